This design comes from an exercise in tuning for small area on the open sky130 flow, not from production work. In this exercise RTL edits were held to simulation tests only and were not proved equivalent to the original. Order is by start time. A run may have started before the one above it ended, and the first run may already hold edits. Not every run is shown, and edits may drop behaviour that the tests do not exercise. No activity file was given, so power comes from the tool's default toggle rates.

## flow/design.v

```verilog
module YD_reg (
	input wire clk,   
	input wire rst,   
	input wire jpc,	 
	input wire dsv,  
	input wire [15:0]din0,
	input wire [3:0]waddr0,
	input wire we0,
	input wire [15:0]din1,
	input wire [3:0]waddr1,
	input wire we1,
	input wire [3:0]raddr0,
	output reg [15:0]dout0, 
	input wire [3:0]raddr1,
	output reg [15:0]dout1, 
	output reg [15:0]PC, 
	output reg [15:0]DKD 
);
reg [15:0]RX[12:0];
reg [15:0]DK;
reg [3:0]raddr0_r; 
reg [3:0]raddr1_r; 
reg [3:0]waddr0_r; 
reg [3:0]waddr1_r; 
reg we0_r; 
reg we1_r; 
reg [15:0]din0_r; 
reg [15:0]din1_r; 
reg [15:0]dout0_r; 
reg [15:0]dout1_r;
localparam ZEA=4'b0000;
localparam DKA=4'b0001;
localparam R0A=4'b0010;
localparam PCA=4'b1111;
always @(posedge clk) begin
if(rst) begin 
	DK <= 16'h0;
	PC <= 16'h0;
	RX[0] <= 16'h0;
	RX[1] <= 16'h0;
	RX[2] <= 16'h0;
	RX[3] <= 16'h0;
	RX[4] <= 16'h0;
	RX[5] <= 16'h0;
	RX[6] <= 16'h0;
	RX[7] <= 16'h0;
	RX[8] <= 16'h0;
	RX[9] <= 16'h0;
	RX[10] <= 16'h0;
	RX[11] <= 16'h0;
	RX[12] <= 16'h0;
	end 
else begin
	if(~jpc && ~dsv) 
		PC <= PC+16'h1;
	if(we0&&we1&&(waddr0==waddr1)) begin 
		case(waddr0)
			ZEA:; 
			DKA:DK <= din0;
			PCA:if(jpc) PC <= din0; 
			default:RX[waddr0-R0A] <= din0;
			endcase 
		end
	else begin 
		if(we0) begin 
			case(waddr0)
				ZEA:;
				DKA:DK <= din0;
				PCA:if(jpc) PC <= din0; 
				default:RX[waddr0-R0A] <= din0;
				endcase 
			end
		if(we1) begin 
			case(waddr1)
				ZEA:;
				DKA:DK <= din1;
				PCA:if(jpc) PC <= din1; 
				default:RX[waddr1-R0A] <= din1;
				endcase 
			end
		end
	end
end
always @(posedge clk) begin
if(rst) begin
	raddr0_r <= 4'h0;
	raddr1_r <= 4'h0;
	waddr0_r <= 4'h0;
	waddr1_r <= 4'h0;
	din0_r <= 16'h0;
	din1_r <= 16'h0;
	we0_r <= 1'b0;
	we1_r <= 1'b0;
	end 
else begin
	raddr0_r <= raddr0; 
	raddr1_r <= raddr1; 
	waddr0_r <= waddr0; 
	waddr1_r <= waddr1; 
	din0_r <= din0; 
	din1_r <= din1; 
	we0_r <= we0;
	we1_r <= we1;
	end
end
always @(*) begin
	case (raddr0_r)
		ZEA:dout0=16'h0;
		DKA:
			if ((raddr0_r==waddr0_r&&we0_r)||(raddr0_r==waddr1_r&&we1_r))  
				if(raddr0_r==waddr0_r&&we0_r)
					dout0=din0_r;
				else if(raddr0_r==waddr1_r&&we1_r)
					dout0=din1_r;
				else
					dout0=DK;
			else
				dout0=DK;
		PCA:
			if (((raddr0_r==waddr0_r&&we0_r)||(raddr0_r==waddr1_r&&we1_r))&&jpc)  
				if(raddr0_r==waddr0_r&&we0_r)
					dout0=din0_r;
				else if(raddr0_r==waddr1_r&&we1_r)
					dout0=din1_r;
				else
					dout0=PC;
			else
				dout0=PC;
		default:
			if ((raddr0_r==waddr0_r&&we0_r)||(raddr0_r==waddr1_r&&we1_r)) 
				if(raddr0_r==waddr0_r&&we0_r)
					dout0=din0_r;
				else if(raddr0_r==waddr1_r&&we1_r)
					dout0=din1_r;
				else
					dout0=RX[raddr0_r-R0A];
			else
				dout0=RX[raddr0_r-R0A];
		endcase
	case (raddr1_r)
		ZEA:dout1=16'h0;
		DKA:
			if ((raddr1_r==waddr0_r&&we0_r)||(raddr1_r==waddr1_r&&we1_r))  
				if(raddr1_r==waddr0_r&&we0_r)
					dout1=din0_r;
				else if(raddr1_r==waddr1_r&&we1_r)
					dout1=din1_r;
				else
					dout1=DK;
			else
				dout1=DK;
		PCA:
			if (((raddr1_r==waddr0_r&&we0_r)||(raddr1_r==waddr1_r&&we1_r))&&jpc)  
				if(raddr1_r==waddr0_r&&we0_r)
					dout1=din0_r;
				else if(raddr1_r==waddr1_r&&we1_r)
					dout1=din1_r;
				else
					dout1=PC;
			else
				dout1=PC;
		default:
			if ((raddr1_r==waddr0_r&&we0_r)||(raddr1_r==waddr1_r&&we1_r)) 
				if(raddr1_r==waddr0_r&&we0_r)
					dout1=din0_r;
				else if(raddr1_r==waddr1_r&&we1_r)
					dout1=din1_r;
				else
					dout1=RX[raddr1_r-R0A];
			else
				dout1=RX[raddr1_r-R0A];
		endcase
end
always @(*) begin
	DKD=DK;
	if(waddr0==DKA && we0 || waddr1==DKA && we1) 
		if(waddr0==DKA && we0)
			DKD=din0;
		else if(waddr1==DKA && we1)
			DKD=din1;
	else
		DKD=DK;
end
wire [15:0]R0W=RX[0];
wire [15:0]R1W=RX[1];
wire [15:0]R2W=RX[2];
wire [15:0]R3W=RX[3];
wire [15:0]R4W=RX[4];
wire [15:0]R5W=RX[5];
wire [15:0]R6W=RX[6];
wire [15:0]R7W=RX[7];
wire [15:0]R8W=RX[8];
wire [15:0]R9W=RX[9];
wire [15:0]RAW=RX[10];
wire [15:0]RBW=RX[11];
wire [15:0]RCW=RX[12];
endmodule
module YD_int
(
	input		wire	clk,  
	input		wire	rst,   
	input 	wire int_vld,  
	output 	reg int_rdy,  
	input wire[15:0]PC,  
	input wire jpc,  
	output reg int_jpc,  
	output reg inp, 
	input wire [15:0]din0,
	input wire [3:0]waddr0,
	input wire we0,
	input wire [15:0]din1,
	input wire [3:0]waddr1,
	input wire we1,
	output reg [15:0]int_din0,
	output reg [3:0]int_waddr0,
	output reg int_we0,
	output reg [15:0]int_din1,
	output reg [3:0]int_waddr1,
	output reg int_we1
);
reg [2:0]state; 
reg sen; 
localparam IDLE=3'h0; 
localparam CPL=3'h1; 
localparam WBK=3'h2; 
localparam RIN=3'h3; 
localparam IED=3'h4; 
reg [15:0]PC_r;
always @(posedge clk) begin
	if(rst) begin
		sen <= 1'b0;
		state <= 3'h0;
		end 
	else begin
		if(int_vld) begin 
			sen <= 1'b1; 
			state <= CPL; 
			PC_r <= PC;
			end
		if(sen) 
			if(state<IED) 
				state <= state+1; 
			else begin 
				state <= IDLE; 
				sen <= 1'b0;
				end
		else 
			if(state!=IDLE)
				state <= IDLE;
		end
end
always @(*) begin
	if(rst) begin
		int_din0=din0;
		int_waddr0=waddr0;
		int_we0=we0;
		int_din1=din1;
		int_waddr1=waddr1;
		int_we1=we1;
		int_rdy=1;
		inp=0;
		int_jpc=jpc;
		end 
	else begin
		case (state)
			IDLE: begin 
				int_din0=din0;
				int_waddr0=waddr0;
				int_we0=we0;
				int_din1=din1;
				int_waddr1=waddr1;
				int_we1=we1;
				int_rdy=1;
				inp=0;
				int_jpc=jpc;
				end
			CPL: begin 
				int_din0=din0;
				int_waddr0=waddr0;
				int_we0=we0;
				int_din1=din1;
				int_waddr1=waddr1;
				int_we1=we1;
				int_rdy=0;
				inp=1;
				int_jpc=jpc;
				end
			WBK: begin 
				int_din0=PC_r; 
				int_waddr0=4'b1110;
				int_we0=1;
				int_din1=16'h0004; 
				int_waddr1=4'b1111;
				int_we1=1;
				int_rdy=0;
				inp=1;
				int_jpc=1;
				end
			RIN: begin 
				int_din0=din0;
				int_waddr0=waddr0;
				int_we0=we0;
				int_din1=din1;
				int_waddr1=waddr1;
				int_we1=we1;
				int_rdy=0;
				inp=1;
				int_jpc=jpc;
				end
			IED: begin 
				int_din0=din0;
				int_waddr0=waddr0;
				int_we0=we0;
				int_din1=din1;
				int_waddr1=waddr1;
				int_we1=we1;
				int_rdy=0;
				inp=0;
				int_jpc=jpc;
				end
			default: begin
				int_din0=din0;
				int_waddr0=waddr0;
				int_we0=we0;
				int_din1=din1;
				int_waddr1=waddr1;
				int_we1=we1;
				int_rdy=1;
				inp=0;
				int_jpc=jpc;
				end
		endcase
		end
end
endmodule
module YD_core
(
	input		wire	clk,  
	input		wire	rst,   
	output 	wire[15:0]	i_addr,  
	input 	wire[15:0]	i_dout,  
	output	reg[15:0]	d_din,  
	output 	reg[15:0]	d_addr,  
	output	reg 		d_we,  
	input 	wire[15:0]	d_dout,  
	input 	wire int_vld,  
	output 	wire int_rdy  
);
reg rst_r; 
reg jpc,jpc_r; 
reg dwi; 
reg dsv_0;
reg dsv_1;
reg dsw; 
reg dsw_r; 
reg [15:0]idata; 
reg [15:0]idata_r; 
reg [15:0]din0;
reg [3:0]waddr0;
reg we0;
reg [15:0]din1;
reg [3:0]waddr1;
reg we1;
reg [3:0]raddr0;
reg [3:0]raddr1;
reg [15:0]d_addr_d0; 
reg [15:0]d_addr_d1; 
reg [15:0]d_addr_z0; 
reg [15:0]d_addr_z1; 
reg [15:0]d_din_z0; 
reg [15:0]d_din_z1; 
reg d_we_z0; 
reg d_we_z1; 
wire [15:0]dout0;
wire [15:0]dout1;
wire [15:0]DKD; 
wire inp;
wire [15:0]int_din0;
wire [3:0]int_waddr0;
wire int_we0;
wire [15:0]int_din1;
wire [3:0]int_waddr1;
wire int_we1;
localparam NF=4'b0000;	 
localparam LD=4'b0001;	 
localparam SV=4'b0010;	 
localparam IN=4'b0011;	 
localparam SW=4'b0100;	 
localparam WR=4'b0101;	 
localparam CR=4'b0110;	 
localparam LA=4'b0111;	 
localparam LO=4'b1000;	 
localparam AD=4'b1001;	 
localparam SB=4'b1010;	 
localparam JW=4'b1011;	 
localparam JA=4'b1100;	 
localparam LL=4'b1101;	 
localparam LR=4'b1110;	 
localparam TL=4'b1111;	 
localparam ZEA=4'b0000;
localparam DKA=4'b0001;
localparam R0A=4'b0010;
localparam PCA=4'b1111;
always @(*) begin
	if(jpc|jpc_r|dwi|inp)
		idata=16'h0;
	else
		idata=i_dout;
end
always @(posedge clk) begin
	if(rst_r)
		idata_r <= 16'h0;
	else
		idata_r <= idata;
end
always @(posedge clk) rst_r <= rst; 
always @(*) begin
	dsw=1'b0;
	raddr0=4'h0;
	d_addr_d0=16'h0;
	dsv_0=1'b0;
	dsv_1=1'b0;
	raddr1=4'h0;
	d_addr_d1=16'h0;
	case (idata[15:12])
		NF:begin 
			dsw=1'b1; 
			raddr0=idata[11:8];
			end
		LD:begin 
			dsw=1'b1;
			d_addr_d0=DKD; 
			end
		SV:begin 
			dsw=1'b1;
			raddr0=idata[11:8];
			dsv_0=1'b1; 
			end
		IN:begin 
			dsw=1'b1;
			raddr0=idata[11:8];
			end
		SW:begin 
			dsw=1'b1;
			raddr0=idata[11:8];
			end
		WR:begin 
			dsw=1'b0; 
			raddr0=idata[11:8];
			raddr1=idata[7:4];
			end
		CR:begin 
			dsw=1'b0;
			raddr0=idata[11:8];
			raddr1=idata[7:4];
			end
		LA:begin 
			dsw=1'b0;
			raddr0=idata[11:8];
			raddr1=idata[7:4];
			end
		LO:begin 
			dsw=1'b0;
			raddr0=idata[11:8];
			raddr1=idata[7:4];
			end
		AD:begin 
			dsw=1'b0;
			raddr0=idata[11:8];
			raddr1=DKA;
			end
		SB:begin 
			dsw=1'b0;
			raddr0=idata[11:8];
			raddr1=DKA;
			end
		JW:begin 
			dsw=1'b0;
			raddr0=idata[11:8];
			raddr1=DKA;
			end
		JA:begin 
			dsw=1'b0;
			raddr0=idata[11:8];
			end
		LL:begin 
			dsw=1'b0;
			raddr0=idata[11:8];
			raddr1=DKA;
			end
		LR:begin 
			dsw=1'b0;
			raddr0=idata[11:8];
			raddr1=DKA;
			end
		TL:begin 
			dsw=1'b0;
			raddr0=idata[11:8];
			raddr1=DKA;
			end
	endcase
	if(dsw) begin
		case (idata[7:4])
			NF:raddr1=idata[3:0];
			LD:d_addr_d1=DKD;
			SV: begin raddr1=idata[3:0]; dsv_1=1'b1; end 
			IN:raddr1=idata[3:0];
			SW:raddr1=idata[3:0];
		endcase
		end
end
always @(*) begin
	dsw_r=1'b0;
	d_din_z0=16'h0;
	d_addr_z0=16'h0;
	d_we_z0=1'b0;
	d_din_z1=16'h0;
	d_addr_z1=16'h0;
	d_we_z1=1'b0;
	din0=16'h0;
	waddr0=4'h0;
	we0=1'b0;
	din1=16'h0;
	waddr1=4'h0;
	we1=1'b0;
	case (idata_r[15:12])
		NF:begin 
			dsw_r=1'b1; 
			din0=~dout0;
			waddr0=idata_r[11:8];
			we0=1'b1;
			end
		LD:begin 
			dsw_r=1'b1;
			din0=d_dout;
			waddr0=idata_r[11:8];
			we0=1'b1;
			end
		SV:begin 
			dsw_r=1'b1;
			d_din_z0=dout0;
			d_addr_z0=DKD;
			d_we_z0=1'b1;
			end
		IN:begin 
			dsw_r=1'b1;
			din0=dout0+1;
			waddr0=idata_r[11:8];
			we0=1'b1;
			end
		SW:begin 
			dsw_r=1'b1;
			din0={dout0[7:0],dout0[15:8]};
			waddr0=idata_r[11:8];
			we0=1'b1;
			end
		WR:begin 
			dsw_r=1'b0; 
			din0=dout0;
			waddr0=idata_r[7:4];
			we0=1'b1;
			end
		CR:begin 
			dsw_r=1'b0;
			din0=dout0>dout1?16'h1:16'h0;
			waddr0=DKA;
			we0=1'b1;
			end
		LA:begin 
			dsw_r=1'b0;
			din0=dout0&dout1;
			waddr0=DKA;
			we0=1'b1;
			end
		LO:begin 
			dsw_r=1'b0;
			din0=dout0|dout1;
			waddr0=DKA;
			we0=1'b1;
			end
		AD:begin 
			dsw_r=1'b0;
			din0=dout1+dout0+{8'h0,idata_r[7:0]};
			waddr0=DKA;
			we0=1'b1;
			end
		SB:begin 
			dsw_r=1'b0;
			din0=dout1-dout0-{8'h0,idata_r[7:0]};
			waddr0=DKA;
			we0=1'b1;
			end
		JW:begin 
			dsw_r=1'b0;
			din0=(dout1!=16'h0)?dout0+{8'h0,idata_r[7:0]}:16'h0;
			waddr0=(dout1!=16'h0)?PCA:4'h0;
			we0=(dout1!=16'h0)?1'b1:1'b0;
			end
		JA:begin 
			dsw_r=1'b0;
			din0=dout0+{8'h0,idata_r[7:0]};
			waddr0=PCA;
			we0=1'b1;
			end
		LL:begin 
			dsw_r=1'b0;
			din0=dout1<<(dout0[3:0]+idata_r[3:0]);
			waddr0=DKA;
			we0=1'b1;
			end
		LR:begin 
			dsw_r=1'b0;
			din0=dout1>>(dout0[3:0]+idata_r[3:0]);
			waddr0=DKA;
			we0=1'b1;
			end
		TL:begin 
			dsw_r=1'b0;
			if(idata_r[0])
				if(idata_r[1]==1'b0)
					din0={dout1[14:0],dout1[15]};
				else
					din0={dout1[0],dout1[15:1]};
			else
				if(dout0==16'h0)
					din0={dout1[14:0],dout1[15]};
				else
					din0={dout1[0],dout1[15:1]};
			waddr0=DKA;
			we0=1'b1;
			end
	endcase
	if(dsw_r) begin
		case (idata[7:4])
			NF:begin 
				din1=~dout1;
				waddr1=idata_r[3:0];
				we1=1'b1;
				end
			LD:begin 
				din1=d_dout;
				waddr1=idata_r[3:0];
				we0=1'b1;
				end
			SV:begin 
				d_din_z1=dout1;
				d_addr_z1=DKD;
				d_we_z1=1'b1;
				end
			IN:begin 
				din1=dout1+1;
				waddr1=idata_r[3:0];
				we1=1'b1;
				end
			SW:begin 
				din1={dout1[7:0],dout1[15:8]};
				waddr1=idata_r[3:0];
				we1=1'b1;
				end
		endcase
	end
end
always @(posedge clk) begin
	if(rst_r) begin
		dwi <= 1'b0;
		jpc <= 1'b0;
		jpc_r <= 1'b0;
		end 
	else begin
		jpc_r <= jpc;
		if(idata[15:12]==JA || idata[15:12]==JW)
			jpc <= 1'b1;
		else
			jpc <= 1'b0;
		if((idata[15:12]==SV || idata[7:4]==SV) && dsw)
			dwi <= 1'b1;
		else
			dwi <= 1'b0;
		end
end
always @(*) begin
	if(rst) begin
		d_din = 16'h0;
		d_addr = 16'h0;
		d_we = 1'b0;
		end
	else begin
		if(dwi) begin
			d_addr = d_addr_z1 | d_addr_z0;
			d_din = d_din_z1 | d_din_z0;
			d_we = d_we_z1 | d_we_z0;
			end
		else begin
			d_din = 16'h0;
			d_addr = d_addr_d0 | d_addr_d1;
			d_we =1'b0;
			end
		end
end
wire [15:0]PC;
assign i_addr=PC; 
YD_reg u_YD_reg 
(
	.clk    (clk),
	.rst    (rst),
	.jpc    (int_jpc),
	.dsv	(dsv_0 | dsv_1),
	.din0   (int_din0),
	.waddr0 (int_waddr0),
	.we0    (int_we0),
	.din1   (int_din1),
	.waddr1 (int_waddr1),
	.we1    (int_we1),
	.raddr0 (raddr0),
	.dout0  (dout0),
	.raddr1 (raddr1),
	.dout1  (dout1),
	.PC     (PC),
	.DKD	(DKD)
);
YD_int u_YD_int 
(
	.clk        (clk),
	.rst        (rst),
	.int_vld    (int_vld),
	.int_rdy    (int_rdy),
	.PC         (PC),
	.jpc        (jpc),
	.int_jpc    (int_jpc),
	.inp        (inp),
	.din0       (din0),
	.waddr0     (waddr0),
	.we0        (we0),
	.din1       (din1),
	.waddr1     (waddr1),
	.we1        (we1),
	.int_din0   (int_din0),
	.int_waddr0 (int_waddr0),
	.int_we0    (int_we0),
	.int_din1   (int_din1),
	.int_waddr1 (int_waddr1),
	.int_we1    (int_we1)
);
endmodule
module ram
#(
	parameter DW = 16,
	parameter AW = 13,
	parameter RAM_AW = 7
)(
	input			clk,  
	input 			rst,   
	input [DW-1:0]	din,  
	input [AW-1:0]	addr,  
	input			we,  
	output [DW-1:0] dout  
);
reg [DW-1:0] mem_r [(2**RAM_AW)-1:0]; 
always @(posedge clk) begin
	if(we)
		mem_r[addr[RAM_AW-1:0]] <= din; 
end
reg [RAM_AW-1:0] addr_r; 
always @(posedge clk) begin
	if (~we)
		addr_r <= addr[RAM_AW-1:0]; 
end
assign dout = mem_r[addr_r[RAM_AW-1:0]];
endmodule
module io
#(
	parameter DW = 16,
	parameter AW = 12 
)(
	input			clk,  
	input 			rst,   
	input [DW-1:0]	din,  
	input [AW-1:0]	addr,  
	input			we,  
	output reg[DW-1:0] dout,  
	input wire [DW-1:0]gpio_in, 
	output wire [DW-1:0]gpio_out 
);
localparam GPI_A = 12'h000;
localparam GPO_A = 12'h001;
reg [DW-1:0]gpio_in_reg;
reg [DW-1:0]gpio_out_reg;
always @(posedge clk) begin
	gpio_in_reg <= gpio_in;
end
assign gpio_out=gpio_out_reg;
always @(posedge clk) begin
if(rst) begin
	gpio_out_reg <= 16'h0;
	dout <= 16'h0;
end	
else
	if(we)
		case (addr)
			GPO_A: gpio_out_reg <= din;
			default: ;
		endcase
	else
		case (addr)
			GPI_A: dout <= gpio_in_reg;
			default: dout <= 0;
		endcase
end
endmodule
module timer
#(
	parameter DW = 16,
	parameter AW = 12 
)(
	input			clk,  
	input			 rst,   
	input [DW-1:0]	din,  
	input [AW-1:0]	addr,  
	input			we,  
	output reg[DW-1:0] dout,  
	output reg T0_PWM_P, 
	output reg T0_PWM_N, 
	output reg T1_PWM_P, 
	output reg T1_PWM_N, 
	output reg intp_T0, 
	output reg intp_T1 
);
localparam TCTR_A = 12'h00; 
localparam TDIV_A = 12'h01; 
localparam TATS0_A = 12'h02; 
localparam TCMP0_A = 12'h03; 
localparam TCNT0_A = 12'h04; 
localparam TATS1_A = 12'h05; 
localparam TCMP1_A = 12'h06; 
localparam TCNT1_A = 12'h07; 
reg[15:0]TCTR;
reg[15:0]TDIV;
reg[15:0]TDIV_r; 
reg[15:0]TATS0;
reg[15:0]TATS0_r; 
reg[15:0]TCMP0;
reg[15:0]TCMP0_r; 
reg[15:0]TCNT0;
reg[15:0]TATS1;
reg[15:0]TATS1_r; 
reg[15:0]TCMP1;
reg[15:0]TCMP1_r; 
reg[15:0]TCNT1;
reg DIV_EN; 
reg [15:0]DIV_CNT; 
always @(posedge clk) begin
	if(rst) begin
		DIV_CNT<=16'h0;
		TDIV_r<=16'h0;
		end
	else begin
		if(DIV_CNT==TDIV_r) begin 
			DIV_EN<=1'b1; 
			DIV_CNT<=16'h0;
			if(TDIV_r!=TDIV) 
				TDIV_r<=TDIV;
			end
		else begin 
			DIV_CNT<=DIV_CNT+1; 
			DIV_EN<=1'b0;
			end
		end
end
always @(posedge clk) begin
if(rst) begin
	TCTR <= 16'h0;
	TDIV <= 16'h0;
	TATS0 <= 16'h0;
	TATS1 <= 16'h0;
	TCMP0 <= 16'h0;
	TCMP1 <= 16'h0;
	dout <= 16'h0;
end	
else
	if(we)
		case (addr) 
			TCTR_A: TCTR <= din;
			TDIV_A: TDIV <= din;
			TATS0_A: TATS0 <= din;
			TCMP0_A: TCMP0 <= din;
			TATS1_A: TATS1 <= din;
			TCMP1_A: TCMP1 <= din;
			default: ;
		endcase
	else begin
		case (addr) 
			TCTR_A: dout <= TCTR;
			TCNT0_A: dout <= TCNT0;
			TCNT1_A: dout <= TCNT1;
			default: dout <= 16'h0;
		endcase
		end
end
always @(posedge clk) begin
if(rst) begin
	TCNT0 <= 16'h0;
	TCNT1 <= 16'h0;
	intp_T0 <= 1'b0;
	intp_T1 <= 1'b0;
	end	
else begin
	if(TCTR[0]) begin 
		if(TCNT0==TATS0_r) begin 
			TCNT0 <= 16'h0; 
			intp_T0 <= 1'b1; 
			TATS0_r <= TATS0; 
			TCMP0_r <= TCMP0; 
			end
		else begin
			TCNT0 <= TCNT0+1; 
			intp_T0 <= 1'b0;
			end
		end
	else begin 
		TCNT0 <= 16'h0;
		intp_T0 <= 1'b0;
		TATS0_r <= TATS0;
		TCMP0_r <= TCMP0;
		end
	if(TCTR[8]) begin 
		if(TCNT1==TATS1_r) begin 
			TCNT1 <= 16'h0; 
			intp_T1 <= 1'b1; 
			TATS1_r <= TATS1; 
			TCMP1_r <= TCMP1; 
			end
		else begin
			TCNT1 <= TCNT1+1; 
			intp_T0 <= 1'b0;
			end
		end
	else begin 
		TCNT1 <= 16'h0;
		intp_T0 <= 1'b0;
		TATS1_r <= TATS1;
		TCMP1_r <= TCMP1;
		end
	end
end
always @(*) begin
if(TCNT0<=TCMP0_r) begin
	T0_PWM_P = TCTR[1];
	T0_PWM_N = ~TCTR[1];
	end
else begin
	T0_PWM_P = ~TCTR[1];
	T0_PWM_N = TCTR[1];
	end
if(TCNT1<=TCMP1_r) begin
	T1_PWM_P = TCTR[9];
	T1_PWM_N = ~TCTR[9];
	end
else begin
	T1_PWM_P = ~TCTR[9];
	T1_PWM_N = TCTR[9];
	end
end
endmodule
module intc
#(
	parameter DW = 16,
	parameter AW = 13 
)(
	input			clk,  
	input			 rst,   
	input [DW-1:0]	din,  
	input [AW-1:0]	addr,  
	input			we,  
	output reg[DW-1:0] dout,  
	input wire[7:0]intp_i, 
	input wire int_rdy, 
	output reg int_vld 
);
localparam INTC_A=12'h0; 
localparam INT0_A=12'h1; 
localparam INT1_A=12'h2; 
reg [10:0]INTC; 
reg [15:0]INT0; 
reg [16:0]INT1; 
wire [31:0]INTA={INT1,INT0};
reg [7:0]intp_i_r; 
reg [7:0]intp_i_rr; 
reg [7:0]intp_c; 
reg [7:0]intp_tg; 
reg [7:0]intp_h; 
reg intp_ht; 
reg [2:0]intp_hn; 
reg [7:0]intp_l; 
reg intp_lt; 
reg [2:0]intp_ln; 
always @(posedge clk) begin
if(rst) begin
	INTC[7:0] <= 8'h0;
	INT0 <= 16'h0;
	INT1 <= 16'h0;
	dout <= 16'h0;
	end	
else begin
	if(we)
		case (addr) 
			INTC_A: INTC[7:0] <= din[7:0];
			INT0_A: INT0 <= din;
			INT1_A: INT1 <= din;
			default: ;
		endcase
	else begin
		case (addr) 
			INTC_A: dout <= INTC;
			INT0_A: dout <= INT0;
			INT1_A: dout <= INT1;
			default: dout <= 16'h0;
		endcase
		end
	end
end
integer j;
always @(*) begin
	for(j=0;j<=7;j=j+1)
		intp_c[j]=INTA[4*j]?intp_i[j]:1'b0;
end
always @(posedge clk) begin
if(rst) begin
	intp_i_r <= 16'h0;
	intp_i_rr <= 16'h0;
	end	
else begin
	intp_i_r <= intp_c;
	intp_i_rr <= intp_i_r;
	end
end
always @(*) begin
	for(j=0;j<=7;j=j+1) begin
		case ({INTA[4*j+3],INTA[4*j+2]})
			2'b00: intp_tg[j]=intp_i_r[j];
			2'b01: intp_tg[j]=~intp_i_r[j];
			2'b10: intp_tg[j]=(intp_i_r[j] && ~intp_i_rr[j])?1'b1:1'b0;
			2'b11: intp_tg[j]=(~intp_i_r[j] && intp_i_rr[j])?1'b1:1'b0;
		endcase
		end
end
always @(*) begin
	for(j=0;j<=7;j=j+1) begin
		if(INTA[4*j+1]) begin
			intp_h[j]=1'b0;
			intp_l[j]=intp_tg[j];
			end
		else begin
			intp_h[j]=intp_tg[j];
			intp_l[j]=1'b0;
			end
		end
end
always @(*) begin
	if(intp_h[0]) begin
		intp_ht=1'b1;
		intp_hn=3'h0;
		end
	else if(intp_h[1]) begin
		intp_ht=1'b1;
		intp_hn=3'h1;
		end
	else if(intp_h[2]) begin
		intp_ht=1'b1;
		intp_hn=3'h2;
		end
	else if(intp_h[3]) begin
		intp_ht=1'b1;
		intp_hn=3'h3;
		end
	else if(intp_h[4]) begin
		intp_ht=1'b1;
		intp_hn=3'h4;
		end
	else if(intp_h[5]) begin
		intp_ht=1'b1;
		intp_hn=3'h5;
		end
	else if(intp_h[6]) begin
		intp_ht=1'b1;
		intp_hn=3'h6;
		end
	else if(intp_h[7]) begin
		intp_ht=1'b1;
		intp_hn=3'h7;
		end
	else begin
		intp_ht=1'b0;
		intp_hn=3'h0;
		end
end
always @(*) begin
	if(intp_l[0]) begin
		intp_lt=1'b1;
		intp_ln=3'h0;
		end
	else if(intp_h[1]) begin
		intp_lt=1'b1;
		intp_ln=3'h1;
		end
	else if(intp_h[2]) begin
		intp_lt=1'b1;
		intp_ln=3'h2;
		end
	else if(intp_h[3]) begin
		intp_lt=1'b1;
		intp_ln=3'h3;
		end
	else if(intp_h[4]) begin
		intp_lt=1'b1;
		intp_ln=3'h4;
		end
	else if(intp_h[5]) begin
		intp_lt=1'b1;
		intp_ln=3'h5;
		end
	else if(intp_h[6]) begin
		intp_lt=1'b1;
		intp_ln=3'h6;
		end
	else if(intp_h[7]) begin
		intp_lt=1'b1;
		intp_ln=3'h7;
		end
	else begin
		intp_lt=1'b0;
		intp_ln=3'h0;
		end
end
always @(posedge clk) begin
	if(rst) begin
		int_vld <= 1'b0;
		INTC[10:8] <= 3'h0;
		end 
	else begin
		if(INTC[0]) begin
			if(intp_ht) begin
				int_vld <= 1'b1;
				INTC[10:8] <= intp_hn;
				end
			else if(intp_lt) begin
				int_vld <= 1'b1;
				INTC[10:8] <= intp_ln;
				end
			else begin
				int_vld <= 1'b0;
				INTC[10:8] <= 3'h0;
				end
			end
		else begin
			int_vld <= 1'b0;
			INTC[10:8] <= 3'h0;
			end
		end
end
endmodule
module dbus
#(
	parameter RAM_AW = 7
)(
	input			clk,  
	input			rst,   
	input [15:0]	din,  
	input [15:0]	addr,  
	input			we,  
	output reg [15:0]	dout,  
	input wire [15:0]	gpio_in, 
	output wire [15:0]gpio_out, 
	output wire T0_PWM_P, 
	output wire T0_PWM_N, 
	output wire T1_PWM_P, 
	output wire T1_PWM_N, 
	input wire [3:0]intp_ext, 
	input wire int_rdy, 
	output wire int_vld 
);
localparam BKAW=12;
localparam DW = 16;
localparam AW = 16;
localparam s0_bk=4'h0; 
wire [DW-1:0]s0_dout; 
reg  [DW-1:0]s0_din; 
reg  [AW-5:0]s0_addr; 
reg  s0_we; 
localparam s1_bk=4'h1;
wire [DW-1:0]s1_dout;
reg  [DW-1:0]s1_din;
reg  [AW-5:0]s1_addr;
reg  s1_we;
localparam s2_bk=4'h2;
wire [DW-1:0]s2_dout;
reg  [DW-1:0]s2_din;
reg  [AW-5:0]s2_addr;
reg  s2_we;
localparam s3_bk=4'h3;
wire [DW-1:0]s3_dout;
reg  [DW-1:0]s3_din;
reg  [AW-5:0]s3_addr;
reg  s3_we;
wire intp_T0;
wire intp_T1;
wire [7:0]intp_i={intp_ext,2'b0,intp_T1,intp_T0};
always @(*) begin
	s0_din=0;
	s0_addr=0;
	s0_we=0;
	s1_din=0;
	s1_addr=0;
	s1_we=0;
	s2_din=0;
	s2_addr=0;
	s2_we=0;
	s3_din=0;
	s3_addr=0;
	s3_we=0;
	case(addr[AW-1:AW-4])
		s0_bk:begin
			s0_din=din; 
			s0_addr=addr[AW-5:0]; 
			s0_we=we; 
			end
		s1_bk:begin
			s1_din=din;
			s1_addr=addr[AW-5:0];
			s1_we=we;
			end
		s2_bk:begin
			s2_din=din;
			s2_addr=addr[AW-5:0];
			s2_we=we;
			end
		s3_bk:begin
			s3_din=din;
			s3_addr=addr[AW-5:0];
			s3_we=we;
			end
		default:;
	endcase
end
reg [3:0]bkr; 
always @(posedge clk ) begin
	if(rst)
		bkr<=4'h0;
	else
		bkr <= addr[AW-1:AW-4];
end
always @(*) begin
	case(bkr)
		s0_bk:dout=s0_dout;
		s1_bk:dout=s1_dout;
		s2_bk:dout=s2_dout;
		s3_bk:dout=s3_dout;
		default:dout=32'h0;
	endcase
end
ram #(
	.DW(16),
	.AW(BKAW),
	.RAM_AW(RAM_AW)
)u_ram(
	.clk     (clk),
	.rst     (rst),
	.din     (s0_din),
	.addr    (s0_addr),
	.we      (s0_we),
	.dout    (s0_dout)
);
io #(
	.DW(16),
	.AW(BKAW)
)u_io(
	.clk     (clk),
	.rst     (rst),
	.din     (s1_din),
	.addr    (s1_addr),
	.we      (s1_we),
	.dout    (s1_dout),
	.gpio_in (gpio_in),
	.gpio_out(gpio_out)
);
timer #(
	.DW(16),
	.AW(BKAW)
)u_timer(
	.clk     (clk),
	.rst     (rst),
	.din     (s2_din),
	.addr    (s2_addr),
	.we      (s2_we),
	.dout    (s2_dout),
	.T0_PWM_P(T0_PWM_P),
	.T0_PWM_N(T0_PWM_N),
	.T1_PWM_P(T1_PWM_P),
	.T1_PWM_N(T1_PWM_N),
	.intp_T0 (intp_T0),
	.intp_T1 (intp_T1)
);
intc #(
	.DW(16),
	.AW(BKAW)
)u_intc (
	.clk     (clk),
	.rst     (rst),
	.din     (s3_din),
	.addr    (s3_addr),
	.we      (s3_we),
	.dout    (s3_dout),
	.intp_i  (intp_i),
	.int_rdy (int_rdy),
	.int_vld (int_vld)
);
endmodule
module ibus
(
	input			clk,
	input [15:0]	addr,
	output wire [15:0] dout,
	output wire [15:0] rom_addr,
	input  wire [15:0] rom_data
    );
reg [15:0] addr_r;
always @(posedge clk) begin
		addr_r <= addr;
end
assign rom_addr = addr_r;
assign dout = rom_data;
endmodule
module yduck_soc (
	input wire clk,
	input wire rst,                  
	output wire [15:0] rom_addr,
	input wire [15:0] rom_data,
	input wire [15:0] gpio_in,
	output wire [15:0] gpio_out,
	output wire T0_PWM_P,
	output wire T0_PWM_N,
	output wire T1_PWM_P,
	output wire T1_PWM_N,
	input wire [3:0] intp_ext,
	input wire intp_s
);
parameter RAM_AW=5;
wire [15:0]i_addr,i_dout,d_din,d_addr,d_dout;
wire d_we;
wire int_rdy,int_vld;
YD_core u_YD_core
(
	.clk    (clk),
	.rst    (rst),
	.i_addr (i_addr),
	.i_dout (i_dout),
	.d_din  (d_din),
	.d_addr (d_addr),
	.d_we   (d_we),
	.d_dout (d_dout),
	.int_vld(int_vld|intp_s),
	.int_rdy(int_rdy)
);
dbus #(
	.RAM_AW(RAM_AW)
) u_dbus (
	.clk      (clk),
	.rst      (rst),
	.din      (d_din),
	.addr     (d_addr),
	.we       (d_we),
	.dout     (d_dout),
	.gpio_in  (gpio_in),
	.gpio_out (gpio_out),
	.T0_PWM_P(T0_PWM_P),
	.T0_PWM_N(T0_PWM_N),
	.T1_PWM_P(T1_PWM_P),
	.T1_PWM_N(T1_PWM_N),
	.intp_ext(intp_ext),
	.int_rdy (int_rdy),
	.int_vld (int_vld)
);
ibus u_ibus (
	.clk(clk),
	.addr(i_addr),
	.dout(i_dout),
	.rom_addr(rom_addr),
	.rom_data(rom_data)
);
endmodule
```

## flow/run.sh

```bash
#!/bin/bash
# synth_recipe.tcl (not shown) runs the flow's synth.tcl, then flattens the netlist and writes it again
# the make line also repeats each setting of config.mk as NAME=value (left out here)
make -C /OpenROAD-flow-scripts/flow DESIGN_CONFIG=/design/flow/config.mk WORK_HOME=/design/flow/orfs CLKGATE_MAP_FILE= SYNTH_SCRIPT=/design/flow/synth_recipe.tcl finish
```

## flow/config.mk

```make
export PLATFORM = sky130hd
export DESIGN_NAME = yduck_soc
export DESIGN_NICKNAME = yduck_soc
export VERILOG_FILES = /design/flow/design.v
export SDC_FILE = /design/flow/constraint.sdc
export NUM_CORES = 4
export LEC_CHECK = 0
export CAP_MARGIN = 20
export CORE_MARGIN = 2
export CORE_UTILIZATION = 40
export SLEW_MARGIN = 20
```

## flow/constraint.sdc

```tcl
create_clock -name core_clock -period 12.0 [get_ports {clk}]
set_input_delay 2.4000 -clock core_clock [delete_from_list [all_inputs] [get_ports {clk}]]
set_output_delay 2.4000 -clock core_clock [all_outputs]
set_load 0.01 [all_outputs]
```

==> results_dict.tcl, run 1 <==
set metrics [dict create \
    outcome "finished clean" \
    final_layout_size_suffix_gt1_frac 0.167 \
    hold_start "u_dbus.u_timer.intp_T0$_SDFF_PP0_" \
    grt_pass1_vias 51200 \
    tns_ps 0 \
    top_level_ports 75 \
    die-area_um2 168000 \
    synth_area_leaders "edfxtp_1 39%, dfxtp_1 12%, mux4_2 8.6%, mux2i_1 3.1%, nor2_1 2.8%" \
    slew-limit-headroom 0.157 \
    firstDrtPassIters 8 \
    ctsResizeCount 0 \
    cts-buffers-inserted 138 \
    cts_tree "yes" \
    crit_top_cell "ha_1" \
    worst_ep_required_time_ps 12710 \
    worstHoldPathType "reg -> reg" \
    reg2reg_slack_ps 1410 \
    htreeDepth 4 \
    core_um2 163000 \
    cts_max_path_buffers 3 \
    antenna_found_initial 20 \
    synthXorXnorAreaFrac 0.0182 \
    syn_area_per_cell_um2 11.2 \
    whs_endpoint "u_dbus.u_intc.intp_i_r[0]$_SDFF_PP0_" \
    track_usage 0.334 \
    start_util 0.403 \
    clk_pin_slew_ps 60 \
    p_per_area_nw_per_um2 170 \
    maxCapViolations 0 \
    finish.utilization 0.459 \
    finalSetupViolCount 0 \
    synth_top_family_by_area "simple AND/OR/NAND/NOR gates" \
    grt_max_degree 78 \
    layout.nets 6152 \
    first_iter_violations 8455 \
    clock_skew_ps 73.9 \
    rsz0062_at_grt "false" \
    post_cts_buffers 0 \
    criticalPathCategory "reg -> reg" \
    port_buffers 74 \
    final_hold_viol_count 0 \
    r2r_end "u_dbus.u_io.gpio_out_reg[14]$_SDFFE_PP0P_" \
    syn2layout_area_growth_pct 13.8 \
    r2r_start "u_YD_core.u_YD_reg.raddr0_r[1]$_SDFF_PP0_" \
    routabilityCongestion 1.04 \
    vias_per_cell 6.52 \
    synthMuxAreaShare 0.124 \
    total_leakage_power_nw 25.4 \
    cts_hold_buffers 0 \
    synth_edf_count 853 \
    end_kind "register" \
    p_switching_w 0.00459 \
    ys_warn_count 10 \
    cts-root-buf "clkbuf_16" \
    pwr-share-seq 0.373 \
    critPathSlowestCell "nor3b_2" \
    antenna_left 0 \
    synth_compound_area_frac 0.136 \
    die-height_um 409 \
    synth_nets 6061 \
    switching_share 0.360 \
    dr_total_vias 53800 \
    cp-start-kind "register" \
    p_comb_frac 0.282 \
    synthCells 5863 \
    ys_seq_elements 1234 \
    placed_cell_area_um2 69900 \
    synth_simple_gate_area_frac 0.143 \
    final_area_um2 74800 \
    p_int_w 0.00816 \
    arrival_ps 11300 \
    worst-path-max-fanout 23 \
    fin_crit_sh 0.882 \
    hold_path_depth 1 \
    largest_reg_flops 512 \
    seq_area_frac_synth 0.506 \
    syn_area_um2 65700 \
    dieWidth_um 409 \
    max_freq_ghz 0.0944 \
    cpPeakStageDelay_ps 800 \
    synthDistinctLibCells 129 \
    worst_pin_slew_ps 1250 \
    synth_top_area_share 0.390 \
    slew_viol_final 0 \
    synthArstFlopShare 0 \
    num_rows 148 \
    hold_slack_ps 400 \
    fillers 15000 \
    wl_mm 286 \
    grt-ovfl-total 0 \
    rr_worst_depth 34 \
    peakVddDrop_uv 156 \
    clkSinkCount 1234 \
    drc 0 \
    ys_dominant_reg_cell "edfxtp_1" \
    wl_per_cell_um 34.7 \
    clkLatencyLatePin_ps 820 \
    grt_pass1_wl_mm 401 \
    dp.final_hpwl_mm 205 \
    synthAdderAreaFrac 0.0320 \
    fin_crit_ps 10590 \
    clkPwrFrac 0.345 \
    synth_top_area_cell "edfxtp_1" \
]
## cells in the mapped netlist, types with 69 or more instances
cell,n
edfxtp_1,853
nor2_1,490
nand2_1,461
dfxtp_1,381
o21ai_0,343
clkbuf_1,276
nand3_1,261
mux4_2,250
a21oi_1,241
mux2i_1,205
inv_1,163
nor3_1,155
ha_1,144
or3_1,98
buf_2,86
a22oi_1,79
nand4_1,73
xor2_1,69
## cells in the final DEF (no fill, tap or decap), drive strengths merged, types with 23 or more instances in the layout
cell,count
a211oi,46
a21boi,23
a21o,34
a21oi,241
a221oi,31
a22o,48
a22oi,80
a31oi,53
and2,47
and3,23
buf,305
clkbuf,178
clkdlybuf4s50,73
clkinv,57
dfxtp,381
edfxtp,853
ha,144
inv,182
mux2,36
mux2i,205
mux4,252
nand2,462
nand2b,46
nand3,261
nand4,75
nor2,493
nor2b,49
nor3,165
nor4,56
o211ai,25
o21ai,368
o221ai,32
o22ai,50
o31ai,59
or2,44
or3,99
xnor2,67
xor2,69
## cells by family (layout without fill, tap and decap cells)
logic type                 Yosys count  count (layout)
DFF                               1234            1234
and+or+nand+nor                   1910            1910
AOI/OAI and AO/OA                 1320            1320
adders and majority gates          159             159
muxes                              493             493
other                                0               7
buffers and inverters              611             818
xor gates and xnor gates           136             136
## worst max-delay path by stage
stage | from | to | slack [ps] | depth (start not counted)
final | u_YD_core.u_YD_reg.raddr0_r[1]$_SDFF_PP0_ | u_dbus.u_io.gpio_out_reg[14]$_SDFFE_PP0P_ | 1410 | 34
after global routing | u_YD_core.u_YD_reg.raddr0_r[1]$_SDFF_PP0_ | u_dbus.u_io.gpio_out_reg[1]$_SDFFE_PP0P_ | 1060 | 34
after CTS | u_YD_core.u_YD_reg.raddr0_r[1]$_SDFF_PP0_ | u_dbus.u_io.gpio_out_reg[2]$_SDFFE_PP0P_ | 1760 | 34
after detailed placement | rst | u_dbus.u_io.gpio_out_reg[2]$_SDFFE_PP0P_ | 1010 | 32
after global placement | rst | u_dbus.u_ram.mem_r[31][10]$_DFFE_PP_ | 1090 | 31
after floorplan | rst | u_dbus.u_ram.mem_r[21][0]$_DFFE_PP_ | 1860 | 30
## layer usage
| metal | up-vias | global-route usage | part of all wire |
|---|---|---|---|
| met3 | 792 | 0.0866 | 0.11 |
| met2 | 3757 | 0.504 | 0.44 |
| met4 | 14 | 0.183 | 0.066 |
| met5 | - | 0 | 0.00033 |
| met1 | 26800 | 0.439 | 0.38 |
| li1 | 22500 | - | - |
## stage by stage
| stage | total power, W | instances | setup WS, ps |
|---|---|---|---|
| after floorplan | 0.00673 | 5863 | 1860 |
| after global placement | 0.00827 | 7985 | 1090 |
| after global routing | 0.0130 | 8245 | 1060 |
| after detailed placement | 0.00824 | 7987 | 1010 |
| final | 0.0127 | 8252 | 1410 |
| after CTS | 0.0126 | 8243 | 1760 |
## power by group through the flow
stage / Clock [W] / Sequential (W) / Combinational, W
3_3_place_gp: 0 / 0.00484 / 0.00343
4_1_cts: 0.00445 / 0.00475 / 0.00342
6_report: 0.00439 / 0.00476 / 0.00360
2_1_floorplan: 0 / 0.00477 / 0.00196
5_1_grt: 0.00461 / 0.00476 / 0.00367
3_5_place_dp: 0 / 0.00484 / 0.00340
## worst max-delay path: cells and delay by family (launching register included)
kind	cells	cell delay, ps
AOI/OAI and AO/OA	13	4080
and+or+nand+nor	8	2370
buffers and inverters	6	1500
adders and majority gates	5	1250
xor gates and xnor gates	2	650
DFF	1	600
## cell type report
cell class / count / area [um2] / share of cell area
diodes: 7 / 17.5 / 0.000234
clock buffers: 177 / 3720 / 0.0498
clock inverters: 79 / 1030 / 0.0138
inverters: 182 / 684 / 0.00915
multi-input cells: 4018 / 30200 / 0.404
flip-flops and latches: 1234 / 33300 / 0.445
well taps: 2175 / 2720 / 0.0364
repair buffers: 380 / 3150 / 0.0421
==> run 2, diff against run 1 <==
==> flow/design.v (replaced) <==
module yduck_soc (
	input wire clk,
	input wire rst,                  
	output wire [15:0] rom_addr,
	input wire [15:0] rom_data,
	input wire [15:0] gpio_in,
	output wire [15:0] gpio_out,
	output wire T0_PWM_P,
	output wire T0_PWM_N,
	output wire T1_PWM_P,
	output wire T1_PWM_N,
	input wire [3:0] intp_ext,
	input wire intp_s
);
localparam NF=4'h0, LD=4'h1, SV=4'h2, IN=4'h3, SW=4'h4, WR=4'h5, CR=4'h6, LA=4'h7,
           LO=4'h8, AD=4'h9, SB=4'ha, JW=4'hb, JA=4'hc, LL=4'hd, LR=4'he, TL=4'hf;
reg        rst_r;
reg [15:0] PC;
reg [15:0] rom_addr_r;
reg [15:0] DK;
reg [15:0] RX [2:14];
reg [15:0] idata_r;
reg        jpc, jpc_r, dwi;
reg        pcb_v;
reg [15:0] pcb_d;
reg [2:0]  state;
reg        sen;
reg [15:0] PC_r;
reg [15:0] mem [0:31];
reg [4:0]  ram_addr_r;
reg        ram_sel_r;
reg [15:0] rdata_r;
reg [15:0] gpio_in_reg, gpio_out_reg;
reg [15:0] TCTR, TATS0, TATS0_r, TCMP0, TCMP0_r, TCNT0, TATS1, TATS1_r, TCMP1, TCMP1_r, TCNT1;
reg        intp_T0, intp_T1;
reg [10:0] INTC;
reg [15:0] INT0, INT1;
reg [7:0]  intp_i_r, intp_i_rr;
reg        int_vld;
assign rom_addr = rom_addr_r;
assign gpio_out = gpio_out_reg;
always @(posedge clk) rst_r <= rst;
always @(posedge clk) rom_addr_r <= PC;
localparam IDLE=3'h0, CPL=3'h1, WBK=3'h2, RIN=3'h3, IED=3'h4;
wire int_req = int_vld | intp_s;
always @(posedge clk) begin
	if (rst) begin
		sen <= 1'b0;
		state <= IDLE;
	end else begin
		if (int_req) begin
			sen <= 1'b1;
			state <= CPL;
			PC_r <= PC;
		end
		if (sen)
			if (state < IED)
				state <= state + 3'd1;
			else begin
				state <= IDLE;
				sen <= 1'b0;
			end
		else if (state != IDLE)
			state <= IDLE;
	end
end
wire wbk = (state == WBK);
wire inp = (state == CPL) | (state == WBK) | (state == RIN);
wire [15:0] idata = (jpc | jpc_r | dwi | inp) ? 16'h0 : rom_data;
wire [3:0]  op_d  = idata[15:12];
wire [3:0]  op2   = idata[7:4];
wire        dsw_d = (op_d <= SW);
wire        dsv   = (op_d == SV) | (dsw_d & (op2 == SV));
always @(posedge clk) begin
	if (rst_r) begin
		idata_r <= 16'h0;
		jpc <= 1'b0;
		jpc_r <= 1'b0;
		dwi <= 1'b0;
	end else begin
		idata_r <= idata;
		jpc <= (op_d == JA) | (op_d == JW);
		jpc_r <= jpc;
		dwi <= dsv;
	end
end
wire [3:0] op    = idata_r[15:12];
wire       dsw_r = (op <= SW);
wire [7:0] imm   = idata_r[7:0];
wire       int_jpc = jpc | wbk;
wire [3:0] ra = idata_r[11:8];
wire       op2r_ok = (idata_r[7:4] == NF) | (idata_r[7:4] == SV) | (idata_r[7:4] == IN) | (idata_r[7:4] == SW);
wire [3:0] rb = dsw_r ? (op2r_ok ? idata_r[3:0] : 4'h0) :
                ((op == CR) | (op == LA) | (op == LO)) ? idata_r[7:4] : 4'h1;
wire [15:0] pc_rd = (int_jpc & pcb_v) ? pcb_d : PC;
reg [15:0] a, b;
always @(*) begin
	case (ra)
		4'h0: a = 16'h0;
		4'h1: a = DK;
		4'hf: a = pc_rd;
		default: a = RX[ra];
	endcase
	case (rb)
		4'h0: b = 16'h0;
		4'h1: b = DK;
		4'hf: b = pc_rd;
		default: b = RX[rb];
	endcase
end
wire [15:0] d_dout;
wire [3:0] sh = a[3:0] + idata_r[3:0];
reg [15:0] din0;
reg [3:0]  waddr0;
reg        we0;
always @(*) begin
	din0 = 16'h0;
	waddr0 = 4'h1;
	we0 = 1'b1;
	case (op)
		NF: begin din0 = ~a; waddr0 = ra; end
		LD: begin din0 = d_dout; waddr0 = ra; end
		SV: begin we0 = 1'b0; waddr0 = 4'h0; end
		IN: begin din0 = a + 16'h1; waddr0 = ra; end
		SW: begin din0 = {a[7:0], a[15:8]}; waddr0 = ra; end
		WR: begin din0 = a; waddr0 = idata_r[7:4]; end
		CR: din0 = (a > b) ? 16'h1 : 16'h0;
		LA: din0 = a & b;
		LO: din0 = a | b;
		AD: din0 = b + a + {8'h0, imm};
		SB: din0 = b - a - {8'h0, imm};
		JW: begin din0 = a + {8'h0, imm}; waddr0 = 4'hf; we0 = (b != 16'h0); end
		JA: begin din0 = a + {8'h0, imm}; waddr0 = 4'hf; end
		LL: din0 = b << sh;
		LR: din0 = b >> sh;
		TL: begin
			if (idata_r[0] ? ~idata_r[1] : (a == 16'h0))
				din0 = {b[14:0], b[15]};
			else
				din0 = {b[0], b[15:1]};
		end
	endcase
end
reg [15:0] din1;
reg        we1;
always @(*) begin
	din1 = 16'h0;
	we1 = 1'b0;
	if (dsw_r)
		case (op2)
			NF: begin din1 = ~b; we1 = 1'b1; end
			IN: begin din1 = b + 16'h1; we1 = 1'b1; end
			SW: begin din1 = {b[7:0], b[15:8]}; we1 = 1'b1; end
			default: ;
		endcase
end
wire [3:0] waddr1 = idata_r[3:0];
wire [15:0] idin0 = wbk ? PC_r : din0;
wire [3:0]  iwa0  = wbk ? 4'he : waddr0;
wire        iwe0  = wbk | we0;
wire [15:0] idin1 = wbk ? 16'h0004 : din1;
wire [3:0]  iwa1  = wbk ? 4'hf : waddr1;
wire        iwe1  = wbk | we1;
wire [15:0] DKD = (iwe0 & (iwa0 == 4'h1)) ? idin0 :
                  (iwe1 & (iwa1 == 4'h1)) ? idin1 : DK;
wire w0pc = iwe0 & (iwa0 == 4'hf);
wire w1pc = iwe1 & (iwa1 == 4'hf);
integer k;
always @(posedge clk) begin
	if (rst) begin
		DK <= 16'h0;
		PC <= 16'h0;
		for (k = 2; k <= 14; k = k + 1) RX[k] <= 16'h0;
		pcb_v <= 1'b0;
	end else begin
		if (iwe0 & (iwa0 == 4'h1)) DK <= idin0;
		else if (iwe1 & (iwa1 == 4'h1)) DK <= idin1;
		for (k = 2; k <= 14; k = k + 1)
			if (iwe0 & (iwa0 == k)) RX[k] <= idin0;
			else if (iwe1 & (iwa1 == k)) RX[k] <= idin1;
		if (int_jpc) begin
			if (w0pc) PC <= idin0;
			else if (w1pc) PC <= idin1;
		end else if (~dsv)
			PC <= PC + 16'h1;
		pcb_v <= w0pc | w1pc;
	end
end
always @(posedge clk) pcb_d <= w0pc ? idin0 : idin1;
wire        d_we = ~rst & dwi & (op == SV);
wire [15:0] d_din = a;
wire [3:0]  bank = DKD[15:12];
wire [11:0] off  = DKD[11:0];
always @(posedge clk)
	if (d_we & (bank == 4'h0)) mem[DKD[4:0]] <= d_din;
reg [15:0] rsel;
always @(*) begin
	rsel = 16'h0;
	case (bank)
		4'h1: if (off == 12'h000) rsel = gpio_in_reg;
		4'h2: case (off)
			12'h000: rsel = TCTR;
			12'h004: rsel = TCNT0;
			12'h007: rsel = TCNT1;
			default: ;
		endcase
		4'h3: case (off)
			12'h000: rsel = {5'h0, INTC};
			12'h001: rsel = INT0;
			12'h002: rsel = INT1;
			default: ;
		endcase
		default: ;
	endcase
end
always @(posedge clk) begin
	ram_addr_r <= DKD[4:0];
	ram_sel_r <= (bank == 4'h0);
	rdata_r <= rsel;
end
assign d_dout = ram_sel_r ? mem[ram_addr_r] : rdata_r;
always @(posedge clk) gpio_in_reg <= gpio_in;
always @(posedge clk)
	if (rst) gpio_out_reg <= 16'h0;
	else if (d_we & (bank == 4'h1) & (off == 12'h001)) gpio_out_reg <= d_din;
wire t_we = d_we & (bank == 4'h2);
always @(posedge clk) begin
	if (rst) begin
		TCTR <= 16'h0;
		TATS0 <= 16'h0;
		TATS1 <= 16'h0;
		TCMP0 <= 16'h0;
		TCMP1 <= 16'h0;
	end else if (t_we)
		case (off)
			12'h000: TCTR <= d_din;
			12'h002: TATS0 <= d_din;
			12'h003: TCMP0 <= d_din;
			12'h005: TATS1 <= d_din;
			12'h006: TCMP1 <= d_din;
			default: ;
		endcase
end
wire eq0 = (TCNT0 == TATS0_r);
wire eq1 = (TCNT1 == TATS1_r);
always @(posedge clk) begin
	if (rst) begin
		TCNT0 <= 16'h0;
		TCNT1 <= 16'h0;
		intp_T0 <= 1'b0;
		intp_T1 <= 1'b0;
	end else begin
		if (TCTR[0] & ~eq0) TCNT0 <= TCNT0 + 16'h1;
		else TCNT0 <= 16'h0;
		if (~TCTR[0] | eq0) begin
			TATS0_r <= TATS0;
			TCMP0_r <= TCMP0;
		end
		if (TCTR[8] & ~eq1) TCNT1 <= TCNT1 + 16'h1;
		else TCNT1 <= 16'h0;
		if (~TCTR[8] | eq1) begin
			TATS1_r <= TATS1;
			TCMP1_r <= TCMP1;
		end
		intp_T0 <= TCTR[0] & eq0 & TCTR[8] & eq1;
		if (TCTR[8] & eq1) intp_T1 <= 1'b1;
	end
end
assign T0_PWM_P = (TCNT0 <= TCMP0_r) ? TCTR[1] : ~TCTR[1];
assign T0_PWM_N = ~T0_PWM_P;
assign T1_PWM_P = (TCNT1 <= TCMP1_r) ? TCTR[9] : ~TCTR[9];
assign T1_PWM_N = ~T1_PWM_P;
wire [31:0] INTA = {INT1, INT0};
wire [7:0]  intp_i = {intp_ext, 2'b0, intp_T1, intp_T0};
wire i_we = d_we & (bank == 4'h3);
always @(posedge clk) begin
	if (rst) begin
		INTC[7:0] <= 8'h0;
		INT0 <= 16'h0;
		INT1 <= 16'h0;
	end else if (i_we)
		case (off)
			12'h000: INTC[7:0] <= d_din[7:0];
			12'h001: INT0 <= d_din;
			12'h002: INT1 <= d_din;
			default: ;
		endcase
end
reg [7:0] intp_c, intp_tg, intp_h;
reg       intp_ht;
reg [2:0] intp_hn;
integer j;
always @(*) begin
	for (j = 0; j <= 7; j = j + 1) begin
		intp_c[j] = INTA[4*j] ? intp_i[j] : 1'b0;
		case ({INTA[4*j+3], INTA[4*j+2]})
			2'b00: intp_tg[j] = intp_i_r[j];
			2'b01: intp_tg[j] = ~intp_i_r[j];
			2'b10: intp_tg[j] = intp_i_r[j] & ~intp_i_rr[j];
			2'b11: intp_tg[j] = ~intp_i_r[j] & intp_i_rr[j];
		endcase
		intp_h[j] = ~INTA[4*j+1] & intp_tg[j];
	end
	intp_ht = |intp_h;
	casez (intp_h)
		8'b???????1: intp_hn = 3'h0;
		8'b??????10: intp_hn = 3'h1;
		8'b?????100: intp_hn = 3'h2;
		8'b????1000: intp_hn = 3'h3;
		8'b???10000: intp_hn = 3'h4;
		8'b??100000: intp_hn = 3'h5;
		8'b?1000000: intp_hn = 3'h6;
		8'b10000000: intp_hn = 3'h7;
		default:     intp_hn = 3'h0;
	endcase
end
wire intp_l0 = INTA[1] & intp_tg[0];
always @(posedge clk) begin
	if (rst) begin
		intp_i_r <= 8'h0;
		intp_i_rr <= 8'h0;
		int_vld <= 1'b0;
		INTC[10:8] <= 3'h0;
	end else begin
		intp_i_r <= intp_c;
		intp_i_rr <= intp_i_r;
		int_vld <= INTC[0] & (intp_ht | intp_l0);
		INTC[10:8] <= (INTC[0] & intp_ht) ? intp_hn : 3'h0;
	end
end
endmodule
--- a/flow/config.mk
+++ b/flow/config.mk
@@ -8,4 +8,5 @@
 export CAP_MARGIN = 20
 export CORE_MARGIN = 2
-export CORE_UTILIZATION = 40
+export CORE_UTILIZATION = 65
+export CTS_BUF_LIST = sky130_fd_sc_hd__clkbuf_4 sky130_fd_sc_hd__clkbuf_8
 export SLEW_MARGIN = 20
==> results_dict.tcl, run 2 <==
set metrics [dict create \
    seq_area_frac_synth 0.481 \
    synthDistinctLibCells 132 \
    routabilityCongestion 1.13 \
    synth_top_area_cell "edfxtp_1" \
    ctsResizeCount 0 \
    outcome "stopped before the end" \
    dp.final_hpwl_mm 202 \
    ys_seq_elements 1113 \
    clkSinkCount 1113 \
    ys_warn_count 34 \
    flow.stopped_at "global routing" \
    cts-root-buf "clkbuf_8" \
    synth_top_area_share 0.303 \
    cts-buffers-inserted 177 \
    synth_common_cells "592 x edfxtp_1, 521 x dfxtp_1, 513 x nor2_1, 454 x nand2_1, 312 x a211oi_1" \
    grt-ovfl-total 5 \
    synth_nets 5678 \
    synth_area_leaders "edfxtp_1 30%, dfxtp_1 18%, mux4_2 6.0%, mux2i_1 4.8%, a211oi_1 4.0%" \
    synthArstFlopShare 0 \
    grt_max_degree 101 \
    syn_area_um2 58700 \
    syn_area_per_cell_um2 10.7 \
    cts_hold_buffers 0 \
    ys_dominant_reg_cell "edfxtp_1" \
    synth_edf_count 592 \
    track_usage 0.697 \
    die-height_um 304 \
    htreeDepth 4 \
    placed_cell_area_um2 60900 \
    synth_most_common_cell "edfxtp_1" \
    synthCells 5482 \
    grt_pass1_wl_mm 458 \
    start_util 0.654 \
    dieWidth_um 304 \
    num_rows 110 \
    cts_max_path_buffers 3 \
    port_buffers 74 \
    tool.error "[ERROR GRT-0116] Global routing finished with congestion. Check the congestion regions in the DRC Viewer." \
    top_level_ports 75 \
    post_cts_buffers 0 \
    grt_pass1_vias 58900 \
]
## run 2: how the worst max path moves through the flow
stage                           start               endpoint  slack, ps  depth (start not counted)
2_1_floorplan   state[0]$_SDFFE_PP0P_    mem[9][0]$_DFFE_PP_       3400                         24
3_3_place_gp   idata_r[13]$_SDFF_PP0_  TCMP1[5]$_SDFFE_PP0P_       2060                         28
3_5_place_dp   idata_r[13]$_SDFF_PP0_   mem[2][13]$_DFFE_PP_       1880                         29
4_1_cts        idata_r[13]$_SDFF_PP0_   mem[16][7]$_DFFE_PP_       1600                         27
## run 2: through the flow
stage | util | worst slack (ps) | cells
3_5_place_dp | 0.678 | 1880 | 6513
4_1_cts | 0.721 | 1600 | 6839
2_1_floorplan | - | 3400 | 5482
3_3_place_gp | 0.678 | 2060 | 6513
## run 2: logic make-up after synthesis
group | synth area share
mux | 0.115
simple gates | 0.133
compound gates | 0.178
fa+ha+maj | 0.0360
flops | 0.481
xor+xnor | 0.0149
buf+inv | 0.0430
## run 2: per-layer routing
metal,GRT overflow,GRT usage
met1,1,0.722
met2,3,0.890
met3,0,0.487
met4,1,0.679
met5,0,0.176
## run 2: power by group through the flow
stage	Sequential, W	Combinational, W	Clock, W
CTS	0.00436	0.00353	0.00365
detailed placement	0.00444	0.00347	0
global placement	0.00443	0.00332	0
floorplan	0.00431	0.00209	0
==> run 3, diff against run 2 <==
--- a/flow/config.mk
+++ b/flow/config.mk
@@ -8,5 +8,5 @@
 export CAP_MARGIN = 20
 export CORE_MARGIN = 2
-export CORE_UTILIZATION = 65
+export CORE_UTILIZATION = 50
 export CTS_BUF_LIST = sky130_fd_sc_hd__clkbuf_4 sky130_fd_sc_hd__clkbuf_8
 export SLEW_MARGIN = 20
==> results_dict.tcl, run 3 <==
set metrics [dict create \
    seq_area_frac_synth 0.481 \
    grt-ovfl-total 0 \
    grt_max_degree 92 \
    grt_pass1_wl_mm 370 \
    criticalPathCategory "reg -> reg" \
    finalSetupViolCount 0 \
    syn2layout_area_growth_pct 11.0 \
    place_inst 6849 \
    rr_worst_depth 27 \
    slew-limit-headroom 0.138 \
    first_iter_violations 7224 \
    largest_reg_flops 512 \
    arrival_ps 11200 \
    top_level_ports 75 \
    worst_pin_slew_ps 1290 \
    worst-path-max-fanout 32 \
    synthArstFlopShare 0 \
    final_layout_size_suffix_gt1_frac 0.153 \
    ys_dominant_reg_cell "edfxtp_1" \
    post_cts_buffers 0 \
    peakVddDrop_uv 118 \
    finish.utilization 0.560 \
    finalNonFillerCells 7190 \
    total_leakage_power_nw 22.9 \
    p_total_w 0.0115 \
    synthDistinctLibCells 132 \
    ys_warn_count 34 \
    mostFrequentLayoutCell "edfxtp_1" \
    cts_tree "yes" \
    syn_area_um2 58700 \
    vias_per_cell 6.93 \
    worstHoldPathType "reg -> reg" \
    p_per_area_nw_per_um2 176 \
    dieWidth_um 347 \
    clock_skew_ps 122 \
    rsz0062_at_grt "false" \
    syn_area_per_cell_um2 10.7 \
    routabilityCongestion 1.16 \
    slew_viol_final 0 \
    antenna_found_initial 21 \
    die-area_um2 120000 \
    fin_crit_sh 0.884 \
    clk_pin_slew_ps 70 \
    cts_hold_buffers 0 \
    drc 0 \
    synth_top_area_cell "edfxtp_1" \
    cts-root-buf "clkbuf_8" \
    reg2reg_slack_ps 1400 \
    max_freq_ghz 0.0943 \
    end_kind "register" \
    r2r_end "mem[1][3]$_DFFE_PP_" \
    worst_ep_required_time_ps 12590 \
    antenna_left 0 \
    synth_top_area_share 0.303 \
    outcome "finished clean" \
    cts-buffers-inserted 181 \
    layout.nets 5707 \
    synthCells 5482 \
    synth_area_leaders "edfxtp_1 30%, dfxtp_1 18%, mux4_2 6.0%, mux2i_1 4.8%, a211oi_1 4.0%" \
    final_hold_viol_count 0 \
    dp.final_hpwl_mm 189 \
    final_cell_mix "592 x edfxtp_1, 514 x dfxtp_1, 499 x nor2_1, 449 x nand2_1, 310 x a211oi_1" \
    synth_most_common_cell "edfxtp_1" \
    core_um2 116000 \
    port_buffers 74 \
    clkLatencyLatePin_ps 990 \
    clkSinkCount 1113 \
    maxCapViolations 0 \
    whs_endpoint "TATS1_r[7]$_DFFE_PP_" \
    htreeDepth 4 \
    synth_nets 5678 \
    firstDrtPassIters 7 \
    start_util 0.504 \
    ctsResizeCount 0 \
    track_usage 0.435 \
    die-height_um 347 \
    synth_edf_count 592 \
    cts_max_path_buffers 3 \
    num_rows 125 \
    hold_path_depth 0 \
    grt_pass1_vias 47800 \
    wl_mm 264 \
    wl_per_cell_um 36.7 \
    synth_common_cells "592 x edfxtp_1, 521 x dfxtp_1, 513 x nor2_1, 454 x nand2_1, 312 x a211oi_1" \
    dr_total_vias 49800 \
    r2r_start "idata_r[15]$_SDFF_PP0_" \
    ys_seq_elements 1113 \
    fin_crit_ps 10600 \
    cp-start-kind "register" \
    hold_start "TATS1[7]$_SDFFE_PP0P_" \
    tns_ps 0 \
]
-- run 3: cell counts after synthesis --
Identical to the previous run, type by type.
-- run 3: kinds of logic after synthesis --
kind of cell / after synthesis / share of synthesized area
simple gates: 1617 / 0.133
xor+xnor: 100 / 0.0149
mux: 471 / 0.115
fa+ha+maj: 157 / 0.0360
compound gates: 1442 / 0.178
flops: 1113 / 0.481
buf+inv: 582 / 0.0430
-- run 3: per-stage QoR --
stage	setup slack (ps)	hold slack (ps)	instance area, um2
6_report	1400	407	65200
5_1_grt	1320	411	65100
4_1_cts	1830	409	65100
3_5_place_dp	1940	413	61200
3_3_place_gp	1960	411	61200
2_1_floorplan	3400	345	58700
-- run 3: worst max path at each step --
stage	startpoint	end	slack, ps	cells past startpoint
after CTS	idata_r[15]$_SDFF_PP0_	mem[1][11]$_DFFE_PP_	1830	27
final	idata_r[15]$_SDFF_PP0_	mem[1][3]$_DFFE_PP_	1400	27
after global routing	idata_r[15]$_SDFF_PP0_	mem[1][11]$_DFFE_PP_	1320	27
after floorplan	state[0]$_SDFFE_PP0P_	mem[9][0]$_DFFE_PP_	3400	24
after global placement	idata_r[13]$_SDFF_PP0_	mem[13][0]$_DFFE_PP_	1960	30
after detailed placement	idata_r[15]$_SDFF_PP0_	mem[1][7]$_DFFE_PP_	1940	27
-- run 3: routing by layer --
layer	global-route usage	share of wire	up-vias
met1	0.515	0.36	24200
met5	0.000400	0.00042	-
met4	0.352	0.099	18
met3	0.116	0.099	1184
met2	0.667	0.44	3429
li1	-	-	21000
-- run 3: layout make-up --
type                            count  area [um2]
Sequential cell                  1113       28200
Clock buffer                      261        3250
Fill cell                       10000       51200
Tap cell                         1524        1910
Inverter                          143         542
Timing Repair Buffer              285        2380
Clock inverter                     69         593
Antenna cell                        8        20.0
Multi-Input combinational cell   3787       28200
-- run 3: critical path, cell delays in order, from the launching register on --
cell       delay (ps)
dfxtp_1           300
buf_4             310
or4b_1            720
o221ai_2          590
o21a_1            650
buf_4             440
a22oi_1           290
o311ai_1          280
o2111ai_4         460
fa_1              530
ha_1              240
a211oi_1          280
o21ai_0           230
a211oi_1          420
o31ai_1           130
a21oi_1           310
xnor2_1           140
a211oi_1          320
nand4_1           130
a2111oi_1         570
a31oi_2           220
a2bb2oi_2         160
buf_4             280
nand2b_1          140
nor4_2            650
nand2_1           450
nor2_1            650
buf_4             310
-- run 3: power breakdown --
part,switching [W],internal [W],leakage (nW)
registers,0.000216,0.00418,9.70
logic,0.00248,0.00109,11.2
clock network,0.00165,0.00186,2.02
total,0.00435,0.00713,22.9
==> run 4, diff against run 3 <==
--- a/flow/design.v
+++ b/flow/design.v
@@ -95,49 +95,65 @@
 wire [15:0] pc_rd = (int_jpc & pcb_v) ? pcb_d : PC;
 reg [15:0] a, b;
+integer n;
 always @(*) begin
-	case (ra)
-		4'h0: a = 16'h0;
-		4'h1: a = DK;
-		4'hf: a = pc_rd;
-		default: a = RX[ra];
-	endcase
-	case (rb)
-		4'h0: b = 16'h0;
-		4'h1: b = DK;
-		4'hf: b = pc_rd;
-		default: b = RX[rb];
-	endcase
+	a = (DK & {16{ra == 4'h1}}) | (pc_rd & {16{ra == 4'hf}});
+	b = (DK & {16{rb == 4'h1}}) | (pc_rd & {16{rb == 4'hf}});
+	for (n = 2; n <= 14; n = n + 1) begin
+		a = a | (RX[n] & {16{ra == n}});
+		b = b | (RX[n] & {16{rb == n}});
+	end
 end
 wire [15:0] d_dout;
+wire op_ad = (op == AD), op_sb = (op == SB), op_cr = (op == CR);
+wire op_j  = (op == JA) | (op == JW);
+wire op_in = (op == IN);
+wire use_b = op_ad | op_sb | op_cr;
+wire use_i = op_ad | op_sb | op_j;
+wire op_nf = (op == NF);
+wire inv   = op_sb | op_cr | op_nf;
+wire [15:0] ximm = use_i ? {8'h0, imm} : 16'h0;
+wire [15:0] xa = a ^ {16{inv}};
+wire [15:0] xi = ximm ^ {16{op_sb}};
+wire [15:0] xb = use_b ? b : 16'h0;
+wire [1:0]  cin = {1'b0, op_sb | op_cr | op_in} + {1'b0, op_sb};
+wire [16:0] sum = {1'b0, xb} + {1'b0, xa} + {1'b0, xi} + {15'h0, cin};
+wire        cr_bit = ~sum[16];
 wire [3:0] sh = a[3:0] + idata_r[3:0];
+wire       shl = (op == LL);
+reg  [15:0] b_rev, s_rev;
+wire [15:0] sh_in = shl ? b_rev : b;
+wire [15:0] sh_out = sh_in >> sh;
+integer q;
+always @(*) for (q = 0; q < 16; q = q + 1) begin
+	b_rev[q] = b[15-q];
+	s_rev[q] = sh_out[15-q];
+end
+wire [15:0] shres = shl ? s_rev : sh_out;
+wire rotl = idata_r[0] ? ~idata_r[1] : (a == 16'h0);
+wire [15:0] rot = rotl ? {b[14:0], b[15]} : {b[0], b[15:1]};
 reg [15:0] din0;
 reg [3:0]  waddr0;
 reg        we0;
 always @(*) begin
-	din0 = 16'h0;
+	din0 = sum[15:0];
 	waddr0 = 4'h1;
 	we0 = 1'b1;
 	case (op)
-		NF: begin din0 = ~a; waddr0 = ra; end
+		NF: waddr0 = ra;
 		LD: begin din0 = d_dout; waddr0 = ra; end
 		SV: begin we0 = 1'b0; waddr0 = 4'h0; end
-		IN: begin din0 = a + 16'h1; waddr0 = ra; end
+		IN: waddr0 = ra;
 		SW: begin din0 = {a[7:0], a[15:8]}; waddr0 = ra; end
-		WR: begin din0 = a; waddr0 = idata_r[7:4]; end
-		CR: din0 = (a > b) ? 16'h1 : 16'h0;
+		WR: waddr0 = idata_r[7:4];
+		CR: din0 = {15'h0, cr_bit};
 		LA: din0 = a & b;
 		LO: din0 = a | b;
-		AD: din0 = b + a + {8'h0, imm};
-		SB: din0 = b - a - {8'h0, imm};
-		JW: begin din0 = a + {8'h0, imm}; waddr0 = 4'hf; we0 = (b != 16'h0); end
-		JA: begin din0 = a + {8'h0, imm}; waddr0 = 4'hf; end
-		LL: din0 = b << sh;
-		LR: din0 = b >> sh;
-		TL: begin
-			if (idata_r[0] ? ~idata_r[1] : (a == 16'h0))
-				din0 = {b[14:0], b[15]};
-			else
-				din0 = {b[0], b[15:1]};
-		end
+		AD: ;
+		SB: ;
+		JW: begin waddr0 = 4'hf; we0 = (b != 16'h0); end
+		JA: waddr0 = 4'hf;
+		LL: din0 = shres;
+		LR: din0 = shres;
+		TL: din0 = rot;
 	endcase
 end
@@ -166,17 +182,19 @@
 wire w0pc = iwe0 & (iwa0 == 4'hf);
 wire w1pc = iwe1 & (iwa1 == 4'hf);
+wire [15:0] wd0 = idin0 & {16{~rst}};
+wire [15:0] wd1 = idin1 & {16{~rst}};
 integer k;
 always @(posedge clk) begin
+	if (rst | (iwe0 & (iwa0 == 4'h1)) | (iwe1 & (iwa1 == 4'h1)))
+		DK <= (iwe0 & (iwa0 == 4'h1)) ? wd0 : wd1;
+	for (k = 2; k <= 14; k = k + 1)
+		if (rst | (iwe0 & (iwa0 == k)) | (iwe1 & (iwa1 == k)))
+			RX[k] <= (iwe0 & (iwa0 == k)) ? wd0 : wd1;
+end
+always @(posedge clk) begin
 	if (rst) begin
-		DK <= 16'h0;
 		PC <= 16'h0;
-		for (k = 2; k <= 14; k = k + 1) RX[k] <= 16'h0;
 		pcb_v <= 1'b0;
 	end else begin
-		if (iwe0 & (iwa0 == 4'h1)) DK <= idin0;
-		else if (iwe1 & (iwa1 == 4'h1)) DK <= idin1;
-		for (k = 2; k <= 14; k = k + 1)
-			if (iwe0 & (iwa0 == k)) RX[k] <= idin0;
-			else if (iwe1 & (iwa1 == k)) RX[k] <= idin1;
 		if (int_jpc) begin
 			if (w0pc) PC <= idin0;
@@ -190,8 +208,12 @@
 wire        d_we = ~rst & dwi & (op == SV);
 wire [15:0] d_din = a;
+wire [15:0] pwd = d_din & {16{~rst}};
 wire [3:0]  bank = DKD[15:12];
 wire [11:0] off  = DKD[11:0];
+wire [15:0] sta  = (idata_r[3:0] == 4'h1) ? ~b : DK;
+wire [3:0]  sbank = sta[15:12];
+wire [11:0] soff  = sta[11:0];
 always @(posedge clk)
-	if (d_we & (bank == 4'h0)) mem[DKD[4:0]] <= d_din;
+	if (d_we & (sbank == 4'h0)) mem[sta[4:0]] <= d_din;
 reg [15:0] rsel;
 always @(*) begin
@@ -219,26 +241,22 @@
 	rdata_r <= rsel;
 end
-assign d_dout = ram_sel_r ? mem[ram_addr_r] : rdata_r;
+reg [15:0] ram_q;
+integer m;
+always @(*) begin
+	ram_q = 16'h0;
+	for (m = 0; m < 32; m = m + 1)
+		ram_q = ram_q | (mem[m] & {16{ram_addr_r == m}});
+end
+assign d_dout = ram_sel_r ? ram_q : rdata_r;
 always @(posedge clk) gpio_in_reg <= gpio_in;
 always @(posedge clk)
-	if (rst) gpio_out_reg <= 16'h0;
-	else if (d_we & (bank == 4'h1) & (off == 12'h001)) gpio_out_reg <= d_din;
-wire t_we = d_we & (bank == 4'h2);
+	if (rst | (d_we & (sbank == 4'h1) & (soff == 12'h001))) gpio_out_reg <= pwd;
+wire t_we = d_we & (sbank == 4'h2);
 always @(posedge clk) begin
-	if (rst) begin
-		TCTR <= 16'h0;
-		TATS0 <= 16'h0;
-		TATS1 <= 16'h0;
-		TCMP0 <= 16'h0;
-		TCMP1 <= 16'h0;
-	end else if (t_we)
-		case (off)
-			12'h000: TCTR <= d_din;
-			12'h002: TATS0 <= d_din;
-			12'h003: TCMP0 <= d_din;
-			12'h005: TATS1 <= d_din;
-			12'h006: TCMP1 <= d_din;
-			default: ;
-		endcase
+	if (rst | (t_we & (soff == 12'h000))) TCTR <= pwd;
+	if (rst | (t_we & (soff == 12'h002))) TATS0 <= pwd;
+	if (rst | (t_we & (soff == 12'h003))) TCMP0 <= pwd;
+	if (rst | (t_we & (soff == 12'h005))) TATS1 <= pwd;
+	if (rst | (t_we & (soff == 12'h006))) TCMP1 <= pwd;
 end
 wire eq0 = (TCNT0 == TATS0_r);
@@ -267,23 +285,25 @@
 	end
 end
-assign T0_PWM_P = (TCNT0 <= TCMP0_r) ? TCTR[1] : ~TCTR[1];
+reg gt0, gt1;
+always @(posedge clk) begin
+	if (rst) begin
+		gt0 <= 1'b0;
+		gt1 <= 1'b0;
+	end else begin
+		gt0 <= TCTR[0] & ~eq0 & (gt0 | (TCNT0 == TCMP0_r));
+		gt1 <= TCTR[8] & ~eq1 & (gt1 | (TCNT1 == TCMP1_r));
+	end
+end
+assign T0_PWM_P = gt0 ^ TCTR[1];
 assign T0_PWM_N = ~T0_PWM_P;
-assign T1_PWM_P = (TCNT1 <= TCMP1_r) ? TCTR[9] : ~TCTR[9];
+assign T1_PWM_P = gt1 ^ TCTR[9];
 assign T1_PWM_N = ~T1_PWM_P;
 wire [31:0] INTA = {INT1, INT0};
 wire [7:0]  intp_i = {intp_ext, 2'b0, intp_T1, intp_T0};
-wire i_we = d_we & (bank == 4'h3);
+wire i_we = d_we & (sbank == 4'h3);
 always @(posedge clk) begin
-	if (rst) begin
-		INTC[7:0] <= 8'h0;
-		INT0 <= 16'h0;
-		INT1 <= 16'h0;
-	end else if (i_we)
-		case (off)
-			12'h000: INTC[7:0] <= d_din[7:0];
-			12'h001: INT0 <= d_din;
-			12'h002: INT1 <= d_din;
-			default: ;
-		endcase
+	if (rst | (i_we & (soff == 12'h000))) INTC[7:0] <= pwd[7:0];
+	if (rst | (i_we & (soff == 12'h001))) INT0 <= pwd;
+	if (rst | (i_we & (soff == 12'h002))) INT1 <= pwd;
 end
 reg [7:0] intp_c, intp_tg, intp_h;
--- a/flow/config.mk
+++ b/flow/config.mk
@@ -6,7 +6,10 @@
 export NUM_CORES = 4
 export LEC_CHECK = 0
+export ABC_AREA = 1
 export CAP_MARGIN = 20
 export CORE_MARGIN = 2
 export CORE_UTILIZATION = 50
-export CTS_BUF_LIST = sky130_fd_sc_hd__clkbuf_4 sky130_fd_sc_hd__clkbuf_8
+export CTS_BUF_LIST = sky130_fd_sc_hd__clkbuf_16
+export CTS_CLUSTER_DIAMETER = 70
+export CTS_CLUSTER_SIZE = 24
 export SLEW_MARGIN = 20
==> results_dict.tcl, run 4 <==
set metrics [dict create \
    seq_area_frac_synth 0.605 \
    worst_pin_slew_ps 1180 \
    p_per_area_nw_per_um2 202 \
    drc 0 \
    start_util 0.502 \
    final_cell_mix "1311 x nand2_1, 952 x edfxtp_1, 559 x nand3_1, 451 x nor2_1, 380 x inv_1" \
    clkSinkCount 1115 \
    rr_worst_depth 37 \
    arrival_ps 9200 \
    grt_max_degree 84 \
    fin_crit_sh 0.714 \
    slew_viol_final 0 \
    synth_most_common_cell "nand2_1" \
    criticalPathCategory "reg -> reg" \
    cpPeakStageDelay_ps 860 \
    dieWidth_um 328 \
    cp_num_buf_inv 6 \
    synth_top_area_cell "edfxtp_1" \
    syn_area_per_cell_um2 9.84 \
    worst_ep_required_time_ps 12630 \
    max_freq_ghz 0.117 \
    worstHoldPathType "reg -> reg" \
    mostFrequentLayoutCell "nand2_1" \
    critPathSlowestCell "a21oi_1" \
    die-height_um 328 \
    fillers 9306 \
    ctsResizeCount 0 \
    reg2reg_slack_ps 3430 \
    finalSetupViolCount 0 \
    fin_crit_ps 8570 \
    vias_per_cell 6.10 \
    port_buffers 74 \
    num_rows 119 \
    synthArstFlopShare 0 \
    syn2layout_area_growth_pct 9.91 \
    cts-root-buf "clkbuf_16" \
    r2r_start "state[0]$_SDFFE_PP0P_" \
    cp-start-kind "register" \
    post_cts_buffers 0 \
    antenna_left 0 \
    ff_latch_area_um2 31900 \
    final_hold_viol_count 0 \
    ys_dominant_reg_cell "edfxtp_1" \
    finish.utilization 0.552 \
    first_iter_violations 5609 \
    cts-buffers-inserted 70 \
    hold_start "TATS1[13]$_DFFE_PP_" \
    finalNonFillerCells 6885 \
    worst-path-stages 37 \
    synthCells 5350 \
    place_inst 6754 \
    cp-startpoint "state[0]$_SDFFE_PP0P_" \
    rsz0062_at_grt "false" \
    synth_common_cells "1311 x nand2_1, 952 x edfxtp_1, 561 x nand3_1, 467 x nor2_1, 372 x inv_1" \
    synth_top_area_share 0.543 \
    clk_pin_slew_ps 100 \
    clkLatencyLatePin_ps 700 \
    largest_reg_flops 512 \
    synthMuxAreaShare 0 \
    synthXorXnorAreaFrac 0.0164 \
    synthDistinctLibCells 70 \
    track_usage 0.360 \
    tns_ps 0 \
    crit_family "simple AND/OR/NAND/NOR gates" \
    maxCapViolations 0 \
    multi_input_comb_area_um2 18300 \
    synth_nets 5435 \
    final_layout_size_suffix_gt1_frac 0.0803 \
    synthAdderAreaFrac 0.0136 \
    synth_simple_gate_area_frac 0.224 \
    wl_mm 196 \
    cts_tree "yes" \
    top_level_ports 75 \
    worst-path-max-fanout 83 \
    synth_top_family_by_area "simple AND/OR/NAND/NOR gates" \
    htreeDepth 3 \
    core_um2 105000 \
    ys_seq_elements 1115 \
    peakVddDrop_uv 113 \
    firstDrtPassIters 6 \
    synth_compound_area_frac 0.0912 \
    dp.final_hpwl_mm 136 \
    grt_pass1_wl_mm 278 \
    cts_hold_buffers 0 \
    grt_pass1_vias 39300 \
    hold_slack_ps 404 \
    synth_edf_count 952 \
    grt-ovfl-total 0 \
    synth_area_leaders "edfxtp_1 54%, nand2_1 9.3%, dfxtp_1 6.2%, nand3_1 5.3%, nor2_1 3.3%" \
    syn_area_um2 52600 \
    routabilityCongestion 1.06 \
    clock_skew_ps 34.7 \
    ys_warn_count 2 \
    endpoint "rdata_r[15]$_DFF_P_" \
    slew-limit-headroom 0.208 \
    crit_top_cell "nand2_1" \
    r2r_end "rdata_r[15]$_DFF_P_" \
    antenna_found_initial 7 \
    dr_total_vias 42000 \
    die-area_um2 108000 \
    p_total_w 0.0117 \
    cts_max_path_buffers 3 \
    layout.nets 5521 \
    outcome "finished clean" \
    end_kind "register" \
    total_leakage_power_nw 21.5 \
    wl_per_cell_um 28.4 \
]
-- run 4: cell count changes after synthesis, moves of 110 or more --
cell,before,now
o21ai_0,213,339
mux4_2,156,0
edfxtp_1,592,952
mux2i_1,284,0
inv_1,131,372
ha_1,137,27
dfxtp_1,521,163
a211oi_1,312,20
nand3_1,137,561
nand2_1,454,1311
clkbuf_1,285,161
-- run 4: worst min path at each step --
stage | depth (start not counted) | end | slack [ps]
2_1_floorplan | 0 | rom_addr_r[5]$_DFF_P_ | 360
3_3_place_gp | 0 | rom_addr_r[5]$_DFF_P_ | 390
3_5_place_dp | 0 | rom_addr_r[5]$_DFF_P_ | 390
4_1_cts | 0 | rom_addr_r[5]$_DFF_P_ | 410
5_1_grt | 0 | rom_addr_r[15]$_DFF_P_ | 400
6_report | 0 | TATS1_r[13]$_DFFE_PP_ | 400
-- run 4: report_power, final --
part / internal [W] / switching [W]
Sequential: 0.00480 / 0.000229
Clock: 0.00126 / 0.00144
Combinational: 0.000919 / 0.00305
-- run 4: cell families (layout without fill, tap and decap cells) --
| group | after synthesis | count (layout) |
|---|---|---|
| other | 0 | 4 |
| DFF | 1115 | 1115 |
| xor gates and xnor gates | 98 | 98 |
| buffers and inverters | 640 | 780 |
| adders and majority gates | 46 | 46 |
| and+or+nand+nor | 2669 | 2669 |
| AOI/OAI and AO/OA | 782 | 782 |
-- run 4: layer usage --
metal | vias to the layer above | GRT usage | wire length (um)
li1 | 18900 | - | -
met1 | 20100 | 0.463 | 74300
met2 | 2320 | 0.567 | 88700
met3 | 653 | 0.0654 | 17900
met4 | 8 | 0.224 | 14900
met5 | - | 0 | 52
-- run 4: final cells by class --
class	count	area share
Clock inverter	53	0.0101
Multi-Input combinational cell	3595	0.316
Clock buffer	73	0.0316
Inverter	404	0.0263
Tap cell	1391	0.0301
Antenna cell	4	0.000173
Sequential cell	1115	0.551
Timing Repair Buffer	250	0.0356
-- run 4: stage by stage --
stage,setup slack [ps],area (um2)
final,3430,57900
after global routing,2890,57800
after CTS,3770,57800
after detailed placement,3860,55400
after global placement,3960,55400
after floorplan,6330,52600
==> run 5, diff against run 4 <==
--- a/flow/config.mk
+++ b/flow/config.mk
@@ -10,6 +10,6 @@
 export CORE_MARGIN = 2
 export CORE_UTILIZATION = 50
-export CTS_BUF_LIST = sky130_fd_sc_hd__clkbuf_16
-export CTS_CLUSTER_DIAMETER = 70
-export CTS_CLUSTER_SIZE = 24
+export CTS_BUF_LIST = sky130_fd_sc_hd__clkbuf_8 sky130_fd_sc_hd__clkbuf_16
+export CTS_CLUSTER_DIAMETER = 60
+export CTS_CLUSTER_SIZE = 16
 export SLEW_MARGIN = 20
==> results_dict.tcl, run 5 <==
set metrics [dict create \
    grt-ovfl-total 0 \
    p_per_area_nw_per_um2 209 \
    grt_pass1_wl_mm 279 \
    clkLatencyLatePin_ps 720 \
    ys_seq_elements 1115 \
    fillers 9213 \
    antenna_found_initial 8 \
    wl_met2_mm 89.1 \
    slew_viol_final 0 \
    synthMuxAreaShare 0 \
    top_level_ports 75 \
    first_iter_violations 5625 \
    die-height_um 328 \
    synth_top_area_cell "edfxtp_1" \
    clkSinkCount 1115 \
    synthDistinctLibCells 70 \
    htreeDepth 3 \
    synthArstFlopShare 0 \
    grt_max_degree 84 \
    final_cell_mix "1311 x nand2_1, 952 x edfxtp_1, 559 x nand3_1, 451 x nor2_1, 387 x inv_1" \
    wl_per_cell_um 28.4 \
    post_cts_buffers 0 \
    dp.final_hpwl_mm 136 \
    cts-buffers-inserted 96 \
    seq_area_frac_synth 0.605 \
    num_rows 119 \
    track_usage 0.361 \
    grt_pass1_vias 39600 \
    max_freq_ghz 0.116 \
    final_hold_viol_count 0 \
    synth_top_family_by_area "simple AND/OR/NAND/NOR gates" \
    peakVddDrop_uv 141 \
    worst_pin_slew_ps 1340 \
    vias_per_cell 6.10 \
    cts-root-buf "clkbuf_16" \
    finish.utilization 0.560 \
    top_layer_used "met5" \
    placed_cell_area_um2 55400 \
    ctsResizeCount 0 \
    dieWidth_um 328 \
    outcome "finished clean" \
    clk_pin_slew_ps 80 \
    synth_simple_gate_area_frac 0.224 \
    synth_nets 5435 \
    cp_num_buf_inv 6 \
    die-area_um2 108000 \
    tns_ps 0 \
    arrival_ps 9250 \
    start_util 0.502 \
    worst_ep_required_time_ps 12640 \
    final_area_um2 58700 \
    end_kind "register" \
    met1Wirelength_mm 75.4 \
    cts_tree "yes" \
    synth_area_leaders "edfxtp_1 54%, nand2_1 9.3%, dfxtp_1 6.2%, nand3_1 5.3%, nor2_1 3.3%" \
    cts_hold_buffers 0 \
    ys_warn_count 2 \
    rsz0062_at_grt "false" \
    crit_family "simple AND/OR/NAND/NOR gates" \
    finalSetupViolCount 0 \
    dr_total_vias 42200 \
    core_um2 105000 \
    maxCapViolations 0 \
    worstHoldPathType "reg -> reg" \
    clock_skew_ps 38.9 \
    p_total_w 0.0123 \
    fin_crit_sh 0.717 \
    firstDrtPassIters 9 \
    layout.nets 5546 \
    routabilityCongestion 1.06 \
    ys_dominant_reg_cell "edfxtp_1" \
    cp-start-kind "register" \
    largest_reg_flops 512 \
    mostFrequentLayoutCell "nand2_1" \
    port_buffers 74 \
    worst-path-max-fanout 83 \
    wl_met3_mm 17.4 \
    syn_area_per_cell_um2 9.84 \
    fin_crit_ps 8600 \
    synth_top_area_share 0.543 \
    drc 0 \
    syn_area_um2 52600 \
    syn2layout_area_growth_pct 11.5 \
    slew-limit-headroom 0.104 \
    synthCells 5350 \
    synthAdderAreaFrac 0.0136 \
    synthXorXnorAreaFrac 0.0164 \
    cpPeakStageDelay_ps 900 \
    antenna_left 0 \
    wl_mm 197 \
    hold_slack_ps 395 \
    critPathSlowestCell "a21oi_1" \
    total_leakage_power_nw 21.9 \
    final_layout_size_suffix_gt1_frac 0.0859 \
    cts_max_path_buffers 3 \
    criticalPathCategory "reg -> reg" \
    synth_common_cells "1311 x nand2_1, 952 x edfxtp_1, 561 x nand3_1, 467 x nor2_1, 372 x inv_1" \
    synth_most_common_cell "nand2_1" \
    synth_edf_count 952 \
    synth_compound_area_frac 0.0912 \
    crit_top_cell "nand2_1" \
]
run 5: worst reg2reg max path, delay by kind of cell, from the launching register on:
family                     cells  cell delay, ps
buffers and inverters          6            1670
AOI/OAI and AO/OA              6            1700
DFF                            1             380
xor gates and xnor gates       1             230
adders and majority gates      3            1000
and+or+nand+nor               21            3580
run 5: kinds of logic (layout without fill, tap and decap cells):
family | after synthesis | in the layout
and+or+nand+nor | 2669 | 2669
DFF | 1115 | 1115
AOI/OAI and AO/OA | 782 | 782
buffers and inverters | 640 | 819
xor gates and xnor gates | 98 | 98
adders and majority gates | 46 | 46
other | 0 | 3
run 5: cell type report:
class	count	area [um2]	share of cell area
multi-input combinational	3595	18300	0.311
clock buffer	104	2560	0.0436
timing repair buffer	249	2050	0.0350
clock inverter	62	697	0.0119
tap	1391	1740	0.0297
inverter	404	1520	0.0259
sequential	1115	31900	0.543
antenna	3	7.51	0.000128
run 5: routing by layer:
metal,vias up,global-route usage
met5,-,0
met4,4,0.222
met3,675,0.0641
met2,2342,0.568
met1,20300,0.467
li1,18900,-
run 5: final timing paths:
check                        start  slack [ps]  depth (start not counted)                     to
max          state[0]$_SDFFE_PP0P_        3400                         37    rdata_r[15]$_DFF_P_
min             PC[5]$_SDFFE_PP0P_         400                          0  rom_addr_r[5]$_DFF_P_
max reg2reg  state[0]$_SDFFE_PP0P_        3400                         37    rdata_r[15]$_DFF_P_
min reg2reg     PC[5]$_SDFFE_PP0P_         400                          0  rom_addr_r[5]$_DFF_P_
run 5: power breakdown:
group | switching, W | total, W | internal [W]
Sequential | 0.000230 | 0.00504 | 0.00481
Clock | 0.00153 | 0.00325 | 0.00172
Combinational | 0.00306 | 0.00398 | 0.000918
Total | 0.00482 | 0.0123 | 0.00745
run 5: stage by stage:
step           setup slack (ps)  instances
2_1_floorplan              6330       5350
3_3_place_gp               3960       6754
3_5_place_dp               3860       6754
4_1_cts                    3800       6920
5_1_grt                    2930       6920
6_report                   3400       6923
==> run 6, diff against run 5 <==
--- a/flow/design.v
+++ b/flow/design.v
@@ -38,4 +38,15 @@
 reg [7:0]  intp_i_r, intp_i_rr;
 reg        int_vld;
+function [15:0] inc16(input [15:0] x);
+	reg c;
+	integer i;
+	begin
+		c = 1'b1;
+		for (i = 0; i < 16; i = i + 1) begin
+			inc16[i] = x[i] ^ c;
+			c = c & x[i];
+		end
+	end
+endfunction
 assign rom_addr = rom_addr_r;
 assign gpio_out = gpio_out_reg;
@@ -116,6 +127,13 @@
 wire [15:0] xi = ximm ^ {16{op_sb}};
 wire [15:0] xb = use_b ? b : 16'h0;
-wire [1:0]  cin = {1'b0, op_sb | op_cr | op_in} + {1'b0, op_sb};
-wire [16:0] sum = {1'b0, xb} + {1'b0, xa} + {1'b0, xi} + {15'h0, cin};
+wire [15:0] s1 = xb ^ xa ^ xi;
+wire [16:0] c1 = {(xb & xa) | (xb & xi) | (xa & xi), op_sb | op_cr | op_in};
+wire [16:0] rc;
+assign rc[0] = op_sb;
+genvar g;
+generate for (g = 0; g < 16; g = g + 1) begin : rca
+	assign rc[g+1] = (s1[g] & c1[g]) | (s1[g] & rc[g]) | (c1[g] & rc[g]);
+end endgenerate
+wire [16:0] sum = {rc[16] ^ c1[16], s1 ^ c1[15:0] ^ rc[15:0]};
 wire        cr_bit = ~sum[16];
 wire [3:0] sh = a[3:0] + idata_r[3:0];
@@ -166,5 +184,5 @@
 		case (op2)
 			NF: begin din1 = ~b; we1 = 1'b1; end
-			IN: begin din1 = b + 16'h1; we1 = 1'b1; end
+			IN: begin din1 = inc16(b); we1 = 1'b1; end
 			SW: begin din1 = {b[7:0], b[15:8]}; we1 = 1'b1; end
 			default: ;
@@ -201,5 +219,5 @@
 			else if (w1pc) PC <= idin1;
 		end else if (~dsv)
-			PC <= PC + 16'h1;
+			PC <= inc16(PC);
 		pcb_v <= w0pc | w1pc;
 	end
@@ -269,5 +287,5 @@
 		intp_T1 <= 1'b0;
 	end else begin
-		if (TCTR[0] & ~eq0) TCNT0 <= TCNT0 + 16'h1;
+		if (TCTR[0] & ~eq0) TCNT0 <= inc16(TCNT0);
 		else TCNT0 <= 16'h0;
 		if (~TCTR[0] | eq0) begin
@@ -275,5 +293,5 @@
 			TCMP0_r <= TCMP0;
 		end
-		if (TCTR[8] & ~eq1) TCNT1 <= TCNT1 + 16'h1;
+		if (TCTR[8] & ~eq1) TCNT1 <= inc16(TCNT1);
 		else TCNT1 <= 16'h0;
 		if (~TCTR[8] | eq1) begin
==> flow/flow/run.sh (new file) <==
#!/bin/bash
# Layout flow: the standard flow (standard.sh), with one change to synthesis:
# ABC maps the combinational logic for area and leaves buffering and gate sizing to
# OpenROAD's repair steps. Flip-flops are mapped (dfflibmap) before ABC runs, so the
# registers, their names and cell types are those of the standard synthesis.
set -euo pipefail
W=$(pwd)
cat > "$W/abc_area_nobuf.script" <<'EOT'
&get -n
&st
&dch
&nf -R 1000 -p
&put
topo
EOT
{
	head -n 1 "$W/synth_recipe.tcl"
	echo "proc abc {args} { set i [lsearch \$args -script]; if {\$i >= 0} { lset args [expr {\$i+1}] $W/abc_area_nobuf.script }; yosys abc {*}\$args }"
	tail -n +2 "$W/synth_recipe.tcl"
} > "$W/area_synth.tcl"
bash "$W/standard.sh" SYNTH_SCRIPT="$W/area_synth.tcl" finish > "$W/make.log" 2>&1
==> flow/standard.sh (new file) <==
#!/bin/bash
# synth_recipe.tcl (not shown) runs the flow's synth.tcl, then flattens the netlist and writes it again
# the make line also repeats each setting of config.mk as NAME=value (left out here)
make -C /OpenROAD-flow-scripts/flow DESIGN_CONFIG=/design/flow/config.mk WORK_HOME=/design/flow/orfs CLKGATE_MAP_FILE= SYNTH_SCRIPT=/design/flow/synth_recipe.tcl "${@:-finish}"
--- a/flow/config.mk
+++ b/flow/config.mk
@@ -10,6 +10,6 @@
 export CORE_MARGIN = 2
 export CORE_UTILIZATION = 50
-export CTS_BUF_LIST = sky130_fd_sc_hd__clkbuf_8 sky130_fd_sc_hd__clkbuf_16
-export CTS_CLUSTER_DIAMETER = 60
-export CTS_CLUSTER_SIZE = 16
+export CTS_BUF_LIST = sky130_fd_sc_hd__clkbuf_16
+export CTS_CLUSTER_DIAMETER = 70
+export CTS_CLUSTER_SIZE = 24
 export SLEW_MARGIN = 20
removed: flow/run.sh
==> results_dict.tcl, run 6 <==
set metrics [dict create \
    dr_total_vias 35600 \
    crit_top_cell "fa_2" \
    finalNonFillerCells 5388 \
    firstDrtPassIters 13 \
    p_per_area_nw_per_um2 189 \
    critPathSlowestCell "fa_1" \
    cpPeakStageDelay_ps 520 \
    syn_area_per_cell_um2 13.0 \
    die-height_um 313 \
    synthArstFlopShare 0 \
    hold_slack_ps 423 \
    synth_top_area_share 0.600 \
    antenna_left 0 \
    worst_ep_required_time_ps 12540 \
    track_usage 0.330 \
    multi_input_comb_area_um2 16400 \
    syn_area_um2 47700 \
    synth_area_leaders "edfxtp_1 60%, dfxtp_1 6.8%, a222oi_1 4.1%, nor2_1 2.9%, nand2_1 2.9%" \
    worstHoldPathType "reg -> reg" \
    cts_hold_buffers 0 \
    synth_edf_count 952 \
    port_buffers 74 \
    cp_num_buf_inv 4 \
    cts-buffers-inserted 66 \
    grt_max_degree 60 \
    synth_nets 3797 \
    end_kind "register" \
    ys_dominant_reg_cell "edfxtp_1" \
    maxCapViolations 0 \
    core_um2 94700 \
    fin_crit_ps 11600 \
    outcome "finished clean" \
    r2r_end "rdata_r[3]$_DFF_P_" \
    synth_most_common_cell "edfxtp_1" \
    cp-startpoint "idata_r[13]$_SDFF_PP0_" \
    routabilityCongestion 0.988 \
    r2r_start "idata_r[13]$_SDFF_PP0_" \
    max_freq_ghz 0.0862 \
    layout.nets 4202 \
    grt-ovfl-total 0 \
    worst-path-max-fanout 7 \
    slew_viol_final 0 \
    grt_pass1_vias 32900 \
    antenna_found_initial 9 \
    crit_family "adder cells" \
    total_leakage_power_nw 19.1 \
    criticalPathCategory "reg -> reg" \
    fin_ws_ps 401 \
    cts_tree "yes" \
    vias_per_cell 6.60 \
    num_rows 113 \
    syn2layout_area_growth_pct 15.3 \
    place_inst 5254 \
    dieWidth_um 313 \
    ff_latch_area_um2 31900 \
    cts-root-buf "clkbuf_16" \
    drc 0 \
    fillers 7707 \
    clkSinkCount 1115 \
    fin_crit_sh 0.967 \
    peakVddDrop_uv 133 \
    arrival_ps 12140 \
    place_ws_ps -171 \
    worst-path-stages 44 \
    wl_mm 165 \
    ys_seq_elements 1115 \
    clkLatencyLatePin_ps 680 \
    largest_reg_flops 512 \
    seq_area_frac_synth 0.668 \
    wl_per_cell_um 30.6 \
    cp-start-kind "register" \
    clk_pin_slew_ps 90 \
    first_iter_violations 6464 \
    final_hold_viol_count 0 \
    endpoint "rdata_r[3]$_DFF_P_" \
    synthCells 3661 \
    top_level_ports 75 \
    synthDistinctLibCells 60 \
    dp.final_hpwl_mm 110 \
    synth_top_area_cell "edfxtp_1" \
    htreeDepth 3 \
    start_util 0.503 \
    worst_pin_slew_ps 1200 \
    cts_max_path_buffers 3 \
    rr_worst_depth 44 \
    clock_skew_ps 38.4 \
    slew-limit-headroom 0.200 \
    finalSetupViolCount 0 \
    grt_pass1_wl_mm 234 \
    reg2reg_slack_ps 400 \
    final_layout_size_suffix_gt1_frac 0.125 \
    die-area_um2 97800 \
    final_cell_mix "952 x edfxtp_1, 365 x nand2_1, 348 x nor2_1, 261 x buf_4, 254 x o21ai_0" \
    mostFrequentLayoutCell "edfxtp_1" \
    ys_warn_count 2 \
    synth_common_cells "952 x edfxtp_1, 372 x nor2_1, 368 x nand2_1, 263 x o21ai_0, 242 x a21oi_1" \
]
[run 6: cell types whose count changed after synthesis, sizes merged, moves of 41 or more]
| cell | delta |
|---|---|
| a21oi | +83 |
| a222oi | +193 |
| a22oi | +122 |
| buf | -75 |
| clkbuf | -161 |
| clkinv | +41 |
| inv | -394 |
| nand2 | -976 |
| nand2b | +41 |
| nand3 | -508 |
| nand4 | -54 |
| nor2 | -130 |
| nor2b | +59 |
| o21ai | -92 |
[run 6: final cells by class]
class	count	area share
timing repair buffer	337	0.0496
clock inverter	53	0.00895
clock buffer	69	0.0314
inverter	51	0.00351
antenna	3	0.000137
tap	1265	0.0288
sequential	1115	0.580
multi-input combinational	2495	0.298
[run 6: cell families (layout without fill, tap and decap cells)]
logic type,after synthesis,in the layout,synth area share
buffers and inverters,51,510,0.00402
adder cells (fa/ha/maj),97,97,0.0307
AND/OR/NAND/NOR,1200,1200,0.117
AO/OA/AOI/OAI,1063,1063,0.154
flip-flops,1115,1115,0.668
other,0,3,0
multiplexers,37,37,0.00782
XOR/XNOR,98,98,0.0180
[run 6: report_power, final]
group / switching [W] / total [W] / internal, W / leakage, nW
Sequential: 0.000213 / 0.00488 / 0.00466 / 10.5
Combinational: 0.00213 / 0.00300 / 0.000867 / 7.44
Clock: 0.00136 / 0.00253 / 0.00116 / 1.15
[run 6: stage by stage]
| step | TNS, ps | util | cell area (um2) | total power [W] |
|---|---|---|---|---|
| 2_1_floorplan | 0 | - | 48000 | 0.00636 |
| 3_3_place_gp | -643 | 0.554 | 52500 | 0.00782 |
| 3_5_place_dp | -1910 | 0.554 | 52500 | 0.00783 |
| 4_1_cts | 0 | 0.578 | 54800 | 0.0103 |
| 5_1_grt | -403 | 0.580 | 54900 | 0.0107 |
| 6_report | 0 | 0.580 | 54900 | 0.0104 |
[run 6: metal layers]
layer,vias to the layer above,global-route usage,part of all wire
li1,15400,-,-
met1,17600,0.464,0.40
met2,2160,0.510,0.45
met3,436,0.0564,0.099
met4,4,0.144,0.048
met5,-,0,0.00016
[run 6: worst min path at each step]
stage	from	endpoint	slack [ps]	depth (start not counted)
6_report	TCMP1[7]$_DFFE_PP_	TCMP1_r[7]$_DFFE_PP_	420	0
5_1_grt	TCMP1[12]$_DFFE_PP_	TCMP1_r[12]$_DFFE_PP_	430	0
4_1_cts	TATS0[5]$_DFFE_PP_	TATS0_r[5]$_DFFE_PP_	420	0
3_5_place_dp	TCMP0[14]$_DFFE_PP_	TCMP0_r[14]$_DFFE_PP_	400	0
3_3_place_gp	TCMP1[13]$_DFFE_PP_	TCMP1_r[13]$_DFFE_PP_	400	0
2_1_floorplan	PC[1]$_SDFFE_PP0P_	rom_addr_r[1]$_DFF_P_	380	0
[run 6: repair_timing]
| item | in CTS | in global routing |
|---|---|---|
| endpoints found under the setup margin | 16 | 16 |
| gates cloned | 1 | 0 |
| setup buffers | 4 | 4 |
| gates resized for setup | 8 | 21 |
| pin swaps | 4 | 21 |
| hold endpoints to repair | 0 | 0 |
==> run 7, diff against run 6 <==
==> flow/run.sh (new file) <==
#!/bin/bash
# synth_recipe.tcl (not shown) runs the flow's synth.tcl, then flattens the netlist and writes it again
# the make line also repeats each setting of config.mk as NAME=value (left out here)
make -C /OpenROAD-flow-scripts/flow DESIGN_CONFIG=/design/flow/config.mk WORK_HOME=/design/flow/orfs CLKGATE_MAP_FILE= SYNTH_SCRIPT=/design/flow/synth_recipe.tcl finish
removed: flow/flow/run.sh
removed: flow/standard.sh
==> results_dict.tcl, run 7 <==
set metrics [dict create \
    antenna_found_initial 2 \
    core_um2 103000 \
    clkSinkCount 1115 \
    track_usage 0.363 \
    synth_area_leaders "edfxtp_1 55%, nand2_1 9.4%, dfxtp_1 6.3%, nand3_1 4.9%, o21ai_0 3.0%" \
    slew-limit-headroom 0.163 \
    num_rows 118 \
    synth_edf_count 952 \
    final_layout_size_suffix_gt1_frac 0.100 \
    slew_viol_final 0 \
    fin_ws_ps 522 \
    cts_max_path_buffers 3 \
    critPathSlowestCell "fa_1" \
    routabilityCongestion 1.07 \
    seq_area_frac_synth 0.611 \
    dieWidth_um 327 \
    start_util 0.504 \
    top_level_ports 75 \
    fin_crit_sh 0.957 \
    synth_most_common_cell "nand2_1" \
    clk_pin_slew_ps 90 \
    grt_max_degree 44 \
    layout.nets 5406 \
    worst_ep_required_time_ps 12570 \
    ys_warn_count 2 \
    die-area_um2 107000 \
    synthArstFlopShare 0 \
    crit_top_cell "fa_1" \
    maxCapViolations 0 \
    p_per_area_nw_per_um2 192 \
    fin_crit_ps 11480 \
    antenna_left 0 \
    vias_per_cell 6.06 \
    ys_dominant_reg_cell "edfxtp_1" \
    total_leakage_power_nw 22.0 \
    syn_area_um2 52100 \
    clkLatencyLatePin_ps 700 \
    drc 0 \
    mostFrequentLayoutCell "nand2_1" \
    worst_pin_slew_ps 1250 \
    synthCells 5135 \
    cp-start-kind "register" \
    cp_num_buf_inv 4 \
    grt_pass1_wl_mm 276 \
    first_iter_violations 5316 \
    dr_total_vias 40600 \
    synth_nets 5271 \
    ys_seq_elements 1115 \
    cpPeakStageDelay_ps 480 \
    end_kind "register" \
    outcome "finished clean" \
    worstHoldPathType "reg -> reg" \
    worst-path-max-fanout 13 \
    cts_tree "yes" \
    tns_ps 0 \
    place_ws_ps 294 \
    synthDistinctLibCells 66 \
    clock_skew_ps 35.5 \
    die-height_um 327 \
    firstDrtPassIters 8 \
    grt_pass1_vias 37700 \
    synth_common_cells "1300 x nand2_1, 952 x edfxtp_1, 515 x nand3_1, 378 x nor2_1, 319 x inv_1" \
    criticalPathCategory "reg -> reg" \
    max_freq_ghz 0.0871 \
    final_cell_mix "1295 x nand2_1, 952 x edfxtp_1, 508 x nand3_1, 370 x nor2_1, 332 x inv_1" \
    finish.utilization 0.557 \
    htreeDepth 3 \
    peakVddDrop_uv 146 \
    largest_reg_flops 512 \
    cts-buffers-inserted 68 \
    dp.final_hpwl_mm 137 \
    wl_mm 196 \
    grt-ovfl-total 0 \
    crit_family "adder cells" \
    cts-root-buf "clkbuf_16" \
    wl_per_cell_um 29.3 \
    final_hold_viol_count 0 \
    cts_hold_buffers 0 \
    finalSetupViolCount 0 \
    synth_top_area_cell "edfxtp_1" \
    syn2layout_area_growth_pct 10.6 \
    synth_top_area_share 0.548 \
    arrival_ps 12050 \
    syn_area_per_cell_um2 10.1 \
    port_buffers 74 \
]
[run 7: cell type report]
class	count	area, um2
Fill cell	9114	45800
Sequential cell	1115	31900
Multi-Input combinational cell	3411	17900
Timing Repair Buffer	302	2490
Clock buffer	72	1800
Tap cell	1380	1730
Inverter	372	1400
Clock inverter	48	463
Antenna cell	1	2.50
[run 7: cell families after synthesis]
group / Yosys count / synth area share
adders and majority gates: 97 / 0.0280
and+or+nand+nor: 2512 / 0.212
muxes: 2 / 0.000432
DFF: 1115 / 0.611
buffers and inverters: 609 / 0.0478
xor gates and xnor gates: 94 / 0.0158
AOI/OAI and AO/OA: 706 / 0.0849
[run 7: routing by layer]
layer	part of all wire	GRT usage	routed length, um	vias up
met5	0	0	0	-
met4	0.072	0.221	14100	0
met3	0.087	0.0638	17000	579
met2	0.45	0.561	88100	2231
met1	0.39	0.481	77000	19600
li1	-	-	-	18200
[run 7: metrics by stage]
stage	cell area [um2]	power (W)	std cells	hold WS, ps
final	57700	0.0111	6701	389
after global routing	57700	0.0114	6700	413
after global placement	55300	0.00844	6575	380
after CTS	57500	0.0110	6695	396
after detailed placement	55300	0.00845	6575	381
after floorplan	52100	0.00682	5135	365
[run 7: worst paths after layout]
kind,start,slack [ps],depth (start not counted),to
worst max-delay path,idata_r[13]$_SDFF_PP0_,520,44,rdata_r[12]$_DFF_P_
worst min-delay path,PC[11]$_SDFFE_PP0P_,390,0,rom_addr_r[11]$_DFF_P_
worst max register to register,idata_r[13]$_SDFF_PP0_,520,44,rdata_r[12]$_DFF_P_
worst min register to register,PC[11]$_SDFFE_PP0P_,390,0,rom_addr_r[11]$_DFF_P_
[run 7: what timing repair did]
| action | CTS | global route |
|---|---|---|
| setup buffers | 0 | 2 |
| setup endpoints to repair | 0 | 19 |
| gates resized for setup | 0 | 12 |
[run 7: power breakdown]
group,internal (W),switching [W],total (W)
logic,0.000859,0.00276,0.00362
registers,0.00470,0.000200,0.00490
clock network,0.00116,0.00142,0.00257
==> run 8, diff against run 7 <==
--- a/flow/design.v
+++ b/flow/design.v
@@ -16,5 +16,5 @@
            LO=4'h8, AD=4'h9, SB=4'ha, JW=4'hb, JA=4'hc, LL=4'hd, LR=4'he, TL=4'hf;
 reg        rst_r;
-reg [15:0] PC;
+reg [1:0]  pcm;     
 reg [15:0] rom_addr_r;
 reg [15:0] DK;
@@ -52,4 +52,5 @@
 assign gpio_out = gpio_out_reg;
 always @(posedge clk) rst_r <= rst;
+wire [15:0] PC = (pcm == 2'd3) ? 16'h0 : pcm[1] ? pcb_d : (pcm[0] ? inc16(rom_addr_r) : rom_addr_r);
 always @(posedge clk) rom_addr_r <= PC;
 localparam IDLE=3'h0, CPL=3'h1, WBK=3'h2, RIN=3'h3, IED=3'h4;
@@ -212,12 +213,9 @@
 always @(posedge clk) begin
 	if (rst) begin
-		PC <= 16'h0;
+		pcm <= 2'd3;
 		pcb_v <= 1'b0;
 	end else begin
-		if (int_jpc) begin
-			if (w0pc) PC <= idin0;
-			else if (w1pc) PC <= idin1;
-		end else if (~dsv)
-			PC <= inc16(PC);
+		if (int_jpc) pcm <= (w0pc | w1pc) ? 2'd2 : 2'd0;
+		else pcm <= ~dsv ? 2'd1 : 2'd0;
 		pcb_v <= w0pc | w1pc;
 	end
==> flow/flow/run.sh (new file) <==
#!/bin/bash
# Layout flow: the standard flow (standard.sh) with these changes:
#  - synthesis: ABC maps the combinational logic for area and leaves buffering and gate
#    sizing to OpenROAD's repair steps. Flip-flops are mapped (dfflibmap) before ABC runs,
#    so the registers, their names and cell types are those of the standard synthesis.
#  - clock tree: clkbuf_16 sink clusters of up to 24 flops, no dummy balancing loads.
#  - port buffers: buf_2 cells.
# Each tool's output goes to the ORFS logs under orfs/logs; make's own output to make.log.
set -euo pipefail
W=$(pwd)
cat > "$W/abc_area_nobuf.script" <<'EOT'
&get -n
&st
&dch
&nf -R 1000 -p
&put
topo
EOT
{
	head -n 1 "$W/synth_recipe.tcl"
	echo "proc abc {args} { set i [lsearch \$args -script]; if {\$i >= 0} { lset args [expr {\$i+1}] $W/abc_area_nobuf.script }; yosys abc {*}\$args }"
	tail -n +2 "$W/synth_recipe.tcl"
} > "$W/area_synth.tcl"
bash "$W/standard.sh" SYNTH_SCRIPT="$W/area_synth.tcl" \
	CTS_ARGS="-sink_clustering_enable -repair_clock_nets -sink_clustering_size 24 -sink_clustering_max_diameter 70 -buf_list sky130_fd_sc_hd__clkbuf_16 -dont_use_dummy_load" \
	BUFFER_PORTS_ARGS="-buffer_cell sky130_fd_sc_hd__buf_2" \
	finish > "$W/make.log" 2>&1
==> flow/standard.sh (new file) <==
#!/bin/bash
# synth_recipe.tcl (not shown) runs the flow's synth.tcl, then flattens the netlist and writes it again
# the make line also repeats each setting of config.mk as NAME=value (left out here)
make -C /OpenROAD-flow-scripts/flow DESIGN_CONFIG=/design/flow/config.mk WORK_HOME=/design/flow/orfs CLKGATE_MAP_FILE= SYNTH_SCRIPT=/design/flow/synth_recipe.tcl "${@:-finish}"
--- a/flow/config.mk
+++ b/flow/config.mk
@@ -10,6 +10,3 @@
 export CORE_MARGIN = 2
 export CORE_UTILIZATION = 50
-export CTS_BUF_LIST = sky130_fd_sc_hd__clkbuf_16
-export CTS_CLUSTER_DIAMETER = 70
-export CTS_CLUSTER_SIZE = 24
 export SLEW_MARGIN = 20
removed: flow/run.sh
==> results_dict.tcl, run 8 <==
set metrics [dict create \
    outcome "finished clean" \
    grt-ovfl-total 0 \
    cpPeakStageDelay_ps 550 \
    wl_per_cell_um 31.4 \
    fin_crit_sh 0.967 \
    vias_per_cell 6.64 \
    syn_area_per_cell_um2 13.1 \
    hold_path_depth 0 \
    cp-start-kind "register" \
    track_usage 0.335 \
    synth_nets 3766 \
    maxCapViolations 0 \
    crit_top_cell "fa_2" \
    worst_ep_required_time_ps 12600 \
    worstHoldPathType "reg -> reg" \
    hold_start "TCMP1[6]$_DFFE_PP_" \
    cts_tree "yes" \
    rr_worst_depth 44 \
    r2r_end "rdata_r[9]$_DFF_P_" \
    seq_area_frac_synth 0.666 \
    dieWidth_um 312 \
    place_inst 5209 \
    largest_reg_flops 512 \
    final_cell_mix "952 x edfxtp_1, 371 x nand2_1, 344 x nor2_1, 252 x o21ai_0, 251 x buf_4" \
    start_util 0.506 \
    synth_area_leaders "edfxtp_1 60%, dfxtp_1 6.3%, a222oi_1 3.9%, nand2_1 3.0%, nor2_1 2.9%" \
    clk_pin_slew_ps 90 \
    cts_max_path_buffers 3 \
    slew_viol_final 0 \
    peakVddDrop_uv 141 \
    ys_dominant_reg_cell "edfxtp_1" \
    synthArstFlopShare 0 \
    synthDistinctLibCells 60 \
    antenna_left 0 \
    wl_mm 166 \
    reg2reg_slack_ps 390 \
    drc 0 \
    arrival_ps 12210 \
    synth_top_area_cell "edfxtp_1" \
    total_leakage_power_nw 18.4 \
    final_layout_size_suffix_gt1_frac 0.132 \
    ys_warn_count 2 \
    syn_area_um2 47400 \
    first_iter_violations 5703 \
    die-area_um2 97300 \
    critPathSlowestCell "fa_1" \
    criticalPathCategory "reg -> reg" \
    port_buffers 74 \
    r2r_start "idata_r[13]$_SDFF_PP0_" \
    synth_common_cells "952 x edfxtp_1, 373 x nand2_1, 367 x nor2_1, 260 x o21ai_0, 218 x a21oi_1" \
    synth_edf_count 952 \
    synthCells 3630 \
    finalSetupViolCount 0 \
    finish.utilization 0.571 \
    whs_endpoint "TCMP1_r[6]$_DFFE_PP_" \
    routabilityCongestion 0.955 \
    cts-root-buf "clkbuf_16" \
    clkSinkCount 1101 \
    core_um2 93600 \
    finalNonFillerCells 5275 \
    firstDrtPassIters 10 \
    antenna_found_initial 4 \
    mostFrequentLayoutCell "edfxtp_1" \
    top_level_ports 75 \
    fin_crit_ps 11610 \
    synth_top_area_share 0.603 \
    dp.final_hpwl_mm 113 \
    htreeDepth 2 \
    die-height_um 312 \
    final_hold_viol_count 0 \
    ys_seq_elements 1101 \
    worst-path-max-fanout 7 \
    num_rows 112 \
    worst_pin_slew_ps 1170 \
    grt_pass1_vias 32600 \
    clock_skew_ps 70.6 \
    slew-limit-headroom 0.219 \
    p_per_area_nw_per_um2 187 \
    syn2layout_area_growth_pct 12.8 \
    dr_total_vias 35000 \
    cts-buffers-inserted 60 \
    grt_max_degree 65 \
    clkLatencyLatePin_ps 710 \
    grt_pass1_wl_mm 236 \
    synth_most_common_cell "edfxtp_1" \
    cp-startpoint "idata_r[13]$_SDFF_PP0_" \
    layout.nets 4158 \
    end_kind "register" \
    max_freq_ghz 0.0861 \
]
run 8: cell types whose count changed after synthesis, sizes merged, moves of 150 or more:
cell    change
a22oi     +150
a222oi    +183
inv       -358
nand3     -477
nand2     -970
clkbuf    -158
run 8: report_power, final:
group          switching, W  internal (W)
sequential         0.000218       0.00463
combinational       0.00221      0.000866
clock               0.00117      0.000883
run 8: worst max-delay path by stage:
stage / end / slack [ps]
floorplan: rdata_r[7]$_DFF_P_ / 40
global placement: rdata_r[0]$_DFF_P_ / -160
detailed placement: rdata_r[5]$_DFF_P_ / -380
CTS: rdata_r[4]$_DFF_P_ / 6
global route: rdata_r[9]$_DFF_P_ / -30
finish: rdata_r[9]$_DFF_P_ / 390
run 8: metrics by stage:
stage                     setup slack (ps)  power, W  cell area, um2  hold WS (ps)  TNS, ps
final                                  390   0.00998           53500           415        0
after CTS                             5.99   0.00989           53400           420        0
after floorplan                       44.0   0.00638           47700           400        0
after global placement                -163   0.00787           51800           400    -1910
after global routing                 -32.1    0.0103           53500           425    -33.9
after detailed placement              -375   0.00789           51800           405    -4610
run 8: worst max-delay path: cells and delay by family, from the launching register on:
family | cells | cell delay [ps]
compound gates | 10 | 1890
buf+inv | 5 | 500
flops | 1 | 370
fa+ha+maj | 17 | 6670
simple gates | 11 | 2080
xor+xnor | 1 | 60
run 8: metal layers:
layer / wire (um) / share of wire / up-vias / global-route usage
met1: 64900 / 0.39 / 17200 / 0.462
li1: - / - / 15200 / -
met3: 15900 / 0.096 / 401 / 0.0536
met2: 75800 / 0.46 / 2136 / 0.528
met4: 9200 / 0.056 / 2 / 0.149
met5: 13 / 0.000078 / - / 0
run 8: timing repair:
action,4_1_cts,5_1_grt
buffers inserted,2,2
hold buffers,0,0
endpoints found under the setup margin,16,44
endpoints found under the hold margin,0,0
gates cloned,0,1
pin swaps,5,19
resized for setup,7,19
run 8: kinds of logic (layout without fill, tap and decap cells):
| kind of cell | Yosys count | in the layout | share of synthesized area |
|---|---|---|---|
| other cells | 0 | 1 | 0 |
| simple gates | 1189 | 1189 | 0.117 |
| xor+xnor | 98 | 98 | 0.0181 |
| fa+ha+maj | 97 | 97 | 0.0308 |
| compound gates | 1044 | 1044 | 0.153 |
| flops | 1101 | 1101 | 0.666 |
| mux | 53 | 53 | 0.0113 |
| buf+inv | 48 | 438 | 0.00380 |
run 8: layout make-up:
class / instances / area [um2]
fillers: 7821 / 40200
flip-flops and latches: 1101 / 31600
multi-input cells: 2481 / 16300
repair buffers: 330 / 2340
well taps: 1254 / 1570
clock buffers: 60 / 1500
inverters: 48 / 180
diodes: 1 / 2.50
==> run 9, diff against run 8 <==
--- a/flow/design.v
+++ b/flow/design.v
@@ -16,5 +16,5 @@
            LO=4'h8, AD=4'h9, SB=4'ha, JW=4'hb, JA=4'hc, LL=4'hd, LR=4'he, TL=4'hf;
 reg        rst_r;
-reg [1:0]  pcm;     
+reg [15:0] PC;
 reg [15:0] rom_addr_r;
 reg [15:0] DK;
@@ -52,5 +52,4 @@
 assign gpio_out = gpio_out_reg;
 always @(posedge clk) rst_r <= rst;
-wire [15:0] PC = (pcm == 2'd3) ? 16'h0 : pcm[1] ? pcb_d : (pcm[0] ? inc16(rom_addr_r) : rom_addr_r);
 always @(posedge clk) rom_addr_r <= PC;
 localparam IDLE=3'h0, CPL=3'h1, WBK=3'h2, RIN=3'h3, IED=3'h4;
@@ -130,11 +129,19 @@
 wire [15:0] s1 = xb ^ xa ^ xi;
 wire [16:0] c1 = {(xb & xa) | (xb & xi) | (xa & xi), op_sb | op_cr | op_in};
-wire [16:0] rc;
-assign rc[0] = op_sb;
+wire [8:0]  rl;             
+wire [16:8] rh0, rh1;       
+assign rl[0] = op_sb;
+assign rh0[8] = 1'b0;
+assign rh1[8] = 1'b1;
 genvar g;
-generate for (g = 0; g < 16; g = g + 1) begin : rca
-	assign rc[g+1] = (s1[g] & c1[g]) | (s1[g] & rc[g]) | (c1[g] & rc[g]);
+generate for (g = 0; g < 8; g = g + 1) begin : rcl
+	assign rl[g+1] = (s1[g] & c1[g]) | (s1[g] & rl[g]) | (c1[g] & rl[g]);
 end endgenerate
-wire [16:0] sum = {rc[16] ^ c1[16], s1 ^ c1[15:0] ^ rc[15:0]};
+generate for (g = 8; g < 16; g = g + 1) begin : rch
+	assign rh0[g+1] = (s1[g] & c1[g]) | (s1[g] & rh0[g]) | (c1[g] & rh0[g]);
+	assign rh1[g+1] = (s1[g] & c1[g]) | (s1[g] & rh1[g]) | (c1[g] & rh1[g]);
+end endgenerate
+wire [16:8] rh = rl[8] ? rh1 : rh0;
+wire [16:0] sum = {rh[16] ^ c1[16], s1[15:8] ^ c1[15:8] ^ rh[15:8], s1[7:0] ^ c1[7:0] ^ rl[7:0]};
 wire        cr_bit = ~sum[16];
 wire [3:0] sh = a[3:0] + idata_r[3:0];
@@ -161,5 +168,5 @@
 		NF: waddr0 = ra;
 		LD: begin din0 = d_dout; waddr0 = ra; end
-		SV: begin we0 = 1'b0; waddr0 = 4'h0; end
+		SV: we0 = 1'b0;
 		IN: waddr0 = ra;
 		SW: begin din0 = {a[7:0], a[15:8]}; waddr0 = ra; end
@@ -177,26 +184,16 @@
 	endcase
 end
-reg [15:0] din1;
-reg        we1;
-always @(*) begin
-	din1 = 16'h0;
-	we1 = 1'b0;
-	if (dsw_r)
-		case (op2)
-			NF: begin din1 = ~b; we1 = 1'b1; end
-			IN: begin din1 = inc16(b); we1 = 1'b1; end
-			SW: begin din1 = {b[7:0], b[15:8]}; we1 = 1'b1; end
-			default: ;
-		endcase
-end
+wire [15:0] din1 = (op2 == IN) ? inc16(b) : (op2 == SW) ? {b[7:0], b[15:8]} : ~b;
+wire        we1 = dsw_r & ((op2 == NF) | (op2 == IN) | (op2 == SW));
 wire [3:0] waddr1 = idata_r[3:0];
 wire [15:0] idin0 = wbk ? PC_r : din0;
 wire [3:0]  iwa0  = wbk ? 4'he : waddr0;
 wire        iwe0  = wbk | we0;
-wire [15:0] idin1 = wbk ? 16'h0004 : din1;
+wire [15:0] idin1 = {din1[15:3] & {13{~wbk}}, din1[2] | wbk, din1[1:0] & {2{~wbk}}};
 wire [3:0]  iwa1  = wbk ? 4'hf : waddr1;
 wire        iwe1  = wbk | we1;
-wire [15:0] DKD = (iwe0 & (iwa0 == 4'h1)) ? idin0 :
-                  (iwe1 & (iwa1 == 4'h1)) ? idin1 : DK;
+wire dk0 = iwe0 & (iwa0 == 4'h1);
+wire dk1 = ~dk0 & iwe1 & (iwa1 == 4'h1);
+wire [15:0] DKD = (idin0 & {16{dk0}}) | (idin1 & {16{dk1}}) | (DK & {16{~(dk0 | dk1)}});
 wire w0pc = iwe0 & (iwa0 == 4'hf);
 wire w1pc = iwe1 & (iwa1 == 4'hf);
@@ -206,16 +203,19 @@
 always @(posedge clk) begin
 	if (rst | (iwe0 & (iwa0 == 4'h1)) | (iwe1 & (iwa1 == 4'h1)))
-		DK <= (iwe0 & (iwa0 == 4'h1)) ? wd0 : wd1;
+		DK <= (wd0 & {16{iwe0 & (iwa0 == 4'h1)}}) | (wd1 & {16{~(iwe0 & (iwa0 == 4'h1)) & iwe1 & (iwa1 == 4'h1)}});
 	for (k = 2; k <= 14; k = k + 1)
 		if (rst | (iwe0 & (iwa0 == k)) | (iwe1 & (iwa1 == k)))
-			RX[k] <= (iwe0 & (iwa0 == k)) ? wd0 : wd1;
+			RX[k] <= (wd0 & {16{iwe0 & (iwa0 == k)}}) | (wd1 & {16{~(iwe0 & (iwa0 == k)) & iwe1 & (iwa1 == k)}});
 end
 always @(posedge clk) begin
 	if (rst) begin
-		pcm <= 2'd3;
+		PC <= 16'h0;
 		pcb_v <= 1'b0;
 	end else begin
-		if (int_jpc) pcm <= (w0pc | w1pc) ? 2'd2 : 2'd0;
-		else pcm <= ~dsv ? 2'd1 : 2'd0;
+		if (int_jpc) begin
+			if (w0pc) PC <= idin0;
+			else if (w1pc) PC <= idin1;
+		end else if (~dsv)
+			PC <= inc16(PC);
 		pcb_v <= w0pc | w1pc;
 	end
@@ -232,24 +232,12 @@
 always @(posedge clk)
 	if (d_we & (sbank == 4'h0)) mem[sta[4:0]] <= d_din;
-reg [15:0] rsel;
-always @(*) begin
-	rsel = 16'h0;
-	case (bank)
-		4'h1: if (off == 12'h000) rsel = gpio_in_reg;
-		4'h2: case (off)
-			12'h000: rsel = TCTR;
-			12'h004: rsel = TCNT0;
-			12'h007: rsel = TCNT1;
-			default: ;
-		endcase
-		4'h3: case (off)
-			12'h000: rsel = {5'h0, INTC};
-			12'h001: rsel = INT0;
-			12'h002: rsel = INT1;
-			default: ;
-		endcase
-		default: ;
-	endcase
-end
+wire hi0 = (off[11:3] == 9'h0);
+wire [15:0] rsel = (gpio_in_reg & {16{(bank == 4'h1) & hi0 & (off[2:0] == 3'd0)}}) |
+                   (TCTR  & {16{(bank == 4'h2) & hi0 & (off[2:0] == 3'd0)}}) |
+                   (TCNT0 & {16{(bank == 4'h2) & hi0 & (off[2:0] == 3'd4)}}) |
+                   (TCNT1 & {16{(bank == 4'h2) & hi0 & (off[2:0] == 3'd7)}}) |
+                   ({5'h0, INTC} & {16{(bank == 4'h3) & hi0 & (off[2:0] == 3'd0)}}) |
+                   (INT0  & {16{(bank == 4'h3) & hi0 & (off[2:0] == 3'd1)}}) |
+                   (INT1  & {16{(bank == 4'h3) & hi0 & (off[2:0] == 3'd2)}});
 always @(posedge clk) begin
 	ram_addr_r <= DKD[4:0];
==> results_dict.tcl, run 9 <==
set metrics [dict create \
    outcome "finished clean" \
    cts_max_path_buffers 3 \
    synth_most_common_cell "edfxtp_1" \
    p_int_w 0.00609 \
    synth_top_area_cell "edfxtp_1" \
    worst_ep_required_time_ps 12670 \
    max_freq_ghz 0.0884 \
    wl_mm 175 \
    slew_viol_final 0 \
    cpPeakStageDelay_ps 510 \
    fin_crit_ps 11310 \
    worstHoldPathType "reg -> reg" \
    p_switching_w 0.00326 \
    wl_per_cell_um 34.8 \
    grt_pass1_wl_mm 245 \
    total_leakage_power_nw 17.8 \
    peakVddDrop_uv 125 \
    final_area_um2 52200 \
    largest_reg_flops 512 \
    hold_start "TATS0[11]$_DFFE_PP_" \
    hold_path_depth 0 \
    synth_area_leaders "edfxtp_1 61%, dfxtp_1 6.9%, a222oi_1 3.6%, nand2_1 2.6%, o22ai_1 2.5%" \
    switching_share 0.349 \
    clock_skew_ps 73.7 \
    slew-limit-headroom 0.188 \
    cts-root-buf "clkbuf_16" \
    crit_top_cell "fa_1" \
    top_level_ports 75 \
    rsz0062_at_grt "false" \
    pwr-share-seq 0.507 \
    synth_edf_count 952 \
    clkLatencyLatePin_ps 720 \
    layout.nets 3905 \
    maxCapViolations 0 \
    dr_total_vias 35100 \
    worst_pin_slew_ps 1220 \
    r2r_end "rdata_r[12]$_DFF_P_" \
    p_comb_frac 0.270 \
    final_hold_viol_count 0 \
    grt_max_degree 72 \
    placed_cell_area_um2 50600 \
    die-area_um2 96900 \
    antenna_left 0 \
    syn_area_um2 47200 \
    port_buffers 74 \
    clkPwrFrac 0.222 \
    syn2layout_area_growth_pct 10.5 \
    dp.final_hpwl_mm 120 \
    reg2reg_slack_ps 690 \
    track_usage 0.354 \
    final_layout_size_suffix_gt1_frac 0.0951 \
    syn_area_per_cell_um2 13.6 \
    ys_dominant_reg_cell "edfxtp_1" \
    synth_nets 3612 \
    r2r_start "idata_r[15]$_SDFF_PP0_" \
    synthCells 3475 \
    ys_warn_count 2 \
    arrival_ps 11980 \
    dieWidth_um 311 \
    routabilityCongestion 1.01 \
    cts-buffers-inserted 60 \
    htreeDepth 2 \
    synth_common_cells "952 x edfxtp_1, 323 x nand2_1, 248 x nor2_1, 191 x o22ai_1, 170 x a222oi_1" \
    synth_top_area_share 0.605 \
    rr_worst_depth 45 \
    clkSinkCount 1115 \
    clk_pin_slew_ps 90 \
    first_iter_violations 5852 \
    tns_ps 0 \
    grt-ovfl-total 0 \
    cp-start-kind "register" \
    synthArstFlopShare 0 \
    synthDistinctLibCells 56 \
    finalSetupViolCount 0 \
    criticalPathCategory "reg -> reg" \
    firstDrtPassIters 12 \
    die-height_um 311 \
    whs_endpoint "TATS0_r[11]$_DFFE_PP_" \
    worst-path-max-fanout 16 \
    end_kind "register" \
    critPathSlowestCell "or3_1" \
    grt_pass1_vias 33500 \
    mostFrequentLayoutCell "edfxtp_1" \
    final_cell_mix "952 x edfxtp_1, 323 x nand2_1, 241 x nor2_1, 191 x o22ai_1, 170 x a222oi_1" \
    antenna_found_initial 12 \
    start_util 0.505 \
    num_rows 112 \
    cts_tree "yes" \
    seq_area_frac_synth 0.674 \
    ys_seq_elements 1115 \
    p_per_area_nw_per_um2 179 \
    core_um2 93500 \
    vias_per_cell 6.98 \
    fin_crit_sh 0.942 \
    drc 0 \
]
-- run 9: changes by cell type after synthesis, moves of 15 or more --
cell | previous run | this run
a21oi_1 | 218 | 138
o22ai_1 | 10 | 191
o32ai_1 | 2 | 34
o21ai_0 | 260 | 153
nand2_1 | 373 | 323
a22oi_1 | 158 | 106
nor2_1 | 367 | 248
o31ai_1 | 15 | 0
a221o_1 | 17 | 52
-- run 9: kinds of logic (layout without fill, tap and decap cells) --
group           after synthesis  after routing  synth area share
xor+xnor                    104            104            0.0193
compound gates             1024           1024             0.158
buf+inv                      59            350           0.00469
mux                          39             39           0.00837
fa+ha+maj                    98             98            0.0299
other cells                   0              7                 0
simple gates               1036           1036             0.106
flops                      1115           1115             0.674
-- run 9: layout make-up --
cell class                 count  area, um2
multi-input combinational   2301      15500
sequential                  1115      31900
inverter                      59        221
antenna                        7       17.5
fill                        7703      41300
tap                         1254       1570
clock buffer                  60       1500
timing repair buffer         231       1550
-- run 9: through the flow --
stage	util	total power, W	hold slack [ps]	instances	setup WS (ps)
2_1_floorplan	-	0.00599	376	3475	6.40
3_3_place_gp	0.541	0.00721	403	4959	385
3_5_place_dp	0.541	0.00724	405	4960	181
4_1_cts	0.557	0.00925	387	5020	149
5_1_grt	0.558	0.00958	386	5021	24.4
6_report	0.558	0.00934	386	5027	690
-- run 9: how the worst max path moves through the flow --
| stage | from | endpoint | slack, ps | cells after the start |
|---|---|---|---|---|
| after CTS | idata_r[15]$_SDFF_PP0_ | rdata_r[6]$_DFF_P_ | 150 | 48 |
| after global routing | idata_r[15]$_SDFF_PP0_ | rdata_r[6]$_DFF_P_ | 20 | 51 |
| final | idata_r[15]$_SDFF_PP0_ | rdata_r[12]$_DFF_P_ | 690 | 45 |
| after global placement | idata_r[15]$_SDFF_PP0_ | rdata_r[12]$_DFF_P_ | 380 | 49 |
| after detailed placement | idata_r[15]$_SDFF_PP0_ | rdata_r[7]$_DFF_P_ | 180 | 48 |
| after floorplan | state[0]$_SDFFE_PP0P_ | rdata_r[12]$_DFF_P_ | 6 | 42 |
-- run 9: power groups by stage --
stage | clock network [W] | logic (W) | registers (W)
global route | 0.00221 | 0.00262 | 0.00476
global placement | 0 | 0.00239 | 0.00482
floorplan | 0 | 0.00125 | 0.00474
detailed placement | 0 | 0.00242 | 0.00482
CTS | 0.00209 | 0.00243 | 0.00473
finish | 0.00208 | 0.00253 | 0.00474
-- run 9: timing repair --
action | CTS | global route
hold buffers | 0 | 0
gates resized for setup | 0 | 13
buffers inserted | 0 | 0
endpoints found under the setup margin | 0 | 17
-- run 9: critical path: cells and delay by family (launching register included) --
| family | cells | cell delay [ps] |
|---|---|---|
| DFF | 1 | 310 |
| AOI/OAI and AO/OA | 18 | 3700 |
| xor gates and xnor gates | 1 | 160 |
| buffers and inverters | 4 | 640 |
| and+or+nand+nor | 14 | 3340 |
| adders and majority gates | 8 | 3150 |
-- run 9: routing by layer --
metal  track usage  part of all wire  vias up  routed length [um]
met5       0.00247          0.000063        -                  11
met4         0.192             0.066        2               11500
met3        0.0693              0.11      483               18400
met2         0.559              0.46     2364               79900
met1         0.462              0.37    17400               64800
li1              -                 -    14800                   -
==> run 10, diff against run 9 <==
--- a/flow/design.v
+++ b/flow/design.v
@@ -129,19 +129,11 @@
 wire [15:0] s1 = xb ^ xa ^ xi;
 wire [16:0] c1 = {(xb & xa) | (xb & xi) | (xa & xi), op_sb | op_cr | op_in};
-wire [8:0]  rl;             
-wire [16:8] rh0, rh1;       
-assign rl[0] = op_sb;
-assign rh0[8] = 1'b0;
-assign rh1[8] = 1'b1;
+wire [16:0] rc;
+assign rc[0] = op_sb;
 genvar g;
-generate for (g = 0; g < 8; g = g + 1) begin : rcl
-	assign rl[g+1] = (s1[g] & c1[g]) | (s1[g] & rl[g]) | (c1[g] & rl[g]);
+generate for (g = 0; g < 16; g = g + 1) begin : rca
+	assign rc[g+1] = (s1[g] & c1[g]) | (s1[g] & rc[g]) | (c1[g] & rc[g]);
 end endgenerate
-generate for (g = 8; g < 16; g = g + 1) begin : rch
-	assign rh0[g+1] = (s1[g] & c1[g]) | (s1[g] & rh0[g]) | (c1[g] & rh0[g]);
-	assign rh1[g+1] = (s1[g] & c1[g]) | (s1[g] & rh1[g]) | (c1[g] & rh1[g]);
-end endgenerate
-wire [16:8] rh = rl[8] ? rh1 : rh0;
-wire [16:0] sum = {rh[16] ^ c1[16], s1[15:8] ^ c1[15:8] ^ rh[15:8], s1[7:0] ^ c1[7:0] ^ rl[7:0]};
+wire [16:0] sum = {rc[16] ^ c1[16], s1 ^ c1[15:0] ^ rc[15:0]};
 wire        cr_bit = ~sum[16];
 wire [3:0] sh = a[3:0] + idata_r[3:0];
--- a/flow/config.mk
+++ b/flow/config.mk
@@ -10,3 +10,4 @@
 export CORE_MARGIN = 2
 export CORE_UTILIZATION = 50
+export SETUP_SLACK_MARGIN = 0.3
 export SLEW_MARGIN = 20
==> results_dict.tcl, run 10 <==
set metrics [dict create \
    outcome "finished clean" \
    cts_hold_buffers 0 \
    synth_common_cells "952 x edfxtp_1, 293 x nand2_1, 229 x o22ai_1, 211 x nor2_1, 181 x a222oi_1" \
    fin_crit_ps 11250 \
    grt_max_degree 40 \
    port_buffers 74 \
    worst-path-max-fanout 8 \
    ys_seq_elements 1115 \
    wl_per_cell_um 33.8 \
    cpPeakStageDelay_ps 450 \
    busiest_layer "met2" \
    rsz0062_at_grt "false" \
    layout.nets 3866 \
    final_layout_size_suffix_gt1_frac 0.123 \
    vias_per_cell 6.94 \
    fillers 7638 \
    peakVddDrop_uv 148 \
    cp-startpoint "idata_r[14]$_SDFF_PP0_" \
    ff_latch_area_um2 31900 \
    finalSetupViolCount 0 \
    tns_ps 0 \
    met2_usage 0.553 \
    grtUsageMet3 0.0590 \
    cp-start-kind "register" \
    critPathSlowestCell "fa_1" \
    antenna_left 0 \
    worst_pin_slew_ps 1110 \
    p_per_area_nw_per_um2 173 \
    num_rows 112 \
    synthDistinctLibCells 60 \
    grt_util_met1 0.466 \
    synthCells 3403 \
    final_cell_mix "952 x edfxtp_1, 292 x nand2_1, 229 x o22ai_1, 194 x nor2_1, 185 x buf_4" \
    top_level_ports 75 \
    max_freq_ghz 0.0889 \
    final_hold_viol_count 0 \
    worst_ep_required_time_ps 12660 \
    clkSinkCount 1115 \
    hold_path_depth 0 \
    mostFrequentLayoutCell "edfxtp_1" \
    place_inst 4909 \
    cts-root-buf "clkbuf_16" \
    ys_dominant_reg_cell "edfxtp_1" \
    antenna_found_initial 5 \
    start_util 0.504 \
    criticalPathCategory "reg -> reg" \
    place_ws_ps 139 \
    synth_edf_count 952 \
    crit_top_cell "fa_2" \
    end_kind "register" \
    dp.final_hpwl_mm 117 \
    core_um2 93200 \
    first_iter_violations 5655 \
    ys_warn_count 2 \
    slew-limit-headroom 0.260 \
    synth_most_common_cell "edfxtp_1" \
    wl_mm 169 \
    largest_reg_flops 512 \
    cts_max_path_buffers 3 \
    clk_pin_slew_ps 90 \
    clock_skew_ps 115 \
    r2r_start "idata_r[14]$_SDFF_PP0_" \
    hold_start "TCMP1[11]$_DFFE_PP_" \
    synthArstFlopShare 0 \
    synth_top_area_share 0.609 \
    dieWidth_um 310 \
    cts_tree "yes" \
    fin_crit_sh 0.938 \
    multi_input_comb_area_um2 15600 \
    grt_pass1_wl_mm 238 \
    die-height_um 310 \
    syn2layout_area_growth_pct 11.8 \
    firstDrtPassIters 10 \
    finalNonFillerCells 4984 \
    grt-ovfl-total 0 \
    seq_area_frac_synth 0.678 \
    arrival_ps 11910 \
    grt_pass1_vias 33300 \
    die-area_um2 96400 \
    fin_ws_ps 746 \
    syn_area_per_cell_um2 13.8 \
    total_leakage_power_nw 17.9 \
    maxCapViolations 0 \
    track_usage 0.345 \
    rr_worst_depth 47 \
    worstHoldPathType "reg -> reg" \
    drc 0 \
    dr_total_vias 34600 \
    slew_viol_final 0 \
    synth_area_leaders "edfxtp_1 61%, dfxtp_1 6.9%, a222oi_1 3.9%, o22ai_1 3.1%, nand2_1 2.3%" \
    synth_nets 3539 \
    htreeDepth 2 \
    clkLatencyLatePin_ps 710 \
    routabilityCongestion 0.965 \
    hold_slack_ps 417 \
    syn_area_um2 47000 \
    synth_top_area_cell "edfxtp_1" \
    cts-buffers-inserted 61 \
]
==> run 10: changes by cell type after synthesis, moves of 19 or more <==
cell     previous run  this run
a221o_1            52        12
a22oi_1           106       136
nand2_1           323       293
nand3_1            43        67
nor2_1            248       211
nor2b_1            41        18
o21ai_0           153       134
o22ai_1           191       229
o32ai_1            34         0
==> run 10: where the power goes <==
part           switching, W  internal, W
sequential         0.000168      0.00453
clock               0.00118     0.000896
combinational       0.00171     0.000626
total               0.00305      0.00605
==> run 10: final timing paths <==
kind	slack (ps)	to
min	420	TCMP1_r[11]$_DFFE_PP_
min reg2reg	420	TCMP1_r[11]$_DFFE_PP_
max reg2reg	750	rdata_r[12]$_DFF_P_
max	750	rdata_r[12]$_DFF_P_
==> run 10: cell type report <==
type                    instances  area share
multi-input cells            2247       0.297
well taps                    1254      0.0299
inverters                      41     0.00298
clock buffers                  61      0.0291
repair buffers                264      0.0344
diodes                          2   0.0000953
flip-flops and latches       1115       0.607
==> run 10: cell families after synthesis <==
family | share of synthesized area
flip-flops | 0.678
AO/OA/AOI/OAI | 0.156
AND/OR/NAND/NOR | 0.105
adder cells (fa/ha/maj) | 0.0311
XOR/XNOR | 0.0179
multiplexers | 0.00925
buffers and inverters | 0.00328
==> run 10: through the flow <==
stage                     total power (W)   util  instance area [um2]
after floorplan                   0.00589      -                47200
after global placement            0.00698  0.545                50800
after detailed placement          0.00700  0.545                50800
after CTS                         0.00903  0.562                52300
after global routing              0.00936  0.563                52500
final                             0.00911  0.563                52500
==> run 10: repair_timing <==
item | 4_1_cts | 5_1_grt
resized for setup | 9 | 21
setup endpoints to repair | 16 | 22
hold endpoints to repair | 0 | 0
setup buffers | 3 | 7
cloned | 0 | 1
pin swaps | 1 | 17
==> run 10: critical path: cells and delay by family, from the launching register on <==
family                   cells  cell delay, ps
flip-flops                   1             390
buffers and inverters        6             590
AND/OR/NAND/NOR             12            2400
AO/OA/AOI/OAI               12            1890
adder cells (fa/ha/maj)     17            5950
==> run 10: routing by layer <==
metal,up-vias,share of wire
li1,14700,-
met1,17500,0.39
met2,2077,0.47
met3,357,0.097
met4,2,0.048
met5,-,0.000065
==> run 11, diff against run 10 <==
--- a/flow/design.v
+++ b/flow/design.v
@@ -129,11 +129,19 @@
 wire [15:0] s1 = xb ^ xa ^ xi;
 wire [16:0] c1 = {(xb & xa) | (xb & xi) | (xa & xi), op_sb | op_cr | op_in};
-wire [16:0] rc;
-assign rc[0] = op_sb;
+wire [8:0]  rl;             
+wire [16:8] rh0, rh1;       
+assign rl[0] = op_sb;
+assign rh0[8] = 1'b0;
+assign rh1[8] = 1'b1;
 genvar g;
-generate for (g = 0; g < 16; g = g + 1) begin : rca
-	assign rc[g+1] = (s1[g] & c1[g]) | (s1[g] & rc[g]) | (c1[g] & rc[g]);
+generate for (g = 0; g < 8; g = g + 1) begin : rcl
+	assign rl[g+1] = (s1[g] & c1[g]) | (s1[g] & rl[g]) | (c1[g] & rl[g]);
 end endgenerate
-wire [16:0] sum = {rc[16] ^ c1[16], s1 ^ c1[15:0] ^ rc[15:0]};
+generate for (g = 8; g < 16; g = g + 1) begin : rch
+	assign rh0[g+1] = (s1[g] & c1[g]) | (s1[g] & rh0[g]) | (c1[g] & rh0[g]);
+	assign rh1[g+1] = (s1[g] & c1[g]) | (s1[g] & rh1[g]) | (c1[g] & rh1[g]);
+end endgenerate
+wire [16:8] rh = rl[8] ? rh1 : rh0;
+wire [16:0] sum = {rh[16] ^ c1[16], s1[15:8] ^ c1[15:8] ^ rh[15:8], s1[7:0] ^ c1[7:0] ^ rl[7:0]};
 wire        cr_bit = ~sum[16];
 wire [3:0] sh = a[3:0] + idata_r[3:0];
@@ -192,11 +200,16 @@
 wire [15:0] wd0 = idin0 & {16{~rst}};
 wire [15:0] wd1 = idin1 & {16{~rst}};
+reg [15:0] sel0, sel1;      
 integer k;
+always @(*) begin
+	for (k = 0; k < 16; k = k + 1) begin
+		sel0[k] = iwe0 & (iwa0 == k);
+		sel1[k] = ~sel0[k] & iwe1 & (iwa1 == k);
+	end
+end
 always @(posedge clk) begin
-	if (rst | (iwe0 & (iwa0 == 4'h1)) | (iwe1 & (iwa1 == 4'h1)))
-		DK <= (wd0 & {16{iwe0 & (iwa0 == 4'h1)}}) | (wd1 & {16{~(iwe0 & (iwa0 == 4'h1)) & iwe1 & (iwa1 == 4'h1)}});
+	DK <= (DK & {16{~rst & ~sel0[1] & ~sel1[1]}}) | (wd0 & {16{sel0[1]}}) | (wd1 & {16{sel1[1]}});
 	for (k = 2; k <= 14; k = k + 1)
-		if (rst | (iwe0 & (iwa0 == k)) | (iwe1 & (iwa1 == k)))
-			RX[k] <= (wd0 & {16{iwe0 & (iwa0 == k)}}) | (wd1 & {16{~(iwe0 & (iwa0 == k)) & iwe1 & (iwa1 == k)}});
+		RX[k] <= (RX[k] & {16{~rst & ~sel0[k] & ~sel1[k]}}) | (wd0 & {16{sel0[k]}}) | (wd1 & {16{sel1[k]}});
 end
 always @(posedge clk) begin
--- a/flow/config.mk
+++ b/flow/config.mk
@@ -10,4 +10,3 @@
 export CORE_MARGIN = 2
 export CORE_UTILIZATION = 50
-export SETUP_SLACK_MARGIN = 0.3
 export SLEW_MARGIN = 20
==> results_dict.tcl, run 11 <==
set metrics [dict create \
    outcome "finished clean" \
    met2_usage 0.530 \
    rsz0062_at_grt "false" \
    place_ws_ps 777 \
    synth_area_leaders "edfxtp_1 47%, dfxtp_1 17%, a22oi_1 5.7%, nand2_1 5.6%, a222oi_1 3.9%" \
    rr_worst_depth 39 \
    clkPwrFrac 0.238 \
    synth_nets 4041 \
    peakVddDrop_uv 127 \
    crit_family "adder cells" \
    syn2layout_area_growth_pct 11.5 \
    firstDrtPassIters 10 \
    r2r_start "idata_r[15]$_SDFF_PP0_" \
    num_rows 112 \
    clock_skew_ps 80.8 \
    total_leakage_power_nw 18.6 \
    p_switching_w 0.00281 \
    worstHoldPathType "reg -> reg" \
    syn_area_um2 46900 \
    criticalPathCategory "reg -> reg" \
    p_int_w 0.00570 \
    slew-limit-headroom 0.229 \
    p_comb_frac 0.239 \
    clk_pin_slew_ps 90 \
    ys_warn_count 2 \
    cpPeakStageDelay_ps 660 \
    cts-buffers-inserted 58 \
    multi_input_comb_area_um2 17500 \
    drc 0 \
    grt_util_met1 0.465 \
    synth_compound_area_frac 0.164 \
    post_cts_buffers 0 \
    p_per_area_nw_per_um2 163 \
    fillers 8098 \
    fin_ws_ps 771 \
    worst_pin_slew_ps 1160 \
    synth_simple_gate_area_frac 0.140 \
    port_buffers 74 \
    dr_total_vias 36200 \
    mostFrequentLayoutCell "edfxtp_1" \
    wl_mm 164 \
    cts_tree "yes" \
    synthArstFlopShare 0 \
    busiest_layer "met2" \
    p_total_w 0.00851 \
    finish.utilization 0.562 \
    top_level_ports 75 \
    endpoint "rdata_r[9]$_DFF_P_" \
    die-height_um 310 \
    synthMuxAreaShare 0.00908 \
    grt_pass1_wl_mm 237 \
    max_freq_ghz 0.0891 \
    r2r_end "rdata_r[9]$_DFF_P_" \
    critPathSlowestCell "fa_1" \
    cts-root-buf "clkbuf_16" \
    routabilityCongestion 0.984 \
    grtUsageMet3 0.0528 \
    htreeDepth 2 \
    antenna_found_initial 8 \
    die-area_um2 96200 \
    synth_top_family_by_area "compound AO/OA/AOI/OAI gates" \
    start_util 0.504 \
    cts_max_path_buffers 3 \
    wl_per_cell_um 29.8 \
    synthAdderAreaFrac 0.0295 \
    layout.nets 4382 \
    track_usage 0.338 \
    worst-path-stages 39 \
    grt_pass1_vias 34200 \
    synthDistinctLibCells 59 \
    antenna_left 0 \
    synthXorXnorAreaFrac 0.0200 \
    dieWidth_um 310 \
    synthCells 3904 \
    grt_max_degree 67 \
    largest_reg_flops 512 \
    cp-startpoint "idata_r[15]$_SDFF_PP0_" \
    final_hold_viol_count 0 \
    dp.final_hpwl_mm 112 \
    worst_ep_required_time_ps 12660 \
    cp-start-kind "register" \
    ys_dominant_reg_cell "edfxtp_1" \
    fin_crit_sh 0.936 \
    ff_latch_area_um2 29600 \
    clkSinkCount 1115 \
    syn_area_per_cell_um2 12.0 \
    finalSetupViolCount 0 \
    cp_num_buf_inv 2 \
    final_layout_size_suffix_gt1_frac 0.105 \
    pwr-share-seq 0.523 \
    seq_area_frac_synth 0.632 \
    arrival_ps 11890 \
    reg2reg_slack_ps 770 \
    synth_top_area_share 0.467 \
    worst-path-max-fanout 16 \
    end_kind "register" \
    switching_share 0.330 \
    core_um2 93000 \
    tns_ps 0 \
    synth_common_cells "728 x edfxtp_1, 701 x nand2_1, 387 x dfxtp_1, 355 x a22oi_1, 248 x nor2_1" \
    synth_top_area_cell "edfxtp_1" \
    first_iter_violations 5636 \
    final_cell_mix "728 x edfxtp_1, 701 x nand2_1, 387 x dfxtp_1, 355 x a22oi_1, 239 x nor2_1" \
    ys_seq_elements 1115 \
    grt-ovfl-total 0 \
    fin_crit_ps 11230 \
    maxCapViolations 0 \
    vias_per_cell 6.59 \
    slew_viol_final 0 \
    synth_most_common_cell "edfxtp_1" \
    synth_edf_count 728 \
    crit_top_cell "fa_1" \
    clkLatencyLatePin_ps 720 \
    hold_slack_ps 400 \
]
==> run 11: changes by cell type after synthesis, sizes merged, moves of 25 or more <==
cell / change
dfxtp: +224
nor2b: +28
nor2: +37
o22ai: -224
o21ai: +25
edfxtp: -224
a22oi: +219
nand2: +408
==> run 11: layer usage <==
layer,part of all wire,vias to the layer above
li1,-,16000
met1,0.40,17900
met2,0.45,1962
met3,0.089,402
met4,0.053,10
met5,0.00038,-
==> run 11: cell families after synthesis <==
| group | count (synthesis) |
|---|---|
| AO/OA/AOI/OAI | 1039 |
| XOR/XNOR | 107 |
| adder cells (fa/ha/maj) | 98 |
| buffers and inverters | 62 |
| flip-flops | 1115 |
| multiplexers | 42 |
| AND/OR/NAND/NOR | 1441 |
==> run 11: worst min path at each step <==
stage	startpoint	end	slack (ps)	cells past startpoint
after floorplan	PC[1]$_SDFFE_PP0P_	rom_addr_r[1]$_DFF_P_	380	0
after global placement	TATS0[1]$_DFFE_PP_	TATS0_r[1]$_DFFE_PP_	400	0
after detailed placement	TATS0[11]$_DFFE_PP_	TATS0_r[11]$_DFFE_PP_	400	0
after CTS	TCMP0[6]$_DFFE_PP_	TCMP0_r[6]$_DFFE_PP_	400	0
after global routing	TCMP0[8]$_DFFE_PP_	TCMP0_r[8]$_DFFE_PP_	410	0
final	TCMP0[6]$_DFFE_PP_	TCMP0_r[6]$_DFFE_PP_	400	0
==> run 11: area by class of cell <==
type,instances,area share
Antenna cell,1,0.0000479
Clock buffer,58,0.0278
Inverter,62,0.00445
Multi-Input combinational cell,2727,0.334
Sequential cell,1115,0.567
Tap cell,1254,0.0300
Timing Repair Buffer,281,0.0369
==> run 11: power groups by stage <==
stage / logic, W / clock network [W] / registers, W
floorplan: 0.00103 / 0 / 0.00446
global placement: 0.00195 / 0 / 0.00453
detailed placement: 0.00196 / 0 / 0.00453
CTS: 0.00197 / 0.00205 / 0.00444
global route: 0.00213 / 0.00216 / 0.00446
finish: 0.00203 / 0.00203 / 0.00445
==> run 11: per-stage QoR <==
stage          std cells  instance area (um2)
2_1_floorplan       3904                46900
3_3_place_gp        5435                50700
3_5_place_dp        5437                50800
4_1_cts             5495                52200
5_1_grt             5497                52200
6_report            5498                52200
==> run 11: what timing repair did <==
item,CTS,global route
endpoints found under the setup margin,0,13
resized for setup,0,1
hold buffers,0,0
==> run 12, diff against run 11 <==
--- a/flow/flow/run.sh
+++ b/flow/flow/run.sh
@@ -1,5 +1,5 @@
 #!/bin/bash
 # Layout flow: the standard flow (standard.sh) with these changes:
-#  - synthesis: ABC maps the combinational logic for area and leaves buffering and gate
+#  - synthesis: ABC maps the combinational logic for area (three rounds) and leaves buffering and gate
 #    sizing to OpenROAD's repair steps. Flip-flops are mapped (dfflibmap) before ABC runs,
 #    so the registers, their names and cell types are those of the standard synthesis.
@@ -10,4 +10,14 @@
 W=$(pwd)
 cat > "$W/abc_area_nobuf.script" <<'EOT'
+&get -n
+&st
+&dch
+&nf -R 1000 -p
+&put
+&get -n
+&st
+&dch
+&nf -R 1000 -p
+&put
 &get -n
 &st
==> results_dict.tcl, run 12 <==
set metrics [dict create \
    outcome "finished clean" \
    clkSinkCount 1115 \
    fin_crit_sh 0.945 \
    grt_max_degree 64 \
    synth_top_area_share 0.470 \
    final_cell_mix "728 x edfxtp_1, 517 x nand2_1, 387 x dfxtp_1, 264 x a22oi_1, 257 x nor2_1" \
    worst-path-max-fanout 16 \
    vias_per_cell 6.91 \
    p_switching_w 0.00330 \
    antenna_found_initial 5 \
    syn2layout_area_growth_pct 12.1 \
    dieWidth_um 309 \
    cp-start-kind "register" \
    synthArstFlopShare 0 \
    synth_common_cells "728 x edfxtp_1, 517 x nand2_1, 387 x dfxtp_1, 278 x nor2_1, 264 x a22oi_1" \
    grt_pass1_vias 35100 \
    arrival_ps 11870 \
    wl_mm 188 \
    fin_crit_ps 11340 \
    worst-path-stages 43 \
    first_iter_violations 7060 \
    crit_top_cell "fa_1" \
    synth_nets 3939 \
    total_leakage_power_nw 19.1 \
    worstHoldPathType "reg -> reg" \
    cts_hold_buffers 0 \
    worst_pin_slew_ps 1240 \
    synthCells 3802 \
    criticalPathCategory "reg -> reg" \
    clock_skew_ps 75.7 \
    ys_dominant_reg_cell "edfxtp_1" \
    pwr-share-seq 0.499 \
    ys_seq_elements 1115 \
    post_cts_buffers 0 \
    syn_area_per_cell_um2 12.2 \
    grt_pass1_wl_mm 263 \
    cts-buffers-inserted 60 \
    synth_area_leaders "edfxtp_1 47%, dfxtp_1 17%, a222oi_1 5.2%, a22oi_1 4.3%, nand2_1 4.2%" \
    start_util 0.505 \
    synth_top_area_cell "edfxtp_1" \
    cts_max_path_buffers 3 \
    syn_area_um2 46500 \
    max_freq_ghz 0.0882 \
    grt-ovfl-total 0 \
    synth_edf_count 728 \
    core_um2 91900 \
    fillers 7943 \
    peakVddDrop_uv 123 \
    cpPeakStageDelay_ps 660 \
    ctsResizeCount 0 \
    p_int_w 0.00592 \
    slew-limit-headroom 0.171 \
    firstDrtPassIters 11 \
    track_usage 0.390 \
    p_total_w 0.00922 \
    ys_warn_count 2 \
    slew_viol_final 0 \
    die-area_um2 95400 \
    p_comb_frac 0.275 \
    die-height_um 309 \
    switching_share 0.358 \
    final_layout_size_suffix_gt1_frac 0.106 \
    maxCapViolations 0 \
    antenna_left 0 \
    port_buffers 74 \
    worst_ep_required_time_ps 12530 \
    finalSetupViolCount 0 \
    routabilityCongestion 1.03 \
    clkPwrFrac 0.226 \
    num_rows 111 \
    crit_family "adder cells" \
    seq_area_frac_synth 0.637 \
    synthDistinctLibCells 62 \
    end_kind "register" \
    reg2reg_slack_ps 660 \
    rsz0062_at_grt "false" \
    htreeDepth 2 \
    rr_worst_depth 43 \
    top_level_ports 75 \
    clkLatencyLatePin_ps 730 \
    cp_num_buf_inv 1 \
    critPathSlowestCell "o21ai_0" \
    final_hold_viol_count 0 \
    cts-root-buf "clkbuf_16" \
    drc 0 \
    cts_tree "yes" \
    dr_total_vias 37400 \
    wl_per_cell_um 34.7 \
    tns_ps 0 \
    hold_path_depth 0 \
    largest_reg_flops 512 \
    synth_most_common_cell "edfxtp_1" \
    clk_pin_slew_ps 90 \
    dp.final_hpwl_mm 126 \
    p_per_area_nw_per_um2 177 \
    layout.nets 4303 \
    mostFrequentLayoutCell "edfxtp_1" \
]
## run 12: final cells by class
class	instances	area, um2	share of cell area
Antenna cell	3	7.51	0.000144
Clock buffer	60	1500	0.0288
Inverter	117	439	0.00843
Multi-Input combinational cell	2570	16900	0.324
Sequential cell	1115	29600	0.568
Tap cell	1243	1560	0.0298
Timing Repair Buffer	302	2120	0.0406
## run 12: path summary, 6_finish.rpt
kind / start / endpoint
worst max-delay path: idata_r[13]$_SDFF_PP0_ / rdata_r[0]$_DFF_P_
worst min-delay path: TATS1[10]$_DFFE_PP_ / TATS1_r[10]$_DFFE_PP_
worst max register to register: idata_r[13]$_SDFF_PP0_ / rdata_r[0]$_DFF_P_
worst min register to register: TATS1[10]$_DFFE_PP_ / TATS1_r[10]$_DFFE_PP_
## run 12: power by group through the flow
| stage | combinational [W] | clock [W] | sequential [W] |
|---|---|---|---|
| after floorplan | 0.00122 | 0 | 0.00457 |
| after global placement | 0.00240 | 0 | 0.00468 |
| after detailed placement | 0.00240 | 0 | 0.00467 |
| after CTS | 0.00241 | 0.00210 | 0.00459 |
| after global routing | 0.00263 | 0.00222 | 0.00462 |
| final | 0.00253 | 0.00208 | 0.00460 |
## run 12: metrics by stage
stage	util	setup WS (ps)	instances	hold slack, ps	area [um2]
after floorplan	-	30.8	3802	375	46500
after global placement	0.549	553	5341	400	50400
after detailed placement	0.549	215	5343	405	50500
after CTS	0.566	165	5403	419	52000
after global routing	0.567	19.6	5407	426	52100
final	0.567	660	5410	418	52100
## run 12: worst reg2reg max path, delay by kind of cell, from the launching register on
kind | cells | cell delay [ps]
buf+inv | 1 | 200
fa+ha+maj | 9 | 3930
simple gates | 17 | 2850
flops | 1 | 450
compound gates | 15 | 3620
xor+xnor | 1 | 160
## run 12: cell families (layout without fill, tap and decap cells)
family | count (synthesis) | after routing | synth area share
muxes | 37 | 37 | 0.00813
and+or+nand+nor | 1275 | 1275 | 0.124
buffers and inverters | 117 | 479 | 0.00945
other | 0 | 3 | 0
DFF | 1115 | 1115 | 0.637
adders and majority gates | 98 | 98 | 0.0298
xor gates and xnor gates | 109 | 109 | 0.0205
AOI/OAI and AO/OA | 1051 | 1051 | 0.171
## run 12: routing by layer
| layer | global-route usage | part of all wire | vias to the layer above |
|---|---|---|---|
| li1 | - | - | 15800 |
| met1 | 0.532 | 0.39 | 18400 |
| met2 | 0.584 | 0.43 | 2569 |
| met3 | 0.0845 | 0.11 | 575 |
| met4 | 0.210 | 0.068 | 4 |
| met5 | 0.00253 | 0.00015 | - |
==> run 13, diff against run 12 <==
--- a/flow/config.mk
+++ b/flow/config.mk
@@ -10,3 +10,4 @@
 export CORE_MARGIN = 2
 export CORE_UTILIZATION = 50
+export PLACE_DENSITY = 0.75
 export SLEW_MARGIN = 20
==> results_dict.tcl, run 13 <==
set metrics [dict create \
    tns_ps 0 \
    syn_area_per_cell_um2 12.2 \
    clk_pin_slew_ps 90 \
    ys_warn_count 2 \
    synth_edf_count 728 \
    slew_viol_final 0 \
    crit_top_cell "fa_1" \
    peakVddDrop_uv 144 \
    worst_ep_required_time_ps 12620 \
    final_hold_viol_count 0 \
    critPathSlowestCell "fa_1" \
    dp.final_hpwl_mm 118 \
    worst-path-max-fanout 16 \
    antenna_left 0 \
    synthDistinctLibCells 62 \
    finalSetupViolCount 0 \
    ys_seq_elements 1115 \
    cp-start-kind "register" \
    syn2layout_area_growth_pct 11.8 \
    synth_top_area_cell "edfxtp_1" \
    grt-ovfl-total 0 \
    synthArstFlopShare 0 \
    fillers 7698 \
    final_cell_mix "728 x edfxtp_1, 517 x nand2_1, 386 x dfxtp_1, 264 x a22oi_1, 251 x nor2_1" \
    clkLatencyLatePin_ps 720 \
    ys_dominant_reg_cell "edfxtp_1" \
    die-height_um 309 \
    fin_crit_sh 0.946 \
    vias_per_cell 7.05 \
    wl_mm 178 \
    firstDrtPassIters 12 \
    start_util 0.505 \
    synth_nets 3939 \
    first_iter_violations 7968 \
    drc 0 \
    final_layout_size_suffix_gt1_frac 0.104 \
    cpPeakStageDelay_ps 480 \
    slew-limit-headroom 0.116 \
    dieWidth_um 309 \
    routabilityCongestion 1.07 \
    clock_skew_ps 110 \
    track_usage 0.366 \
    ctsResizeCount 0 \
    synth_top_area_share 0.470 \
    rr_worst_depth 44 \
    arrival_ps 11970 \
    largest_reg_flops 512 \
    clkSinkCount 1115 \
    worst_pin_slew_ps 1310 \
    die-area_um2 95400 \
    final_area_um2 51900 \
    cts_tree "yes" \
    post_cts_buffers 0 \
    syn_area_um2 46500 \
    max_freq_ghz 0.0881 \
    layout.nets 4290 \
    top_level_ports 75 \
    placed_cell_area_um2 50400 \
    grt_pass1_vias 35300 \
    synth_common_cells "728 x edfxtp_1, 517 x nand2_1, 387 x dfxtp_1, 278 x nor2_1, 264 x a22oi_1" \
    dr_total_vias 38100 \
    cts_max_path_buffers 3 \
    num_rows 111 \
    fin_crit_ps 11350 \
    cts-buffers-inserted 59 \
    p_total_w 0.00912 \
    synthCells 3802 \
    maxCapViolations 0 \
    worstHoldPathType "reg -> reg" \
    synth_area_leaders "edfxtp_1 47%, dfxtp_1 17%, a222oi_1 5.2%, a22oi_1 4.3%, nand2_1 4.2%" \
    total_leakage_power_nw 19.1 \
    htreeDepth 2 \
    wl_per_cell_um 32.9 \
    grt_max_degree 71 \
    end_kind "register" \
    antenna_found_initial 3 \
    p_per_area_nw_per_um2 176 \
    synth_most_common_cell "edfxtp_1" \
    mostFrequentLayoutCell "edfxtp_1" \
    cts_hold_buffers 0 \
    port_buffers 74 \
    hold_path_depth 0 \
    criticalPathCategory "reg -> reg" \
    cts-root-buf "clkbuf_16" \
    grt_pass1_wl_mm 251 \
    rsz0062_at_grt "false" \
    seq_area_frac_synth 0.637 \
    outcome "finished clean" \
    core_um2 91900 \
]
## run 13: cell counts after synthesis
No cell type changed its count.
## run 13: power by group
part	leakage [nW]	total, W	switching (W)	internal, W
combinational	7.54	0.00247	0.00182	0.000647
clock	0.727	0.00205	0.00118	0.000870
sequential	10.8	0.00461	0.000245	0.00436
total	19.1	0.00912	0.00324	0.00588
## run 13: cell families (layout without fill, tap and decap cells)
family	after synthesis	count (layout)	synth area share
other cells	0	4	0
flops	1115	1115	0.637
buf+inv	117	466	0.00945
xor+xnor	109	109	0.0205
fa+ha+maj	98	98	0.0298
compound gates	1051	1051	0.171
simple gates	1275	1275	0.124
mux	37	37	0.00813
## run 13: per-stage QoR
stage	utilization	std cells	hold WS, ps	worst slack, ps
detailed placement	0.548	5334	405	420
global route	0.565	5394	425	35.4
CTS	0.564	5393	418	388
floorplan	-	3802	375	30.8
global placement	0.548	5334	400	715
finish	0.565	5398	413	648
## run 13: worst paths after layout
path / startpoint / to / slack [ps]
worst min register to register: TATS1[5]$_DFFE_PP_ / TATS1_r[5]$_DFFE_PP_ / 410
worst max register to register: idata_r[13]$_SDFF_PP0_ / rdata_r[8]$_DFF_P_ / 650
worst min-delay path: TATS1[5]$_DFFE_PP_ / TATS1_r[5]$_DFFE_PP_ / 410
worst max-delay path: idata_r[13]$_SDFF_PP0_ / rdata_r[8]$_DFF_P_ / 650
## run 13: critical path: cells and delay by family (launching register included)
family	cells	cell delay, ps
adders and majority gates	9	3930
AOI/OAI and AO/OA	16	3350
and+or+nand+nor	16	2940
buffers and inverters	2	440
DFF	1	430
xor gates and xnor gates	1	180
## run 13: per-layer routing
| layer | part of all wire | vias to the layer above | track usage |
|---|---|---|---|
| met2 | 0.42 | 3200 | 0.532 |
| met1 | 0.37 | 18400 | 0.488 |
| met4 | 0.069 | 4 | 0.194 |
| li1 | - | 15800 | - |
| met3 | 0.15 | 728 | 0.118 |
| met5 | 0.00053 | - | 0.00809 |
## run 13: final cells by class
class / instances / area, um2 / share of cell area
flip-flops and latches: 1115 / 29600 / 0.570
multi-input cells: 2570 / 16900 / 0.325
repair buffers: 290 / 2000 / 0.0385
well taps: 1243 / 1560 / 0.0299
clock buffers: 59 / 1480 / 0.0284
inverters: 117 / 439 / 0.00845
diodes: 4 / 10.0 / 0.000193
==> run 14, diff against run 13 <==
--- a/flow/flow/run.sh
+++ b/flow/flow/run.sh
@@ -5,5 +5,5 @@
 #    so the registers, their names and cell types are those of the standard synthesis.
 #  - clock tree: clkbuf_16 sink clusters of up to 24 flops, no dummy balancing loads.
-#  - port buffers: buf_2 cells.
+#  - port buffers: buf_2 cells; buf_4 and buf_6 not used.
 # Each tool's output goes to the ORFS logs under orfs/logs; make's own output to make.log.
 set -euo pipefail
@@ -32,6 +32,10 @@
 	tail -n +2 "$W/synth_recipe.tcl"
 } > "$W/area_synth.tcl"
+# The platform's don't-use cells, plus the mid-size buffers, so that OpenROAD's repair
+# steps buffer high-fanout nets with buf_2 cells.
+DONT_USE="sky130_fd_sc_hd__probe_p_8 sky130_fd_sc_hd__probec_p_8 sky130_fd_sc_hd__lpflow_bleeder_1 sky130_fd_sc_hd__lpflow_clkbufkapwr_1 sky130_fd_sc_hd__lpflow_clkbufkapwr_16 sky130_fd_sc_hd__lpflow_clkbufkapwr_2 sky130_fd_sc_hd__lpflow_clkbufkapwr_4 sky130_fd_sc_hd__lpflow_clkbufkapwr_8 sky130_fd_sc_hd__lpflow_clkinvkapwr_1 sky130_fd_sc_hd__lpflow_clkinvkapwr_16 sky130_fd_sc_hd__lpflow_clkinvkapwr_2 sky130_fd_sc_hd__lpflow_clkinvkapwr_4 sky130_fd_sc_hd__lpflow_clkinvkapwr_8 sky130_fd_sc_hd__lpflow_decapkapwr_12 sky130_fd_sc_hd__lpflow_decapkapwr_3 sky130_fd_sc_hd__lpflow_decapkapwr_4 sky130_fd_sc_hd__lpflow_decapkapwr_6 sky130_fd_sc_hd__lpflow_decapkapwr_8 sky130_fd_sc_hd__lpflow_inputiso0n_1 sky130_fd_sc_hd__lpflow_inputiso0p_1 sky130_fd_sc_hd__lpflow_inputiso1n_1 sky130_fd_sc_hd__lpflow_inputiso1p_1 sky130_fd_sc_hd__lpflow_inputisolatch_1 sky130_fd_sc_hd__lpflow_isobufsrc_1 sky130_fd_sc_hd__lpflow_isobufsrc_16 sky130_fd_sc_hd__lpflow_isobufsrc_2 sky130_fd_sc_hd__lpflow_isobufsrc_4 sky130_fd_sc_hd__lpflow_isobufsrc_8 sky130_fd_sc_hd__lpflow_isobufsrckapwr_16 sky130_fd_sc_hd__lpflow_lsbuf_lh_hl_isowell_tap_1 sky130_fd_sc_hd__lpflow_lsbuf_lh_hl_isowell_tap_2 sky130_fd_sc_hd__lpflow_lsbuf_lh_hl_isowell_tap_4 sky130_fd_sc_hd__lpflow_lsbuf_lh_isowell_4 sky130_fd_sc_hd__lpflow_lsbuf_lh_isowell_tap_1 sky130_fd_sc_hd__lpflow_lsbuf_lh_isowell_tap_2 sky130_fd_sc_hd__lpflow_lsbuf_lh_isowell_tap_4 sky130_fd_sc_hd__buf_4 sky130_fd_sc_hd__buf_6"
 bash "$W/standard.sh" SYNTH_SCRIPT="$W/area_synth.tcl" \
 	CTS_ARGS="-sink_clustering_enable -repair_clock_nets -sink_clustering_size 24 -sink_clustering_max_diameter 70 -buf_list sky130_fd_sc_hd__clkbuf_16 -dont_use_dummy_load" \
 	BUFFER_PORTS_ARGS="-buffer_cell sky130_fd_sc_hd__buf_2" \
+	DONT_USE_CELLS="$DONT_USE" \
 	finish > "$W/make.log" 2>&1
--- a/flow/config.mk
+++ b/flow/config.mk
@@ -10,4 +10,3 @@
 export CORE_MARGIN = 2
 export CORE_UTILIZATION = 50
-export PLACE_DENSITY = 0.75
 export SLEW_MARGIN = 20
==> results_dict.tcl, run 14 <==
set metrics [dict create \
    tns_ps 0 \
    grt-ovfl-total 0 \
    first_iter_violations 6955 \
    wl_per_cell_um 33.9 \
    finalNonFillerCells 5420 \
    final_hold_viol_count 0 \
    syn2layout_area_growth_pct 11.4 \
    worst_ep_required_time_ps 12550 \
    slew-limit-headroom 0.129 \
    worstHoldPathType "reg -> reg" \
    synth_most_common_cell "edfxtp_1" \
    clk_pin_slew_ps 90 \
    synth_top_area_share 0.470 \
    worst_pin_slew_ps 1310 \
    crit_top_cell "fa_1" \
    final_area_um2 51800 \
    maxCapViolations 0 \
    cpPeakStageDelay_ps 560 \
    p_per_area_nw_per_um2 179 \
    grt_pass1_wl_mm 257 \
    antenna_found_initial 8 \
    clkLatencyLatePin_ps 670 \
    place_inst 5346 \
    die-height_um 309 \
    num_rows 111 \
    ys_warn_count 2 \
    grt_max_degree 63 \
    worst-path-max-fanout 12 \
    fin_crit_sh 0.934 \
    cp-start-kind "register" \
    arrival_ps 11760 \
    dr_total_vias 37700 \
    final_layout_size_suffix_gt1_frac 0.108 \
    finalSetupViolCount 0 \
    r2r_end "rdata_r[5]$_DFF_P_" \
    reg2reg_slack_ps 800 \
    fin_crit_ps 11200 \
    track_usage 0.379 \
    synthDistinctLibCells 62 \
    vias_per_cell 6.95 \
    drc 0 \
    r2r_start "idata_r[15]$_SDFF_PP0_" \
    cts-root-buf "clkbuf_16" \
    die-area_um2 95400 \
    synth_top_area_cell "edfxtp_1" \
    largest_reg_flops 512 \
    layout.nets 4314 \
    htreeDepth 3 \
    slew_viol_final 0 \
    mostFrequentLayoutCell "edfxtp_1" \
    routabilityCongestion 1.07 \
    ys_dominant_reg_cell "edfxtp_1" \
    total_leakage_power_nw 19.2 \
    max_freq_ghz 0.0893 \
    syn_area_um2 46500 \
    critPathSlowestCell "nor2_2" \
    clock_skew_ps 65.8 \
    cts-buffers-inserted 67 \
    cts_tree "yes" \
    firstDrtPassIters 14 \
    cts_max_path_buffers 3 \
    rsz0062_at_grt "false" \
    syn_area_per_cell_um2 12.2 \
    wl_mm 183 \
    synth_common_cells "728 x edfxtp_1, 517 x nand2_1, 387 x dfxtp_1, 278 x nor2_1, 264 x a22oi_1" \
    dieWidth_um 309 \
    outcome "finished clean" \
    seq_area_frac_synth 0.637 \
    end_kind "register" \
    final_cell_mix "728 x edfxtp_1, 517 x nand2_1, 387 x dfxtp_1, 298 x buf_2, 264 x a22oi_1" \
    cts_hold_buffers 0 \
    endpoint "rdata_r[5]$_DFF_P_" \
    criticalPathCategory "reg -> reg" \
    port_buffers 74 \
    synth_area_leaders "edfxtp_1 47%, dfxtp_1 17%, a222oi_1 5.2%, a22oi_1 4.3%, nand2_1 4.2%" \
    peakVddDrop_uv 119 \
    synthCells 3802 \
    antenna_left 0 \
    synth_edf_count 728 \
    finish.utilization 0.563 \
    top_level_ports 75 \
    synthArstFlopShare 0 \
    grt_pass1_vias 34600 \
    synth_nets 3939 \
    clkSinkCount 1115 \
    dp.final_hpwl_mm 124 \
    cp-startpoint "idata_r[15]$_SDFF_PP0_" \
    placed_cell_area_um2 49900 \
    rr_worst_depth 44 \
    hold_slack_ps 401 \
    start_util 0.505 \
    core_um2 91900 \
    ys_seq_elements 1115 \
]
## run 14: cell types whose count changed in the layout (fill, tap and decap cells not counted), moves of 3 or more
cell and change:
buf_2 +225, nor2_1 +6, nor2_2 -8, clkbuf_16 +8, buf_12 +3, buf_4 -216
## run 14: cell type report
class                   instances  area [um2]
well taps                    1243        1560
diodes                          2        5.00
multi-input cells            2570       16900
flip-flops and latches       1115       29600
repair buffers                306        1630
fillers                      7871       40200
inverters                     117         439
clock buffers                  67        1680
## run 14: routing by layer
metal / track usage / wire length [um] / vias to the layer above
met4: 0.195 / 11700 / 8
li1: - / - / 15900
met5: 0 / 41 / -
met3: 0.0983 / 22200 / 606
met2: 0.566 / 79000 / 2670
met1: 0.512 / 70500 / 18500
## run 14: cells by family (layout without fill, tap and decap cells)
kind of cell / count (synthesis) / count (layout) / share of synthesized area
other: 0 / 2 / 0
buffers and inverters: 117 / 490 / 0.00945
adder cells (fa/ha/maj): 98 / 98 / 0.0298
AND/OR/NAND/NOR: 1275 / 1275 / 0.124
AO/OA/AOI/OAI: 1051 / 1051 / 0.171
multiplexers: 37 / 37 / 0.00813
flip-flops: 1115 / 1115 / 0.637
XOR/XNOR: 109 / 109 / 0.0205
## run 14: worst min path at each step
stage	from	slack (ps)	cells past startpoint	end
2_1_floorplan	PC[12]$_SDFFE_PP0P_	380	0	rom_addr_r[12]$_DFF_P_
4_1_cts	TATS0[9]$_DFFE_PP_	400	0	TATS0_r[9]$_DFFE_PP_
5_1_grt	TATS1[13]$_DFFE_PP_	400	0	TATS1_r[13]$_DFFE_PP_
6_report	TATS0[9]$_DFFE_PP_	400	0	TATS0_r[9]$_DFFE_PP_
3_5_place_dp	TATS0[13]$_DFFE_PP_	400	0	TATS0_r[13]$_DFFE_PP_
3_3_place_gp	TCMP1[10]$_DFFE_PP_	400	0	TCMP1_r[10]$_DFFE_PP_
## run 14: critical path, delay by kind of cell, from the launching register on
kind / cells / cell delay, ps
adders and majority gates: 9 / 3940
AOI/OAI and AO/OA: 16 / 3310
and+or+nand+nor: 17 / 3100
DFF: 1 / 350
buffers and inverters: 1 / 250
xor gates and xnor gates: 1 / 170
## run 14: where the power goes
part / switching [W] / internal, W / leakage [nW] / total, W
Clock: 0.00121 / 0.000996 / 0.826 / 0.00221
Combinational: 0.00185 / 0.000615 / 7.62 / 0.00246
Sequential: 0.000234 / 0.00436 / 10.8 / 0.00459
## run 14: repair_timing
item                                    in CTS  in global routing
gates resized for setup                      0                  8
buffers inserted                             0                  3
endpoints found under the setup margin       0                 16
## run 14: stage by stage
| step | total power [W] | worst slack, ps |
|---|---|---|
| 2_1_floorplan | 0.00580 | 30.8 |
| 3_3_place_gp | 0.00698 | 659 |
| 3_5_place_dp | 0.00698 | 298 |
| 4_1_cts | 0.00912 | 300 |
| 5_1_grt | 0.00948 | 56.7 |
| 6_report | 0.00926 | 798 |
==> run 15, diff against run 14 <==
--- a/flow/config.mk
+++ b/flow/config.mk
@@ -10,3 +10,4 @@
 export CORE_MARGIN = 2
 export CORE_UTILIZATION = 50
+export PLACE_DENSITY = 0.75
 export SLEW_MARGIN = 20
==> results_dict.tcl, run 15 <==
set metrics [dict create \
    outcome "finished clean" \
    worst_pin_slew_ps 1260 \
    htreeDepth 3 \
    synth_common_cells "728 x edfxtp_1, 517 x nand2_1, 387 x dfxtp_1, 278 x nor2_1, 264 x a22oi_1" \
    seq_area_frac_synth 0.637 \
    start_util 0.505 \
    cp-startpoint "idata_r[13]$_SDFF_PP0_" \
    firstDrtPassIters 14 \
    dieWidth_um 309 \
    synthDistinctLibCells 62 \
    p_int_w 0.00597 \
    synth_top_area_share 0.470 \
    ys_seq_elements 1115 \
    clock_skew_ps 141 \
    core_um2 91900 \
    switching_share 0.355 \
    p_total_w 0.00925 \
    fin_crit_ps 11390 \
    reg2reg_slack_ps 610 \
    wl_per_cell_um 33.0 \
    grt-ovfl-total 0 \
    clk_pin_slew_ps 90 \
    synth_area_leaders "edfxtp_1 47%, dfxtp_1 17%, a222oi_1 5.2%, a22oi_1 4.3%, nand2_1 4.2%" \
    cts_hold_buffers 0 \
    syn_area_um2 46500 \
    syn_area_per_cell_um2 12.2 \
    cp-start-kind "register" \
    first_iter_violations 7588 \
    synthCells 3802 \
    dr_total_vias 38000 \
    die-height_um 309 \
    antenna_left 0 \
    r2r_end "rdata_r[8]$_DFF_P_" \
    cts_max_path_buffers 3 \
    maxCapViolations 0 \
    crit_top_cell "fa_1" \
    num_rows 111 \
    die-area_um2 95400 \
    synth_top_area_cell "edfxtp_1" \
    worst-path-stages 44 \
    largest_reg_flops 512 \
    wl_mm 179 \
    endpoint "rdata_r[8]$_DFF_P_" \
    ys_dominant_reg_cell "edfxtp_1" \
    cp_num_buf_inv 1 \
    dp.final_hpwl_mm 119 \
    worst_ep_required_time_ps 12570 \
    worstHoldPathType "reg -> reg" \
    synth_most_common_cell "edfxtp_1" \
    clkPwrFrac 0.238 \
    final_cell_mix "728 x edfxtp_1, 517 x nand2_1, 386 x dfxtp_1, 301 x buf_2, 262 x a22oi_1" \
    fin_crit_sh 0.949 \
    routabilityCongestion 1.04 \
    rr_worst_depth 44 \
    p_per_area_nw_per_um2 179 \
    slew_viol_final 0 \
    total_leakage_power_nw 19.2 \
    r2r_start "idata_r[13]$_SDFF_PP0_" \
    top_level_ports 75 \
    synth_edf_count 728 \
    cts_tree "yes" \
    fillers 7726 \
    grt_max_degree 46 \
    antenna_found_initial 5 \
    end_kind "register" \
    slew-limit-headroom 0.157 \
    final_area_um2 51800 \
    crit_family "adder cells" \
    peakVddDrop_uv 109 \
    synth_nets 3939 \
    clkLatencyLatePin_ps 690 \
    criticalPathCategory "reg -> reg" \
    placed_cell_area_um2 49900 \
    cts-buffers-inserted 67 \
    grt_pass1_wl_mm 252 \
    cts-root-buf "clkbuf_16" \
    syn2layout_area_growth_pct 11.4 \
    cpPeakStageDelay_ps 500 \
    layout.nets 4315 \
    drc 0 \
    mostFrequentLayoutCell "edfxtp_1" \
    worst-path-max-fanout 13 \
    port_buffers 74 \
    final_layout_size_suffix_gt1_frac 0.112 \
    grt_pass1_vias 35400 \
    synthArstFlopShare 0 \
    arrival_ps 11960 \
    critPathSlowestCell "fa_1" \
    p_comb_frac 0.263 \
    finalSetupViolCount 0 \
    p_switching_w 0.00328 \
    max_freq_ghz 0.0878 \
    clkSinkCount 1115 \
    track_usage 0.369 \
    final_hold_viol_count 0 \
    vias_per_cell 7.01 \
    ys_warn_count 2 \
    pwr-share-seq 0.498 \
]
==> run 15: cell counts after synthesis <==
Identical to the previous run, type by type.
==> run 15: metal layers <==
metal,vias up,part of all wire,GRT usage
met2,3163,0.42,0.534
met4,8,0.067,0.201
met5,-,0.00031,0
met1,18300,0.37,0.491
li1,15900,-,-
met3,705,0.15,0.121
==> run 15: cell families after synthesis <==
family	count (synthesis)	synth area share
simple gates	1275	0.124
flops	1115	0.637
compound gates	1051	0.171
buf+inv	117	0.00945
xor+xnor	109	0.0205
fa+ha+maj	98	0.0298
mux	37	0.00813
==> run 15: worst register-to-register path, delay by kind of cell (launching register included) <==
| kind | cells | cell delay [ps] |
|---|---|---|
| AND/OR/NAND/NOR | 17 | 3260 |
| flip-flops | 1 | 430 |
| XOR/XNOR | 1 | 160 |
| buffers and inverters | 1 | 250 |
| AO/OA/AOI/OAI | 16 | 3270 |
| adder cells (fa/ha/maj) | 9 | 3950 |
==> run 15: through the flow <==
step	std cells	setup TNS (ps)	util	hold WS [ps]	setup WS, ps
floorplan	3802	0	-	375	30.8
global placement	5332	0	0.543	400	687
detailed placement	5333	0	0.543	405	415
CTS	5400	0	0.561	404	344
global route	5419	-13.5	0.563	407	-13.5
finish	5421	0	0.563	398	606
==> run 15: how the worst min path moves through the flow <==
stage | start | end | slack (ps) | cells past startpoint
5_1_grt | PC[7]$_SDFFE_PP0P_ | rom_addr_r[7]$_DFF_P_ | 410 | 0
6_report | PC[7]$_SDFFE_PP0P_ | rom_addr_r[7]$_DFF_P_ | 400 | 0
3_3_place_gp | TCMP1[6]$_DFFE_PP_ | TCMP1_r[6]$_DFFE_PP_ | 400 | 0
2_1_floorplan | PC[12]$_SDFFE_PP0P_ | rom_addr_r[12]$_DFF_P_ | 380 | 0
3_5_place_dp | TATS0[15]$_DFFE_PP_ | TATS0_r[15]$_DFFE_PP_ | 400 | 0
4_1_cts | PC[7]$_SDFFE_PP0P_ | rom_addr_r[7]$_DFF_P_ | 400 | 0
==> run 15: layout make-up <==
type                    count  area (um2)  share of cell area
inverters                 117         439             0.00848
diodes                      2        5.00           0.0000966
clock buffers              67        1680              0.0324
well taps                1243        1560              0.0300
flip-flops and latches   1115       29600               0.572
multi-input cells        2570       16900               0.327
repair buffers            307        1580              0.0306
==> run 15: what timing repair did <==
action | in CTS | in global routing
buffers inserted | 0 | 16
endpoints found under the setup margin | 0 | 16
resized for setup | 0 | 12
==> run 15: power by group through the flow <==
| stage | registers (W) | logic [W] | clock network (W) |
|---|---|---|---|
| 2_1_floorplan | 0.00457 | 0.00122 | 0 |
| 3_3_place_gp | 0.00468 | 0.00223 | 0 |
| 3_5_place_dp | 0.00468 | 0.00225 | 0 |
| 4_1_cts | 0.00459 | 0.00226 | 0.00220 |
| 5_1_grt | 0.00462 | 0.00250 | 0.00233 |
| 6_report | 0.00461 | 0.00244 | 0.00220 |
==> run 16, diff against run 15 <==
--- a/flow/flow/run.sh
+++ b/flow/flow/run.sh
@@ -4,5 +4,5 @@
 #    sizing to OpenROAD's repair steps. Flip-flops are mapped (dfflibmap) before ABC runs,
 #    so the registers, their names and cell types are those of the standard synthesis.
-#  - clock tree: clkbuf_16 sink clusters of up to 24 flops, no dummy balancing loads.
+#  - clock tree: clkbuf_16 sink clusters of up to 28 flops, no dummy balancing loads.
 #  - port buffers: buf_2 cells; buf_4 and buf_6 not used.
 # Each tool's output goes to the ORFS logs under orfs/logs; make's own output to make.log.
@@ -36,5 +36,5 @@
 DONT_USE="sky130_fd_sc_hd__probe_p_8 sky130_fd_sc_hd__probec_p_8 sky130_fd_sc_hd__lpflow_bleeder_1 sky130_fd_sc_hd__lpflow_clkbufkapwr_1 sky130_fd_sc_hd__lpflow_clkbufkapwr_16 sky130_fd_sc_hd__lpflow_clkbufkapwr_2 sky130_fd_sc_hd__lpflow_clkbufkapwr_4 sky130_fd_sc_hd__lpflow_clkbufkapwr_8 sky130_fd_sc_hd__lpflow_clkinvkapwr_1 sky130_fd_sc_hd__lpflow_clkinvkapwr_16 sky130_fd_sc_hd__lpflow_clkinvkapwr_2 sky130_fd_sc_hd__lpflow_clkinvkapwr_4 sky130_fd_sc_hd__lpflow_clkinvkapwr_8 sky130_fd_sc_hd__lpflow_decapkapwr_12 sky130_fd_sc_hd__lpflow_decapkapwr_3 sky130_fd_sc_hd__lpflow_decapkapwr_4 sky130_fd_sc_hd__lpflow_decapkapwr_6 sky130_fd_sc_hd__lpflow_decapkapwr_8 sky130_fd_sc_hd__lpflow_inputiso0n_1 sky130_fd_sc_hd__lpflow_inputiso0p_1 sky130_fd_sc_hd__lpflow_inputiso1n_1 sky130_fd_sc_hd__lpflow_inputiso1p_1 sky130_fd_sc_hd__lpflow_inputisolatch_1 sky130_fd_sc_hd__lpflow_isobufsrc_1 sky130_fd_sc_hd__lpflow_isobufsrc_16 sky130_fd_sc_hd__lpflow_isobufsrc_2 sky130_fd_sc_hd__lpflow_isobufsrc_4 sky130_fd_sc_hd__lpflow_isobufsrc_8 sky130_fd_sc_hd__lpflow_isobufsrckapwr_16 sky130_fd_sc_hd__lpflow_lsbuf_lh_hl_isowell_tap_1 sky130_fd_sc_hd__lpflow_lsbuf_lh_hl_isowell_tap_2 sky130_fd_sc_hd__lpflow_lsbuf_lh_hl_isowell_tap_4 sky130_fd_sc_hd__lpflow_lsbuf_lh_isowell_4 sky130_fd_sc_hd__lpflow_lsbuf_lh_isowell_tap_1 sky130_fd_sc_hd__lpflow_lsbuf_lh_isowell_tap_2 sky130_fd_sc_hd__lpflow_lsbuf_lh_isowell_tap_4 sky130_fd_sc_hd__buf_4 sky130_fd_sc_hd__buf_6"
 bash "$W/standard.sh" SYNTH_SCRIPT="$W/area_synth.tcl" \
-	CTS_ARGS="-sink_clustering_enable -repair_clock_nets -sink_clustering_size 24 -sink_clustering_max_diameter 70 -buf_list sky130_fd_sc_hd__clkbuf_16 -dont_use_dummy_load" \
+	CTS_ARGS="-sink_clustering_enable -repair_clock_nets -sink_clustering_size 28 -sink_clustering_max_diameter 80 -buf_list sky130_fd_sc_hd__clkbuf_16 -dont_use_dummy_load" \
 	BUFFER_PORTS_ARGS="-buffer_cell sky130_fd_sc_hd__buf_2" \
 	DONT_USE_CELLS="$DONT_USE" \
--- a/flow/config.mk
+++ b/flow/config.mk
@@ -10,4 +10,3 @@
 export CORE_MARGIN = 2
 export CORE_UTILIZATION = 50
-export PLACE_DENSITY = 0.75
 export SLEW_MARGIN = 20
==> results_dict.tcl, run 16 <==
set metrics [dict create \
    outcome "finished clean" \
    fin_crit_ps 11400 \
    hold_slack_ps 397 \
    cpPeakStageDelay_ps 590 \
    synth_edf_count 728 \
    synthCells 3802 \
    grt-ovfl-total 0 \
    cp-start-kind "register" \
    die-area_um2 95400 \
    grt_pass1_wl_mm 257 \
    worst_ep_required_time_ps 12590 \
    rsz0062_at_grt "false" \
    synth_top_family_by_area "compound AO/OA/AOI/OAI gates" \
    cp_num_buf_inv 1 \
    fin_crit_sh 0.950 \
    slew-limit-headroom 0.138 \
    routabilityCongestion 1.07 \
    cts-root-buf "clkbuf_16" \
    peakVddDrop_uv 127 \
    dr_total_vias 37500 \
    final_layout_size_suffix_gt1_frac 0.105 \
    slew_viol_final 0 \
    antenna_found_initial 8 \
    clkLatencyLatePin_ps 700 \
    synthMuxAreaShare 0.00813 \
    final_hold_viol_count 0 \
    synthArstFlopShare 0 \
    worst_pin_slew_ps 1290 \
    cts_hold_buffers 0 \
    vias_per_cell 6.93 \
    clkSinkCount 1115 \
    crit_top_cell "fa_1" \
    critPathSlowestCell "nor3_4" \
    top_level_ports 75 \
    core_um2 91900 \
    synth_common_cells "728 x edfxtp_1, 517 x nand2_1, 387 x dfxtp_1, 278 x nor2_1, 264 x a22oi_1" \
    finalSetupViolCount 0 \
    seq_area_frac_synth 0.637 \
    syn_area_per_cell_um2 12.2 \
    wl_mm 184 \
    synth_compound_area_frac 0.171 \
    total_leakage_power_nw 19.0 \
    synth_top_area_cell "edfxtp_1" \
    ys_dominant_reg_cell "edfxtp_1" \
    maxCapViolations 0 \
    drc 0 \
    layout.nets 4297 \
    syn2layout_area_growth_pct 10.5 \
    max_freq_ghz 0.0877 \
    first_iter_violations 6789 \
    end_kind "register" \
    port_buffers 74 \
    cts-buffers-inserted 51 \
    crit_family "adder cells" \
    track_usage 0.379 \
    mostFrequentLayoutCell "edfxtp_1" \
    p_per_area_nw_per_um2 175 \
    criticalPathCategory "reg -> reg" \
    place_ws_ps 298 \
    wl_per_cell_um 34.0 \
    fillers 7924 \
    cts_tree "yes" \
    placed_cell_area_um2 49900 \
    worstHoldPathType "reg -> reg" \
    final_area_um2 51400 \
    die-height_um 309 \
    finish.utilization 0.559 \
    final_cell_mix "728 x edfxtp_1, 517 x nand2_1, 387 x dfxtp_1, 298 x buf_2, 264 x a22oi_1" \
    syn_area_um2 46500 \
    ys_warn_count 2 \
    htreeDepth 2 \
    num_rows 111 \
    synthDistinctLibCells 62 \
    synth_area_leaders "edfxtp_1 47%, dfxtp_1 17%, a222oi_1 5.2%, a22oi_1 4.3%, nand2_1 4.2%" \
    ys_seq_elements 1115 \
    synthAdderAreaFrac 0.0298 \
    dieWidth_um 309 \
    start_util 0.505 \
    synthXorXnorAreaFrac 0.0205 \
    grt_pass1_vias 34500 \
    synth_most_common_cell "edfxtp_1" \
    fin_ws_ps 601 \
    synth_simple_gate_area_frac 0.124 \
    synth_nets 3939 \
    grt_max_degree 63 \
    largest_reg_flops 512 \
    clk_pin_slew_ps 100 \
    dp.final_hpwl_mm 124 \
    antenna_left 0 \
    clock_skew_ps 52.4 \
    tns_ps 0 \
    cts_max_path_buffers 3 \
    arrival_ps 11990 \
    worst-path-max-fanout 16 \
    synth_top_area_share 0.470 \
    firstDrtPassIters 12 \
]
## run 16: changes by cell type in the layout (fill, tap and decap cells not counted), moves of 2 or more
cell,delta
clkbuf_16,-16
nor2_2,-12
nor3_4,-6
buf_2,-3
nor3_2,+7
a22oi_2,-2
nor2_1,+11
a22oi_1,+2
## run 16: layout make-up
cell class / instances / area, um2 / share of cell area
multi-input combinational: 2570 / 16900 / 0.329
sequential: 1115 / 29600 / 0.576
clock buffer: 51 / 1280 / 0.0248
antenna: 2 / 5.00 / 0.0000974
timing repair buffer: 305 / 1610 / 0.0313
inverter: 117 / 439 / 0.00855
tap: 1243 / 1560 / 0.0303
## run 16: routing by layer
metal,part of all wire,track usage,vias up
met5,0.00022,0,-
met4,0.067,0.204,8
met3,0.12,0.106,632
met2,0.43,0.558,2650
met1,0.38,0.509,18400
li1,-,-,15800
## run 16: final timing paths
| kind | from | slack (ps) | depth (start not counted) | to |
|---|---|---|---|---|
| setup / recovery | idata_r[15]$_SDFF_PP0_ | 600 | 44 | rdata_r[7]$_DFF_P_ |
| hold / removal | TATS1[0]$_DFFE_PP_ | 400 | 0 | TATS1_r[0]$_DFFE_PP_ |
| setup reg to reg | idata_r[15]$_SDFF_PP0_ | 600 | 44 | rdata_r[7]$_DFF_P_ |
| hold reg to reg | TATS1[0]$_DFFE_PP_ | 400 | 0 | TATS1_r[0]$_DFFE_PP_ |
## run 16: power breakdown
group	leakage [nW]	total, W	internal, W	switching (W)
sequential	10.8	0.00459	0.00436	0.000233
clock	0.628	0.00192	0.000761	0.00116
combinational	7.61	0.00246	0.000616	0.00185
## run 16: through the flow
step	total power (W)	instances
6_report	0.00898	5403
5_1_grt	0.00920	5401
4_1_cts	0.00884	5397
3_5_place_dp	0.00698	5346
3_3_place_gp	0.00698	5345
2_1_floorplan	0.00580	3802
## run 16: repair_timing
item,CTS,global route
endpoints found under the setup margin,0,16
buffers inserted,0,2
resized for setup,0,9
endpoints found under the hold margin,0,0
## run 16: kinds of logic after synthesis
logic type / after synthesis
multiplexers: 37
flip-flops: 1115
AND/OR/NAND/NOR: 1275
adder cells (fa/ha/maj): 98
XOR/XNOR: 109
buffers and inverters: 117
AO/OA/AOI/OAI: 1051
==> run 17, diff against run 16 <==
--- a/flow/design.v
+++ b/flow/design.v
@@ -83,7 +83,12 @@
 wire        dsw_d = (op_d <= SW);
 wire        dsv   = (op_d == SV) | (dsw_d & (op2 == SV));
+wire        op2d_ok = (op2 == NF) | (op2 == SV) | (op2 == IN) | (op2 == SW);
+wire [3:0]  rb_d  = dsw_d ? (op2d_ok ? idata[3:0] : 4'h0) :
+                    ((op_d == CR) | (op_d == LA) | (op_d == LO)) ? idata[7:4] : 4'h1;
+reg  [3:0]  rb;
 always @(posedge clk) begin
 	if (rst_r) begin
 		idata_r <= 16'h0;
+		rb <= 4'h0;
 		jpc <= 1'b0;
 		jpc_r <= 1'b0;
@@ -91,4 +96,5 @@
 	end else begin
 		idata_r <= idata;
+		rb <= rb_d;
 		jpc <= (op_d == JA) | (op_d == JW);
 		jpc_r <= jpc;
@@ -101,7 +107,4 @@
 wire       int_jpc = jpc | wbk;
 wire [3:0] ra = idata_r[11:8];
-wire       op2r_ok = (idata_r[7:4] == NF) | (idata_r[7:4] == SV) | (idata_r[7:4] == IN) | (idata_r[7:4] == SW);
-wire [3:0] rb = dsw_r ? (op2r_ok ? idata_r[3:0] : 4'h0) :
-                ((op == CR) | (op == LA) | (op == LO)) ? idata_r[7:4] : 4'h1;
 wire [15:0] pc_rd = (int_jpc & pcb_v) ? pcb_d : PC;
 reg [15:0] a, b;
==> flow/flow/run.sh: back to that of run 14 <==
==> results_dict.tcl, run 17 <==
set metrics [dict create \
    outcome "finished clean" \
    rsz0062_at_grt "false" \
    place_ws_ps 932 \
    met1Wirelength_mm 74.5 \
    syn2layout_area_growth_pct 11.2 \
    synth_common_cells "728 x edfxtp_1, 472 x nand2_1, 391 x dfxtp_1, 273 x a222oi_1, 272 x nor2_1" \
    total_leakage_power_nw 19.0 \
    grt-ovfl-total 0 \
    final_layout_size_suffix_gt1_frac 0.106 \
    synthDistinctLibCells 58 \
    p_per_area_nw_per_um2 171 \
    firstDrtPassIters 14 \
    synth_top_area_share 0.470 \
    ys_warn_count 2 \
    drc 0 \
    ctsResizeCount 0 \
    finalSetupViolCount 0 \
    clkSinkCount 1119 \
    worst_ep_required_time_ps 12550 \
    p_int_w 0.00582 \
    clock_skew_ps 114 \
    num_rows 111 \
    antenna_found_initial 15 \
    cts_tree "yes" \
    grt_pass1_vias 33900 \
    max_freq_ghz 0.0881 \
    fin_crit_sh 0.946 \
    vias_per_cell 7.06 \
    cts-root-buf "clkbuf_16" \
    cp-startpoint "state[0]$_SDFFE_PP0P_" \
    end_kind "register" \
    clk_pin_slew_ps 90 \
    start_util 0.506 \
    wl_per_cell_um 34.9 \
    syn_area_per_cell_um2 12.4 \
    critPathSlowestCell "nor3_2" \
    ys_seq_elements 1119 \
    worst-path-max-fanout 16 \
    peakVddDrop_uv 143 \
    tns_ps 0 \
    ys_dominant_reg_cell "edfxtp_1" \
    cts_hold_buffers 0 \
    cts-buffers-inserted 67 \
    p_switching_w 0.00299 \
    dieWidth_um 309 \
    criticalPathCategory "reg -> reg" \
    mostFrequentLayoutCell "edfxtp_1" \
    port_buffers 74 \
    worst_pin_slew_ps 1280 \
    htreeDepth 3 \
    hold_start "TATS0[12]$_DFFE_PP_" \
    wl_mm 187 \
    slew-limit-headroom 0.146 \
    p_comb_frac 0.233 \
    cpPeakStageDelay_ps 950 \
    dp.final_hpwl_mm 128 \
    final_cell_mix "728 x edfxtp_1, 472 x nand2_1, 391 x dfxtp_1, 286 x buf_2, 273 x a222oi_1" \
    cts_max_path_buffers 3 \
    arrival_ps 11910 \
    seq_area_frac_synth 0.639 \
    r2r_start "state[0]$_SDFFE_PP0P_" \
    switching_share 0.340 \
    clkLatencyLatePin_ps 690 \
    wl_met2_mm 77.4 \
    clkPwrFrac 0.252 \
    final_hold_viol_count 0 \
    first_iter_violations 8086 \
    worstHoldPathType "reg -> reg" \
    dr_total_vias 37800 \
    maxCapViolations 0 \
    cp-start-kind "register" \
    routabilityCongestion 1.02 \
    top_layer_used "met5" \
    grt_max_degree 40 \
    synth_most_common_cell "edfxtp_1" \
    slew_viol_final 0 \
    hold_slack_ps 417 \
    synthCells 3747 \
    die-area_um2 95400 \
    antenna_left 0 \
    synth_nets 3884 \
    syn_area_um2 46500 \
    post_cts_buffers 0 \
    fin_crit_ps 11350 \
    top_level_ports 75 \
    largest_reg_flops 512 \
    grt_pass1_wl_mm 260 \
    synthArstFlopShare 0 \
    synth_edf_count 728 \
    track_usage 0.385 \
    layout.nets 4243 \
    crit_top_cell "fa_1" \
    fin_ws_ps 646 \
    wl_met3_mm 27.1 \
    die-height_um 309 \
    pwr-share-seq 0.515 \
    synth_top_area_cell "edfxtp_1" \
    synth_area_leaders "edfxtp_1 47%, dfxtp_1 17%, a222oi_1 5.9%, a22oi_1 3.8%, nand2_1 3.8%" \
    core_um2 91900 \
]
[run 17: cell count changes after synthesis, sizes merged, moves of 12 or more]
cell    before  now
clkinv     117  105
nand2      517  472
a22oi      264  237
a311oi      12    0
o211ai       8   38
a222oi     241  273
and2        47   61
nor2b       39   24
a221oi      58   45
a21oi      168  155
[run 17: critical path, delay by kind of cell, from the launching register on]
family          cells  cell delay [ps]
compound gates     10             2420
mux                 1              140
fa+ha+maj          10             4210
simple gates       13             2690
flops               1              400
buf+inv             5             1290
xor+xnor            1              130
[run 17: final timing paths]
path                            to  slack, ps  cells past startpoint
max             rdata_r[1]$_DFF_P_        650                     40
min          TATS0_r[12]$_DFFE_PP_        420                      0
max reg2reg     rdata_r[1]$_DFF_P_        650                     40
min reg2reg  TATS0_r[12]$_DFFE_PP_        420                      0
[run 17: logic make-up (layout without fill, tap and decap cells)]
family | Yosys count | after routing | synth area share
AND/OR/NAND/NOR | 1229 | 1229 | 0.121
flip-flops | 1119 | 1119 | 0.639
AO/OA/AOI/OAI | 1045 | 1045 | 0.172
XOR/XNOR | 108 | 108 | 0.0204
buffers and inverters | 105 | 462 | 0.00848
adder cells (fa/ha/maj) | 98 | 98 | 0.0301
multiplexers | 43 | 43 | 0.00939
other | 0 | 4 | 0
[run 17: cell type report]
| type | count | area [um2] |
|---|---|---|
| antenna | 4 | 10.0 |
| tap | 1243 | 1560 |
| multi-input combinational | 2523 | 16900 |
| inverter | 105 | 394 |
| timing repair buffer | 290 | 1480 |
| sequential | 1119 | 29700 |
| clock buffer | 67 | 1680 |
| fill | 7801 | 40300 |
[run 17: stage by stage]
step	cell area [um2]	util	cells	power, W
detailed placement	49900	0.543	5278	0.00656
finish	51700	0.562	5351	0.00881
global route	51700	0.562	5347	0.00901
CTS	51600	0.561	5345	0.00871
global placement	49900	0.543	5277	0.00656
floorplan	46500	-	3747	0.00553
[run 17: per-layer routing]
metal,vias up,global-route usage
met1,18500,0.566
li1,15800,-
met5,-,0
met2,2993,0.544
met4,8,0.134
met3,462,0.111
[run 17: power by group through the flow]
stage	clock (W)	sequential, W	combinational, W
after CTS	0.00223	0.00452	0.00196
after floorplan	0	0.00451	0.00103
after global placement	0	0.00461	0.00194
after detailed placement	0	0.00461	0.00195
after global routing	0.00235	0.00455	0.00212
final	0.00222	0.00454	0.00205
==> run 18, diff against run 17 <==
==> flow/flow/run.sh: back to that of run 16 <==
==> results_dict.tcl, run 18 <==
set metrics [dict create \
    final_cell_mix "728 x edfxtp_1, 472 x nand2_1, 391 x dfxtp_1, 286 x buf_2, 273 x a222oi_1" \
    synth_edf_count 728 \
    drc 0 \
    grt-ovfl-total 0 \
    cts_hold_buffers 0 \
    worst_ep_required_time_ps 12590 \
    fin_crit_sh 0.955 \
    cts_max_path_buffers 3 \
    seq_area_frac_synth 0.639 \
    maxCapViolations 0 \
    post_cts_buffers 0 \
    antenna_left 0 \
    fillers 7825 \
    p_per_area_nw_per_um2 167 \
    htreeDepth 2 \
    ff_latch_area_um2 29700 \
    clkSinkCount 1119 \
    clock_skew_ps 94.5 \
    final_hold_viol_count 0 \
    synth_compound_area_frac 0.172 \
    cp_num_buf_inv 5 \
    synthCells 3747 \
    antenna_found_initial 16 \
    worstHoldPathType "reg -> reg" \
    synth_top_area_share 0.470 \
    crit_top_cell "fa_1" \
    final_layout_size_suffix_gt1_frac 0.103 \
    grt_pass1_vias 33800 \
    place_ws_ps 932 \
    dieWidth_um 309 \
    hold_slack_ps 422 \
    largest_reg_flops 512 \
    wl_met2_mm 76.9 \
    top_level_ports 75 \
    vias_per_cell 7.03 \
    synth_nets 3884 \
    wl_met3_mm 27.2 \
    die-height_um 309 \
    synth_top_area_cell "edfxtp_1" \
    dr_total_vias 37600 \
    synthArstFlopShare 0 \
    outcome "finished clean" \
    cts-root-buf "clkbuf_16" \
    synth_common_cells "728 x edfxtp_1, 472 x nand2_1, 391 x dfxtp_1, 273 x a222oi_1, 272 x nor2_1" \
    critPathSlowestCell "nor3_2" \
    grt_max_degree 40 \
    num_rows 111 \
    track_usage 0.385 \
    cpPeakStageDelay_ps 960 \
    cp-start-kind "register" \
    ys_dominant_reg_cell "edfxtp_1" \
    synth_most_common_cell "edfxtp_1" \
    rsz0062_at_grt "false" \
    peakVddDrop_uv 115 \
    firstDrtPassIters 12 \
    wl_per_cell_um 34.9 \
    synth_simple_gate_area_frac 0.121 \
    multi_input_comb_area_um2 16900 \
    synthMuxAreaShare 0.00940 \
    total_leakage_power_nw 18.9 \
    syn_area_um2 46500 \
    ctsResizeCount 0 \
    mostFrequentLayoutCell "edfxtp_1" \
    syn_area_per_cell_um2 12.4 \
    met1Wirelength_mm 74.5 \
    layout.nets 4228 \
    clk_pin_slew_ps 100 \
    crit_family "adder cells" \
    syn2layout_area_growth_pct 10.4 \
    cts_tree "yes" \
    worst_pin_slew_ps 1260 \
    fin_crit_ps 11460 \
    finalSetupViolCount 0 \
    ys_seq_elements 1119 \
    clkLatencyLatePin_ps 710 \
    start_util 0.506 \
    arrival_ps 12050 \
    routabilityCongestion 1.02 \
    max_freq_ghz 0.0873 \
    cts-buffers-inserted 53 \
    tns_ps 0 \
    synthXorXnorAreaFrac 0.0204 \
    end_kind "register" \
    die-area_um2 95400 \
    criticalPathCategory "reg -> reg" \
    slew_viol_final 0 \
    ys_warn_count 2 \
    r2r_start "state[0]$_SDFFE_PP0P_" \
    hold_start "TATS0[1]$_DFFE_PP_" \
    synthAdderAreaFrac 0.0301 \
    worst-path-max-fanout 16 \
    grt_pass1_wl_mm 260 \
    dp.final_hpwl_mm 128 \
    port_buffers 74 \
    synth_area_leaders "edfxtp_1 47%, dfxtp_1 17%, a222oi_1 5.9%, a22oi_1 3.8%, nand2_1 3.8%" \
    core_um2 91900 \
    fin_ws_ps 543 \
    wl_mm 186 \
    slew-limit-headroom 0.158 \
    top_layer_used "met5" \
    synthDistinctLibCells 58 \
    synth_top_family_by_area "compound AO/OA/AOI/OAI gates" \
    first_iter_violations 7702 \
    cp-startpoint "state[0]$_SDFFE_PP0P_" \
]
==> run 18: report_power, final <==
part | total, W | switching (W) | leakage, nW | internal (W)
logic | 0.00205 | 0.00154 | 7.45 | 0.000508
clock network | 0.00199 | 0.00120 | 0.653 | 0.000788
registers | 0.00454 | 0.000229 | 10.8 | 0.00431
total | 0.00858 | 0.00297 | 18.9 | 0.00561
==> run 18: cell families after synthesis <==
logic type | Yosys count
buf+inv | 105
compound gates | 1045
simple gates | 1229
flops | 1119
fa+ha+maj | 98
mux | 43
xor+xnor | 108
==> run 18: layout make-up <==
cell class / instances / share of cell area
Tap cell: 1243 / 0.0303
Antenna cell: 7 / 0.000341
Multi-Input combinational cell: 2523 / 0.329
Inverter: 105 / 0.00768
Clock buffer: 53 / 0.0258
Sequential cell: 1119 / 0.579
Timing Repair Buffer: 289 / 0.0285
==> run 18: routing by layer <==
layer / up-vias / global-route usage
met5: - / 0
met1: 18500 / 0.567
met2: 2874 / 0.544
met3: 465 / 0.112
met4: 14 / 0.128
li1: 15700 / -
==> run 18: stage by stage <==
stage	instance area (um2)	instances	total power, W	util
after floorplan	46500	3747	0.00553	-
after global placement	49900	5277	0.00656	0.543
after detailed placement	49900	5278	0.00656	0.543
after CTS	51300	5331	0.00848	0.557
after global routing	51300	5332	0.00877	0.558
final	51300	5339	0.00858	0.558
==> run 18: path summary, 6_finish.rpt <==
kind	end	depth (start not counted)	slack, ps
max reg2reg	rdata_r[6]$_DFF_P_	40	540
min	TATS0_r[1]$_DFFE_PP_	0	420
max	rdata_r[6]$_DFF_P_	40	540
min reg2reg	TATS0_r[1]$_DFFE_PP_	0	420

[static timing again, ports no longer ideal]
How much do the figures lean on ideal ports? The routed layouts below were timed once more, with nothing changed but the port constraints.
Step 1: set_driving_cell puts a clkbuf_16 on clk and a buf_2 on each other input, an assumption about the parent block.
Step 2, shift: input delay + t, output delay - t, t = (earliest + latest rising clock arrival at the registers) / 2. This alone moves slack from input paths to output paths.
a / b / c = ideal ports / drivers / drivers and shift; a / b = the first two.
| run | shift t [ns] | setup slack, ns | worst register clock-pin slew, ns | worst slew at a driven data input, ns | pins driven straight from the clock port |
|---|---|---|---|---|---|
| run 1 | 0.875 | 1.411 / 1.411 / 0.634 | 0.07 / 0.07 | 0.17 | 1 |
| run 3 | 1.017 | 1.396 / 1.396 / 1.396 | 0.08 / 0.08 | 0.10 | 1 |
| run 4 | 0.759 | 3.430 / 3.430 / 3.430 | 0.10 / 0.10 | 0.05 | 1 |
| run 5 | 0.782 | 3.399 / 3.399 / 3.399 | 0.08 / 0.08 | 0.06 | 1 |
| run 6 | 0.733 | 0.401 / 0.401 / 0.401 | 0.10 / 0.10 | 0.05 | 1 |
| run 7 | 0.768 | 0.522 / 0.522 / 0.522 | 0.10 / 0.10 | 0.04 | 1 |
| run 8 | 0.746 | 0.390 / 0.390 / 0.390 | 0.10 / 0.10 | 0.07 | 1 |
| run 9 | 0.760 | 0.690 / 0.690 / 0.690 | 0.10 / 0.10 | 0.12 | 1 |
| run 10 | 0.730 | 0.746 / 0.746 / 0.746 | 0.10 / 0.10 | 0.05 | 1 |
| run 11 | 0.756 | 0.771 / 0.771 / 0.771 | 0.10 / 0.10 | 0.04 | 1 |
| run 12 | 0.770 | 0.660 / 0.660 / 0.660 | 0.11 / 0.11 | 0.04 | 1 |
| run 13 | 0.742 | 0.648 / 0.648 / 0.648 | 0.10 / 0.10 | 0.05 | 1 |
| run 14 | 0.709 | 0.798 / 0.798 / 0.798 | 0.10 / 0.10 | 0.05 | 1 |
| run 15 | 0.696 | 0.606 / 0.606 / 0.606 | 0.10 / 0.10 | 0.04 | 1 |
| run 16 | 0.736 | 0.601 / 0.601 / 0.601 | 0.11 / 0.11 | 0.05 | 1 |
| run 17 | 0.706 | 0.646 / 0.646 / 0.646 | 0.10 / 0.10 | 0.18 | 1 |
| run 18 | 0.744 | 0.543 / 0.543 / 0.543 | 0.11 / 0.11 | 0.17 | 1 |
After both steps every run listed still meets setup and hold. For run 1, which loses most, drivers alone change the setup slack by 0.000 ns; drivers and shift together by -0.777 ns.
